Context: an optimization exercise on an open-source flow, tuned for small area, a short achievable clock period and few clock cycles. The choices shown serve that exercise and are no tape-out recipe.
The RTL was checked by simulation tests, not by an equivalence proof against the original design.
Runs are listed by start time; runs that overlapped did not see each other's results, and the first one shown may already differ from the original design.
Not every run is shown, and edits may drop behaviour that the tests do not exercise.

==> flow/config.mk <==
export PLATFORM = sky130hd
export DESIGN_NAME = beta
export DESIGN_NICKNAME = beta
export VERILOG_FILES = /design/flow/design.v
export SDC_FILE = /design/flow/constraint.sdc
export NUM_CORES = 4
export LEC_CHECK = 0
export CAP_MARGIN = 20
export CORE_MARGIN = 2
export CORE_UTILIZATION = 40
export SLEW_MARGIN = 20
==> flow/constraint.sdc <==
create_clock -name core_clock -period 12.0 [get_ports {clk}]
set_input_delay 2.4000 -clock core_clock [delete_from_list [all_inputs] [get_ports {clk}]]
set_output_delay 2.4000 -clock core_clock [all_outputs]
set_load 0.01 [all_outputs]
==> flow/design.v <==
module bool(input logic [3:0] ALUOp,
            input logic [31:0] A, B,
	    output logic [31:0] boolout);
always_comb begin
	case(ALUOp)
		4'b1010:	boolout <= A;
		4'b1000:	boolout <= A & B;
		4'b0001:	boolout <= ~(A | B);
		4'b1110:	boolout <= A | B;
		4'b1001:	boolout <= ~(A ^ B);
		4'b0110:	boolout <= (A ^ B);
		default:	boolout <= 32'd0;
	endcase
end
endmodule
module arith(input logic [1:0] op,
             input logic [31:0] A, B,
	     output logic [31:0] arithout,
	     output logic z, v, n);
logic [31:0] two_B;
always_comb begin
	if(op == 2'b0) begin
		two_B <= B;
	end
	else begin
		two_B <= ~B + 1;
	end
end
assign arithout = A + two_B;
always_comb begin
	if((~A[31] & ~two_B[31] & arithout[31]) || (A[31] & two_B[31] & ~arithout[31]))
		v <= 1;
	else
		v <= 0;
end
assign z = (arithout == 0);
assign n = (arithout[31] == 1);
endmodule
module comp(input logic op1, op2,
	    input logic z, v, n,
	    output logic [31:0] compout);
always_comb begin
	if(op1 && !op2) begin
		if(!n && !z && v)	compout <= 1;
		else if((n || z) && !v)	compout <= 1;
		else				compout <= 0;
	end
	else if(!op1 && !op2) begin
		if(!n && z)			compout <= 1;
		else				compout <= 0;
	end
	else if(!op1 && op2) begin
		if(!z && n && !v)	compout <= 1;
		else if(!z && !n && v)	compout <= 1;
		else					compout <= 0;
	end
	else
		compout <= 0;
end
endmodule
module shift(	input logic [1:0] ALUOp, 
				input logic [31:0] A, B,
				output logic [31:0] shiftout);
int A_int;
assign A_int = A;
always_comb begin
	case(ALUOp)
		2'b00:		shiftout <= A << B;
		2'b01:		shiftout <= A >> B;
		2'b11:		shiftout <= A_int >>> B;
		default:	shiftout <= 0;
	endcase
end
endmodule
module alu(input logic [31:0] A, B,
	   input logic [4:0] ALUOp,
	   output logic [31:0] Y,
	   output logic z, v, n);
logic [31:0] boolout, shiftout, arithout, compout;
bool xbool(ALUOp[3:0], A, B, boolout);
arith xarith(ALUOp[1:0],A,B,arithout,z,v,n);
comp xcomp(ALUOp[3], ALUOp[1], z,v,n,compout);
shift xshift(ALUOp[1:0],A,B,shiftout);
always_comb begin
	if(ALUOp >= 5'b10000)			Y <= boolout;
	else if(ALUOp[3:2] == 2'b10)	Y <= shiftout;
	else if(ALUOp[2] == 1'b1 && ALUOp[0] == 1'b1)	Y <= compout;
	else if(ALUOp == 5'b0 || ALUOp == 5'b1)			Y <= arithout;
	else										Y <= 32'b0;
end
endmodule
module ctl(	input logic reset, 
			input logic [5:0] opCode, funct,
			output logic RegDst, ALUSrc, RegWrite,
			output logic MemWrite, MemRead, MemToReg,
			output logic [4:0] ALUOp);
always_comb begin
	if(reset == 1) begin
		RegDst <= 0;
		ALUSrc <= 0;
		RegWrite <= 0;
		MemWrite <= 0;
		MemRead <= 0;
		MemToReg <= 0;
		ALUOp <= 0;
	end
	else begin
		if(opCode == 6'b0) begin
			if(funct == 6'b100000) begin 		 
				RegDst <= 0;
				RegWrite <= 1;
				ALUSrc <= 0;
				MemWrite <= 0;
				MemRead <= 0;
				MemToReg <= 0;
				ALUOp <= 5'b0;
			end
			else if(funct == 6'b100010)	begin
				RegDst <= 0;
				RegWrite <= 1;
				ALUSrc <= 0;
				MemWrite <= 0;
				MemRead <= 0;
				MemToReg <= 0;
				ALUOp <= 5'b1;			 
			end
			else if(funct == 6'b100100)	begin
				RegDst <= 0;
				RegWrite <= 1;
				ALUSrc <= 0;
				MemWrite <= 0;
				MemRead <= 0;
				MemToReg <= 0;
				ALUOp <= 5'b11000;   
			end
			else if(funct == 6'b100111)	begin
				RegDst <= 0;
				RegWrite <= 1;
				ALUSrc <= 0;
				MemWrite <= 0;
				MemRead <= 0;
				MemToReg <= 0;
				ALUOp <= 5'b10001;
			end    
			else if(funct == 6'b100101) begin
				RegDst <= 0;
				RegWrite <= 1;
				ALUSrc <= 0;
				MemWrite <= 0;
				MemRead <= 0;
				MemToReg <= 0;
				ALUOp <= 5'b11110;   
			end
			else if(funct == 6'b100110)	begin
				RegDst <= 0;
				RegWrite <= 1;
				ALUSrc <= 0;
				MemWrite <= 0;
				MemRead <= 0;
				MemToReg <= 0;
				ALUOp <= 5'b10110;   
			end
			else if(funct == 6'b101010) begin
				RegDst <= 0;
				RegWrite <= 1;
				ALUSrc <= 0;
				MemWrite <= 0;
				MemRead <= 0;
				MemToReg <= 0;
				ALUOp <= 5'b00111;
			end
			else if(funct == 6'b0) begin  
				RegDst <= 0;
				ALUSrc <= 1;
				RegWrite <= 1;
				MemWrite <= 0;
				MemRead <= 0;
				MemToReg <= 0;
				ALUOp <= 5'b01000;
			end
			else if(funct == 6'b000010) begin  
				RegDst <= 0;
				ALUSrc <= 1;
				RegWrite <= 1;
				MemWrite <= 0;
				MemRead <= 0;
				MemToReg <= 0;
				ALUOp <= 5'b01001;
			end
			else if(funct == 6'b000011) begin  
				RegDst <= 0;
				ALUSrc <= 1;
				RegWrite <= 1;
				MemWrite <= 0;
				MemRead <= 0;
				MemToReg <= 0;
				ALUOp <= 5'b01011;
			end
			else begin
				RegDst <= 0;
				ALUSrc <= 0;
				RegWrite <= 0;
				MemWrite <= 0;
				MemRead <= 0;
				MemToReg <= 0;
				ALUOp <= 0;
			end
		end
		else if(opCode == 6'b001000) begin  
			RegDst <= 1;
			ALUSrc <= 1;
			RegWrite <= 1;
			MemWrite <= 0;
			MemRead <= 0;
			MemToReg <= 0;
			ALUOp <= 5'b0;
		end
		else if(opCode == 6'b001100) begin  
			RegDst <= 1;
			ALUSrc <= 1;
			RegWrite <= 1;
			MemWrite <= 0;
			MemRead <= 0;
			MemToReg <= 0;
			ALUOp <= 5'b11000;
		end
		else if(opCode == 6'b001101) begin  
			RegDst <= 1;
			ALUSrc <= 1;
			RegWrite <= 1;
			MemWrite <= 0;
			MemRead <= 0;
			MemToReg <= 0;
			ALUOp <= 5'b11110;
		end
		else if(opCode == 6'b001110) begin  
			RegDst <= 1;
			ALUSrc <= 1;
			RegWrite <= 1;
			MemWrite <= 0;
			MemRead <= 0;
			MemToReg <= 0;
			ALUOp <= 5'b10110;
		end
		else if(opCode == 6'b100011) begin  
			RegDst <= 1;
			ALUSrc <= 1;
			RegWrite <= 1;
			MemWrite <= 0;
			MemRead <= 1;
			MemToReg <= 1;
			ALUOp <= 5'b0;
		end
		else if(opCode == 6'b101011) begin  
			RegDst <= 0;
			ALUSrc <= 1;
			RegWrite <= 0;
			MemWrite <= 1;
			MemRead <= 0;
			MemToReg <= 0;
			ALUOp <= 5'b0;
		end
		else begin
			RegDst <= 0;
			ALUSrc <= 0;
			RegWrite <= 0;
			MemWrite <= 0;
			MemRead <= 0;
			MemToReg <= 0;
			ALUOp <= 0;
		end
	end
end
endmodule
module pc(	input logic clk, reset,
			output logic [31:0] ia);
always_ff @(posedge clk or posedge reset) begin
	if(reset==1)
		ia <= 0;
	else
		ia <= ia + 4;
end
endmodule
module regfile(	input logic clk, RegWrite, RegDst,
				input logic [4:0] ra, rb, rc,
				input logic [31:0] wdata,
				output logic [31:0] radata, rbdata);
logic [31:0] memory [31:0];
assign radata = (ra == 5'b0) ? 32'b0 : memory[ra];
assign rbdata = (rb == 5'b0) ? 32'b0 : memory[rb];
always_ff @(posedge clk) begin
	if(RegWrite) begin
		if(!RegDst) memory[rc] <= wdata;
		else 		memory[rb] <= wdata;
	end
end
endmodule
module beta(    input logic clk, reset,
                input logic [31:0] id, memReadData,
                output logic [31:0] ia, memAddr, memWriteData,
                output logic MemRead, MemWrite);
logic RegDst, ALUSrc, RegWrite, MemToReg, z, v, n;
logic [4:0] ALUOp;
logic [31:0] radata, ext_data , alu_2nd_src, rbdata, wdata;
pc pc_module(clk, reset, ia);
ctl ctl_module(reset, id[31:26], id[5:0], RegDst, ALUSrc, RegWrite, MemWrite, MemRead, MemToReg, ALUOp );
regfile regfile_module(clk, RegWrite, RegDst, id[25:21], id[20:16], id[15:11], wdata, radata, rbdata);
alu alu_module(radata, alu_2nd_src, ALUOp, memAddr, z, v, n);
always_comb begin
    if(ALUOp[4] == 1'b1)  
        ext_data <= {{16'b0}, id[15:0]};
    else if(ALUOp == 5'b01000 || ALUOp == 5'b01001 || ALUOp == 5'b01011)  
        ext_data <= {{27'b0}, id[10:6]};  
    else if(ALUOp == 5'b0 || ALUOp == 5'b1 || ALUOp == 5'b00111 || ALUOp == 5'b00101 || ALUOp == 5'b01101  ) 
        ext_data <= {{16{id[15]}}, id[15:0]};  
    else
        ext_data <= 32'b0; 
end
always_comb begin
    case(ALUSrc)
        1'b1:       alu_2nd_src <= ext_data;
        1'b0:       alu_2nd_src <= rbdata;
     default:       alu_2nd_src <= 32'b0;
    endcase
end
always_comb begin
    case (MemToReg)
        1'b1:   wdata <= memReadData;
        1'b0:   wdata <= memAddr;
     default:   wdata <= 32'b0;
    endcase
end
assign memWriteData = rbdata;
endmodule
==> flow/run.sh <==
#!/bin/bash
# synth_recipe.tcl (not shown) runs the flow's synth.tcl, then flattens the netlist and writes it again
# the make line also repeats each setting of config.mk as NAME=value (left out here)
make -C /OpenROAD-flow-scripts/flow DESIGN_CONFIG=/design/flow/config.mk WORK_HOME=/design/flow/orfs CLKGATE_MAP_FILE= SYNTH_SCRIPT=/design/flow/synth_recipe.tcl finish
==> results of run 1 <==
==> final cells by class <==
type,count,area share [%]
sequential,1045,44.8
multi-input combinational,2823,37.3
timing repair buffer,716,9.07
clock buffer,126,3.91
tap,1917,3.44
clock inverter,70,1.00
inverter,94,0.506
antenna,6,0.0215
==> sequential cells by signal, summed over array words and instances, names as in the netlist <==
register               flops
pc_module.ia              30
regfile_module.memory   1015
==> layer usage <==
layer  GRT usage (%)  vias to the layer above  share of wire [%]
met1            42.4                    23200                 37
met2            51.3                     3063                 45
met3            7.00                      698                 11
li1                -                    18400                  -
met5               0                        -              0.024
met4            18.9                        8                6.6
==> stage by stage <==
stage | setup slack, ps | TNS, ps | cell area (µm²)
final | 341 | 0 | 69800
after global routing | 30.9 | 0 | 69800
after CTS | 14.7 | 0 | 69700
after detailed placement | -296 | -296 | 66200
after global placement | -247 | -247 | 66200
after floorplan | 654 | 0 | 58500
==> cell usage in the layout (no fill, tap or decap), types with 23 or more instances in the layout <==
| cell type | synthesis | routed |
|---|---|---|
| dfrtp_1 | 30 | 30 |
| buf_4 | 22 | 512 |
| buf_12 | 0 | 42 |
| a221oi_1 | 34 | 34 |
| mux4_2 | 366 | 366 |
| mux2i_1 | 360 | 359 |
| o22ai_1 | 41 | 41 |
| a211o_1 | 23 | 23 |
| a22oi_1 | 225 | 224 |
| clkinv_2 | 0 | 28 |
| a31oi_1 | 53 | 48 |
| ha_1 | 98 | 98 |
| clkbuf_16 | 0 | 106 |
| nand2_1 | 192 | 191 |
| o21ai_0 | 151 | 149 |
| inv_1 | 90 | 90 |
| nor3_1 | 60 | 53 |
| nor2_1 | 284 | 241 |
| nand4_1 | 47 | 47 |
| a22o_1 | 41 | 41 |
| xnor2_1 | 64 | 63 |
| edfxtp_1 | 1015 | 1015 |
| nor2_4 | 0 | 37 |
| nand3_1 | 99 | 98 |
| mux2_2 | 76 | 76 |
| clkdlybuf4s50_1 | 0 | 153 |
| a21oi_1 | 174 | 171 |
| o211ai_1 | 57 | 57 |
==> worst max-delay path, delay by kind of cell <==
family / cells / cell delay [ps]
multiplexers: 3 / 1220
AND/OR/NAND/NOR: 4 / 450
adder cells (fa/ha/maj): 1 / 330
buffers and inverters: 10 / 2190
XOR/XNOR: 2 / 280
AO/OA/AOI/OAI: 12 / 2300
==> final timing paths <==
kind,end,slack [ps],cells after the start
min in group asynchronous,pc_module.ia[17],2750,3
max in group asynchronous,pc_module.ia[29],8890,3
hold reg to reg,pc_module.ia[31],480,1
setup reg to reg,regfile_module.memory[21][31],4990,29
setup / recovery,memAddr[31],340,32
hold / removal,pc_module.ia[31],480,1
==> logic make-up (layout without fill, tap and decap cells) <==
logic type / after synthesis / count (layout) / synth area share, %
AO/OA/AOI/OAI: 996 / 996 / 11.6
XOR/XNOR: 84 / 84 / 1.26
adder cells (fa/ha/maj): 100 / 100 / 2.15
buffers and inverters: 406 / 1006 / 3.04
flip-flops: 1045 / 1045 / 53.4
multiplexers: 803 / 803 / 21.7
other: 1 / 8 / 0.00641
AND/OR/NAND/NOR: 838 / 838 / 6.81
==> timing repair <==
item                       in CTS  in global routing
gates resized for setup        11                 15
setup endpoints to repair       2                  3
hold buffers                    0                  0
pin swaps                       3                  2
setup buffers                   0                  1
==> flow_metrics.tcl, run 1 <==
set metrics [dict create \
    num_io_pins 164 \
    multi_input_area_mm2 0.0260 \
    synthToLayoutAreaGrowth_pct 19.2 \
    final_util_pct 48.0 \
    fp.dieW_um 387 \
    period_share_pct 97.2 \
    critPathKind "in -> out" \
    coreArea_mm2 0.145 \
    setup-violations-final 0 \
    grt_max_degree 91 \
    path_clk_slew_ps 50 \
    cts_root_buffer "clkbuf_16" \
    critPathSlowestCell "mux4_2" \
    clock-skew-final_ps 72.9 \
    worst_path_most_repeated_cell "buf_4" \
    r2r-start "regfile_module.memory[11][3]" \
    rsz0062_at_grt "no" \
    drt-total-wl_um 251000 \
    gp_congestion 1.05 \
    cp_max_fo 28 \
    numCtsBuffers 106 \
    hold_ws_ps 478 \
    period_minus_slack_ps 11660 \
    avgSynthCellArea_um2 13.7 \
    dr.pass1.iters 9 \
    dieHeight_um 387 \
    cts_buffer_depth 3 \
    ant_nets 0 \
    numPortBuffers 161 \
    cts_tree "yes" \
    drv_cap 0 \
    hpwlAfterDp_um 173000 \
    grt-ovfl-total 0 \
    worst_ep_arrival_time_ps 9260 \
    synth_commonest_cells "edfxtp_1, mux4_2, mux2i_1" \
    dr_total_vias 45400 \
    ys_seq_elements 1045 \
    grtUsageTotal_pct 32.8 \
    fillers 12700 \
    netlist_area_mm2 0.0585 \
    synth-edff-count 1015 \
    fin_nets 4951 \
    cp_data_required_time_ps 9600 \
    min_from "pc_module.ia[31]" \
    critPathCaptureType "primary output" \
    synth_flop_cell "edfxtp_1" \
    grt_pass1_wl_um 346000 \
    first_iter_violations 6196 \
    antenna_found_initial 14 \
    grt_pass1_vias 44300 \
    async_flop_share_pct 2.87 \
    critPathMaxStageDelay_ps 540 \
    clock_latency_ps 770 \
    cts-htree-levels 3 \
    syn_inst 4273 \
    synth_top_area_cell "edfxtp_1" \
    final_cells 6797 \
    drive_gt1_share_pct 26.4 \
    post-synth-top-count-cell "edfxtp_1" \
    rows 140 \
    synth_top_area_share_pct 52.1 \
    fmax_mhz 85.8 \
    synth_cell_types 97 \
    post-place-cells 6594 \
    synth_warnings 9 \
    start_util_pct 40.3 \
    slew_violations 0 \
    worstSetupStartpointType "input port" \
    die_area_mm2 0.149 \
    slew_headroom_pct 21.9 \
    hold_viol_final 0 \
    status "complete, no violations" \
    layout.area.seq_mm2 0.0312 \
    vias_per_cell 6.67 \
    cts_sinks 1045 \
    worstMarginPinSlew_ps 1160 \
    seq_area_frac_synth_pct 53.4 \
    startpoint "id[16]" \
    hold_path.class "reg -> reg" \
    yosys-top-cells-area "edfxtp_1, mux4_2, mux2i_1" \
    drc 0 \
    wl_per_cell_um 36.9 \
]
Testbench counts, summed over its fixed seeds: cycles 12,992.
Power of run 1 is not shown: the default activity estimate is doubtful for this run.
==> run 2: changes to the inputs <==
==> flow/design.v (replaced) <==
module arith(input  logic        cin,
             input  logic [31:0] A, B,
             output logic [31:0] sum);
logic [32:0] s;
assign s   = {A, 1'b1} + {B, cin};
assign sum = s[32:1];
endmodule
module comp(input  logic [31:0] A, nb,
            input  logic        s31,
            output logic        slt);
logic t31, v;
assign t31 = nb[31] ^ (&nb[30:0]);
assign v   = (~A[31] & ~t31 & s31) | (A[31] & t31 & ~s31);
assign slt = ~(&(A ^ nb)) & (s31 ^ v);
endmodule
module shift(input  logic [31:0] A,
             input  logic [4:0]  shamt,
             input  logic        left, arith,
             output logic [31:0] shl, shr);
logic [31:0]        ar, sh;
logic signed [32:0] ax;
logic [32:0]        r;
always_comb
	for (int i = 0; i < 32; i++) ar[i] = left ? A[31-i] : A[i];
assign ax = {arith & A[31], ar};
assign r  = ax >>> shamt;
assign sh = r[31:0];
always_comb
	for (int i = 0; i < 32; i++) shl[i] = sh[31-i];
assign shr = sh;
endmodule
module alu(input  logic [31:0] A, B,
           input  logic [4:0]  shamt,
           input  logic        cin, sAdd, sSlt, sAnd, sOr, sXor, sNor,
           input  logic        sSll, sSrl, sSra,
           output logic [31:0] Y);
logic [31:0] sum, shl, shr;
logic        slt;
arith xarith(cin, A, B, sum);
comp  xcomp(A, B, sum[31], slt);
shift xshift(A, shamt, sSll, sSra, shl, shr);
always_comb begin
	Y = ({32{sAdd}} & sum)
	  | ({32{sAnd}} & (A & B))
	  | ({32{sOr}}  & (A | B))
	  | ({32{sXor}} & (A ^ B))
	  | ({32{sNor}} & ~(A | B))
	  | ({32{sSll}} & shl)
	  | ({32{sSrl | sSra}} & shr)
	  | {31'b0, sSlt & slt};
end
endmodule
module ctl(input  logic [31:0] ins,
           output logic        valid,    
           output logic        usesRt,   
           output logic        imm,      
           output logic        zext,     
           output logic [4:0]  dst,      
           output logic        load, store,
           output logic        sub, sAdd, sSlt, sAnd, sOr, sXor, sNor,
           output logic        sSll, sSrl, sSra);
logic [5:0] op, fn;
logic       rtype, fadd, fsub, fand, for_, fxor, fnor, fslt, fsll, fsrl, fsra;
logic       addi, andi, ori, xori;
assign op = ins[31:26];
assign fn = ins[5:0];
assign rtype = (op == 6'b000000);
assign fadd = rtype & (fn == 6'b100000);
assign fsub = rtype & (fn == 6'b100010);
assign fand = rtype & (fn == 6'b100100);
assign for_ = rtype & (fn == 6'b100101);
assign fxor = rtype & (fn == 6'b100110);
assign fnor = rtype & (fn == 6'b100111);
assign fslt = rtype & (fn == 6'b101010);
assign fsll = rtype & (fn == 6'b000000);
assign fsrl = rtype & (fn == 6'b000010);
assign fsra = rtype & (fn == 6'b000011);
assign addi  = (op == 6'b001000);
assign andi  = (op == 6'b001100);
assign ori   = (op == 6'b001101);
assign xori  = (op == 6'b001110);
assign load  = (op == 6'b100011);
assign store = (op == 6'b101011);
assign sAdd = fadd | fsub | addi | load | store;
assign sub  = fsub | fslt;
assign sSlt = fslt;
assign sAnd = fand | andi;
assign sOr  = for_ | ori;
assign sXor = fxor | xori;
assign sNor = fnor;
assign sSll = fsll;
assign sSrl = fsrl;
assign sSra = fsra;
assign usesRt = fadd | fsub | fand | for_ | fxor | fnor | fslt | store;
assign imm    = addi | andi | ori | xori | load | store;
assign zext   = andi | ori | xori;
assign valid  = usesRt | fsll | fsrl | fsra | imm;
always_comb begin
	if (fadd | fsub | fand | for_ | fxor | fnor | fslt | fsll | fsrl | fsra)
		dst = ins[15:11];
	else if (addi | andi | ori | xori | load)
		dst = ins[20:16];
	else
		dst = 5'b0;
end
endmodule
module pc(input  logic        clk, rst, hold,
          output logic [31:0] ia);
logic [29:0] word;
always_ff @(posedge clk) begin
	if (rst)        word <= 30'b0;
	else if (!hold) word <= word + 30'd1;
end
assign ia = {word, 2'b00};
endmodule
module regfile(input  logic        clk,
               input  logic [4:0]  ra, rb,
               output logic [31:0] rda, rdb,
               input  logic [4:0]  wa,
               input  logic [31:0] wd);
logic [31:0]  r [1:31];
logic [991:0] flat;
logic [31:1]  sa, sb, sw;
dec5 deca(ra, sa);
dec5 decb(rb, sb);
dec5 decw(wa, sw);
always_ff @(posedge clk) begin
	for (int i = 1; i < 32; i++)
		if (sw[i]) r[i] <= wd;
end
always_comb
	for (int i = 1; i < 32; i++) flat[32*(i-1) +: 32] = r[i];
rdport porta(sa, flat, rda);
rdport portb(sb, flat, rdb);
endmodule
module dec5(input  logic [4:0]  a,
            output logic [31:1] sel);
always_comb
	for (int i = 1; i < 32; i++) sel[i] = (a == i[4:0]);
endmodule
module rdport(input  logic [31:1]  sel,
              input  logic [991:0] d,
              output logic [31:0]  q);
always_comb begin
	q = 32'b0;
	for (int i = 1; i < 32; i++)
		q = q | ({32{sel[i]}} & d[32*(i-1) +: 32]);
end
endmodule
module beta(    input logic clk, reset,
                input logic [31:0] id, memReadData,
                output logic [31:0] ia, memAddr, memWriteData,
                output logic MemRead, MemWrite);
logic        stall, rst;
always_ff @(posedge clk or posedge reset) begin
	if (reset) rst <= 1'b1;
	else       rst <= 1'b0;
end
logic [31:0] IR;
logic        vD;
pc pc_module(clk, rst, stall, ia);
always_ff @(posedge clk) begin
	if (rst)         vD <= 1'b0;
	else if (!stall) vD <= 1'b1;
end
always_ff @(posedge clk) begin
	if (!stall) IR <= id;
end
logic        valid, usesRt, immI, zext, load, store;
logic        sub, sAdd, sSlt, sAnd, sOr, sXor, sNor, sSll, sSrl, sSra;
logic [4:0]  dst, rs, rt;
logic [31:0] rfa, rfb, fa, fb, immval, mval, Y, wb;
logic [4:0]  dE, dM, dW;
logic        ldE, stE;
logic        hitEa, hitMa, hitWa, hitEb, hitMb, hitWb;
ctl ctl_module(IR, valid, usesRt, immI, zext, dst, load, store,
               sub, sAdd, sSlt, sAnd, sOr, sXor, sNor, sSll, sSrl, sSra);
assign rs = IR[25:21];
assign rt = IR[20:16];
regfile regfile_module(clk, rs, rt, rfa, rfb, dW, wb);
assign hitEa = (dE == rs) & (rs != 5'b0);
assign hitMa = (dM == rs) & (rs != 5'b0);
assign hitWa = (dW == rs) & (rs != 5'b0);
assign hitEb = (dE == rt) & (rt != 5'b0);
assign hitMb = (dM == rt) & (rt != 5'b0);
assign hitWb = (dW == rt) & (rt != 5'b0);
assign mval = MemRead ? memReadData : memAddr;
always_comb begin
	if (hitEa)      fa = Y;
	else if (hitMa) fa = mval;
	else if (hitWa) fa = wb;
	else            fa = rfa;
	if (hitEb)      fb = Y;
	else if (hitMb) fb = mval;
	else if (hitWb) fb = wb;
	else            fb = rfb;
end
assign immval = {zext ? 16'b0 : {16{IR[15]}}, IR[15:0]};
assign stall = vD & valid & ldE & ((dE == rs) | (usesRt & (dE == rt))) & (dE != 5'b0);
logic [31:0] A, Bop, Bv;
logic [4:0]  shE;
logic        subE, sAddE, sSltE, sAndE, sOrE, sXorE, sNorE, sSllE, sSrlE, sSraE;
always_ff @(posedge clk) begin
	A     <= fa;
	Bop   <= immI ? immval : (fb ^ {32{sub}});
	Bv    <= fb;
	shE   <= IR[10:6];
	subE  <= sub;
	sAddE <= sAdd;
	sSltE <= sSlt;
	sAndE <= sAnd;
	sOrE  <= sOr;
	sXorE <= sXor;
	sNorE <= sNor;
	sSllE <= sSll;
	sSrlE <= sSrl;
	sSraE <= sSra;
end
always_ff @(posedge clk) begin
	if (rst) begin
		dE  <= 5'b0;
		ldE <= 1'b0;
		stE <= 1'b0;
	end else begin
		dE  <= (vD & !stall) ? dst : 5'b0;
		ldE <= vD & !stall & load;
		stE <= vD & !stall & store;
	end
end
alu alu_module(A, Bop, shE, subE, sAddE, sSltE, sAndE, sOrE, sXorE, sNorE,
               sSllE, sSrlE, sSraE, Y);
always_ff @(posedge clk) begin
	memAddr      <= Y;
	memWriteData <= Bv;
end
always_ff @(posedge clk) begin
	if (rst) dM <= 5'b0;
	else     dM <= dE;
end
always_ff @(posedge clk or posedge reset) begin
	if (reset) begin
		MemRead  <= 1'b0;
		MemWrite <= 1'b0;
	end else begin
		MemRead  <= ldE;
		MemWrite <= stE;
	end
end
always_ff @(posedge clk) begin
	wb <= mval;
end
always_ff @(posedge clk) begin
	if (rst) dW <= 5'b0;
	else     dW <= dM;
end
endmodule
==> flow/flow/run.sh (new file) <==
#!/bin/bash
set -euo pipefail
MARGIN=$(cat flow/margin.txt)
bash standard.sh SETUP_SLACK_MARGIN=$MARGIN finish > flow_make.log 2>&1
==> flow/flow/margin.txt (new file) <==
9.0
==> flow/standard.sh (new file) <==
#!/bin/bash
# synth_recipe.tcl (not shown) runs the flow's synth.tcl, then flattens the netlist and writes it again
# the make line also repeats each setting of config.mk as NAME=value (left out here)
make -C /OpenROAD-flow-scripts/flow DESIGN_CONFIG=/design/flow/config.mk WORK_HOME=/design/flow/orfs CLKGATE_MAP_FILE= SYNTH_SCRIPT=/design/flow/synth_recipe.tcl "${@:-finish}"
--- a/flow/config.mk
+++ b/flow/config.mk
@@ -9,3 +9,4 @@
 export CORE_MARGIN = 2
 export CORE_UTILIZATION = 40
 export SLEW_MARGIN = 20
+export SYNTH_HIERARCHICAL = 1
removed: flow/run.sh
==> run 2 against run 1 <==
- via count grew 8.3%
- worst setup slack gained 7800 ps
- sequential cell count grew 237
- final cell count grew 5.9%
- first-iteration DRC count grew 24%
- synthesized cell count grew 9.3%
- register-to-register slack gained 3200 ps
- sequential share of layout area grew 3.6 points
- synthesized area grew 3.5%
- design area grew 7.6%
- global-route usage shrank 1.5 points
- wire length grew 1.6%
- critical path type is now reg -> reg
- largest cell class unchanged
==> flow_metrics.tcl, run 2 <==
set metrics [dict create \
    status "complete, no violations" \
    period_share_pct 32.0 \
    worstSetupStartpointType "register" \
    cts_tree "yes" \
    synth_flop_cell "edfxtp_1" \
    reg2reg_depth 14 \
    vias_per_cell 6.83 \
    synthToLayoutAreaGrowth_pct 23.9 \
    hold_buffers 0 \
    synth_cell_types 110 \
    fin_nets 5234 \
    netlist_area_mm2 0.0606 \
    worst_path_most_repeated_cell "mux2i_2" \
    grtUsageTotal_pct 31.4 \
    numCtsBuffers 139 \
    first_iter_violations 7659 \
    ys_seq_elements 1282 \
    drive_gt1_share_pct 29.7 \
    ant_nets 0 \
    clock_latency_ps 820 \
    cp_data_required_time_ps 12660 \
    synth-edff-count 1024 \
    rsz0062_at_grt "yes" \
    seq_area_frac_synth_pct 59.3 \
    final_cells 7195 \
    hpwlAfterDp_um 153000 \
    die_area_mm2 0.155 \
    rows 142 \
    async_flop_share_pct 0.234 \
    setup-violations-final 0 \
    critical_path.cell_chain "buf_12, buf_4, mux2_4, mux2i_2, mux2i_2, mux4_2, a211o_4, a221oi_2, nand3_2, nor2_1, a31oi_1, o311a_1, mux2i_1, or3b_1" \
    fmax_mhz 261 \
    tns_ps 0 \
    dieHeight_um 393 \
    worstMarginPinSlew_ps 1230 \
    fp.dieW_um 393 \
    avgSynthCellArea_um2 13.0 \
    period_minus_slack_ps 3830 \
    cts_sinks 1282 \
    slew_violations 0 \
    clock-skew-final_ps 47.2 \
    final_common_cell "edfxtp_1" \
    critPathCaptureType "register" \
    critPathSlowestCell "mux4_2" \
    worst_ep_arrival_time_ps 4500 \
    hold_depth 0 \
    post-place-cells 6618 \
    place_area_mm2 0.0646 \
    slew_headroom_pct 17.2 \
    grt-ovfl-total 0 \
    start_util_pct 40.3 \
    yosys-top-cells-area "edfxtp_1, a22oi_1, dfxtp_1" \
    synth_commonest_cells "edfxtp_1, a22oi_1, dfxtp_1" \
    cts-htree-levels 4 \
    mostFrequentLayoutCells "edfxtp_1, a22oi_1, buf_4, buf_6, nand3_1" \
    drc 0 \
    numPortBuffers 161 \
    syn_inst 4670 \
    drv_cap 0 \
    synth_top_area_cell "edfxtp_1" \
    coreArea_mm2 0.150 \
    regMostFlops "regfile_module.r" \
    largest_reg_flops 992 \
    synth_top_area_share_pct 50.8 \
    cts_root_buffer "clkbuf_16" \
    hold_viol_final 0 \
    gp_congestion 1.06 \
    cts_buffer_depth 3 \
    fillers 12800 \
    grt_pass1_wl_um 347000 \
    grt_pass1_vias 46500 \
    design_area_mm2 0.0751 \
    wl_per_cell_um 35.4 \
    critPathKind "reg -> reg" \
    drt-total-wl_um 255000 \
    synth_warnings 15 \
    dr_total_vias 49100 \
    grt_max_degree 65 \
    antenna_found_initial 12 \
    dr.pass1.iters 8 \
    hold_path.class "reg -> reg" \
    cp_max_fo 6 \
    critPathMaxStageDelay_ps 510 \
    num_io_pins 164 \
    path_clk_slew_ps 70 \
    post-synth-top-count-cell "edfxtp_1" \
]
[run 2: cell types whose count changed after synthesis, moves of 107 or more]
cell / delta
mux4_2: -335
mux2i_1: -269
a21oi_1: -116
dfxtp_1: +255
a22oi_1: +606
nand4_1: +108
nand2_1: -107
[run 2: critical path: cells and delay by family, from the launching register on]
family,cells,cell delay (ps)
muxes,5,1370
and+or+nand+nor,3,620
buffers and inverters,2,300
DFF,1,430
AOI/OAI and AO/OA,4,940
[run 2: kinds of logic after synthesis]
logic type / after synthesis / synth area share (%)
DFF: 1282 / 59.3
xor gates and xnor gates: 107 / 1.55
buffers and inverters: 458 / 3.58
and+or+nand+nor: 1015 / 9.20
muxes: 203 / 4.39
AOI/OAI and AO/OA: 1505 / 19.9
adders and majority gates: 98 / 2.03
other: 2 / 0.0124
[run 2: layer usage]
metal  part of all wire [%]  global-route usage [%]  vias to the layer above  wire length [µm]
met1                     37                    40.9                    24700             94100
met3                     13                    9.13                      688             32200
met2                     45                    47.6                     3701            114000
met5                  0.015                       0                        -                38
li1                       -                       -                    20000                 -
met4                    5.8                    15.9                        8             14700
[run 2: repair_timing]
item / in CTS / in global routing
setup endpoints to repair: 292 / 234
setup buffers: 219 / 83
cloned: 14 / 12
gates resized for setup: 1116 / 194
pin swaps: 153 / 117
[run 2: cell type report]
class | instances | area (µm²) | area share [%]
tap | 2016 | 2520 | 3.36
antenna | 2 | 5.00 | 0.00667
clock buffer | 174 | 3700 | 4.93
clock inverter | 73 | 693 | 0.923
timing repair buffer | 625 | 6460 | 8.60
timing repair inverter | 1 | 7.51 | 0.0100
inverter | 87 | 337 | 0.448
sequential | 1282 | 36300 | 48.3
multi-input combinational | 2935 | 25100 | 33.4
[run 2: final timing paths]
kind	to	slack (ps)	from
setup / recovery	Bop[1]	8170	sSllE
hold / removal	memWriteData[9]	320	Bv[9]
setup reg to reg	Bop[1]	8170	sSllE
hold reg to reg	memWriteData[9]	320	Bv[9]
max in group asynchronous	rst	10040	reset
min in group asynchronous	MemWrite	1750	reset
[run 2: stage by stage]
step	setup WS, ps	utilization, %	hold WS, ps
final	8170	50.0	319
after global routing	8090	50.0	329
after CTS	8210	48.8	320
after detailed placement	7340	43.0	312
after global placement	7330	43.0	311
after floorplan	8540	-	310
[run 2: per-module statistics from Yosys, one instance, submodules excluded, a selection]
module   copies in the design  cell area (µm²)  cells inside
beta                        1            10200           921
dec5                        3              218            46
comp                        1              432            57
pc                          1             1490           169
regfile                     1            29800           992
arith                       1             1740           241
rdport                      2             5340           733
Testbench counts for the RTL of run 2, summed over its fixed seeds: cycles 13,274.
Power of run 2 is not shown: the default activity estimate is doubtful for this run.
==> run 3: changes to the inputs <==
--- a/flow/design.v
+++ b/flow/design.v
@@ -15,19 +15,14 @@
 endmodule
 module shift(input  logic [31:0] A,
              input  logic [4:0]  shamt,
-             input  logic        left, arith,
+             input  logic        arith,
              output logic [31:0] shl, shr);
-logic [31:0]        ar, sh;
 logic signed [32:0] ax;
 logic [32:0]        r;
-always_comb
-	for (int i = 0; i < 32; i++) ar[i] = left ? A[31-i] : A[i];
-assign ax = {arith & A[31], ar};
-assign r  = ax >>> shamt;
-assign sh = r[31:0];
-always_comb
-	for (int i = 0; i < 32; i++) shl[i] = sh[31-i];
-assign shr = sh;
+assign ax  = {arith & A[31], A};
+assign r   = ax >>> shamt;
+assign shl = A << shamt;
+assign shr = r[31:0];
 endmodule
 module alu(input  logic [31:0] A, B,
            input  logic [4:0]  shamt,
@@ -38,7 +33,7 @@
 logic        slt;
 arith xarith(cin, A, B, sum);
 comp  xcomp(A, B, sum[31], slt);
-shift xshift(A, shamt, sSll, sSra, shl, shr);
+shift xshift(A, shamt, sSra, shl, shr);
 always_comb begin
 	Y = ({32{sAdd}} & sum)
 	  | ({32{sAnd}} & (A & B))
@@ -171,7 +166,7 @@
 logic [4:0]  dst, rs, rt;
 logic [31:0] rfa, rfb, fa, fb, immval, mval, Y, wb;
 logic [4:0]  dE, dM, dW;
-logic        ldE, stE;
+logic        ldE, stE, ldM;
 logic        hitEa, hitMa, hitWa, hitEb, hitMb, hitWb;
 ctl ctl_module(IR, valid, usesRt, immI, zext, dst, load, store,
                sub, sAdd, sSlt, sAnd, sOr, sXor, sNor, sSll, sSrl, sSra);
@@ -184,7 +179,7 @@
 assign hitEb = (dE == rt) & (rt != 5'b0);
 assign hitMb = (dM == rt) & (rt != 5'b0);
 assign hitWb = (dW == rt) & (rt != 5'b0);
-assign mval = MemRead ? memReadData : memAddr;
+assign mval = ldM ? memReadData : memAddr;
 always_comb begin
 	if (hitEa)      fa = Y;
 	else if (hitMa) fa = mval;
@@ -234,8 +229,13 @@
 	memWriteData <= Bv;
 end
 always_ff @(posedge clk) begin
-	if (rst) dM <= 5'b0;
-	else     dM <= dE;
+	if (rst) begin
+		dM  <= 5'b0;
+		ldM <= 1'b0;
+	end else begin
+		dM  <= dE;
+		ldM <= ldE;
+	end
 end
 always_ff @(posedge clk or posedge reset) begin
 	if (reset) begin
==> flow/flow/margin.txt (replaced) <==
8.6
==> run 3 against run 2 <==
- design area down 2.1%
- first-iteration DRC count up 1.6%
- critical endpoint is now Bop[15]
- critical path type unchanged
- via count down 1.4%
- critical path depth up 3
- final cell count about the same
- global-route usage down 2.2 points
==> flow_metrics.tcl, run 3 <==
set metrics [dict create \
    whs_endpoint "memWriteData[16]" \
    synthToLayoutAreaGrowth_pct 19.3 \
    grt_pass1_wl_um 334000 \
    worst_ep_arrival_time_ps 4450 \
    vias_per_cell 6.73 \
    period_share_pct 31.5 \
    setup-violations-final 0 \
    drt-total-wl_um 238000 \
    rrSetupSlack_ps 8210 \
    hold_buffers 0 \
    hold_viol_final 0 \
    hold_depth 0 \
    clock_latency_ps 810 \
    slew_headroom_pct 30.8 \
    coreArea_mm2 0.154 \
    drv_cap 0 \
    rows 144 \
    async_flop_share_pct 0.234 \
    antenna_found_initial 13 \
    status "complete, no violations" \
    cts_root_buffer "clkbuf_16" \
    rsz0062_at_grt "yes" \
    grt_pass1_vias 45600 \
    min_from "Bv[16]" \
    critPathCaptureType "register" \
    r2r_end "Bop[15]" \
    ys_seq_elements 1283 \
    cts_sinks 1283 \
    synth_flop_cell "edfxtp_1" \
    gp_congestion 0.995 \
    netlist_area_mm2 0.0616 \
    grt-ovfl-total 0 \
    cp_data_required_time_ps 12670 \
    mostFrequentLayoutCells "edfxtp_1, a22oi_1, buf_4, nor2_1, nand3_1" \
    die_area_mm2 0.157 \
    cts-htree-levels 4 \
    tns_ps 0 \
    numPortBuffers 161 \
    numCtsBuffers 137 \
    period_minus_slack_ps 3790 \
    grtUsageTotal_pct 29.2 \
    dr_total_vias 48400 \
    synth_warnings 14 \
    reg2reg_depth 17 \
    ant_nets 0 \
    cts_buffer_depth 3 \
    r2r-start "Bop[0]" \
    largest_reg_flops 992 \
    start_util_pct 40.2 \
    path_clk_slew_ps 60 \
    wl_per_cell_um 33.1 \
    fin_nets 5205 \
    num_io_pins 164 \
    synth_top_area_cell "edfxtp_1" \
    worstMarginPinSlew_ps 1040 \
    cp_max_fo 3 \
    worstSetupStartpointType "register" \
    drc 0 \
    slew_violations 0 \
    yosys-top-cells-area "edfxtp_1, a22oi_1, dfxtp_1" \
    hold_path.class "reg -> reg" \
    clock-skew-final_ps 42.2 \
    dr.pass1.iters 9 \
    syn_inst 4781 \
    seq_area_frac_synth_pct 58.3 \
    post-synth-top-count-cell "edfxtp_1" \
    hpwlAfterDp_um 149000 \
    fp.dieW_um 397 \
    grt_max_degree 65 \
    dieHeight_um 397 \
    avgSynthCellArea_um2 12.9 \
    final_common_cell "edfxtp_1" \
    cts_tree "yes" \
    fmax_mhz 264 \
    critPathKind "reg -> reg" \
    regMostFlops "regfile_module.r" \
    synth_top_area_share_pct 49.9 \
    drive_gt1_share_pct 25.3 \
    synth_cell_types 109 \
    synth-edff-count 1024 \
    first_iter_violations 7781 \
    synth_commonest_cells "edfxtp_1, a22oi_1, nor2_1" \
]
-- run 3: cell types whose count changed in the layout (fill, tap and decap cells not counted), moves of 17 or more --
cell	previous run	this run
a211oi_1	28	45
a22oi_2	42	12
a22oi_1	789	833
buf_6	176	121
mux4_2	39	68
dfxtp_2	78	95
nor2_1	138	162
mux2i_1	66	93
buf_4	300	262
buf_12	38	8
-- run 3: metrics by stage --
stage / util [%] / area (µm²) / setup WS [ps] / hold WS (ps) / cells
finish: 47.9 / 73500 / 8210 / 325 / 7193
global route: 47.9 / 73500 / 8070 / 323 / 7189
CTS: 47.4 / 72800 / 8240 / 324 / 7156
detailed placement: 42.9 / 65800 / 7360 / 312 / 6764
global placement: 42.9 / 65800 / 7480 / 311 / 6764
floorplan: - / 61800 / 8540 / 310 / 4782
-- run 3: how the worst max path moves through the flow --
stage	start	to	slack, ps	cells after the start
final	Bop[0]	Bop[15]	8210	17
after global placement	shE[1]	Bop[4]	7480	12
after floorplan	memReadData[16]	Bop[16]	8540	4
after global routing	Bop[0]	Bop[15]	8070	17
after CTS	Bop[0]	Bop[0]	8240	19
after detailed placement	shE[1]	Bop[4]	7360	12
-- run 3: final cells by class --
type,count,area [µm²]
Antenna cell,5,12.5
Fill cell,13400,80000
Tap cell,2044,2560
Inverter,86,324
Timing Repair Buffer,486,4700
Sequential cell,1283,36300
Multi-Input combinational cell,3048,25300
Clock inverter,60,543
Clock buffer,181,3740
-- run 3: cells by family (layout without fill, tap and decap cells) --
kind of cell               Yosys count  after routing  synth area share [%]
other                                2              8                0.0122
xor gates and xnor gates           106            106                  1.51
AOI/OAI and AO/OA                 1545           1545                  20.1
and+or+nand+nor                   1061           1061                  9.38
buffers and inverters              451            813                  3.38
muxes                              235            235                  5.34
DFF                               1283           1283                  58.3
adders and majority gates           98             98                  2.00
-- run 3: modules after synthesis (local to each module, per instance), excerpt --
module / flip-flops and latches / cells / area [µm²]
arith: 0 / 241 / 1740
ctl: 0 / 54 / 369
shift: 0 / 431 / 3940
beta: 261 / 923 / 10200
pc: 30 / 169 / 1490
regfile: 992 / 992 / 29800
dec5: 0 / 46 / 218
-- run 3: layer usage --
metal | vias up | GRT usage [%] | share of wire (%) | routed length (µm)
met4 | 0 | 12.0 | 4.5 | 10600
li1 | 20300 | - | - | -
met1 | 24300 | 39.5 | 39 | 92700
met3 | 532 | 6.78 | 11 | 27100
met2 | 3318 | 45.0 | 45 | 108000
met5 | - | 0 | 0 | 0
-- run 3: repair_timing --
item	in CTS	in global routing
gates resized for setup	886	103
gates cloned	10	1
pin swaps	94	58
endpoints found under the setup margin	277	187
setup buffers	141	31
-- run 3: worst max-delay path: stages, from the launching register on --
cell	delay (ps)
dfxtp_4	350
fa_2	390
a21o_1	200
a221oi_4	290
buf_6	150
o31ai_4	70
buf_6	140
nor3b_4	270
buf_4	190
o21ai_0	110
xor2_1	180
a22oi_1	200
nand3_2	140
nor2_1	150
a31oi_1	130
o311a_1	180
mux2i_1	140
or3b_1	360
Testbench counts for the RTL of run 3, summed over its fixed seeds: cycles 13,274.
Power of run 3 is not shown: the default activity estimate is doubtful for this run.
==> run 4: changes to the inputs <==
--- a/flow/design.v
+++ b/flow/design.v
@@ -164,7 +164,8 @@
 logic        valid, usesRt, immI, zext, load, store;
 logic        sub, sAdd, sSlt, sAnd, sOr, sXor, sNor, sSll, sSrl, sSra;
 logic [4:0]  dst, rs, rt;
-logic [31:0] rfa, rfb, fa, fb, immval, mval, Y, wb;
+logic [31:0] rfa, rfb, fa, fb, faE, fbE, bop, immval, mval, Y, wb;
+logic        selEa, selMa, selOa, selEb, selMb, selOb;
 logic [4:0]  dE, dM, dW;
 logic        ldE, stE, ldM;
 logic        hitEa, hitMa, hitWa, hitEb, hitMb, hitWb;
@@ -181,15 +182,24 @@
 assign hitWb = (dW == rt) & (rt != 5'b0);
 assign mval = ldM ? memReadData : memAddr;
 always_comb begin
-	if (hitEa)      fa = Y;
-	else if (hitMa) fa = mval;
-	else if (hitWa) fa = wb;
-	else            fa = rfa;
-	if (hitEb)      fb = Y;
-	else if (hitMb) fb = mval;
-	else if (hitWb) fb = wb;
-	else            fb = rfb;
-end
+	if (hitMa)      faE = memAddr;
+	else if (hitWa) faE = wb;
+	else            faE = rfa;
+	if (hitMb)      fbE = memAddr;
+	else if (hitWb) fbE = wb;
+	else            fbE = rfb;
+end
+assign selEa = hitEa;
+assign selMa = ~hitEa & hitMa & ldM;
+assign selOa = ~hitEa & ~(hitMa & ldM);
+assign selEb = hitEb;
+assign selMb = ~hitEb & hitMb & ldM;
+assign selOb = ~hitEb & ~(hitMb & ldM);
+fwd fwda(selEa, selMa, selOa, Y, memReadData, faE, fa);
+fwd fwdb(selEb, selMb, selOb, Y, memReadData, fbE, fb);
+fwd fwdo(selEb & ~immI, selMb & ~immI, selOb | immI,
+         Y ^ {32{sub}}, memReadData ^ {32{sub}},
+         immI ? immval : (fbE ^ {32{sub}}), bop);
 assign immval = {zext ? 16'b0 : {16{IR[15]}}, IR[15:0]};
 assign stall = vD & valid & ldE & ((dE == rs) | (usesRt & (dE == rt))) & (dE != 5'b0);
 logic [31:0] A, Bop, Bv;
@@ -197,7 +207,7 @@
 logic        subE, sAddE, sSltE, sAndE, sOrE, sXorE, sNorE, sSllE, sSrlE, sSraE;
 always_ff @(posedge clk) begin
 	A     <= fa;
-	Bop   <= immI ? immval : (fb ^ {32{sub}});
+	Bop   <= bop;
 	Bv    <= fb;
 	shE   <= IR[10:6];
 	subE  <= sub;
@@ -254,3 +264,8 @@
 	else     dW <= dM;
 end
 endmodule
+module fwd(input  logic        sE, sM, sO,
+           input  logic [31:0] e, m, o,
+           output logic [31:0] q);
+assign q = ({32{sE}} & e) | ({32{sM}} & m) | ({32{sO}} & o);
+endmodule
==> flow/flow/run.sh (replaced) <==
#!/bin/bash
set -euo pipefail
MARGIN=$(cat flow/margin.txt)
bash standard.sh SETUP_SLACK_MARGIN=$MARGIN \
  "BUFFER_PORTS_ARGS=-buffer_cell sky130_fd_sc_hd__buf_4" \
  finish > flow_make.log 2>&1
--- a/flow/config.mk
+++ b/flow/config.mk
@@ -7,6 +7,8 @@
 export LEC_CHECK = 0
 export CAP_MARGIN = 20
 export CORE_MARGIN = 2
-export CORE_UTILIZATION = 40
+export CORE_UTILIZATION = 55
+export CTS_CLUSTER_DIAMETER = 60
+export CTS_CLUSTER_SIZE = 24
 export SLEW_MARGIN = 20
 export SYNTH_HIERARCHICAL = 1
==> run 4 against run 3 <==
- clock-buffer cell count fell by 70
- register-to-register slack improved by 50 ps
- critical path depth fell by 2
- still clean on timing, DRC and antenna
- synthesized cell count rose by 2.9%
- global-route usage rose by 12 points
- highest routed layer is now met5
- clock skew rose by 20 ps
- via count rose by 5.5%
==> flow_metrics.tcl, run 4 <==
set metrics [dict create \
    rsz0062_at_grt "yes" \
    hpwlAfterDp_um 149000 \
    design_area_mm2 0.0745 \
    ant_nets 0 \
    critical_path.cell_chain "or2_4, buf_12, buf_6, nor2_4, buf_12, buf_12, buf_4, buf_6, a22oi_2, nand4_1, or4_4, a2bb2oi_4, nor2_1, a222oi_1, inv_1" \
    critPathCaptureType "register" \
    final_common_cell "edfxtp_1" \
    start_util_pct 55.5 \
    synthAdderAreaFrac_pct 1.97 \
    syn_inst 4920 \
    worst_path_most_repeated_cell "buf_12" \
    cts-htree-levels 3 \
    mostFrequentLayoutCells "edfxtp_1, a22oi_1, buf_4, inv_1, a222oi_1" \
    largest_reg_flops 992 \
    avgSynthCellArea_um2 12.7 \
    reg2reg_depth 15 \
    cts_sinks 1283 \
    dr_total_vias 51100 \
    rows 123 \
    num_io_pins 164 \
    grt-ovfl-total 0 \
    top_layer "met5" \
    hold_path.class "reg -> reg" \
    hold_buffers 0 \
    cpLargestDelayFamily "simple AND/OR/NAND/NOR gates" \
    cts_buffer_depth 3 \
    tns_ps 0 \
    synth_compound_area_share_pct 20.3 \
    grt_max_degree 82 \
    routed-wl-met3_um 34800 \
    worst_ep_arrival_time_ps 4330 \
    critPathMaxStageDelay_ps 570 \
    hold_depth 0 \
    slew_headroom_pct 5.13 \
    met2WireLength_um 110000 \
    fin_nets 5386 \
    numPortBuffers 161 \
    synth_simple_gate_area_share_pct 8.49 \
    first_iter_violations 9303 \
    fillers 8384 \
    synth_top_family_by_area "compound AO/OA/AOI/OAI gates" \
    regMostFlops "regfile_module.r" \
    place_area_mm2 0.0655 \
    synth-edff-count 1024 \
    drc 0 \
    synth_cell_types 109 \
    drt-total-wl_um 249000 \
    critPathKind "reg -> reg" \
    post-place-cells 6363 \
    cp_max_fo 5 \
    drive_gt1_share_pct 27.7 \
    fp.dieW_um 341 \
    hold_viol_final 0 \
    ys_seq_elements 1283 \
    final_cells 6817 \
    period_minus_slack_ps 3730 \
    clock_latency_ps 770 \
    grt_pass1_wl_um 346000 \
    synth_commonest_cells "edfxtp_1, a22oi_1, dfxtp_1" \
    clock-skew-final_ps 61.9 \
    fmax_mhz 268 \
    worstSetupStartpointType "register" \
    vias_per_cell 7.50 \
    synth_warnings 14 \
    coreArea_mm2 0.113 \
    synthToLayoutAreaGrowth_pct 19.2 \
    synth_flop_cell "edfxtp_1" \
    synth_top_area_cell "edfxtp_1" \
    wl_per_cell_um 36.5 \
    grtUsageTotal_pct 41.3 \
    critPathSlowestCell "or4_4" \
    cp_num_cells 15 \
    met1_length_um 90600 \
    dr.pass1.iters 9 \
    setup-violations-final 0 \
    dieHeight_um 341 \
    async_flop_share_pct 0.234 \
    post-synth-top-count-cell "edfxtp_1" \
    antenna_found_initial 14 \
    die_area_mm2 0.116 \
    slew_violations 0 \
    netlist_area_mm2 0.0625 \
    path_clk_slew_ps 80 \
    numCtsBuffers 105 \
    worstMarginPinSlew_ps 1420 \
    synth_top_area_share_pct 49.2 \
    cts_root_buffer "clkbuf_16" \
    drv_cap 0 \
    status "complete, no violations" \
    synth_xor_area_share_pct 2.37 \
    seq_area_frac_synth_pct 57.5 \
    cts_tree "yes" \
    cp_data_required_time_ps 12600 \
    final_util_pct 66.2 \
    period_share_pct 31.1 \
    grt_pass1_vias 47700 \
    cp_num_buf_inv 7 \
    muxShareOfSynthArea_pct 5.29 \
    yosys-top-cells-area "edfxtp_1, a22oi_1, dfxtp_1" \
    gp_congestion 0.995 \
]
-- run 4: cell types whose count changed after synthesis, moves of 32 or more --
cell / change
nand2_1: +49
a222oi_1: +96
o32a_1: -32
nor3_1: -46
inv_1: +96
a21o_1: -32
nor2_1: -46
xor2_1: +66
o21ai_1: +64
a211oi_1: -34
-- run 4: per-stage QoR --
stage / setup slack (ps) / hold slack (ps)
after global routing: 8120 / 331
after detailed placement: 7470 / 312
final: 8270 / 322
after floorplan: 8600 / 310
after CTS: 8270 / 325
after global placement: 7510 / 310
-- run 4: logic make-up after synthesis --
group                      after synthesis
AOI/OAI and AO/OA                     1590
xor gates and xnor gates               169
adders and majority gates               98
buffers and inverters                  555
DFF                                   1283
muxes                                  236
other                                    2
and+or+nand+nor                        987
-- run 4: per-layer routing --
layer  track usage, %  vias to the layer above
met2             62.0                     4166
li1                 -                    20800
met3             12.9                      796
met4             18.7                       12
met1             55.2                    25400
met5                0                        -
-- run 4: worst paths after layout --
| kind | start | end | slack, ps |
|---|---|---|---|
| max reg2reg | IR[20] | Bv[6] | 8270 |
| max in group asynchronous | reset | rst | 10250 |
| max | IR[20] | Bv[6] | 8270 |
| min in group asynchronous | reset | MemWrite | 1530 |
| min reg2reg | Bv[26] | memWriteData[26] | 320 |
| min | Bv[26] | memWriteData[26] | 320 |
-- run 4: Yosys stat by module (local to each module, per instance) --
| module | flops+latches | area (µm²) |
|---|---|---|
| regfile | 992 | 29800 |
| beta | 261 | 9590 |
| rdport | 0 | 5340 |
| shift | 0 | 3940 |
| alu | 0 | 2320 |
| arith | 0 | 1740 |
| pc | 30 | 1490 |
| fwd | 0 | 504 |
| comp | 0 | 432 |
| ctl | 0 | 369 |
| dec5 | 0 | 218 |
-- run 4: timing repair --
item	CTS	global route
setup buffers	166	70
setup endpoints to repair	221	224
gates cloned	8	9
pin swaps	95	140
gates resized for setup	545	233
-- run 4: cell type report --
class	count	area, µm²	area share (%)
diodes	2	5.00	0.00672
clock buffers	111	2690	3.61
clock inverters	88	1090	1.47
inverters	182	687	0.922
multi-input cells	3084	26100	35.0
flip-flops and latches	1283	36300	48.8
well taps	1500	1880	2.52
repair buffers	566	5710	7.66
repair inverters	1	5.00	0.00672
Testbench counts for the RTL of run 4, summed over its fixed seeds: cycles 13,274.
Power of run 4 is not shown: the default activity estimate is doubtful for this run.
==> run 5: changes to the inputs <==
--- a/flow/design.v
+++ b/flow/design.v
@@ -1,17 +1,14 @@
 module arith(input  logic        cin,
              input  logic [31:0] A, B,
-             output logic [31:0] sum);
+             output logic [31:0] sum,
+             output logic        slt);
 logic [32:0] s;
+logic        t31, v;
 assign s   = {A, 1'b1} + {B, cin};
 assign sum = s[32:1];
-endmodule
-module comp(input  logic [31:0] A, nb,
-            input  logic        s31,
-            output logic        slt);
-logic t31, v;
-assign t31 = nb[31] ^ (&nb[30:0]);
-assign v   = (~A[31] & ~t31 & s31) | (A[31] & t31 & ~s31);
-assign slt = ~(&(A ^ nb)) & (s31 ^ v);
+assign t31 = B[31] ^ (&B[30:0]);
+assign v   = (~A[31] & ~t31 & sum[31]) | (A[31] & t31 & ~sum[31]);
+assign slt = ~(&(A ^ B)) & (sum[31] ^ v);
 endmodule
 module shift(input  logic [31:0] A,
              input  logic [4:0]  shamt,
@@ -28,21 +25,20 @@
            input  logic [4:0]  shamt,
            input  logic        cin, sAdd, sSlt, sAnd, sOr, sXor, sNor,
            input  logic        sSll, sSrl, sSra,
-           output logic [31:0] Y);
-logic [31:0] sum, shl, shr;
-logic        slt;
-arith xarith(cin, A, B, sum);
-comp  xcomp(A, B, sum[31], slt);
+           output logic [31:0] sum,
+           output logic        slt,
+           output logic [31:0] Yo, Y);
+logic [31:0] shl, shr;
+arith xarith(cin, A, B, sum, slt);
 shift xshift(A, shamt, sSra, shl, shr);
 always_comb begin
-	Y = ({32{sAdd}} & sum)
-	  | ({32{sAnd}} & (A & B))
-	  | ({32{sOr}}  & (A | B))
-	  | ({32{sXor}} & (A ^ B))
-	  | ({32{sNor}} & ~(A | B))
-	  | ({32{sSll}} & shl)
-	  | ({32{sSrl | sSra}} & shr)
-	  | {31'b0, sSlt & slt};
+	Yo = ({32{sAnd}} & (A & B))
+	   | ({32{sOr}}  & (A | B))
+	   | ({32{sXor}} & (A ^ B))
+	   | ({32{sNor}} & ~(A | B))
+	   | ({32{sSll}} & shl)
+	   | ({32{sSrl | sSra}} & shr);
+	Y = ({32{sAdd}} & sum) | {31'b0, sSlt & slt} | Yo;
 end
 endmodule
 module ctl(input  logic [31:0] ins,
@@ -165,7 +161,9 @@
 logic        sub, sAdd, sSlt, sAnd, sOr, sXor, sNor, sSll, sSrl, sSra;
 logic [4:0]  dst, rs, rt;
 logic [31:0] rfa, rfb, fa, fb, faE, fbE, bop, immval, mval, Y, wb;
-logic        selEa, selMa, selOa, selEb, selMb, selOb;
+logic        selSa, selTa, selYa, selMa, selOa, selSb, selTb, selYb, selMb, selOb;
+logic        np, nn, slt;
+logic [31:0] sum, Yo;
 logic [4:0]  dE, dM, dW;
 logic        ldE, stE, ldM;
 logic        hitEa, hitMa, hitWa, hitEb, hitMb, hitWb;
@@ -189,17 +187,23 @@
 	else if (hitWb) fbE = wb;
 	else            fbE = rfb;
 end
-assign selEa = hitEa;
+assign selSa = hitEa & sAddE;
+assign selTa = hitEa & sSltE;
+assign selYa = hitEa & ~sAddE & ~sSltE;
 assign selMa = ~hitEa & hitMa & ldM;
 assign selOa = ~hitEa & ~(hitMa & ldM);
-assign selEb = hitEb;
+assign selSb = hitEb & sAddE;
+assign selTb = hitEb & sSltE;
+assign selYb = hitEb & ~sAddE & ~sSltE;
 assign selMb = ~hitEb & hitMb & ldM;
 assign selOb = ~hitEb & ~(hitMb & ldM);
-fwd fwda(selEa, selMa, selOa, Y, memReadData, faE, fa);
-fwd fwdb(selEb, selMb, selOb, Y, memReadData, fbE, fb);
-fwd fwdo(selEb & ~immI, selMb & ~immI, selOb | immI,
-         Y ^ {32{sub}}, memReadData ^ {32{sub}},
-         immI ? immval : (fbE ^ {32{sub}}), bop);
+assign np = ~immI & ~sub;
+assign nn = ~immI & sub;
+fwd fwda(selSa, selTa, selYa, selMa, selOa, sum, slt, Yo, memReadData, faE, fa);
+fwd fwdb(selSb, selTb, selYb, selMb, selOb, sum, slt, Yo, memReadData, fbE, fb);
+fwdx fwdo(selSb & np, selSb & nn, selTb & np, selTb & nn, selYb & np, selYb & nn,
+          selMb & np, selMb & nn, selOb | immI,
+          sum, slt, Yo, memReadData, immI ? immval : (fbE ^ {32{sub}}), bop);
 assign immval = {zext ? 16'b0 : {16{IR[15]}}, IR[15:0]};
 assign stall = vD & valid & ldE & ((dE == rs) | (usesRt & (dE == rt))) & (dE != 5'b0);
 logic [31:0] A, Bop, Bv;
@@ -233,7 +237,7 @@
 	end
 end
 alu alu_module(A, Bop, shE, subE, sAddE, sSltE, sAndE, sOrE, sXorE, sNorE,
-               sSllE, sSrlE, sSraE, Y);
+               sSllE, sSrlE, sSraE, sum, slt, Yo, Y);
 always_ff @(posedge clk) begin
 	memAddr      <= Y;
 	memWriteData <= Bv;
@@ -264,8 +268,22 @@
 	else     dW <= dM;
 end
 endmodule
-module fwd(input  logic        sE, sM, sO,
-           input  logic [31:0] e, m, o,
+module fwd(input  logic        sS, sT, sY, sM, sO,
+           input  logic [31:0] s,
+           input  logic        t,
+           input  logic [31:0] y, m, o,
            output logic [31:0] q);
-assign q = ({32{sE}} & e) | ({32{sM}} & m) | ({32{sO}} & o);
-endmodule
+assign q = ({32{sS}} & s) | {31'b0, sT & t} | ({32{sY}} & y)
+         | ({32{sM}} & m) | ({32{sO}} & o);
+endmodule
+module fwdx(input  logic        sSp, sSn, sTp, sTn, sYp, sYn, sMp, sMn, sO,
+            input  logic [31:0] s,
+            input  logic        t,
+            input  logic [31:0] y, m, o,
+            output logic [31:0] q);
+assign q = ({32{sSp}} & s) | ({32{sSn}} & ~s)
+         | {31'b0, sTp & t} | {{31{sTn}}, sTn & ~t}
+         | ({32{sYp}} & y) | ({32{sYn}} & ~y)
+         | ({32{sMp}} & m) | ({32{sMn}} & ~m)
+         | ({32{sO}} & o);
+endmodule
==> run 5 against run 4 <==
- clock-buffer cell count grew 8
- sequential cell count is the same
- first-iteration DRC count grew 19%
- clock skew shrank 6.8 ps
- synthesized area grew 0.90%
- critical path depth shrank 14
- wire length grew 12%
- largest cell class unchanged
- highest routed layer unchanged
==> flow_metrics.tcl, run 5 <==
set metrics [dict create \
    path_clk_slew_ps 90 \
    drt-total-wl_um 279000 \
    die_area_mm2 0.117 \
    synthAdderAreaFrac_pct 1.95 \
    ys_seq_elements 1283 \
    worstMarginPinSlew_ps 1190 \
    synth_warnings 14 \
    grt_max_degree 97 \
    largest_reg_flops 992 \
    place_area_mm2 0.0661 \
    rsz0062_at_grt "yes" \
    num_io_pins 164 \
    numCtsBuffers 110 \
    startpoint "memAddr[0]" \
    tns_ps 0 \
    grt_pass1_vias 49900 \
    coreArea_mm2 0.114 \
    fmax_mhz 268 \
    cts-htree-levels 3 \
    first_iter_violations 11000 \
    rrSetupSlack_ps 8470 \
    synth_flop_cell "edfxtp_1" \
    mostFrequentLayoutCells "edfxtp_1, a22oi_1, buf_4, nand4_1, mux2i_1" \
    cts_sinks 1283 \
    rows 124 \
    cp_max_fo 2 \
    gp_congestion 1.01 \
    grt_pass1_wl_um 377000 \
    fin_nets 5460 \
    hold_path.class "reg -> reg" \
    status "complete, no violations" \
    hpwlAfterDp_um 170000 \
    critPathKind "reg -> out" \
    critPathCaptureType "primary output" \
    cts_tree "yes" \
    multi_input_area_mm2 0.0262 \
    synth_top_area_cell "edfxtp_1" \
    synth_top_area_share_pct 48.7 \
    cp_data_required_time_ps 9600 \
    final_common_cell "edfxtp_1" \
    slew_headroom_pct 20.6 \
    dr_total_vias 54000 \
    synth_top_family_by_area "compound AO/OA/AOI/OAI gates" \
    drive_gt1_share_pct 25.2 \
    crit_end "memAddr[0]" \
    cp_num_cells 1 \
    synthToLayoutAreaGrowth_pct 17.8 \
    layout.area.seq_mm2 0.0363 \
    clock-skew-final_ps 55.1 \
    r2r_end "A[21]" \
    period_minus_slack_ps 3730 \
    cts_buffer_depth 3 \
    slew_violations 0 \
    cp_num_buf_inv 1 \
    dr.pass1.iters 10 \
    post-synth-top-count-cell "edfxtp_1" \
    hold_ws_ps 315 \
    vias_per_cell 7.81 \
    dieHeight_um 343 \
    async_flop_share_pct 0.234 \
    syn_inst 5032 \
    period_share_pct 31.1 \
    design_area_mm2 0.0743 \
    regMostFlops "regfile_module.r" \
    worstSetupStartpointType "register" \
    drv_cap 0 \
    synth_xor_area_share_pct 1.01 \
    wl_per_cell_um 40.4 \
    cpLargestDelayFamily "flip-flops" \
    setup-violations-final 0 \
    yosys-top-cells-area "edfxtp_1, a22oi_1, dfxtp_1" \
    seq_area_frac_synth_pct 57.0 \
    netlist_area_mm2 0.0631 \
    muxShareOfSynthArea_pct 6.43 \
    synth_cell_types 111 \
    fp.dieW_um 343 \
    clock_latency_ps 780 \
    numPortBuffers 161 \
    grtUsageTotal_pct 45.4 \
    synth_compound_area_share_pct 20.4 \
    start_util_pct 55.3 \
    critPathMaxStageDelay_ps 440 \
    synth-edff-count 1024 \
    cts_root_buffer "clkbuf_16" \
    avgSynthCellArea_um2 12.5 \
    critPathSlowestCell "dfxtp_4" \
    synth_simple_gate_area_share_pct 9.18 \
    grt-ovfl-total 0 \
    worst_ep_arrival_time_ps 1330 \
    antenna_found_initial 18 \
    r2r-start "IR[22]" \
    critical_path.cell_chain "buf_6" \
    hold_viol_final 0 \
    drc 0 \
    ant_nets 0 \
    fillers 8549 \
    synth_commonest_cells "edfxtp_1, a22oi_1, dfxtp_1" \
    reg2reg_depth 14 \
]
==> run 5: repair_timing <==
action                                  in CTS  in global routing
pin swaps                                   36                119
cloned                                       2                 10
hold endpoints to repair                     0                  0
buffers inserted                           131                 89
endpoints found under the setup margin     224                192
resized for setup                          342                257
hold buffers                                 0                  0
==> run 5: area by class of cell <==
cell class | count | share of cell area, %
flip-flops and latches | 1283 | 48.8
multi-input cells | 3226 | 35.3
repair buffers | 550 | 7.19
clock buffers | 119 | 3.86
well taps | 1512 | 2.55
clock inverters | 91 | 1.62
inverters | 125 | 0.640
diodes | 7 | 0.0236
repair inverters | 1 | 0.00674
==> run 5: worst min-delay path by stage <==
stage | from | endpoint | slack (ps) | cells after the start
after detailed placement | Bv[4] | memWriteData[4] | 310 | 0
final | Bv[13] | memWriteData[13] | 310 | 0
after floorplan | Bv[0] | memWriteData[0] | 310 | 0
after global placement | Bv[0] | memWriteData[0] | 310 | 0
after CTS | Bv[13] | memWriteData[13] | 320 | 0
after global routing | stE | MemWrite | 330 | 0
==> run 5: per-layer routing <==
| metal | vias to the layer above | part of all wire [%] | track usage [%] |
|---|---|---|---|
| met1 | 26500 | 34 | 58.9 |
| met3 | 1151 | 16 | 16.5 |
| met5 | - | 0.15 | 0.441 |
| li1 | 21200 | - | - |
| met4 | 26 | 7.5 | 28.5 |
| met2 | 5095 | 42 | 64.7 |
==> run 5: per-stage QoR <==
stage	utilization [%]	setup WS (ps)	std cells
after global placement	57.9	7830	6465
after global routing	65.1	8250	6907
after detailed placement	58.0	7840	6465
after floorplan	-	8690	5033
after CTS	63.4	8260	6808
final	65.2	8270	6914
==> run 5: modules after synthesis, one instance, submodules excluded, excerpt <==
module	area, µm²	cells inside	copies in the design	flip-flops and latches
alu	2350	323	1	0
regfile	29800	992	1	992
shift	3940	431	1	0
rdport	5340	733	2	0
pc	1490	169	1	30
ctl	369	54	1	0
dec5	218	46	3	0
==> run 5: cells by family (layout without fill, tap and decap cells) <==
logic type	after synthesis	after routing
flip-flops	1283	1283
adder cells (fa/ha/maj)	98	98
AND/OR/NAND/NOR	1078	1079
other	2	10
AO/OA/AOI/OAI	1656	1656
multiplexers	317	317
buffers and inverters	525	886
XOR/XNOR	73	73
Testbench counts for the RTL of run 5, summed over its fixed seeds: cycles 13,274.
Power of run 5 is not shown: the default activity estimate is doubtful for this run.
==> run 6: changes to the inputs <==
--- a/flow/design.v
+++ b/flow/design.v
@@ -160,32 +160,26 @@
 logic        valid, usesRt, immI, zext, load, store;
 logic        sub, sAdd, sSlt, sAnd, sOr, sXor, sNor, sSll, sSrl, sSra;
 logic [4:0]  dst, rs, rt;
-logic [31:0] rfa, rfb, fa, fb, faE, fbE, bop, immval, mval, Y, wb;
+logic [31:0] rfa, rfb, fa, fb, faE, fbE, bop, immval, mval, Y;
 logic        selSa, selTa, selYa, selMa, selOa, selSb, selTb, selYb, selMb, selOb;
 logic        np, nn, slt;
 logic [31:0] sum, Yo;
-logic [4:0]  dE, dM, dW;
+logic [4:0]  dE, dM;
 logic        ldE, stE, ldM;
-logic        hitEa, hitMa, hitWa, hitEb, hitMb, hitWb;
+logic        hitEa, hitMa, hitEb, hitMb;
 ctl ctl_module(IR, valid, usesRt, immI, zext, dst, load, store,
                sub, sAdd, sSlt, sAnd, sOr, sXor, sNor, sSll, sSrl, sSra);
 assign rs = IR[25:21];
 assign rt = IR[20:16];
-regfile regfile_module(clk, rs, rt, rfa, rfb, dW, wb);
+regfile regfile_module(clk, rs, rt, rfa, rfb, dM, mval);
 assign hitEa = (dE == rs) & (rs != 5'b0);
 assign hitMa = (dM == rs) & (rs != 5'b0);
-assign hitWa = (dW == rs) & (rs != 5'b0);
 assign hitEb = (dE == rt) & (rt != 5'b0);
 assign hitMb = (dM == rt) & (rt != 5'b0);
-assign hitWb = (dW == rt) & (rt != 5'b0);
 assign mval = ldM ? memReadData : memAddr;
 always_comb begin
-	if (hitMa)      faE = memAddr;
-	else if (hitWa) faE = wb;
-	else            faE = rfa;
-	if (hitMb)      fbE = memAddr;
-	else if (hitWb) fbE = wb;
-	else            fbE = rfb;
+	faE = hitMa ? memAddr : rfa;
+	fbE = hitMb ? memAddr : rfb;
 end
 assign selSa = hitEa & sAddE;
 assign selTa = hitEa & sSltE;
@@ -260,13 +254,6 @@
 		MemWrite <= stE;
 	end
 end
-always_ff @(posedge clk) begin
-	wb <= mval;
-end
-always_ff @(posedge clk) begin
-	if (rst) dW <= 5'b0;
-	else     dW <= dM;
-end
 endmodule
 module fwd(input  logic        sS, sT, sY, sM, sO,
            input  logic [31:0] s,
--- a/flow/config.mk
+++ b/flow/config.mk
@@ -12,3 +12,4 @@
 export CTS_CLUSTER_SIZE = 24
 export SLEW_MARGIN = 20
 export SYNTH_HIERARCHICAL = 1
+export TNS_END_PERCENT = 10
==> run 6 against run 5 <==
- first-iteration DRC count fell by 22%
- global-route usage is 4.3 points lower
- maximum frequency grew 0.25%
- sequential cell count shrank 37
- die area down 2.2%
- worst hold slack better by 13 ps
==> flow_metrics.tcl, run 6 <==
set metrics [dict create \
    status "complete, no violations" \
    tns_ps 0 \
    fmax_mhz 269 \
    period_minus_slack_ps 3720 \
    numPortBuffers 161 \
    cts_sinks 1246 \
    worstSetupStartpointType "register" \
    layout.area.seq_mm2 0.0354 \
    yosys-top-cells-area "edfxtp_1, a22oi_1, dfxtp_1" \
    clock_latency_ps 770 \
    netlist_area_mm2 0.0617 \
    fp.dieW_um 339 \
    synth_top_area_cell "edfxtp_1" \
    worst_ep_arrival_time_ps 1320 \
    dr.pass1.iters 10 \
    critPathKind "reg -> out" \
    cp_num_buf_inv 1 \
    drt-total-wl_um 244000 \
    coreArea_mm2 0.111 \
    dr_total_vias 49900 \
    numCtsBuffers 108 \
    cpLargestDelayFamily "flip-flops" \
    regMostFlops "regfile_module.r" \
    fin_nets 5199 \
    ys_seq_elements 1246 \
    drc 0 \
    syn_inst 4931 \
    critical_path.cell_chain "buf_6" \
    hpwlAfterDp_um 155000 \
    avgSynthCellArea_um2 12.5 \
    grtUsageTotal_pct 41.1 \
    critPathMaxStageDelay_ps 450 \
    seq_area_frac_synth_pct 57.1 \
    synth-edff-count 1024 \
    num_io_pins 164 \
    start_util_pct 55.6 \
    vias_per_cell 7.54 \
    cts-htree-levels 3 \
    hold_path.class "reg -> reg" \
    post-place-cells 6352 \
    post-place-ws_ps 7990 \
    critPathSlowestCell "dfxtp_4" \
    rows 122 \
    clock-skew-final_ps 46.3 \
    cp_max_fo 1 \
    grt_pass1_vias 45900 \
    async_flop_share_pct 0.241 \
    synth_commonest_cells "edfxtp_1, a22oi_1, nand2_1" \
    gp_congestion 1.02 \
    final_cells 6625 \
    die_area_mm2 0.115 \
    final_util_pct 62.9 \
    final.setup.worst_slack_ps 8280 \
    synth_top_area_share_pct 49.9 \
    hold_viol_final 0 \
    cp_data_required_time_ps 9600 \
    final_common_cell "edfxtp_1" \
    synth_cell_types 110 \
    setup-violations-final 0 \
    fillers 8490 \
    hold_buffers 0 \
    largest_reg_flops 992 \
    slew_violations 0 \
    first_iter_violations 8649 \
    cts_buffer_depth 3 \
    path_clk_slew_ps 70 \
    critPathCaptureType "primary output" \
    grt_max_degree 72 \
    cts_tree "yes" \
    drv_cap 0 \
    antenna_found_initial 13 \
    grt_pass1_wl_um 342000 \
    rsz0062_at_grt "yes" \
    post-synth-top-count-cell "edfxtp_1" \
    worstMarginPinSlew_ps 1040 \
    synth_flop_cell "edfxtp_1" \
    cts_root_buffer "clkbuf_16" \
    synth_warnings 14 \
    wl_per_cell_um 36.8 \
    mostFrequentLayoutCells "edfxtp_1, a22oi_1, buf_4, nand2_1, nand4_1" \
    slew_headroom_pct 30.0 \
    period_share_pct 31.0 \
    ant_nets 0 \
    drive_gt1_share_pct 21.2 \
    multi_input_area_mm2 0.0250 \
    dieHeight_um 339 \
    grt-ovfl-total 0 \
    synthToLayoutAreaGrowth_pct 13.1 \
]
run 6: routing by layer:
metal	global-route usage [%]	share of wire [%]
met5	0	0.027
met3	9.91	13
met4	22.4	6.6
met1	56.3	37
met2	60.5	43
run 6: repair_timing:
| item | 4_1_cts | 5_1_grt |
|---|---|---|
| buffers inserted | 24 | 36 |
| endpoints found under the setup margin | 219 | 210 |
| pin swaps | 3 | 18 |
| gates cloned | 1 | 1 |
| resized for setup | 120 | 121 |
run 6: path summary, 6_finish.rpt:
path                       depth (start not counted)  slack, ps              from          endpoint
min in group asynchronous                          2       1500             reset          MemWrite
setup reg to reg                                  11       8400            IR[19]           Bop[15]
setup / recovery                                   1       8280  memWriteData[28]  memWriteData[28]
hold / removal                                     0        330            Bv[16]  memWriteData[16]
hold reg to reg                                    0        330            Bv[16]  memWriteData[16]
max in group asynchronous                          2      10290             reset               rst
run 6: area by class of cell:
class / count / area share, %
multi-input cells: 3213 / 35.9
clock inverters: 89 / 1.74
well taps: 1488 / 2.67
repair buffers: 373 / 4.31
clock buffers: 116 / 4.02
inverters: 94 / 0.511
diodes: 6 / 0.0215
flip-flops and latches: 1246 / 50.8
run 6: kinds of logic (layout without fill, tap and decap cells):
family                     count (synthesis)  count (layout)  synth area share (%)
AOI/OAI and AO/OA                       1499            1499                  19.1
xor gates and xnor gates                  63              63                 0.895
adders and majority gates                 98              98                  2.00
buffers and inverters                    475             672                  3.66
DFF                                     1246            1246                  57.1
muxes                                    317             317                  6.71
other                                      2               9                0.0122
and+or+nand+nor                         1231            1233                  10.5
run 6: worst register-to-register path, cell delays in order (launching register included):
cell and delay, ps:
edfxtp_1 510, buf_4 190, nand2b_4 170, nor2_4 60
buf_4 310, a221oi_2 440, nand3_1 270, or4_1 760
or3_1 420, nand4_1 170, a21oi_1 100, nand4_1 130
run 6: Yosys stat by module (local to each module, per instance):
module   cell area (µm²)  flip-flops and latches
fwdx                1460                       0
fwd                  682                       0
arith               1800                       0
pc                  1490                      30
dec5                 218                       0
regfile            29800                     992
shift               3940                       0
beta                7770                     224
ctl                  369                       0
rdport              5340                       0
alu                 2350                       0
run 6: per-stage QoR:
step	instance area [µm²]	hold slack, ps
floorplan	61700	310
global placement	64500	311
detailed placement	64500	312
CTS	69000	329
global route	69700	339
finish	69800	328
Testbench counts for the RTL of run 6, summed over its fixed seeds: cycles 13,274.
Power of run 6 is not shown: the default activity estimate is doubtful for this run.
==> run 7: changes to the inputs <==
--- a/flow/design.v
+++ b/flow/design.v
@@ -160,7 +160,7 @@
 logic        valid, usesRt, immI, zext, load, store;
 logic        sub, sAdd, sSlt, sAnd, sOr, sXor, sNor, sSll, sSrl, sSra;
 logic [4:0]  dst, rs, rt;
-logic [31:0] rfa, rfb, fa, fb, faE, fbE, bop, immval, mval, Y;
+logic [31:0] rfa, rfb, fa, fb, faE, fbE, bop, immval, mval, Y, res;
 logic        selSa, selTa, selYa, selMa, selOa, selSb, selTb, selYb, selMb, selOb;
 logic        np, nn, slt;
 logic [31:0] sum, Yo;
@@ -176,10 +176,10 @@
 assign hitMa = (dM == rs) & (rs != 5'b0);
 assign hitEb = (dE == rt) & (rt != 5'b0);
 assign hitMb = (dM == rt) & (rt != 5'b0);
-assign mval = ldM ? memReadData : memAddr;
-always_comb begin
-	faE = hitMa ? memAddr : rfa;
-	fbE = hitMb ? memAddr : rfb;
+assign mval = ldM ? memReadData : res;
+always_comb begin
+	faE = hitMa ? res : rfa;
+	fbE = hitMb ? res : rfb;
 end
 assign selSa = hitEa & sAddE;
 assign selTa = hitEa & sSltE;
@@ -233,7 +233,8 @@
 alu alu_module(A, Bop, shE, subE, sAddE, sSltE, sAndE, sOrE, sXorE, sNorE,
                sSllE, sSrlE, sSraE, sum, slt, Yo, Y);
 always_ff @(posedge clk) begin
-	memAddr      <= Y;
+	res          <= Y;
+	memAddr      <= {32{ldE | stE}} & Y;
 	memWriteData <= Bv;
 end
 always_ff @(posedge clk) begin
==> flow/flow/run.sh (replaced) <==
#!/bin/bash
set -euo pipefail
MARGIN=$(cat flow/margin.txt)
bash standard.sh SETUP_SLACK_MARGIN=$MARGIN \
  "BUFFER_PORTS_ARGS=-buffer_cell sky130_fd_sc_hd__buf_2" \
  finish > flow_make.log 2>&1
==> flow/flow/margin.txt (replaced) <==
8.35
--- a/flow/config.mk
+++ b/flow/config.mk
@@ -8,7 +8,7 @@
 export CAP_MARGIN = 20
 export CORE_MARGIN = 2
 export CORE_UTILIZATION = 55
-export CTS_CLUSTER_DIAMETER = 60
+export CTS_CLUSTER_DIAMETER = 100
 export CTS_CLUSTER_SIZE = 24
 export SLEW_MARGIN = 20
 export SYNTH_HIERARCHICAL = 1
==> run 7 against run 6 <==
- sequential share of layout area grew 2.6 points
- clock skew rose by 24 ps
- die area up 1.4%
- register-to-register slack worse by 80 ps
- global-route usage shrank 0.42 points
- synthesized cell count up 1.7%
- worst hold slack improved by 5.4 ps
- first-iteration DRC count fell by 7.7%
- final cell count is 0.71% lower
- clock-buffer cell count shrank 27
- utilization fell by 3.2 points
- critical path type unchanged
==> flow_metrics.tcl, run 7 <==
set metrics [dict create \
    post-synth-top-count-cell "edfxtp_1" \
    synthAdderAreaFrac_pct 1.97 \
    mostFrequentLayoutCells "edfxtp_1, a22oi_1, nand2_1, nand4_1, nand3_1" \
    grtUsageTotal_pct 40.7 \
    routed-wl-met3_um 30200 \
    gp_congestion 1.01 \
    ys_seq_elements 1278 \
    critPathMaxStageDelay_ps 410 \
    period_minus_slack_ps 3720 \
    numPortBuffers 161 \
    critPathCaptureType "primary output" \
    cts_sinks 1278 \
    grt-ovfl-total 0 \
    rows 123 \
    cts_buffer_depth 3 \
    avgSynthCellArea_um2 12.5 \
    start_util_pct 55.5 \
    fmax_mhz 269 \
    dr.pass1.iters 12 \
    critPathKind "reg -> out" \
    worst_ep_arrival_time_ps 1320 \
    largest_reg_flops 992 \
    startpoint "memAddr[29]" \
    antenna_found_initial 10 \
    synth_top_family_by_area "compound AO/OA/AOI/OAI gates" \
    regMostFlops "regfile_module.r" \
    ant_nets 0 \
    r2r_end "memAddr[0]" \
    reg2reg_depth 9 \
    hold_path.class "reg -> reg" \
    grt_max_degree 98 \
    numCtsBuffers 60 \
    path_clk_slew_ps 100 \
    status "complete, no violations" \
    syn_inst 5013 \
    top_layer "met5" \
    met1_length_um 91000 \
    clock_latency_ps 770 \
    dieHeight_um 341 \
    hold_viol_final 0 \
    coreArea_mm2 0.113 \
    synth_cell_types 107 \
    drt-total-wl_um 243000 \
    cp_num_buf_inv 1 \
    async_flop_share_pct 0.235 \
    synth_compound_area_share_pct 18.8 \
    cts_root_buffer "clkbuf_16" \
    synth_top_area_cell "edfxtp_1" \
    clock-skew-final_ps 70.8 \
    synth_simple_gate_area_share_pct 10.8 \
    r2r-start "A[20]" \
    critical_path.cell_chain "buf_2" \
    cp_num_cells 1 \
    tns_ps 0 \
    grt_pass1_wl_um 341000 \
    rsz0062_at_grt "yes" \
    yosys-top-cells-area "edfxtp_1, a22oi_1, dfxtp_1" \
    synth_xor_area_share_pct 0.882 \
    first_iter_violations 7983 \
    cts_tree "yes" \
    synthToLayoutAreaGrowth_pct 7.54 \
    crit_end "memAddr[29]" \
    setup-violations-final 0 \
    wl_per_cell_um 37.0 \
    rrSetupSlack_ps 8320 \
    fin_nets 5195 \
    period_share_pct 31.0 \
    seq_area_frac_synth_pct 57.3 \
    drc 0 \
    vias_per_cell 7.50 \
    dr_total_vias 49300 \
    cp_max_fo 1 \
    slew_headroom_pct 27.4 \
    synth_commonest_cells "edfxtp_1, a22oi_1, nand2_1" \
    final_common_cell "edfxtp_1" \
    critPathSlowestCell "dfxtp_2" \
    drive_gt1_share_pct 16.9 \
    synth-edff-count 1024 \
    synth_warnings 14 \
    cts-htree-levels 2 \
    worstMarginPinSlew_ps 1090 \
    netlist_area_mm2 0.0625 \
    cp_data_required_time_ps 9600 \
    grt_pass1_vias 46100 \
    synth_flop_cell "edfxtp_1" \
    worstSetupStartpointType "register" \
    muxShareOfSynthArea_pct 6.61 \
    cpLargestDelayFamily "flip-flops" \
    fp.dieW_um 341 \
    met2WireLength_um 105000 \
    num_io_pins 164 \
    hpwlAfterDp_um 156000 \
    slew_violations 0 \
    die_area_mm2 0.116 \
    drv_cap 0 \
    synth_top_area_share_pct 49.2 \
]
## run 7: worst reg2reg max path: stages, from the launching register on
cell and delay (ps):
dfxtp_1 890, ha_1 450, and2_1 220, a221o_1 380, o21ai_4 170, a31oi_4 170, and3_1 230, or4_4 560
a221o_1 320, nor2b_1 130
## run 7: worst min-delay path by stage
stage,startpoint,endpoint,slack (ps),cells after the start
after floorplan,Bv[0],memWriteData[0],310,0
after global placement,Bv[7],memWriteData[7],310,0
after detailed placement,Bv[11],memWriteData[11],310,0
after CTS,Bv[11],memWriteData[11],330,0
after global routing,Bv[15],memWriteData[15],340,0
final,Bv[11],memWriteData[11],330,0
## run 7: cell type report
| type | instances | area (µm²) |
|---|---|---|
| fillers | 9023 | 45400 |
| clock inverters | 9 | 148 |
| inverters | 94 | 353 |
| clock buffers | 89 | 1610 |
| diodes | 10 | 25.0 |
| flip-flops and latches | 1278 | 35900 |
| multi-input cells | 3261 | 25100 |
| repair buffers | 337 | 2180 |
| well taps | 1500 | 1880 |
## run 7: logic make-up (layout without fill, tap and decap cells)
family / count (synthesis) / count (layout)
compound gates: 1499 / 1499
simple gates: 1280 / 1281
buf+inv: 476 / 529
fa+ha+maj: 98 / 98
xor+xnor: 63 / 63
flops: 1278 / 1278
other cells: 2 / 13
mux: 317 / 317
## run 7: layer usage
| metal | up-vias | GRT usage, % |
|---|---|---|
| li1 | 20400 | - |
| met1 | 24600 | 55.4 |
| met2 | 3787 | 60.2 |
| met3 | 651 | 9.22 |
| met4 | 6 | 23.3 |
| met5 | - | 0 |
## run 7: modules after synthesis (local to each module, per instance), excerpt
module   area [µm²]  cells  copies in the design  flip-flops and latches
regfile       29800    992                     1                     992
rdport         5340    733                     2                       0
fwd             682    108                     2                       0
ctl             369     54                     1                       0
beta           8640    799                     1                     256
pc             1490    169                     1                      30
dec5            218     46                     3                       0
alu            2350    323                     1                       0
fwdx           1460    186                     1                       0
shift          3940    431                     1                       0
## run 7: metrics by stage
stage | utilization [%] | hold slack, ps | instances | setup WS, ps | cell area (µm²)
floorplan | - | 310 | 5014 | 8620 | 62500
global placement | 57.6 | 310 | 6439 | 7830 | 64900
detailed placement | 57.6 | 312 | 6439 | 7910 | 64900
CTS | 59.3 | 333 | 6545 | 8230 | 66800
global route | 59.7 | 338 | 6569 | 8250 | 67200
finish | 59.7 | 333 | 6578 | 8280 | 67300
## run 7: timing repair
item                                    CTS  global route
setup buffers                             7            23
pin swaps                                 3             7
gates cloned                              1             0
hold buffers                              0             0
endpoints found under the setup margin  174           134
resized for setup                        30            68
endpoints found under the hold margin     0             0
Testbench counts for the RTL of run 7, summed over its fixed seeds: cycles 13,274.
Power of run 7 is not shown: the default activity estimate is doubtful for this run.
==> run 8: changes to the inputs <==
--- a/flow/design.v
+++ b/flow/design.v
@@ -160,7 +160,7 @@
 logic        valid, usesRt, immI, zext, load, store;
 logic        sub, sAdd, sSlt, sAnd, sOr, sXor, sNor, sSll, sSrl, sSra;
 logic [4:0]  dst, rs, rt;
-logic [31:0] rfa, rfb, fa, fb, faE, fbE, bop, immval, mval, Y, res;
+logic [31:0] rfa, rfb, fa, fb, faE, fbE, bop, immval, mval, Y;
 logic        selSa, selTa, selYa, selMa, selOa, selSb, selTb, selYb, selMb, selOb;
 logic        np, nn, slt;
 logic [31:0] sum, Yo;
@@ -176,10 +176,10 @@
 assign hitMa = (dM == rs) & (rs != 5'b0);
 assign hitEb = (dE == rt) & (rt != 5'b0);
 assign hitMb = (dM == rt) & (rt != 5'b0);
-assign mval = ldM ? memReadData : res;
-always_comb begin
-	faE = hitMa ? res : rfa;
-	fbE = hitMb ? res : rfb;
+assign mval = ldM ? memReadData : memAddr;
+always_comb begin
+	faE = hitMa ? memAddr : rfa;
+	fbE = hitMb ? memAddr : rfb;
 end
 assign selSa = hitEa & sAddE;
 assign selTa = hitEa & sSltE;
@@ -233,8 +233,7 @@
 alu alu_module(A, Bop, shE, subE, sAddE, sSltE, sAndE, sOrE, sXorE, sNorE,
                sSllE, sSrlE, sSraE, sum, slt, Yo, Y);
 always_ff @(posedge clk) begin
-	res          <= Y;
-	memAddr      <= {32{ldE | stE}} & Y;
+	memAddr      <= Y;
 	memWriteData <= Bv;
 end
 always_ff @(posedge clk) begin
==> run 8 against run 7 <==
- still clean
- sequential cell count fell by 32
- global-route usage decreased by 0.42 points
- design area down 1.2%
- critical endpoint is now memAddr[30]
- largest cell class unchanged
- worst hold slack lost 0.98 ps
- first-iteration DRC count fell by 1.8%
==> flow_metrics.tcl, run 8 <==
set metrics [dict create \
    slew_violations 0 \
    critPathKind "reg -> out" \
    numPortBuffers 161 \
    wl_per_cell_um 36.7 \
    cts-htree-levels 2 \
    hpwlAfterDp_um 154000 \
    ant_nets 0 \
    cp_num_buf_inv 1 \
    cp_max_fo 2 \
    post-place-cells 6343 \
    gp_congestion 1.04 \
    path_clk_slew_ps 110 \
    largest_reg_flops 992 \
    hold_buffers 0 \
    avgSynthCellArea_um2 12.5 \
    rsz0062_at_grt "yes" \
    status "complete, no violations" \
    synth_commonest_cells "edfxtp_1, a22oi_1, nand2_1" \
    clock-skew-final_ps 70.7 \
    fillers 8911 \
    final_cells 6483 \
    die_area_mm2 0.115 \
    first_iter_violations 7839 \
    fmax_mhz 270 \
    async_flop_share_pct 0.241 \
    dieHeight_um 339 \
    antenna_found_initial 21 \
    critPathMaxStageDelay_ps 440 \
    synth_top_area_cell "edfxtp_1" \
    grtUsageTotal_pct 40.2 \
    final_common_cell "edfxtp_1" \
    ys_seq_elements 1246 \
    synth_flop_cell "edfxtp_1" \
    cts_buffer_depth 3 \
    dr.pass1.iters 12 \
    worstMarginPinSlew_ps 1020 \
    critPathCaptureType "primary output" \
    slew_headroom_pct 31.9 \
    grt_pass1_wl_um 335000 \
    cts_root_buffer "clkbuf_16" \
    cp_data_required_time_ps 9600 \
    syn_inst 4931 \
    period_minus_slack_ps 3710 \
    synth_warnings 14 \
    critPathSlowestCell "dfxtp_4" \
    synth-edff-count 1024 \
    numCtsBuffers 59 \
    grt_pass1_vias 45100 \
    rows 122 \
    regMostFlops "regfile_module.r" \
    start_util_pct 55.6 \
    period_share_pct 30.9 \
    tns_ps 0 \
    fp.dieW_um 339 \
    hold_path.class "reg -> reg" \
    coreArea_mm2 0.111 \
    vias_per_cell 7.52 \
    critical_path.cell_chain "buf_6" \
    drc 0 \
    drt-total-wl_um 238000 \
    setup-violations-final 0 \
    clock_latency_ps 770 \
    drive_gt1_share_pct 17.7 \
    grt_max_degree 97 \
    worstSetupStartpointType "register" \
    rrSetupSlack_ps 8300 \
    mostFrequentLayoutCells "edfxtp_1, a22oi_1, nand2_1, nand4_1, nand3_1" \
    synthToLayoutAreaGrowth_pct 7.74 \
    hold_viol_final 0 \
    cts_tree "yes" \
    seq_area_frac_synth_pct 57.1 \
    cts_sinks 1246 \
    yosys-top-cells-area "edfxtp_1, a22oi_1, dfxtp_1" \
    netlist_area_mm2 0.0617 \
    dr_total_vias 48700 \
    grt-ovfl-total 0 \
    cpLargestDelayFamily "flip-flops" \
    synth_top_area_share_pct 49.9 \
    synth_cell_types 110 \
    fin_nets 5114 \
    drv_cap 0 \
    post-synth-top-count-cell "edfxtp_1" \
    num_io_pins 164 \
    worst_ep_arrival_time_ps 1310 \
]
[run 8: cell types whose count changed in the layout (fill, tap and decap cells not counted), moves of 15 or more]
cell     delta
a31oi_1    +16
and2_1     -15
buf_2      -18
dfxtp_1    -68
dfxtp_2    +15
dfxtp_4    +21
nor2_1     -16
nor2b_1    -32
nor4_1     +16
o21ai_1    -23
[run 8: per-module statistics from Yosys (local to each module, per instance)]
| module | cells inside | cell area, µm² |
|---|---|---|
| fwd | 108 | 682 |
| alu | 323 | 2350 |
| shift | 431 | 3940 |
| pc | 169 | 1490 |
| regfile | 992 | 29800 |
| rdport | 733 | 5340 |
| arith | 239 | 1800 |
| ctl | 54 | 369 |
| beta | 717 | 7770 |
| dec5 | 46 | 218 |
| fwdx | 186 | 1460 |
[run 8: kinds of logic after synthesis]
kind of cell             Yosys count  synth area share (%)
flip-flops                      1246                  57.1
XOR/XNOR                          63                 0.895
multiplexers                     317                  6.71
other                              2                0.0122
AND/OR/NAND/NOR                 1231                  10.5
adder cells (fa/ha/maj)           98                  2.00
AO/OA/AOI/OAI                   1499                  19.1
buffers and inverters            475                  3.66
[run 8: repair_timing]
action                                 CTS  global route
pin swaps                                1             5
gates resized for setup                114            48
setup endpoints to repair              139           153
endpoints found under the hold margin    0             0
setup buffers                           14            21
[run 8: worst reg2reg max path, cell delays in order (launching register included)]
cell	delay [ps]
edfxtp_1	580
nand2_1	410
nor2_2	60
buf_4	310
a222oi_1	490
nand3_1	320
or4_1	740
or3_1	420
nand4_1	100
a21oi_1	90
nand4_1	140
[run 8: worst paths after layout]
| check | start | endpoint | depth (start not counted) |
|---|---|---|---|
| setup / recovery | memAddr[30] | memAddr[30] | 1 |
| hold / removal | Bv[2] | memWriteData[2] | 0 |
| setup reg to reg | IR[19] | Bop[18] | 10 |
| hold reg to reg | Bv[2] | memWriteData[2] | 0 |
| max in group asynchronous | reset | rst | 2 |
| min in group asynchronous | reset | MemRead | 2 |
[run 8: cell type report]
cell class              instances  area (µm²)  area share [%]
clock buffers                  90        1620            2.44
flip-flops and latches       1246       35400            53.3
well taps                    1488        1860            2.80
repair buffers                339        2270            3.42
inverters                      94         353           0.531
multi-input cells            3211       24800            37.3
clock inverters                 6         129           0.194
diodes                          9        22.5          0.0339
[run 8: per-layer routing]
layer | global-route usage [%] | vias up | share of wire [%]
met4 | 24.5 | 12 | 7.3
met5 | 0 | - | 0.029
met2 | 59.6 | 3676 | 44
li1 | - | 20100 | -
met3 | 8.76 | 684 | 12
met1 | 54.4 | 24200 | 37
[run 8: metrics by stage]
stage / worst slack [ps] / area, µm² / util [%] / hold slack, ps
floorplan: 8690 / 61700 / - / 310
global placement: 8100 / 64000 / 57.7 / 311
detailed placement: 8040 / 64000 / 57.7 / 312
CTS: 8270 / 66100 / 59.6 / 332
global route: 8260 / 66400 / 59.9 / 337
finish: 8290 / 66400 / 59.9 / 332
Testbench counts for the RTL of run 8, summed over its fixed seeds: cycles 13,274.
Power of run 8 is not shown: the default activity estimate is doubtful for this run.
==> run 9: changes to the inputs <==
--- a/flow/design.v
+++ b/flow/design.v
@@ -160,7 +160,7 @@
 logic        valid, usesRt, immI, zext, load, store;
 logic        sub, sAdd, sSlt, sAnd, sOr, sXor, sNor, sSll, sSrl, sSra;
 logic [4:0]  dst, rs, rt;
-logic [31:0] rfa, rfb, fa, fb, faE, fbE, bop, immval, mval, Y;
+logic [31:0] rfa, rfb, fa, fb, faE, fbE, bop, immval, mval, Y, res;
 logic        selSa, selTa, selYa, selMa, selOa, selSb, selTb, selYb, selMb, selOb;
 logic        np, nn, slt;
 logic [31:0] sum, Yo;
@@ -172,14 +172,27 @@
 assign rs = IR[25:21];
 assign rt = IR[20:16];
 regfile regfile_module(clk, rs, rt, rfa, rfb, dM, mval);
-assign hitEa = (dE == rs) & (rs != 5'b0);
-assign hitMa = (dM == rs) & (rs != 5'b0);
-assign hitEb = (dE == rt) & (rt != 5'b0);
-assign hitMb = (dM == rt) & (rt != 5'b0);
-assign mval = ldM ? memReadData : memAddr;
-always_comb begin
-	faE = hitMa ? memAddr : rfa;
-	fbE = hitMb ? memAddr : rfb;
+logic [4:0] nrs, nrt, dstD;
+assign nrs  = stall ? IR[25:21] : id[25:21];
+assign nrt  = stall ? IR[20:16] : id[20:16];
+assign dstD = vD ? dst : 5'b0;
+always_ff @(posedge clk) begin
+	if (rst) begin
+		hitEa <= 1'b0;
+		hitEb <= 1'b0;
+		hitMa <= 1'b0;
+		hitMb <= 1'b0;
+	end else begin
+		hitEa <= ~stall & (dstD != 5'b0) & (dstD == id[25:21]);
+		hitEb <= ~stall & (dstD != 5'b0) & (dstD == id[20:16]);
+		hitMa <= (dE != 5'b0) & (dE == nrs);
+		hitMb <= (dE != 5'b0) & (dE == nrt);
+	end
+end
+assign mval = ldM ? memReadData : res;
+always_comb begin
+	faE = hitMa ? res : rfa;
+	fbE = hitMb ? res : rfb;
 end
 assign selSa = hitEa & sAddE;
 assign selTa = hitEa & sSltE;
@@ -199,7 +212,7 @@
           selMb & np, selMb & nn, selOb | immI,
           sum, slt, Yo, memReadData, immI ? immval : (fbE ^ {32{sub}}), bop);
 assign immval = {zext ? 16'b0 : {16{IR[15]}}, IR[15:0]};
-assign stall = vD & valid & ldE & ((dE == rs) | (usesRt & (dE == rt))) & (dE != 5'b0);
+assign stall = vD & valid & ldE & (hitEa | (usesRt & hitEb));
 logic [31:0] A, Bop, Bv;
 logic [4:0]  shE;
 logic        subE, sAddE, sSltE, sAndE, sOrE, sXorE, sNorE, sSllE, sSrlE, sSraE;
@@ -233,7 +246,8 @@
 alu alu_module(A, Bop, shE, subE, sAddE, sSltE, sAndE, sOrE, sXorE, sNorE,
                sSllE, sSrlE, sSraE, sum, slt, Yo, Y);
 always_ff @(posedge clk) begin
-	memAddr      <= Y;
+	res          <= Y;
+	memAddr      <= {32{ldE | stE}} & Y;
 	memWriteData <= Bv;
 end
 always_ff @(posedge clk) begin
==> flow/flow/run.sh (replaced) <==
#!/bin/bash
set -euo pipefail
MARGIN=$(cat flow/margin.txt)
bash standard.sh SETUP_SLACK_MARGIN=$MARGIN \
  "BUFFER_PORTS_ARGS=-buffer_cell sky130_fd_sc_hd__buf_4" \
  finish > flow_make.log 2>&1
==> flow/flow/margin.txt (replaced) <==
8.6
==> run 9 against run 8 <==
- still clean
- via count down 0.73%
- clock skew down 37 ps
- sequential cell count up 36
- wire length down 1.6%
- largest cell class unchanged
- highest routed layer unchanged
==> flow_metrics.tcl, run 9 <==
set metrics [dict create \
    status "complete, no violations" \
    rows 123 \
    final_util_pct 61.4 \
    coreArea_mm2 0.112 \
    cpLargestDelayFamily "flip-flops" \
    grt-ovfl-total 0 \
    cp_num_buf_inv 1 \
    hpwlAfterDp_um 146000 \
    avgSynthCellArea_um2 12.8 \
    period_share_pct 30.1 \
    rrSetupSlack_ps 8390 \
    gp_congestion 1.06 \
    r2r_end "memAddr[0]" \
    synth_warnings 14 \
    hold_depth 0 \
    dieHeight_um 340 \
    seq_area_frac_synth_pct 57.8 \
    start_util_pct 55.4 \
    hold_ws_ps 320 \
    critical_path.cell_chain "buf_4" \
    synth_top_area_cell "edfxtp_1" \
    critPathSlowestCell "dfxtp_4" \
    fp.dieW_um 340 \
    globalRouteMet2Util_pct 58.6 \
    fin_nets 5082 \
    drive_gt1_share_pct 21.3 \
    path_clk_slew_ps 110 \
    grt_pass1_vias 44500 \
    fmax_mhz 276 \
    use_met1_pct 53.5 \
    first_iter_violations 8560 \
    worstSetupStartpointType "register" \
    ant_nets 0 \
    synth_top_area_share_pct 49.5 \
    startpoint "memAddr[29]" \
    post-synth-top-count-cell "edfxtp_1" \
    largest_reg_flops 992 \
    reg2reg_depth 9 \
    cp_data_required_time_ps 9600 \
    netlist_area_mm2 0.0621 \
    grtUsageTotal_pct 38.4 \
    async_flop_share_pct 0.234 \
    fillers 8845 \
    regMostFlops "regfile_module.r" \
    post-place-ws_ps 7910 \
    setup-violations-final 0 \
    cts-htree-levels 3 \
    worst_ep_arrival_time_ps 1220 \
    antenna_found_initial 8 \
    grt_max_degree 56 \
    mostFrequentLayoutCells "edfxtp_1, a22oi_1, buf_4, nand4_1, dfxtp_1" \
    dr_total_vias 48400 \
    numPortBuffers 161 \
    r2r-start "A[23]" \
    die_area_mm2 0.116 \
    synth_commonest_cells "edfxtp_1, a22oi_1, dfxtp_1" \
    yosys-top-cells-area "edfxtp_1, a22oi_1, dfxtp_1" \
    num_io_pins 164 \
    cts_root_buffer "clkbuf_16" \
    rsz0062_at_grt "yes" \
    ys_seq_elements 1282 \
    slew_headroom_pct 18.7 \
    tns_ps 0 \
    cp_max_fo 1 \
    worstMarginPinSlew_ps 1220 \
    cts_buffer_depth 3 \
    drv_cap 0 \
    hold_path.class "reg -> reg" \
    cts_sinks 1282 \
    clock-skew-final_ps 34.0 \
    vias_per_cell 7.50 \
    cp_num_cells 1 \
    synthToLayoutAreaGrowth_pct 10.9 \
    grt_pass1_wl_um 323000 \
    use_met3_pct 10.0 \
    hold_buffers 0 \
    grt_busiest_layer "met2" \
    crit_end "memAddr[29]" \
    synth-edff-count 1024 \
    cts_tree "yes" \
    drc 0 \
    drt-total-wl_um 234000 \
    critPathCaptureType "primary output" \
    syn_inst 4835 \
    synth_cell_types 109 \
    numCtsBuffers 66 \
    critPathMaxStageDelay_ps 380 \
    wl_per_cell_um 36.3 \
    synth_flop_cell "edfxtp_1" \
    final.setup.worst_slack_ps 8380 \
    dr.pass1.iters 8 \
    period_minus_slack_ps 3620 \
    final_common_cell "edfxtp_1" \
    hold_viol_final 0 \
    slew_violations 0 \
    critPathKind "reg -> out" \
    clock_latency_ps 700 \
]
-- run 9: changes by cell type after synthesis, sizes merged, moves of 14 or more --
cell | previous run | this run
nand2 | 267 | 172
dfxtp | 219 | 255
mux2 | 86 | 119
nand4 | 221 | 189
nand3 | 214 | 183
or3 | 45 | 14
nor2b | 20 | 47
xnor2 | 39 | 66
o21ai | 80 | 103
a31oi | 26 | 10
nor2 | 214 | 199
nor4 | 26 | 12
-- run 9: layout make-up --
cell class                      instances  area [µm²]  area share (%)
Timing Repair Buffer                  377        3290            4.77
Inverter                              101         387           0.561
Tap cell                             1500        1880            2.72
Clock buffer                           85        1790            2.59
Timing Repair inverter                  1        5.00         0.00727
Clock inverter                          9         159           0.231
Antenna cell                            2        5.00         0.00727
Multi-Input combinational cell       3090       25300            36.7
Sequential cell                      1282       36100            52.4
-- run 9: worst min path at each step --
stage | from | to
5_1_grt | Bv[20] | memWriteData[20]
3_5_place_dp | Bv[8] | memWriteData[8]
3_3_place_gp | Bv[16] | memWriteData[16]
2_1_floorplan | Bv[0] | memWriteData[0]
4_1_cts | Bv[20] | memWriteData[20]
6_report | Bv[20] | memWriteData[20]
-- run 9: repair_timing --
item | 4_1_cts | 5_1_grt
pin swaps | 10 | 104
setup endpoints to repair | 263 | 229
gates resized for setup | 83 | 236
buffers inserted | 17 | 64
hold endpoints to repair | 0 | 0
gates cloned | 3 | 12
-- run 9: Yosys stat by module (local to each module, per instance) --
module   flops+latches  cells
rdport               0    733
ctl                  0     54
beta               260    621
shift                0    431
fwd                  0    108
alu                  0    323
dec5                 0     46
pc                  30    169
fwdx                 0    186
regfile            992    992
arith                0    239
-- run 9: cell families after synthesis --
family | Yosys count | share of synthesized area [%]
AO/OA/AOI/OAI | 1518 | 19.1
XOR/XNOR | 88 | 1.24
adder cells (fa/ha/maj) | 98 | 1.98
buffers and inverters | 468 | 3.58
flip-flops | 1282 | 57.8
multiplexers | 357 | 7.37
other | 2 | 0.0121
AND/OR/NAND/NOR | 1022 | 8.86
-- run 9: metal layers --
layer	wire, µm	up-vias	share of wire, %
li1	-	19900	-
met1	89500	24300	38
met2	105000	3564	45
met3	29200	603	12
met4	10400	4	4.5
met5	26	-	0.011
-- run 9: stage by stage --
| step | instances | cell area [µm²] |
|---|---|---|
| 2_1_floorplan | 4836 | 62100 |
| 3_3_place_gp | 6255 | 64800 |
| 3_5_place_dp | 6255 | 64800 |
| 4_1_cts | 6369 | 67200 |
| 5_1_grt | 6445 | 68900 |
| 6_report | 6447 | 68900 |
Testbench counts for the RTL of run 9, summed over its fixed seeds: cycles 13,274.
Power of run 9 is not shown: the default activity estimate is doubtful for this run.
==> run 10: changes to the inputs <==
--- a/flow/design.v
+++ b/flow/design.v
@@ -247,7 +247,7 @@
                sSllE, sSrlE, sSraE, sum, slt, Yo, Y);
 always_ff @(posedge clk) begin
 	res          <= Y;
-	memAddr      <= {32{ldE | stE}} & Y;
+	memAddr      <= sum;
 	memWriteData <= Bv;
 end
 always_ff @(posedge clk) begin
--- a/flow/config.mk
+++ b/flow/config.mk
@@ -9,7 +9,7 @@
 export CORE_MARGIN = 2
 export CORE_UTILIZATION = 55
 export CTS_CLUSTER_DIAMETER = 100
-export CTS_CLUSTER_SIZE = 24
+export CTS_CLUSTER_SIZE = 20
 export SLEW_MARGIN = 20
 export SYNTH_HIERARCHICAL = 1
 export TNS_END_PERCENT = 10
==> run 10 against run 9 <==
- clock skew increased by 9.3 ps
- worst setup slack worse by 2.2 ps
- maximum frequency about the same
- still clean on timing, DRC and antenna
- critical path depth unchanged
- largest cell class unchanged
- die area shrank 0.36%
- utilization is 0.23 points higher
- non-clock buffer count rose by 16
- final cell count barely moved
- synthesized area fell by 0.37%
- sequential cell count stayed put
- via count rose by 1.1%
- global-route usage grew 1.8 points
==> flow_metrics.tcl, run 10 <==
set metrics [dict create \
    status "complete, no violations" \
    synth-edff-count 1024 \
    die_area_mm2 0.115 \
    cts-htree-levels 3 \
    regMostFlops "regfile_module.r" \
    yosys-top-cells-area "edfxtp_1, a22oi_1, dfxtp_1" \
    dr_total_vias 48900 \
    critPathKind "reg -> out" \
    grt-ovfl-total 0 \
    numCtsBuffers 75 \
    grt_max_degree 58 \
    antenna_found_initial 10 \
    syn_inst 4797 \
    cts_buffer_depth 3 \
    fillers 8819 \
    slew_headroom_pct 21.1 \
    hold_path.class "reg -> reg" \
    fin_nets 5074 \
    synth_cell_types 109 \
    worstMarginPinSlew_ps 1180 \
    hold_viol_final 0 \
    synth_commonest_cells "edfxtp_1, a22oi_1, dfxtp_1" \
    vias_per_cell 7.59 \
    hpwlAfterDp_um 147000 \
    final_cells 6442 \
    drc 0 \
    critPathCaptureType "primary output" \
    synth_top_area_share_pct 49.7 \
    final_common_cell "edfxtp_1" \
    largest_reg_flops 992 \
    layout.area.seq_mm2 0.0360 \
    avgSynthCellArea_um2 12.9 \
    numPortBuffers 161 \
    gp_congestion 0.993 \
    ant_nets 0 \
    grtUsageTotal_pct 40.2 \
    cp_num_buf_inv 1 \
    rsz0062_at_grt "yes" \
    critical_path.cell_chain "buf_4" \
    grt_pass1_wl_um 335000 \
    grt_pass1_vias 45500 \
    synthToLayoutAreaGrowth_pct 11.6 \
    synth_top_area_cell "edfxtp_1" \
    first_iter_violations 8246 \
    start_util_pct 55.2 \
    critPathMaxStageDelay_ps 390 \
    post-place-cells 6233 \
    netlist_area_mm2 0.0619 \
    coreArea_mm2 0.112 \
    fmax_mhz 276 \
    rows 123 \
    dieHeight_um 339 \
    slew_violations 0 \
    cpLargestDelayFamily "flip-flops" \
    drt-total-wl_um 242000 \
    seq_area_frac_synth_pct 58.1 \
    clock-skew-final_ps 43.3 \
    worstSetupStartpointType "register" \
    cts_tree "yes" \
    hold_buffers 0 \
    ys_seq_elements 1282 \
    clock_latency_ps 710 \
    path_clk_slew_ps 100 \
    cp_data_required_time_ps 9600 \
    wl_per_cell_um 37.6 \
    synth_warnings 14 \
    synth_flop_cell "edfxtp_1" \
    period_share_pct 30.2 \
    worst_ep_arrival_time_ps 1220 \
    mostFrequentLayoutCells "edfxtp_1, a22oi_1, buf_4, dfxtp_1, nand4_1" \
    num_io_pins 164 \
    cts_sinks 1282 \
    dr.pass1.iters 8 \
    multi_input_area_mm2 0.0250 \
    period_minus_slack_ps 3620 \
    drv_cap 0 \
    fp.dieW_um 339 \
    drive_gt1_share_pct 21.3 \
    tns_ps 0 \
    async_flop_share_pct 0.234 \
    critPathSlowestCell "dfxtp_2" \
    cts_root_buffer "clkbuf_16" \
    cp_max_fo 1 \
    setup-violations-final 0 \
    post-synth-top-count-cell "edfxtp_1" \
]
run 10: cell types whose count changed in the layout (fill, tap and decap cells not counted), sizes merged:
cell	before	now
nor2b	47	16
buf	368	386
clkbuf	92	101
diode	2	5
nand2	172	175
bufbuf	2	0
clkinv	4	6
clkinvlp	3	1
nand3b	15	13
inv	104	103
nor2	203	202
o21ai	103	102
run 10: logic make-up (layout without fill, tap and decap cells):
kind of cell | count (synthesis) | count (layout) | share of synthesized area (%)
AO/OA/AOI/OAI | 1517 | 1517 | 19.2
XOR/XNOR | 88 | 88 | 1.25
adder cells (fa/ha/maj) | 98 | 98 | 1.99
buffers and inverters | 462 | 597 | 3.56
flip-flops | 1282 | 1282 | 58.1
multiplexers | 357 | 357 | 7.40
other | 2 | 8 | 0.0121
AND/OR/NAND/NOR | 991 | 995 | 8.56
run 10: Yosys stat by module, one instance, submodules excluded:
module	area, µm²	cells inside	flip-flops and latches
regfile	29800	992	992
beta	7980	583	260
rdport	5340	733	0
shift	3940	431	0
alu	2350	323	0
arith	1800	239	0
pc	1490	169	30
fwdx	1460	186	0
fwd	682	108	0
ctl	369	54	0
dec5	218	46	0
run 10: area by class of cell:
cell class                      instances  share of cell area (%)
Multi-Input combinational cell       3058                    36.3
Clock inverter                          9                   0.237
Antenna cell                            5                  0.0181
Inverter                              101                   0.549
Clock buffer                           94                    2.82
Sequential cell                      1282                    52.2
Tap cell                             1500                    2.72
Timing Repair Buffer                  393                    5.18
run 10: routing by layer:
metal / wire length, µm / vias up / GRT usage [%]
met5: 40 / - / 0
met4: 12000 / 6 / 16.7
met3: 32700 / 676 / 10.9
met2: 106000 / 3849 / 60.3
met1: 90800 / 24500 / 55.6
li1: - / 19800 / -
run 10: what timing repair did:
item / in CTS / in global routing
gates cloned: 4 / 9
setup buffers: 45 / 43
pin swaps: 20 / 80
resized for setup: 124 / 198
setup endpoints to repair: 225 / 202
run 10: path summary, 6_finish.rpt:
kind / from / end / slack, ps / depth (start not counted)
setup / recovery: memAddr[25] / memAddr[25] / 8380 / 1
hold reg to reg: stE / MemWrite / 330 / 0
setup reg to reg: IR[20] / Bop[29] / 8420 / 13
min in group asynchronous: reset / MemWrite / 1570 / 2
hold / removal: stE / MemWrite / 330 / 0
max in group asynchronous: reset / rst / 10210 / 2
run 10: through the flow:
stage               cell area [µm²]  hold slack [ps]  util (%)  setup WS [ps]
floorplan                     61900              310         -           8630
global placement              64700              310      57.7           7910
detailed placement            64700              312      57.7           7930
CTS                           67600              330      60.4           8350
global route                  69000              332      61.6           8350
finish                        69000              329      61.6           8380
Testbench counts for the RTL of run 10, summed over its fixed seeds: cycles 13,274.
Power of run 10 is not shown: the default activity estimate is doubtful for this run.
==> run 11: changes to the inputs <==
==> flow/flow/margin.txt (replaced) <==
8.45
==> run 11 against run 10 <==
- maximum frequency decreased by 3.1%
- design area decreased by 1.6%
- critical path depth increased by 7
- synthesized area unchanged
- final cell count decreased by 0.79%
- wire length decreased by 3.5%
- worst setup slack got worse by 120 ps
- worst hold slack got worse by 22 ps
- sequential cell count unchanged
- synthesized cell count unchanged
- non-clock buffer count decreased by 55
==> flow_metrics.tcl, run 11 <==
set metrics [dict create \
    status "complete, no violations" \
    dieHeight_um 339 \
    synthToLayoutAreaGrowth_pct 9.83 \
    fillers 8884 \
    min_from "Bv[0]" \
    cp_max_fo 62 \
    layout.area.seq_mm2 0.0361 \
    synth_top_area_cell "edfxtp_1" \
    use_met3_pct 9.69 \
    grt-ovfl-total 0 \
    async_flop_share_pct 0.234 \
    cts_buffer_depth 3 \
    ys_seq_elements 1282 \
    first_iter_violations 7924 \
    fmax_mhz 268 \
    ant_nets 0 \
    worstSetupStartpointType "register" \
    numCtsBuffers 76 \
    rsz0062_at_grt "yes" \
    cp_data_required_time_ps 12560 \
    cts_tree "yes" \
    critPathSlowestCell "nor2b_2" \
    critPathCaptureType "register" \
    synth_top_area_share_pct 49.7 \
    syn_inst 4797 \
    critical_path.cell_chain "buf_4, nor2b_2, a22oi_1, o221ai_1, o21ai_0, nand3_1, mux2i_1, nand4_1" \
    cts-htree-levels 3 \
    gp_congestion 1.01 \
    final_common_cell "edfxtp_1" \
    slew_violations 0 \
    rows 123 \
    netlist_area_mm2 0.0619 \
    clock-skew-final_ps 51.7 \
    final_util_pct 60.7 \
    grtUsageTotal_pct 39.2 \
    path_clk_slew_ps 90 \
    yosys-top-cells-area "edfxtp_1, a22oi_1, dfxtp_1" \
    period_minus_slack_ps 3730 \
    critPathKind "reg -> reg" \
    fp.dieW_um 339 \
    hold_buffers 0 \
    drt-total-wl_um 233000 \
    worstMarginPinSlew_ps 1140 \
    num_io_pins 164 \
    mostFrequentLayoutCells "edfxtp_1, a22oi_1, buf_4, nand4_1, dfxtp_1" \
    antenna_found_initial 14 \
    final_cells 6391 \
    hpwlAfterDp_um 146000 \
    globalRouteMet2Util_pct 60.3 \
    post-synth-top-count-cell "edfxtp_1" \
    dr.pass1.iters 12 \
    drv_cap 0 \
    die_area_mm2 0.115 \
    period_share_pct 31.1 \
    hold_ws_ps 308 \
    drc 0 \
    tns_ps 0 \
    avgSynthCellArea_um2 12.9 \
    worst_ep_arrival_time_ps 4290 \
    synth_commonest_cells "edfxtp_1, a22oi_1, dfxtp_1" \
    drive_gt1_share_pct 20.0 \
    cts_root_buffer "clkbuf_16" \
    regMostFlops "regfile_module.r" \
    grt_max_degree 63 \
    use_met1_pct 53.7 \
    synth_warnings 14 \
    seq_area_frac_synth_pct 58.1 \
    startpoint "shE[3]" \
    dr_total_vias 48000 \
    cts_sinks 1282 \
    slew_headroom_pct 23.4 \
    multi_input_area_mm2 0.0247 \
    wl_per_cell_um 36.5 \
    grt_busiest_layer "met2" \
    fin_nets 5020 \
    synth_flop_cell "edfxtp_1" \
    numPortBuffers 161 \
    r2r-start "shE[3]" \
    synth_cell_types 109 \
    vias_per_cell 7.51 \
    setup-violations-final 0 \
    cp_num_buf_inv 1 \
    hold_viol_final 0 \
    start_util_pct 55.2 \
    grt_pass1_vias 44600 \
    grt_pass1_wl_um 327000 \
    critPathMaxStageDelay_ps 740 \
    coreArea_mm2 0.112 \
    clock_latency_ps 730 \
    post-place-cells 6223 \
    largest_reg_flops 992 \
    synth-edff-count 1024 \
    cpLargestDelayFamily "simple AND/OR/NAND/NOR gates" \
    hold_path.class "reg -> reg" \
]
run 11: cell counts after synthesis:
No cell type changed its count.
run 11: cell type report:
cell class / instances / area share [%]
Inverter: 101 / 0.563
Clock buffer: 93 / 2.91
Sequential cell: 1282 / 53.1
Tap cell: 1500 / 2.76
Antenna cell: 6 / 0.0221
Clock inverter: 13 / 0.401
Timing Repair Buffer: 338 / 3.98
Multi-Input combinational cell: 3058 / 36.3
run 11: final timing paths:
| check | end | depth (start not counted) | slack (ps) |
|---|---|---|---|
| min in group asynchronous | MemRead | 2 | 1580 |
| max in group asynchronous | rst | 2 | 10210 |
| worst max register to register | Bop[9] | 8 | 8270 |
| worst min register to register | memWriteData[0] | 0 | 310 |
| worst min-delay path | memWriteData[0] | 0 | 310 |
| worst max-delay path | Bop[9] | 8 | 8270 |
run 11: through the flow:
step / area [µm²] / worst slack [ps]
after detailed placement: 64600 / 7860
after floorplan: 61900 / 8560
after global placement: 64600 / 7850
after CTS: 67300 / 8330
final: 68000 / 8270
after global routing: 68000 / 8290
run 11: cells by family (layout without fill, tap and decap cells):
logic type,Yosys count,after routing,share of synthesized area (%)
flops,1282,1282,58.1
fa+ha+maj,98,98,1.99
mux,357,357,7.40
buf+inv,462,545,3.56
simple gates,991,995,8.56
other cells,2,9,0.0121
compound gates,1517,1517,19.2
xor+xnor,88,88,1.25
run 11: routing by layer:
layer / routed length, µm / share of wire (%)
met1: 88100 / 38
met2: 105000 / 45
met3: 29300 / 13
met4: 11300 / 4.8
met5: 138 / 0.059
run 11: Yosys stat by module (local to each module, per instance), a selection:
module	cell area, µm²	cells inside	times used	flip-flops and latches
beta	7980	583	1	260
rdport	5340	733	2	0
shift	3940	431	1	0
alu	2350	323	1	0
arith	1800	239	1	0
pc	1490	169	1	30
fwd	682	108	2	0
ctl	369	54	1	0
dec5	218	46	3	0
run 11: repair_timing:
action / 4_1_cts / 5_1_grt
endpoints found under the setup margin: 202 / 181
gates cloned: 4 / 0
resized for setup: 78 / 116
pin swaps: 8 / 36
buffers inserted: 18 / 34
Power of run 11 is not shown: the default activity estimate is doubtful for this run.
==> run 12: changes to the inputs <==
--- a/flow/design.v
+++ b/flow/design.v
@@ -18,10 +18,11 @@
 logic [32:0]        r;
 assign ax  = {arith & A[31], A};
 assign r   = ax >>> shamt;
-assign shl = A << shamt;
 assign shr = r[31:0];
-endmodule
-module alu(input  logic [31:0] A, B,
+always_comb
+	for (int i = 0; i < 32; i++) shl[i] = shr[31-i];
+endmodule
+module alu(input  logic [31:0] A, B, As,
            input  logic [4:0]  shamt,
            input  logic        cin, sAdd, sSlt, sAnd, sOr, sXor, sNor,
            input  logic        sSll, sSrl, sSra,
@@ -30,7 +31,7 @@
            output logic [31:0] Yo, Y);
 logic [31:0] shl, shr;
 arith xarith(cin, A, B, sum, slt);
-shift xshift(A, shamt, sSra, shl, shr);
+shift xshift(As, shamt, sSra, shl, shr);
 always_comb begin
 	Yo = ({32{sAnd}} & (A & B))
 	   | ({32{sOr}}  & (A | B))
@@ -213,11 +214,15 @@
           sum, slt, Yo, memReadData, immI ? immval : (fbE ^ {32{sub}}), bop);
 assign immval = {zext ? 16'b0 : {16{IR[15]}}, IR[15:0]};
 assign stall = vD & valid & ldE & (hitEa | (usesRt & hitEb));
-logic [31:0] A, Bop, Bv;
+logic [31:0] A, As, Bop, Bv;
+logic [31:0] farev;
 logic [4:0]  shE;
 logic        subE, sAddE, sSltE, sAndE, sOrE, sXorE, sNorE, sSllE, sSrlE, sSraE;
+always_comb
+	for (int i = 0; i < 32; i++) farev[i] = fa[31-i];
 always_ff @(posedge clk) begin
 	A     <= fa;
+	As    <= sSll ? farev : fa;
 	Bop   <= bop;
 	Bv    <= fb;
 	shE   <= IR[10:6];
@@ -243,7 +248,7 @@
 		stE <= vD & !stall & store;
 	end
 end
-alu alu_module(A, Bop, shE, subE, sAddE, sSltE, sAndE, sOrE, sXorE, sNorE,
+alu alu_module(A, Bop, As, shE, subE, sAddE, sSltE, sAndE, sOrE, sXorE, sNorE,
                sSllE, sSrlE, sSraE, sum, slt, Yo, Y);
 always_ff @(posedge clk) begin
 	res          <= Y;
==> flow/flow/margin.txt (replaced) <==
8.6
==> run 12 against run 11 <==
- via count up 0.53%
- die area is 0.65% lower
- critical path type is now reg -> out
- still clean on timing, DRC and antenna
- register-to-register slack better by 110 ps
- critical path depth decreased by 7
- clock-buffer cell count is 13 higher
- maximum frequency up 3.0%
- first-iteration DRC count up 2.7%
- global-route usage up 1.6 points
==> flow_metrics.tcl, run 12 <==
set metrics [dict create \
    synth_top_area_cell "edfxtp_1" \
    yosys-top-cells-area "edfxtp_1, a22oi_1, dfxtp_1" \
    clock_latency_ps 720 \
    final_cells 6354 \
    async_flop_share_pct 0.228 \
    coreArea_mm2 0.111 \
    final_common_cell "edfxtp_1" \
    mostFrequentLayoutCells "edfxtp_1, a22oi_1, buf_4, dfxtp_1, nand4_1" \
    antenna_found_initial 7 \
    largest_reg_flops 992 \
    ant_nets 0 \
    period_share_pct 30.2 \
    post-synth-top-count-cell "edfxtp_1" \
    synth-edff-count 1024 \
    wl_per_cell_um 38.6 \
    synth_warnings 15 \
    cp_num_buf_inv 1 \
    die_area_mm2 0.114 \
    cts_tree "yes" \
    worstSetupStartpointType "register" \
    seq_area_frac_synth_pct 59.5 \
    first_iter_violations 8134 \
    synthToLayoutAreaGrowth_pct 12.0 \
    cts_buffer_depth 3 \
    cts-htree-levels 3 \
    drv_cap 0 \
    period_minus_slack_ps 3620 \
    netlist_area_mm2 0.0615 \
    grtUsageTotal_pct 40.8 \
    cpLargestDelayFamily "flip-flops" \
    fmax_mhz 276 \
    rsz0062_at_grt "yes" \
    slew_violations 0 \
    drt-total-wl_um 245000 \
    grt_pass1_wl_um 336000 \
    start_util_pct 55.5 \
    ys_seq_elements 1314 \
    critPathCaptureType "primary output" \
    post-place-cells 6120 \
    worst_ep_arrival_time_ps 1220 \
    synth_cell_types 110 \
    critPathMaxStageDelay_ps 390 \
    hold_viol_final 0 \
    path_clk_slew_ps 90 \
    cp_data_required_time_ps 9600 \
    regMostFlops "regfile_module.r" \
    dieHeight_um 338 \
    grt-ovfl-total 0 \
    rows 122 \
    hpwlAfterDp_um 150000 \
    critPathSlowestCell "dfxtp_2" \
    drc 0 \
    cts_root_buffer "clkbuf_16" \
    synth_flop_cell "edfxtp_1" \
    grt_pass1_vias 44300 \
    hold_path.class "reg -> reg" \
    critPathKind "reg -> out" \
    dr.pass1.iters 9 \
    final_util_pct 62.1 \
    dr_total_vias 48200 \
    tns_ps 0 \
    fin_nets 4991 \
    hold_buffers 0 \
    gp_congestion 0.983 \
    place_area_mm2 0.0641 \
    worstMarginPinSlew_ps 1100 \
    fp.dieW_um 338 \
    drive_gt1_share_pct 22.7 \
    synth_commonest_cells "edfxtp_1, a22oi_1, dfxtp_1" \
    cp_max_fo 1 \
    design_area_mm2 0.0688 \
    cts_sinks 1314 \
    syn_inst 4715 \
    setup-violations-final 0 \
    synth_top_area_share_pct 50.0 \
    status "complete, no violations" \
    vias_per_cell 7.59 \
    slew_headroom_pct 26.3 \
    numPortBuffers 161 \
    grt_max_degree 55 \
    num_io_pins 164 \
    fillers 8601 \
    clock-skew-final_ps 36.3 \
    avgSynthCellArea_um2 13.0 \
    critical_path.cell_chain "buf_6" \
    numCtsBuffers 76 \
]
==> run 12: area by class of cell <==
cell class	instances	area, µm²	area share, %
antenna	2	5.00	0.00727
clock buffer	106	2060	2.99
clock inverter	8	158	0.229
inverter	100	383	0.556
multi-input combinational	2937	24100	35.0
sequential	1314	36700	53.3
tap	1488	1860	2.70
timing repair buffer	399	3610	5.24
==> run 12: final timing paths <==
kind                              from           to  slack [ps]  cells past startpoint
setup / recovery           memAddr[26]  memAddr[26]        8380                      1
hold / removal                     stE     MemWrite         320                      0
setup reg to reg                Bop[0]        As[0]        8380                     13
hold reg to reg                    stE     MemWrite         320                      0
max in group asynchronous        reset          rst       10230                      2
min in group asynchronous        reset     MemWrite        1550                      2
==> run 12: cell families (layout without fill, tap and decap cells) <==
group	after synthesis	in the layout	synth area share (%)
buffers and inverters	468	613	3.72
DFF	1314	1314	59.5
adders and majority gates	98	98	2.00
and+or+nand+nor	935	938	8.28
muxes	321	321	6.25
other	2	5	0.0122
AOI/OAI and AO/OA	1488	1488	19.0
xor gates and xnor gates	89	89	1.27
==> run 12: metrics by stage <==
stage | setup slack, ps | hold slack, ps
floorplan | 8620 | 310
global placement | 8020 | 312
detailed placement | 8010 | 312
CTS | 8360 | 324
global route | 8310 | 333
finish | 8380 | 319
==> run 12: metal layers <==
| metal | GRT usage (%) | vias to the layer above | wire length (µm) |
|---|---|---|---|
| li1 | - | 19400 | - |
| met1 | 56.3 | 24000 | 90900 |
| met2 | 59.4 | 4042 | 104000 |
| met3 | 9.51 | 697 | 33400 |
| met4 | 23.1 | 12 | 16800 |
| met5 | 0 | - | 80 |
==> run 12: repair_timing <==
| item | CTS | global route |
|---|---|---|
| pin swaps | 47 | 52 |
| endpoints found under the setup margin | 240 | 200 |
| resized for setup | 214 | 139 |
| endpoints found under the hold margin | 0 | 0 |
| buffers inserted | 67 | 36 |
| cloned | 5 | 10 |
==> run 12: per-module statistics from Yosys, one instance, submodules excluded <==
| module | area, µm² | cells | copies in the design |
|---|---|---|---|
| arith | 1800 | 239 | 1 |
| ctl | 369 | 54 | 1 |
| fwd | 682 | 108 | 2 |
| dec5 | 218 | 46 | 3 |
| pc | 1490 | 169 | 1 |
| alu | 2350 | 323 | 1 |
| shift | 2430 | 272 | 1 |
| rdport | 5340 | 733 | 2 |
| fwdx | 1460 | 186 | 1 |
| beta | 9080 | 660 | 1 |
| regfile | 29800 | 992 | 1 |
Testbench counts for the RTL of run 12, summed over its fixed seeds: cycles 13,274.
Power of run 12 is not shown: the default activity estimate is doubtful for this run.
==> run 13: changes to the inputs <==
==> flow/flow/margin.txt (replaced) <==
8.5
--- a/flow/config.mk
+++ b/flow/config.mk
@@ -9,7 +9,7 @@
 export CORE_MARGIN = 2
 export CORE_UTILIZATION = 55
 export CTS_CLUSTER_DIAMETER = 100
-export CTS_CLUSTER_SIZE = 20
+export CTS_CLUSTER_SIZE = 22
 export SLEW_MARGIN = 20
 export SYNTH_HIERARCHICAL = 1
-export TNS_END_PERCENT = 10
+export TNS_END_PERCENT = 5
==> run 13 against run 12 <==
- final cell count is 0.55% lower
- synthesized area stayed put
- critical endpoint is now As[11]
- critical path depth is 11 higher
- utilization down 0.70 points
- die area stayed put
- sequential share of layout area rose by 0.60 points
- worst setup slack lost 63 ps
- still clean
- design area down 1.1%
- wire length shrank 4.1%
- synthesized cell count unchanged
- maximum frequency down 1.7%
- critical path type is now reg -> reg
==> flow_metrics.tcl, run 13 <==
set metrics [dict create \
    path_clk_slew_ps 100 \
    regMostFlops "regfile_module.r" \
    cpLargestDelayFamily "simple AND/OR/NAND/NOR gates" \
    period_share_pct 30.7 \
    slew_violations 0 \
    final.setup.worst_slack_ps 8310 \
    rows 122 \
    synth_warnings 15 \
    synth_commonest_cells "edfxtp_1, a22oi_1, dfxtp_1" \
    period_minus_slack_ps 3690 \
    gp_congestion 0.988 \
    setup-violations-final 0 \
    hold_viol_final 0 \
    rsz0062_at_grt "yes" \
    grtUsageTotal_pct 39.6 \
    fmax_mhz 271 \
    clock_latency_ps 720 \
    vias_per_cell 7.49 \
    status "complete, no violations" \
    grt-ovfl-total 0 \
    synth-edff-count 1024 \
    worstSetupStartpointType "register" \
    wl_per_cell_um 37.2 \
    cp_num_buf_inv 3 \
    fp.dieW_um 338 \
    cts_tree "yes" \
    hpwlAfterDp_um 149000 \
    dr.pass1.iters 10 \
    cts_root_buffer "clkbuf_16" \
    startpoint "IR[24]" \
    drv_cap 0 \
    drive_gt1_share_pct 21.9 \
    fin_nets 4954 \
    async_flop_share_pct 0.228 \
    synth_top_area_cell "edfxtp_1" \
    grt_pass1_wl_um 328000 \
    cp_max_fo 32 \
    hold_ws_ps 328 \
    cp_data_required_time_ps 12580 \
    synth_cell_types 110 \
    grt_max_degree 56 \
    synthToLayoutAreaGrowth_pct 10.7 \
    post-place-ws_ps 7900 \
    start_util_pct 55.5 \
    critPathCaptureType "register" \
    grt_pass1_vias 43500 \
    final_common_cell "edfxtp_1" \
    numPortBuffers 161 \
    critPathMaxStageDelay_ps 650 \
    critPathSlowestCell "or4_4" \
    slew_headroom_pct 19.2 \
    final_util_pct 61.4 \
    netlist_area_mm2 0.0615 \
    r2r-start "IR[24]" \
    critPathKind "reg -> reg" \
    worst_ep_arrival_time_ps 4270 \
    num_io_pins 164 \
    critical_path.cell_chain "buf_4, nand2b_4, buf_4, nor2_2, buf_4, a22oi_1, nand3_2, or4_4, mux2_2, a22oi_1, nand2_1, mux2_2" \
    avgSynthCellArea_um2 13.0 \
    worstMarginPinSlew_ps 1210 \
    hold_path.class "reg -> reg" \
    ys_seq_elements 1314 \
    coreArea_mm2 0.111 \
    worst_path_most_repeated_cell "buf_4" \
    die_area_mm2 0.114 \
    numCtsBuffers 71 \
    mostFrequentLayoutCells "edfxtp_1, a22oi_1, buf_4, dfxtp_1, nand4_1" \
    drt-total-wl_um 235000 \
    syn_inst 4715 \
    yosys-top-cells-area "edfxtp_1, a22oi_1, dfxtp_1" \
    antenna_found_initial 8 \
    synth_flop_cell "edfxtp_1" \
    post-synth-top-count-cell "edfxtp_1" \
    largest_reg_flops 992 \
    cts_sinks 1314 \
    dr_total_vias 47400 \
    cts_buffer_depth 3 \
    dieHeight_um 338 \
    drc 0 \
    clock-skew-final_ps 49.5 \
    min_from "Bv[20]" \
    synth_top_area_share_pct 50.0 \
    cts-htree-levels 3 \
    seq_area_frac_synth_pct 59.5 \
    tns_ps 0 \
    first_iter_violations 7640 \
    ant_nets 0 \
]
run 13: final cells by class:
cell class,count,area [µm²]
clock inverters,12,193
repair buffers,367,3080
clock buffers,96,1890
flip-flops and latches,1314,36700
fillers,8720,42800
inverters,100,383
multi-input cells,2937,24000
diodes,5,12.5
well taps,1488,1860
run 13: modules after synthesis, one instance, submodules excluded:
module   flops+latches  area, µm²  cells inside
pc                  30       1490           169
ctl                  0        369            54
alu                  0       2350           323
fwdx                 0       1460           186
regfile            992      29800           992
fwd                  0        682           108
dec5                 0        218            46
arith                0       1800           239
shift                0       2430           272
beta               292       9080           660
rdport               0       5340           733
run 13: worst paths after layout:
path	to	slack, ps	depth (start not counted)
max in group asynchronous	rst	10230	2
hold reg to reg	memWriteData[20]	330	0
hold / removal	memWriteData[20]	330	0
setup reg to reg	As[11]	8310	12
min in group asynchronous	MemWrite	1560	2
setup / recovery	As[11]	8310	12
run 13: repair_timing:
| action | in CTS | in global routing |
|---|---|---|
| cloned | 4 | 1 |
| hold buffers | 0 | 0 |
| endpoints found under the setup margin | 235 | 193 |
| pin swaps | 24 | 46 |
| buffers inserted | 52 | 30 |
| resized for setup | 168 | 137 |
run 13: per-layer routing:
layer | global-route usage (%) | up-vias | part of all wire (%)
met3 | 8.01 | 559 | 12
met4 | 21.1 | 4 | 6.3
met1 | 54.3 | 23800 | 38
met2 | 59.6 | 3605 | 44
li1 | - | 19300 | -
met5 | 0 | - | 0.012
run 13: per-stage QoR:
step	instances	instance area, µm²
global placement	6119	64100
CTS	6283	67200
finish	6319	68100
floorplan	4716	61500
global route	6314	68000
detailed placement	6119	64100
run 13: cells by family (layout without fill, tap and decap cells):
| kind of cell | count (synthesis) | after routing | share of synthesized area [%] |
|---|---|---|---|
| fa+ha+maj | 98 | 98 | 2.00 |
| buf+inv | 468 | 575 | 3.72 |
| mux | 321 | 321 | 6.25 |
| flops | 1314 | 1314 | 59.5 |
| simple gates | 935 | 938 | 8.28 |
| compound gates | 1488 | 1488 | 19.0 |
| other cells | 2 | 8 | 0.0122 |
| xor+xnor | 89 | 89 | 1.27 |
Power of run 13 is not shown: the default activity estimate is doubtful for this run.
==> run 14: changes to the inputs <==
--- a/flow/design.v
+++ b/flow/design.v
@@ -18,11 +18,10 @@
 logic [32:0]        r;
 assign ax  = {arith & A[31], A};
 assign r   = ax >>> shamt;
+assign shl = A << shamt;
 assign shr = r[31:0];
-always_comb
-	for (int i = 0; i < 32; i++) shl[i] = shr[31-i];
-endmodule
-module alu(input  logic [31:0] A, B, As,
+endmodule
+module alu(input  logic [31:0] A, B,
            input  logic [4:0]  shamt,
            input  logic        cin, sAdd, sSlt, sAnd, sOr, sXor, sNor,
            input  logic        sSll, sSrl, sSra,
@@ -31,7 +30,7 @@
            output logic [31:0] Yo, Y);
 logic [31:0] shl, shr;
 arith xarith(cin, A, B, sum, slt);
-shift xshift(As, shamt, sSra, shl, shr);
+shift xshift(A, shamt, sSra, shl, shr);
 always_comb begin
 	Yo = ({32{sAnd}} & (A & B))
 	   | ({32{sOr}}  & (A | B))
@@ -110,20 +109,22 @@
                output logic [31:0] rda, rdb,
                input  logic [4:0]  wa,
                input  logic [31:0] wd);
-logic [31:0]  r [1:31];
 logic [991:0] flat;
 logic [31:1]  sa, sb, sw;
 dec5 deca(ra, sa);
 dec5 decb(rb, sb);
 dec5 decw(wa, sw);
-always_ff @(posedge clk) begin
-	for (int i = 1; i < 32; i++)
-		if (sw[i]) r[i] <= wd;
-end
-always_comb
-	for (int i = 1; i < 32; i++) flat[32*(i-1) +: 32] = r[i];
+for (genvar i = 1; i < 32; i++) begin : row
+	rfrow u(clk, sw[i], ~sw[i], wd, flat[32*(i-1) +: 32]);
+end
 rdport porta(sa, flat, rda);
 rdport portb(sb, flat, rdb);
+endmodule
+module rfrow(input  logic        clk, we, hold,
+             input  logic [31:0] d,
+             output logic [31:0] q);
+always_ff @(posedge clk)
+	q <= ({32{we}} & d) | ({32{hold}} & q);
 endmodule
 module dec5(input  logic [4:0]  a,
             output logic [31:1] sel);
@@ -214,15 +215,11 @@
           sum, slt, Yo, memReadData, immI ? immval : (fbE ^ {32{sub}}), bop);
 assign immval = {zext ? 16'b0 : {16{IR[15]}}, IR[15:0]};
 assign stall = vD & valid & ldE & (hitEa | (usesRt & hitEb));
-logic [31:0] A, As, Bop, Bv;
-logic [31:0] farev;
+logic [31:0] A, Bop, Bv;
 logic [4:0]  shE;
 logic        subE, sAddE, sSltE, sAndE, sOrE, sXorE, sNorE, sSllE, sSrlE, sSraE;
-always_comb
-	for (int i = 0; i < 32; i++) farev[i] = fa[31-i];
 always_ff @(posedge clk) begin
 	A     <= fa;
-	As    <= sSll ? farev : fa;
 	Bop   <= bop;
 	Bv    <= fb;
 	shE   <= IR[10:6];
@@ -248,7 +245,7 @@
 		stE <= vD & !stall & store;
 	end
 end
-alu alu_module(A, Bop, As, shE, subE, sAddE, sSltE, sAndE, sOrE, sXorE, sNorE,
+alu alu_module(A, Bop, shE, subE, sAddE, sSltE, sAndE, sOrE, sXorE, sNorE,
                sSllE, sSrlE, sSraE, sum, slt, Yo, Y);
 always_ff @(posedge clk) begin
 	res          <= Y;
==> flow/flow/run.sh (replaced) <==
#!/bin/bash
set -euo pipefail
MARGIN=$(cat flow/margin.txt)
bash standard.sh SETUP_SLACK_MARGIN=$MARGIN \
  "BUFFER_PORTS_ARGS=-buffer_cell sky130_fd_sc_hd__buf_2" \
  finish > flow_make.log 2>&1
==> flow/flow/margin.txt (replaced) <==
8.35
--- a/flow/config.mk
+++ b/flow/config.mk
@@ -12,4 +12,4 @@
 export CTS_CLUSTER_SIZE = 22
 export SLEW_MARGIN = 20
 export SYNTH_HIERARCHICAL = 1
-export TNS_END_PERCENT = 5
+export TNS_END_PERCENT = 10
==> run 14 against run 13 <==
- final cell count rose by 18%
- worst setup slack got worse by 83 ps
- worst hold slack improved by 1.3 ps
- non-clock buffer count fell by 18
- sequential cell count fell by 32
- first-iteration DRC count rose by 33%
- critical endpoint is now A[10]
- largest cell class is now multi-input gates
- highest routed layer unchanged
==> flow_metrics.tcl, run 14 <==
set metrics [dict create \
    drv_cap 0 \
    mostFrequentLayoutCells "dfxtp_1, a22o_1, a22oi_1, nand4_1, nand2_1" \
    grt-ovfl-total 0 \
    fin_nets 6074 \
    critPathSlowestCell "or4_1" \
    drive_gt1_share_pct 17.1 \
    synth_top_area_cell "dfxtp_1" \
    path_clk_slew_ps 100 \
    clock-skew-final_ps 43.7 \
    setup-violations-final 0 \
    synthToLayoutAreaGrowth_pct 5.17 \
    synth_commonest_cells "dfxtp_1, a22o_1, a22oi_1" \
    cp_data_required_time_ps 12580 \
    ys_seq_elements 1282 \
    cts_sinks 1282 \
    largest_reg_flops 992 \
    min_from "Bv[18]" \
    status "complete, no violations" \
    multi_input_area_mm2 0.0337 \
    tns_ps 0 \
    grt_max_degree 63 \
    numPortBuffers 161 \
    hold_viol_final 0 \
    gp_congestion 1.01 \
    period_share_pct 31.4 \
    die_area_mm2 0.118 \
    hold_depth 0 \
    critPathMaxStageDelay_ps 700 \
    worst_path_most_repeated_cell "a22oi_1" \
    num_io_pins 164 \
    coreArea_mm2 0.114 \
    reg2reg_depth 9 \
    slew_violations 0 \
    cp_max_fo 32 \
    worstMarginPinSlew_ps 1210 \
    async_flop_share_pct 0.234 \
    dieHeight_um 343 \
    grtUsageTotal_pct 45.5 \
    final_common_cell "dfxtp_1" \
    antenna_found_initial 38 \
    synth_cell_types 114 \
    rows 124 \
    synth-edff-count 32 \
    critPathKind "reg -> reg" \
    avgSynthCellArea_um2 10.5 \
    rsz0062_at_grt "yes" \
    numCtsBuffers 68 \
    grt_pass1_wl_um 394000 \
    yosys-top-cells-area "dfxtp_1, a22o_1, a22oi_1" \
    rrSetupSlack_ps 8230 \
    period_minus_slack_ps 3770 \
    hpwlAfterDp_um 177000 \
    dr.pass1.iters 10 \
    synth_top_area_share_pct 39.5 \
    fillers 9955 \
    critPathCaptureType "register" \
    slew_headroom_pct 19.1 \
    cpLargestDelayFamily "simple AND/OR/NAND/NOR gates" \
    cts-htree-levels 3 \
    hold_path.class "reg -> reg" \
    grt_pass1_vias 52900 \
    first_iter_violations 10200 \
    regMostFlops "regfile_module.row.u.q" \
    worst_ep_arrival_time_ps 4350 \
    drc 0 \
    netlist_area_mm2 0.0632 \
    ant_nets 0 \
    cts_buffer_depth 3 \
    cts_root_buffer "clkbuf_16" \
    vias_per_cell 7.81 \
    cp_num_buf_inv 1 \
    cts_tree "yes" \
    seq_area_frac_synth_pct 41.2 \
    drt-total-wl_um 281000 \
    critical_path.cell_chain "nand3b_1, nor2_2, buf_4, a22oi_1, nand4_1, or4_1, mux2_2, a22oi_1, nand2_1" \
    synth_flop_cell "dfxtp_1" \
    wl_per_cell_um 37.7 \
    fp.dieW_um 343 \
    dr_total_vias 58300 \
    start_util_pct 55.3 \
    r2r_end "A[10]" \
    whs_endpoint "memWriteData[18]" \
    worstSetupStartpointType "register" \
    r2r-start "IR[22]" \
    syn_inst 6044 \
    layout.area.seq_mm2 0.0261 \
    fmax_mhz 265 \
    clock_latency_ps 710 \
    synth_warnings 13 \
    post-synth-top-count-cell "dfxtp_1" \
]
-- run 14: cell types whose count changed in the layout (fill, tap and decap cells not counted), sizes merged, moves of 25 or more --
cell,before,now
mux4,36,61
a22o,70,1065
mux2i,142,170
dfxtp,287,1247
edfxtp,1024,32
nor2,164,201
-- run 14: per-stage QoR --
step                instances  cell area, µm²  util [%]  hold WS (ps)  setup slack (ps)
finish                   7461           66400      58.2           329              8230
floorplan                6045           63200         -           310              8560
CTS                      7404           65700      57.5           331              8230
global placement         7305           63600      55.7           311              7890
detailed placement       7305           63600      55.7           312              7870
global route             7443           66400      58.1           337              8230
-- run 14: area by class of cell --
cell class	count	share of cell area, %
Multi-Input combinational cell	4078	50.7
Sequential cell	1282	39.2
Timing Repair Buffer	349	3.57
Tap cell	1512	2.85
Clock buffer	79	2.70
Inverter	132	0.751
Clock inverter	7	0.109
Antenna cell	22	0.0829
-- run 14: cell families (layout without fill, tap and decap cells) --
kind of cell,Yosys count,count (layout),share of synthesized area (%)
DFF,1282,1282,41.2
other,2,25,0.0119
xor gates and xnor gates,88,88,1.22
adders and majority gates,98,98,1.95
and+or+nand+nor,1001,1005,8.48
AOI/OAI and AO/OA,2529,2529,32.9
muxes,355,355,7.17
buffers and inverters,689,567,7.06
-- run 14: worst reg2reg max path, cell delays in order, from the launching register on --
cell and delay, ps:
edfxtp_1 610, nand3b_1 470, nor2_2 60, buf_4 350
a22oi_1 320, nand4_1 630, or4_1 710, mux2_2 290
a22oi_1 150, nand2_1 70
-- run 14: how the worst max path moves through the flow --
stage	from	endpoint	cells past startpoint
2_1_floorplan	id[23]	hitMa	5
3_3_place_gp	A[0]	Bop[28]	12
3_5_place_dp	A[0]	Bop[16]	11
4_1_cts	pc_module.word[21]	ia[23]	1
5_1_grt	IR[25]	A[27]	10
6_report	IR[22]	A[10]	9
-- run 14: per-layer routing --
metal / GRT usage, % / vias up / part of all wire (%)
li1: - / 24000 / -
met1: 58.8 / 28500 / 37
met2: 66.0 / 4776 / 41
met3: 14.4 / 1045 / 13
met4: 28.3 / 34 / 7.9
met5: 0 / - / 0.074
-- run 14: per-module statistics from Yosys, one instance, submodules excluded --
module / area [µm²] / cells inside
shift: 4180 / 469
alu: 2350 / 323
fwd: 682 / 108
ctl: 369 / 54
arith: 1800 / 239
beta: 7980 / 583
fwdx: 1460 / 186
dec5: 218 / 46
pc: 1490 / 169
regfile: 116 / 31
rdport: 5340 / 733
rfrow: 991 / 70
-- run 14: timing repair --
action / 4_1_cts / 5_1_grt
endpoints found under the setup margin: 120 / 115
cloned: 0 / 4
buffers inserted: 13 / 31
hold buffers: 0 / 0
pin swaps: 4 / 28
gates resized for setup: 37 / 117
Testbench counts for the RTL of run 14, summed over its fixed seeds: cycles 13,274.
Power of run 14 is not shown: the default activity estimate is doubtful for this run.
==> run 15: changes to the inputs <==
--- a/flow/design.v
+++ b/flow/design.v
@@ -162,7 +162,7 @@
 logic        valid, usesRt, immI, zext, load, store;
 logic        sub, sAdd, sSlt, sAnd, sOr, sXor, sNor, sSll, sSrl, sSra;
 logic [4:0]  dst, rs, rt;
-logic [31:0] rfa, rfb, fa, fb, faE, fbE, bop, immval, mval, Y, res;
+logic [31:0] rfa, rfb, fa, fb, faE, fbE, bop, immval, mval, Y;
 logic        selSa, selTa, selYa, selMa, selOa, selSb, selTb, selYb, selMb, selOb;
 logic        np, nn, slt;
 logic [31:0] sum, Yo;
@@ -174,27 +174,14 @@
 assign rs = IR[25:21];
 assign rt = IR[20:16];
 regfile regfile_module(clk, rs, rt, rfa, rfb, dM, mval);
-logic [4:0] nrs, nrt, dstD;
-assign nrs  = stall ? IR[25:21] : id[25:21];
-assign nrt  = stall ? IR[20:16] : id[20:16];
-assign dstD = vD ? dst : 5'b0;
-always_ff @(posedge clk) begin
-	if (rst) begin
-		hitEa <= 1'b0;
-		hitEb <= 1'b0;
-		hitMa <= 1'b0;
-		hitMb <= 1'b0;
-	end else begin
-		hitEa <= ~stall & (dstD != 5'b0) & (dstD == id[25:21]);
-		hitEb <= ~stall & (dstD != 5'b0) & (dstD == id[20:16]);
-		hitMa <= (dE != 5'b0) & (dE == nrs);
-		hitMb <= (dE != 5'b0) & (dE == nrt);
-	end
-end
-assign mval = ldM ? memReadData : res;
-always_comb begin
-	faE = hitMa ? res : rfa;
-	fbE = hitMb ? res : rfb;
+assign hitEa = (dE == rs) & (rs != 5'b0);
+assign hitMa = (dM == rs) & (rs != 5'b0);
+assign hitEb = (dE == rt) & (rt != 5'b0);
+assign hitMb = (dM == rt) & (rt != 5'b0);
+assign mval = ldM ? memReadData : memAddr;
+always_comb begin
+	faE = hitMa ? memAddr : rfa;
+	fbE = hitMb ? memAddr : rfb;
 end
 assign selSa = hitEa & sAddE;
 assign selTa = hitEa & sSltE;
@@ -214,7 +201,7 @@
           selMb & np, selMb & nn, selOb | immI,
           sum, slt, Yo, memReadData, immI ? immval : (fbE ^ {32{sub}}), bop);
 assign immval = {zext ? 16'b0 : {16{IR[15]}}, IR[15:0]};
-assign stall = vD & valid & ldE & (hitEa | (usesRt & hitEb));
+assign stall = vD & valid & ldE & ((dE == rs) | (usesRt & (dE == rt))) & (dE != 5'b0);
 logic [31:0] A, Bop, Bv;
 logic [4:0]  shE;
 logic        subE, sAddE, sSltE, sAndE, sOrE, sXorE, sNorE, sSllE, sSrlE, sSraE;
@@ -248,8 +235,7 @@
 alu alu_module(A, Bop, shE, subE, sAddE, sSltE, sAndE, sOrE, sXorE, sNorE,
                sSllE, sSrlE, sSraE, sum, slt, Yo, Y);
 always_ff @(posedge clk) begin
-	res          <= Y;
-	memAddr      <= sum;
+	memAddr      <= Y;
 	memWriteData <= Bv;
 end
 always_ff @(posedge clk) begin
==> run 15 against run 14 <==
- register-to-register slack worse by 110 ps
- clock-buffer cell count down 2
- sequential cell count down 36
- global-route usage up 1.1 points
- worst hold slack better by 3.9 ps
- die area down 0.74%
- utilization up 0.93 points
- synthesized area down 0.75%
- maximum frequency down 2.8%
- critical path depth up 3
- sequential share of layout area down 1.2 points
- worst setup slack worse by 110 ps
==> flow_metrics.tcl, run 15 <==
set metrics [dict create \
    status "complete, no violations" \
    cts_sinks 1246 \
    fin_nets 6301 \
    seq_area_frac_synth_pct 40.3 \
    start_util_pct 55.6 \
    drv_cap 0 \
    grtUsageTotal_pct 46.7 \
    synthToLayoutAreaGrowth_pct 6.35 \
    synth_top_area_cell "dfxtp_1" \
    slew_violations 0 \
    dr_total_vias 59900 \
    period_minus_slack_ps 3880 \
    synth_warnings 13 \
    multi_input_area_mm2 0.0339 \
    worstMarginPinSlew_ps 1290 \
    post-synth-top-count-cell "dfxtp_1" \
    worst_path_most_repeated_cell "nand4_1" \
    cts_tree "yes" \
    drive_gt1_share_pct 17.1 \
    numPortBuffers 161 \
    final_common_cell "dfxtp_1" \
    grt_pass1_vias 53600 \
    synth_flop_cell "dfxtp_1" \
    cts_buffer_depth 3 \
    mostFrequentLayoutCells "dfxtp_1, a22o_1, a22oi_1, nand2_1, buf_4" \
    setup-violations-final 0 \
    drc 0 \
    regMostFlops "regfile_module.row.u.q" \
    grt-ovfl-total 0 \
    hold_path.class "reg -> reg" \
    critPathKind "reg -> reg" \
    use_met3_pct 17.6 \
    dieHeight_um 342 \
    yosys-top-cells-area "dfxtp_1, a22o_1, a22oi_1" \
    grt_busiest_layer "met2" \
    netlist_area_mm2 0.0627 \
    fillers 9728 \
    worstSetupStartpointType "register" \
    critPathMaxStageDelay_ps 640 \
    hold_viol_final 0 \
    die_area_mm2 0.117 \
    path_clk_slew_ps 90 \
    async_flop_share_pct 0.241 \
    rsz0062_at_grt "yes" \
    syn_inst 6208 \
    ant_nets 0 \
    tns_ps 0 \
    synth_commonest_cells "dfxtp_1, a22o_1, a22oi_1" \
    avgSynthCellArea_um2 10.1 \
    cp_num_buf_inv 3 \
    grt_max_degree 98 \
    critPathCaptureType "register" \
    coreArea_mm2 0.113 \
    fmax_mhz 258 \
    layout.area.seq_mm2 0.0254 \
    wl_per_cell_um 37.8 \
    vias_per_cell 7.81 \
    synth_top_area_share_pct 38.7 \
    rows 123 \
    drt-total-wl_um 290000 \
    first_iter_violations 10700 \
    cp_max_fo 16 \
    dr.pass1.iters 10 \
    fp.dieW_um 342 \
    use_met1_pct 60.1 \
    cts_root_buffer "clkbuf_16" \
    clock-skew-final_ps 41.9 \
    largest_reg_flops 992 \
    synth_cell_types 112 \
    globalRouteMet2Util_pct 64.0 \
    synth-edff-count 32 \
    hpwlAfterDp_um 181000 \
    numCtsBuffers 66 \
    period_share_pct 32.3 \
    num_io_pins 164 \
    grt_pass1_wl_um 401000 \
    worst_ep_arrival_time_ps 4430 \
    clock_latency_ps 710 \
    cts-htree-levels 3 \
    cpLargestDelayFamily "simple AND/OR/NAND/NOR gates" \
    gp_congestion 1.07 \
    slew_headroom_pct 13.9 \
    cp_data_required_time_ps 12550 \
    antenna_found_initial 53 \
    critPathSlowestCell "nor2_4" \
    ys_seq_elements 1246 \
    critical_path.cell_chain "buf_6, buf_4, or3b_4, buf_4, nor2_4, a22oi_1, nand4_1, or4_4, or3_1, nand4_1, a21oi_1, nand4_1" \
]
## run 15: modules after synthesis (local to each module, per instance)
module,cell area (µm²),times used,cells
alu,2350,1,323
arith,1800,1,239
beta,7770,1,717
ctl,369,1,54
dec5,218,3,46
fwd,682,2,108
fwdx,1460,1,186
pc,1490,1,169
rdport,5340,2,733
regfile,116,1,31
rfrow,991,31,70
shift,3920,1,499
## run 15: routing by layer
metal,vias up,wire [µm]
li1,24600,-
met3,979,45200
met1,29300,106000
met4,56,23800
met5,-,351
met2,4944,115000
## run 15: worst paths after layout
check | start | cells past startpoint | slack [ps] | to
max | IR[18] | 12 | 8120 | Bop[15]
max reg2reg | IR[18] | 12 | 8120 | Bop[15]
min | Bv[27] | 0 | 330 | memWriteData[27]
min reg2reg | Bv[27] | 0 | 330 | memWriteData[27]
min in group asynchronous | reset | 2 | 1550 | MemRead
max in group asynchronous | reset | 2 | 10240 | rst
## run 15: cell type report
cell class	count	area share (%)
multi-input cells	4271	50.8
flip-flops and latches	1246	38.0
repair buffers	425	4.77
well taps	1500	2.81
clock buffers	77	2.65
inverters	127	0.726
clock inverters	5	0.0976
diodes	15	0.0563
repair inverters	1	0.0113
## run 15: timing repair
| action | CTS | global route |
|---|---|---|
| gates cloned | 1 | 8 |
| setup endpoints to repair | 159 | 149 |
| hold buffers | 0 | 0 |
| resized for setup | 82 | 118 |
| setup buffers | 16 | 82 |
| pin swaps | 10 | 25 |
## run 15: logic make-up after synthesis
group / share of synthesized area (%)
other: 0.0120
XOR/XNOR: 0.880
adder cells (fa/ha/maj): 1.97
buffers and inverters: 7.09
AO/OA/AOI/OAI: 33.1
multiplexers: 6.14
AND/OR/NAND/NOR: 10.5
flip-flops: 40.3
## run 15: worst register-to-register path, cell delays in order (launching register included)
cell      delay, ps
edfxtp_1        540
buf_6           180
buf_4           130
or3b_4          470
buf_4           240
nor2_4          640
a22oi_1         220
nand4_1         380
or4_4           260
or3_1           120
nand4_1         120
a21oi_1         340
nand4_1         120
## run 15: stage by stage
stage	cell area (µm²)	hold WS, ps	setup slack (ps)	instances	util, %
after detailed placement	63100	312	7740	7463	56.0
after floorplan	62700	310	8700	6209	-
after CTS	65400	333	8230	7562	58.0
final	66700	333	8120	7667	59.1
after global placement	63100	311	7780	7462	55.9
after global routing	66600	340	8250	7653	59.1
Testbench counts for the RTL of run 15, summed over its fixed seeds: cycles 13,274.
Power of run 15 is not shown: the default activity estimate is doubtful for this run.
==> run 16: changes to the inputs <==
==> flow/flow/run.sh (replaced) <==
#!/bin/bash
set -euo pipefail
MARGIN=$(cat flow/margin.txt)
bash standard.sh SETUP_SLACK_MARGIN=$MARGIN \
  "BUFFER_PORTS_ARGS=-buffer_cell sky130_fd_sc_hd__buf_4" \
  finish > flow_make.log 2>&1
==> flow/flow/margin.txt (replaced) <==
8.5
==> run 16 against run 15 <==
- sequential share of layout area down 0.16 points
- non-clock buffer count down 11
- design area is 0.93% higher
- final cell count decreased by 0.17%
- sequential cell count unchanged
- via count is 0.81% higher
- synthesized area did not move
- global-route usage is 0.60 points higher
- critical path depth is 3 lower
- critical endpoint is now A[0]
==> flow_metrics.tcl, run 16 <==
set metrics [dict create \
    drive_gt1_share_pct 17.9 \
    ys_seq_elements 1246 \
    numPortBuffers 161 \
    coreArea_mm2 0.113 \
    ant_nets 0 \
    rsz0062_at_grt "yes" \
    clock_latency_ps 720 \
    antenna_found_initial 43 \
    worst_ep_arrival_time_ps 4280 \
    async_flop_share_pct 0.241 \
    drt-total-wl_um 289000 \
    syn_inst 6208 \
    hpwlAfterDp_um 182000 \
    synthToLayoutAreaGrowth_pct 7.34 \
    critPathSlowestCell "or4_4" \
    cts_tree "yes" \
    tns_ps 0 \
    status "complete, no violations" \
    grt-ovfl-total 0 \
    hold_viol_final 0 \
    grt_pass1_vias 54500 \
    start_util_pct 55.6 \
    num_io_pins 164 \
    grt_pass1_wl_um 406000 \
    worstMarginPinSlew_ps 1190 \
    synth-edff-count 32 \
    die_area_mm2 0.117 \
    period_minus_slack_ps 3750 \
    numCtsBuffers 67 \
    cts_sinks 1246 \
    critical_path.cell_chain "or3_4, nor2_4, buf_4, a22oi_1, nand4_1, or4_4, mux2_2, a222oi_1, nand2_1" \
    cts_buffer_depth 3 \
    synth_top_area_share_pct 38.7 \
    netlist_area_mm2 0.0627 \
    post-synth-top-count-cell "dfxtp_1" \
    place_area_mm2 0.0636 \
    vias_per_cell 7.89 \
    layout.area.seq_mm2 0.0255 \
    drc 0 \
    slew_violations 0 \
    synth_warnings 13 \
    cp_max_fo 32 \
    largest_reg_flops 992 \
    synth_commonest_cells "dfxtp_1, a22o_1, a22oi_1" \
    critPathCaptureType "register" \
    period_share_pct 31.3 \
    rrSetupSlack_ps 8250 \
    dieHeight_um 342 \
    final_util_pct 59.7 \
    path_clk_slew_ps 100 \
    yosys-top-cells-area "dfxtp_1, a22o_1, a22oi_1" \
    clock-skew-final_ps 80.3 \
    synth_cell_types 112 \
    cts_root_buffer "clkbuf_16" \
    gp_congestion 1.11 \
    dr_total_vias 60400 \
    hold_buffers 0 \
    fp.dieW_um 342 \
    multi_input_area_mm2 0.0340 \
    synth_top_area_cell "dfxtp_1" \
    cts-htree-levels 3 \
    final_cells 7654 \
    fmax_mhz 267 \
    dr.pass1.iters 11 \
    critPathMaxStageDelay_ps 750 \
    cp_data_required_time_ps 12530 \
    grtUsageTotal_pct 47.3 \
    seq_area_frac_synth_pct 40.3 \
    synth_flop_cell "dfxtp_1" \
    setup-violations-final 0 \
    fillers 9698 \
    drv_cap 0 \
    mostFrequentLayoutCells "dfxtp_1, a22o_1, a22oi_1, buf_4, nand2_1" \
    first_iter_violations 11100 \
    critPathKind "reg -> reg" \
    grt_max_degree 97 \
    rows 123 \
    regMostFlops "regfile_module.row.u.q" \
    design_area_mm2 0.0673 \
    avgSynthCellArea_um2 10.1 \
    slew_headroom_pct 20.9 \
    post-place-cells 7467 \
    final_common_cell "dfxtp_1" \
    worstSetupStartpointType "register" \
    fin_nets 6291 \
    hold_path.class "reg -> reg" \
    wl_per_cell_um 37.8 \
]
[run 16: Yosys stat by module, one instance, submodules excluded]
| module | cells inside | flip-flops and latches | times used | area (µm²) |
|---|---|---|---|---|
| pc | 169 | 30 | 1 | 1490 |
| beta | 717 | 224 | 1 | 7770 |
| ctl | 54 | 0 | 1 | 369 |
| shift | 499 | 0 | 1 | 3920 |
| regfile | 31 | 0 | 1 | 116 |
| rdport | 733 | 0 | 2 | 5340 |
| dec5 | 46 | 0 | 3 | 218 |
| alu | 323 | 0 | 1 | 2350 |
| fwdx | 186 | 0 | 1 | 1460 |
| fwd | 108 | 0 | 2 | 682 |
| rfrow | 70 | 32 | 31 | 991 |
| arith | 239 | 0 | 1 | 1800 |
[run 16: worst paths after layout]
path,start,to,depth (start not counted)
setup / recovery,IR[21],A[0],9
hold / removal,Bv[2],memWriteData[2],0
setup reg to reg,IR[21],A[0],9
hold reg to reg,Bv[2],memWriteData[2],0
max in group asynchronous,reset,rst,2
min in group asynchronous,reset,MemWrite,2
[run 16: routing by layer]
layer,GRT usage [%],up-vias,share of wire (%),wire length (µm)
li1,-,24600,-,-
met1,60.8,29400,37,106000
met2,65.7,5163,40,115000
met3,16.6,1113,15,43200
met4,33.3,56,8.6,24800
met5,0.204,-,0.17,504
[run 16: area by class of cell]
cell class | count | share of cell area [%]
tap | 1500 | 2.79
sequential | 1246 | 37.9
multi-input combinational | 4271 | 50.5
antenna | 13 | 0.0483
timing repair buffer | 414 | 5.21
clock inverter | 7 | 0.138
clock buffer | 75 | 2.66
inverter | 127 | 0.718
timing repair inverter | 1 | 0.00744
[run 16: per-stage QoR]
stage	hold slack [ps]	setup WS [ps]
after floorplan	310	8700
after global placement	312	7840
after detailed placement	313	7840
after CTS	302	8360
after global routing	315	8280
final	313	8250
[run 16: timing repair]
item                                    CTS  global route
setup buffers                            40            48
hold endpoints to repair                  0             0
endpoints found under the setup margin  225           212
resized for setup                       162           127
pin swaps                                 6            36
cloned                                    2             1
[run 16: cell families (layout without fill, tap and decap cells)]
group	count (synthesis)	after routing	share of synthesized area [%]
simple gates	1263	1265	10.5
fa+ha+maj	98	98	1.97
flops	1246	1246	40.3
xor+xnor	63	63	0.880
compound gates	2525	2525	33.1
buf+inv	694	624	7.09
mux	317	317	6.14
other cells	2	16	0.0120
[run 16: worst max-delay path: cells and delay by family (launching register included)]
| family | cells | cell delay [ps] |
|---|---|---|
| compound gates | 2 | 520 |
| buf+inv | 1 | 310 |
| flops | 1 | 620 |
| mux | 1 | 280 |
| simple gates | 5 | 1790 |
Power of run 16 is not shown: the default activity estimate is doubtful for this run.

-- afterwards: timing with drivers on the ports --
No port has a modelled driver above. Below, the same layouts with a new extraction and two added sets of constraints. Step 1, drivers: a clkbuf_16 drives clk and a buf_2 each remaining input, both assumed. Step 2, shift: input delay + t, output delay - t, t = (earliest + latest rising clock arrival at the registers) / 2. This alone moves slack from input paths to output paths. a / b / c = ideal / step 1 / step 2; a / b = the first two.
| run | t, ns | setup slack, ns | clock arrival spread, ns |
|---|---|---|---|
| run 1 | 0.804 | 0.341 / 0.275 / 0.275 | 0.073 / 0.073 |
| run 2 | 0.878 | 8.166 / 8.166 / 7.881 | 0.051 / 0.050 |
| run 3 | 0.861 | 8.214 / 8.199 / 7.977 | 0.050 / 0.050 |
| run 4 | 0.823 | 8.268 / 8.256 / 8.268 | 0.064 / 0.064 |
| run 5 | 0.833 | 8.267 / 8.185 / 8.469 | 0.067 / 0.067 |
| run 6 | 0.832 | 8.276 / 8.190 / 8.401 | 0.048 / 0.048 |
| run 7 | 0.820 | 8.278 / 8.193 / 8.319 | 0.073 / 0.074 |
| run 8 | 0.815 | 8.291 / 8.211 / 8.303 | 0.074 / 0.074 |
| run 9 | 0.754 | 8.383 / 8.313 / 8.378 | 0.035 / 0.034 |
| run 10 | 0.756 | 8.381 / 8.309 / 8.363 | 0.045 / 0.045 |
| run 11 | 0.792 | 8.266 / 8.266 / 8.266 | 0.054 / 0.055 |
| run 12 | 0.782 | 8.376 / 8.293 / 8.381 | 0.039 / 0.038 |
| run 13 | 0.776 | 8.313 / 8.294 / 8.313 | 0.051 / 0.051 |
| run 14 | 0.769 | 8.230 / 8.230 / 8.030 | 0.047 / 0.046 |
| run 15 | 0.759 | 8.123 / 8.123 / 7.963 | 0.046 / 0.046 |
| run 16 | 0.759 | 8.250 / 8.250 / 8.092 | 0.084 / 0.084 |
After both steps every run listed still meets setup and hold. For run 2, which loses most, drivers alone change the setup slack by 0.000 ns; drivers and shift together by -0.285 ns.
